Background: an optimization exercise with open tools, aiming at small area. Do not read the settings as production practice. Function was checked by simulation only, so behaviour that the tests miss may differ from the original. Order is by start time. A run may have started before the one above it ended, and the first run may already hold edits. The series may have gaps, and a smaller design here may also do less where the tests do not look. Power and IR drop assume default switching activity.

--- design/flow/design.v ---
`timescale 1ns / 1ps
module XNOR1x7(
    input[6:0] img,
    input[6:0] wgt,
    input[2:0] height,
    output wire[6:0] xnor_out
    );
    wire [6:0] img_cal;
    assign img_cal[6] = height == 7? img[6] : 1'b1;
    assign img_cal[5] = height >= 5? img[5] : 1'b1;
    assign img_cal[4:2] = img[4:2];
    assign img_cal[1] = height >= 5? img[1] : 1'b1;
    assign img_cal[0] = height == 7? img[0] : 1'b1;
    assign xnor_out = img_cal~^wgt;
endmodule
`timescale 1ns / 1ps
module BPU(
    input clk,
    input ce, 
    input rst,
    input sel,
    input [2:0]height, 
    input [4:0]instruction,  
    input wgt_en,
    input [6:0][6:0] img, 
    input [6:0]wgt_input, 
    output reg signed[6:0] popcnt_add 
    );
    wire psum_rst; 
    assign psum_rst = instruction[0];
    wire [2:0]lut_sel; 
    assign lut_sel = instruction[3:1];
    wire psum_add; 
    assign psum_add = instruction[4];
    reg [6:0][6:0]wgt;
    always@(posedge clk)begin
        if(rst)begin
            wgt <= 0;
        end
        else if(ce & wgt_en & sel)begin
            wgt <= {wgt[5:0],wgt_input};
        end
    end
    wire [6:0][6:0] xnor_out;
    XNOR1x7 xnor0(
    .img(img[0]),
    .wgt(wgt[0]),
    .height(height),
    .xnor_out(xnor_out[0]));
    XNOR1x7 xnor1(
    .img(img[1]),
    .wgt(wgt[1]),
    .height(height),
    .xnor_out(xnor_out[1]));
    XNOR1x7 xnor2(
    .img(img[2]),
    .wgt(wgt[2]),
    .height(height),
    .xnor_out(xnor_out[2]));
    XNOR1x7 xnor3(
    .img(img[3]),
    .wgt(wgt[3]),
    .height(height),
    .xnor_out(xnor_out[3]));
    XNOR1x7 xnor4(
    .img(img[4]),
    .wgt(wgt[4]),
    .height(height),
    .xnor_out(xnor_out[4]));
    XNOR1x7 xnor5(
    .img(img[5]),
    .wgt(wgt[5]),
    .height(height),
    .xnor_out(xnor_out[5]));
    XNOR1x7 xnor6(
    .img(img[6]),
    .wgt(wgt[6]),
    .height(height),
    .xnor_out(xnor_out[6]));
    wire [6:0] lut_in_origin;
    assign lut_in_origin = (lut_sel == 3'd7) ? 7'd0 : xnor_out[lut_sel];
    wire [5:0] lut_in;
    assign lut_in = lut_in_origin[5:0];
    wire[63:0][2:0]reg_popcnt;
    genvar gi;
    generate
        for (gi = 0; gi < 64; gi = gi + 1) begin : g_popcnt
            assign reg_popcnt[gi] = ((gi>>5)&1)+((gi>>4)&1)+((gi>>3)&1)+((gi>>2)&1)+((gi>>1)&1)+(gi&1);
        end
    endgenerate
    reg signed[4:0] popcnt;
    wire[3:0] intern;
    assign intern=(reg_popcnt[lut_in]+lut_in_origin[6])<<1;
    always @(*) begin
        popcnt = intern-height;
    end
    always @(posedge clk) begin
        if(rst) begin
            popcnt_add <= 0;
        end
        else if(ce) begin
            if(psum_rst) popcnt_add <= 0;
            else
            if(psum_add) begin
                popcnt_add <= popcnt_add + $signed({{2{popcnt[4]}},popcnt});
            end
        end
    end
endmodule
`timescale 1ns / 1ps
module BPUG(
    input clk,
    input ce, 
    input rst,
    input [2:0]height,
    input sel,
    input [2:0]bpu_enable,
    input [12:0] instruction_in, 
    input [7:0]data_in, 
    output wire signed[7:0][6:0] bpu_out 
    );
    wire[7:0] bpu_ce;
    assign bpu_ce[0] = ce;
    assign bpu_ce[1] = ce & (bpu_enable>=1);
    assign bpu_ce[2] = ce & (bpu_enable>=2);
    assign bpu_ce[3] = ce & (bpu_enable>=3);
    assign bpu_ce[4] = ce & (bpu_enable>=4);
    assign bpu_ce[5] = ce & (bpu_enable>=5);
    assign bpu_ce[6] = ce & (bpu_enable>=6);
    assign bpu_ce[7] = ce & (bpu_enable>=7);
    wire[4:0] instruction; 
    assign instruction =instruction_in[4:0];
    wire data_sel; 
    assign data_sel = instruction_in[5]; 
    wire[1:0]en; 
    assign en = instruction_in[7:6];
    wire img_reg_up; 
    assign img_reg_up = instruction_in[8];
    wire img_reg_sel; 
    assign  img_reg_sel = instruction_in[9];
    wire [2:0] wgt_sel;
    assign wgt_sel = instruction_in[12:10];
    wire [7:0]img_in; 
    assign img_in = data_in;
    wire [6:0]wgt_in; 
    assign wgt_in = data_in[6:0];
    wire img_en; 
    assign img_en = en[1];
    wire wgt_en; 
    assign wgt_en = en[0];
    reg [15:0][7:0]img_reg; 
    always@(posedge clk)begin
        if(rst) begin
            img_reg<=0;
        end
        else if(ce & img_en & sel & (!img_reg_up))begin
            if (!img_reg_sel) begin
                img_reg[0] <= {img_reg[0][6:0],img_in[0]}; 
                img_reg[1] <= {img_reg[1][6:0],img_in[1]};
                img_reg[2] <= {img_reg[2][6:0],img_in[2]};
                img_reg[3] <= {img_reg[3][6:0],img_in[3]};
                img_reg[4] <= {img_reg[4][6:0],img_in[4]};
                img_reg[5] <= {img_reg[5][6:0],img_in[5]};
                img_reg[6] <= {img_reg[6][6:0],img_in[6]};
                img_reg[7] <= {img_reg[7][6:0],img_in[7]};
            end
            else if(img_reg_sel) begin
                img_reg[8] <= {img_reg[8][6:0],img_in[0]}; 
                img_reg[9] <= {img_reg[9][6:0],img_in[1]};
                img_reg[10] <= {img_reg[10][6:0],img_in[2]};
                img_reg[11] <= {img_reg[11][6:0],img_in[3]};
                img_reg[12] <= {img_reg[12][6:0],img_in[4]};
                img_reg[13] <= {img_reg[13][6:0],img_in[5]};
                img_reg[14] <= {img_reg[14][6:0],img_in[6]};
                img_reg[15] <= {img_reg[15][6:0],img_in[7]};
            end
        end
        else if (ce & img_reg_up & (!img_en)) begin
            img_reg[15:1] <= img_reg[14:0];
        end
    end
    wire [6:0][6:0]img;
    assign img[0] = data_sel? img_reg[9][7:1]:img_reg[9][6:0];
    assign img[1] = data_sel? img_reg[10][7:1]:img_reg[10][6:0];
    assign img[2] = data_sel? img_reg[11][7:1]:img_reg[11][6:0];
    assign img[3] = data_sel? img_reg[12][7:1]:img_reg[12][6:0];
    assign img[4] = data_sel? img_reg[13][7:1]:img_reg[13][6:0];
    assign img[5] = data_sel? img_reg[14][7:1]:img_reg[14][6:0];
    assign img[6] = data_sel? img_reg[15][7:1]:img_reg[15][6:0];
    wire[7:0] wgt_en_bpu;
    assign wgt_en_bpu[0] = wgt_sel==0? wgt_en:0;
    assign wgt_en_bpu[1] = wgt_sel==1? wgt_en:0;
    assign wgt_en_bpu[2] = wgt_sel==2? wgt_en:0;
    assign wgt_en_bpu[3] = wgt_sel==3? wgt_en:0;
    assign wgt_en_bpu[4] = wgt_sel==4? wgt_en:0;
    assign wgt_en_bpu[5] = wgt_sel==5? wgt_en:0;
    assign wgt_en_bpu[6] = wgt_sel==6? wgt_en:0;
    assign wgt_en_bpu[7] = wgt_sel==7? wgt_en:0;
    BPU bpu0(.clk(clk),
    .ce(bpu_ce[0]),
    .rst(rst),
    .sel(sel),
    .height(height),
    .wgt_en(wgt_en_bpu[0]),
    .instruction(instruction),
    .img(img),
    .wgt_input(wgt_in),
    .popcnt_add(bpu_out[0]));
    BPU bpu1(.clk(clk),
    .ce(bpu_ce[1]),
    .rst(rst),
    .sel(sel),
    .height(height),
    .wgt_en(wgt_en_bpu[1]),
    .instruction(instruction),
    .img(img),
    .wgt_input(wgt_in),
    .popcnt_add(bpu_out[1]));
    BPU bpu2(.clk(clk),
    .ce(bpu_ce[2]),
    .rst(rst),
    .sel(sel),
    .height(height),
    .wgt_en(wgt_en_bpu[2]),
    .instruction(instruction),
    .img(img),
    .wgt_input(wgt_in),
    .popcnt_add(bpu_out[2]));
    BPU bpu3(.clk(clk),
    .ce(bpu_ce[3]),
    .rst(rst),
    .sel(sel),
    .height(height),
    .wgt_en(wgt_en_bpu[3]),
    .instruction(instruction),
    .img(img),
    .wgt_input(wgt_in),
    .popcnt_add(bpu_out[3]));
    BPU bpu4(.clk(clk),
    .ce(bpu_ce[4]),
    .rst(rst),
    .sel(sel),
    .height(height),
    .wgt_en(wgt_en_bpu[4]),
    .instruction(instruction),
    .img(img),
    .wgt_input(wgt_in),
    .popcnt_add(bpu_out[4]));
    BPU bpu5(.clk(clk),
    .ce(bpu_ce[5]),
    .rst(rst),
    .sel(sel),
    .height(height),
    .wgt_en(wgt_en_bpu[5]),
    .instruction(instruction),
    .img(img),
    .wgt_input(wgt_in),
    .popcnt_add(bpu_out[5]));
    BPU bpu6(.clk(clk),
    .ce(bpu_ce[6]),
    .rst(rst),
    .sel(sel),
    .height(height),
    .wgt_en(wgt_en_bpu[6]),
    .instruction(instruction),
    .img(img),
    .wgt_input(wgt_in),
    .popcnt_add(bpu_out[6]));
    BPU bpu7(.clk(clk),
    .ce(bpu_ce[7]),
    .rst(rst),
    .sel(sel),
    .height(height),
    .wgt_en(wgt_en_bpu[7]),
    .instruction(instruction),
    .img(img),
    .wgt_input(wgt_in),
    .popcnt_add(bpu_out[7]));
endmodule
`timescale 1ns / 1ps
module BNNCore(
    input clk,
    input rst,
    input [3:0][7:0]data_in, 
    input [19:0] instruction, 
    output wire[3:0][7:0]result_bins 
    );
    reg[2:0][7:0]pooling_reg; 
    reg[15:0] bpug_enable;
    reg[2:0] bpu_enable;
    reg[2:0] height;
    always@(posedge clk) begin
        if (rst)begin
            bpug_enable <= 0;
            height <= 0;
            bpu_enable <= 0;
        end
        else if(instruction[15]&instruction[8])begin
            bpug_enable <= {data_in[1],data_in[0]};
            height <= data_in[2][2:0];
            bpu_enable <= data_in[2][5:3];
        end
    end
    wire[15:0] ce_bpug;
    assign ce_bpug = bpug_enable;
    wire[15:0]clkk;
    assign clkk = {16{clk}};
    wire [12:0] instruction_bpug; 
    assign instruction_bpug[3:0] = instruction[3:0];
    assign instruction_bpug[7:4] = instruction[8:5];
    assign instruction_bpug[9:8] = instruction[16:15];
    assign instruction_bpug[12:10] = instruction[19:17];
    wire [3:0] bpug_sel; 
    assign bpug_sel = instruction[4:1];
    wire psum_add;
    assign psum_add = instruction[9];
    wire cal_bin_wr; 
    assign cal_bin_wr = instruction[10];
    wire bias_wr; 
    assign bias_wr = instruction[11];
    wire pooling_en; 
    assign pooling_en = instruction[12];
    wire pooling_sel;
    assign pooling_sel = instruction[13];
    wire store; 
    assign store = instruction[14];
    wire img_reg_up; 
    assign img_reg_up = instruction[15];
    wire img_reg_sel; 
    assign img_reg_sel = instruction[16];
    wire[3:0] chip_sel;
    assign chip_sel[0] = bpug_sel==0? 1:0;
    assign chip_sel[1] = bpug_sel==1? 1:0;
    assign chip_sel[2] = bpug_sel==2? 1:0;
    assign chip_sel[3] = bpug_sel==3? 1:0;
    wire[7:0] cal_bin; 
    wire[1:0] pooling_cnt;
    assign pooling_cnt ={instruction[6],pooling_sel};
    reg[7:0][7:0]reg_bins;
    always@(posedge clk)begin
        if(rst)begin
            reg_bins <= 0;
            pooling_reg <= 0;
        end
        else begin
            if(cal_bin_wr)begin
                if(pooling_en)begin
                    if(pooling_cnt<2'b11) begin
                        pooling_reg[pooling_cnt]<=cal_bin;
                    end
                    else if(pooling_cnt==2'b11)begin
                        reg_bins <= {reg_bins[6:0],pooling_reg[0]|pooling_reg[1]|pooling_reg[2]|cal_bin};
                    end
                end
                else begin
                    reg_bins <= {reg_bins[6:0],cal_bin};
                end
            end
        end
    end
    assign result_bins = store? (instruction[6]?{reg_bins[7][7],reg_bins[6][7],reg_bins[5][7],reg_bins[4][7],reg_bins[3][7],reg_bins[2][7],reg_bins[1][7],reg_bins[0][7],reg_bins[7][6],reg_bins[6][6],reg_bins[5][6],reg_bins[4][6],reg_bins[3][6],reg_bins[2][6],reg_bins[1][6],reg_bins[0][6],reg_bins[7][5],reg_bins[6][5],reg_bins[5][5],reg_bins[4][5],reg_bins[3][5],reg_bins[2][5],reg_bins[1][5],reg_bins[0][5],reg_bins[7][4],reg_bins[6][4],reg_bins[5][4],reg_bins[4][4],reg_bins[3][4],reg_bins[2][4],reg_bins[1][4],reg_bins[0][4]}:
    {reg_bins[7][3],reg_bins[6][3],reg_bins[5][3],reg_bins[4][3],reg_bins[3][3],reg_bins[2][3],reg_bins[1][3],reg_bins[0][3],reg_bins[7][2],reg_bins[6][2],reg_bins[5][2],reg_bins[4][2],reg_bins[3][2],reg_bins[2][2],reg_bins[1][2],reg_bins[0][2],reg_bins[7][1],reg_bins[6][1],reg_bins[5][1],reg_bins[4][1],reg_bins[3][1],reg_bins[2][1],reg_bins[1][1],reg_bins[0][1],reg_bins[7][0],reg_bins[6][0],reg_bins[5][0],reg_bins[4][0],reg_bins[3][0],reg_bins[2][0],reg_bins[1][0],reg_bins[0][0]}) : 32'd0;
    wire [15:0][7:0][6:0] bpu_out; 
    wire[7:0][6:0] bpu_out_add;
    assign bpu_out_add = bpu_out[bpug_sel];
    reg[7:0][7:0] bias;
    always@(posedge clk)begin
        if(rst) bias <=0;
        else begin
            if(bias_wr)begin
                bias<={bias[3:0],data_in};
            end
        end
    end
    BPUG bpug0(.clk(clk),
    .ce(ce_bpug[0]),
    .rst(rst),
    .instruction_in(instruction_bpug),
    .data_in(data_in[0]),
    .height(height),
    .bpu_enable(bpu_enable),
    .sel(chip_sel[0]),
    .bpu_out(bpu_out[0]));
    BPUG bpug1(.clk(clk),
    .ce(ce_bpug[1]),
    .rst(rst),
    .instruction_in(instruction_bpug),
    .data_in(data_in[1]),
    .height(height),
    .bpu_enable(bpu_enable),
    .sel(chip_sel[0]),
    .bpu_out(bpu_out[1]));
    BPUG bpug2(.clk(clk),
    .ce(ce_bpug[2]),
    .rst(rst),
    .instruction_in(instruction_bpug),
    .data_in(data_in[2]),
    .height(height),
    .bpu_enable(bpu_enable),
    .sel(chip_sel[0]),
    .bpu_out(bpu_out[2]));
    BPUG bpug3(.clk(clk),
    .ce(ce_bpug[3]),
    .rst(rst),
    .instruction_in(instruction_bpug),
    .data_in(data_in[3]),
    .height(height),
    .bpu_enable(bpu_enable),
    .sel(chip_sel[0]),
    .bpu_out(bpu_out[3]));
    BPUG bpug4(.clk(clk),
    .ce(ce_bpug[4]),
    .rst(rst),
    .instruction_in(instruction_bpug),
    .data_in(data_in[0]),
    .height(height),
    .bpu_enable(bpu_enable),
    .sel(chip_sel[1]),
    .bpu_out(bpu_out[4]));
    BPUG bpug5(.clk(clk),
    .ce(ce_bpug[5]),
    .rst(rst),
    .instruction_in(instruction_bpug),
    .data_in(data_in[1]),
    .height(height),
    .bpu_enable(bpu_enable),
    .sel(chip_sel[1]),
    .bpu_out(bpu_out[5]));
    BPUG bpug6(.clk(clk),
    .ce(ce_bpug[6]),
    .rst(rst),
    .instruction_in(instruction_bpug),
    .data_in(data_in[2]),
    .height(height),
    .bpu_enable(bpu_enable),
    .sel(chip_sel[1]),
    .bpu_out(bpu_out[6]));
    BPUG bpug7(.clk(clk),
    .ce(ce_bpug[7]),
    .rst(rst),
    .instruction_in(instruction_bpug),
    .data_in(data_in[3]),
    .height(height),
    .bpu_enable(bpu_enable),
    .sel(chip_sel[1]),
    .bpu_out(bpu_out[7]));
    BPUG bpug8(.clk(clk),
    .ce(ce_bpug[8]),
    .rst(rst),
    .instruction_in(instruction_bpug),
    .data_in(data_in[0]),
    .height(height),
    .bpu_enable(bpu_enable),
    .sel(chip_sel[2]),
    .bpu_out(bpu_out[8]));
    BPUG bpug9(.clk(clk),
    .ce(ce_bpug[9]),
    .rst(rst),
    .instruction_in(instruction_bpug),
    .data_in(data_in[1]),
    .height(height),
    .bpu_enable(bpu_enable),
    .sel(chip_sel[2]),
    .bpu_out(bpu_out[9]));
    BPUG bpug10(.clk(clk),
    .ce(ce_bpug[10]),
    .rst(rst),
    .instruction_in(instruction_bpug),
    .data_in(data_in[2]),
    .height(height),
    .bpu_enable(bpu_enable),
    .sel(chip_sel[2]),
    .bpu_out(bpu_out[10]));
    BPUG bpug11(.clk(clk),
    .ce(ce_bpug[11]),
    .rst(rst),
    .instruction_in(instruction_bpug),
    .data_in(data_in[3]),
    .height(height),
    .bpu_enable(bpu_enable),
    .sel(chip_sel[2]),
    .bpu_out(bpu_out[11]));
    BPUG bpug12(.clk(clk),
    .ce(ce_bpug[12]),
    .rst(rst),
    .instruction_in(instruction_bpug),
    .data_in(data_in[0]),
    .height(height),
    .bpu_enable(bpu_enable),
    .sel(chip_sel[3]),
    .bpu_out(bpu_out[12]));
    BPUG bpug13(.clk(clk),
    .ce(ce_bpug[13]),
    .rst(rst),
    .instruction_in(instruction_bpug),
    .data_in(data_in[1]),
    .height(height),
    .bpu_enable(bpu_enable),
    .sel(chip_sel[3]),
    .bpu_out(bpu_out[13]));
    BPUG bpug14(.clk(clk),
    .ce(ce_bpug[14]),
    .rst(rst),
    .instruction_in(instruction_bpug),
    .data_in(data_in[2]),
    .height(height),
    .bpu_enable(bpu_enable),
    .sel(chip_sel[3]),
    .bpu_out(bpu_out[14]));
    BPUG bpug15(.clk(clk),
    .ce(ce_bpug[15]),
    .rst(rst),
    .instruction_in(instruction_bpug),
    .data_in(data_in[3]),
    .height(height),
    .bpu_enable(bpu_enable),
    .sel(chip_sel[3]),
    .bpu_out(bpu_out[15]));
    reg signed[7:0][10:0]cal_intern; 
    always @(posedge clk) begin
        if(rst||instruction[0]) begin
            cal_intern[0] <= $signed({{3{bias[0][7]}},bias[0]});
            cal_intern[1] <= $signed({{3{bias[1][7]}},bias[1]});
            cal_intern[2] <= $signed({{3{bias[2][7]}},bias[2]});
            cal_intern[3] <= $signed({{3{bias[3][7]}},bias[3]});
            cal_intern[4] <= $signed({{3{bias[4][7]}},bias[4]});
            cal_intern[5] <= $signed({{3{bias[5][7]}},bias[5]});
            cal_intern[6] <= $signed({{3{bias[6][7]}},bias[6]});
            cal_intern[7] <= $signed({{3{bias[7][7]}},bias[7]});
        end
        else if(psum_add)begin
            cal_intern[0] <= cal_intern[0]+$signed({{4{bpu_out_add[0][6]}},bpu_out_add[0]});
            cal_intern[1] <= cal_intern[1]+$signed({{4{bpu_out_add[1][6]}},bpu_out_add[1]});
            cal_intern[2] <= cal_intern[2]+$signed({{4{bpu_out_add[2][6]}},bpu_out_add[2]});
            cal_intern[3] <= cal_intern[3]+$signed({{4{bpu_out_add[3][6]}},bpu_out_add[3]});
            cal_intern[4] <= cal_intern[4]+$signed({{4{bpu_out_add[4][6]}},bpu_out_add[4]});
            cal_intern[5] <= cal_intern[5]+$signed({{4{bpu_out_add[5][6]}},bpu_out_add[5]});
            cal_intern[6] <= cal_intern[6]+$signed({{4{bpu_out_add[6][6]}},bpu_out_add[6]});
            cal_intern[7] <= cal_intern[7]+$signed({{4{bpu_out_add[7][6]}},bpu_out_add[7]});
        end
    end
    assign cal_bin[0] = ~cal_intern[0][10];
    assign cal_bin[1] = ~cal_intern[1][10];
    assign cal_bin[2] = ~cal_intern[2][10];
    assign cal_bin[3] = ~cal_intern[3][10];
    assign cal_bin[4] = ~cal_intern[4][10];
    assign cal_bin[5] = ~cal_intern[5][10];
    assign cal_bin[6] = ~cal_intern[6][10];
    assign cal_bin[7] = ~cal_intern[7][10];
endmodule
`timescale 1ns / 1ps
module BNNCtrl(
    input clk,
    input rst,
    input pause,
    input [15:0]inst, 
    output reg[19:0]bnncore_ctrl, 
    output reg[15:0]datasram_ctrl, 
    output wire[12:0]instsram_ctrl 
    );
    reg [15:0]pc1;
    reg [15:0]pc2;
    reg [15:0]pc3;
    reg [15:0]pc4;
    reg [15:0]r1;
    reg [15:0]r2;
    reg [15:0]r3;
    reg [15:0]r4;
    reg [15:0]r5;
    reg [15:0]r6;
    reg [15:0]r7;
    reg [15:0]r8;
    reg [15:0]r9;
    reg [15:0]r10;
    reg [15:0]r11;
    reg [15:0]r12;
    assign instsram_ctrl[10:0] = pc1[10:0];
    assign instsram_ctrl[11] = 1'b0;
    assign instsram_ctrl[12] = 1'b1;
    always @(posedge clk) begin
        if (rst) begin
            datasram_ctrl[15] <= 1;
            datasram_ctrl[14] <= 1;
            datasram_ctrl[13:0] <= 0;
            bnncore_ctrl <= 0;
            pc1 <= 0;
            pc2 <= 0;
            pc3 <= 0;
            pc4 <= 0;
            r1 <= 0;
            r2 <= 0;
            r3 <= 0;
            r4 <= 0;
            r5 <= 0;
            r6 <= 0;
            r7 <= 0;
            r8 <= 0;
            r9 <= 0;
            r10 <= 0;
            r11 <= 0;
            r12 <= 0;
        end
        else if (pause) begin
            bnncore_ctrl <= 0;
            datasram_ctrl[14] <= 1;
        end
        else case(inst[15:11])
        5'b00000: begin
            datasram_ctrl[14] <= 1;
            pc1<=pc1+1;
        end
        5'b00001: begin
                case(inst[10:8])
                    3'b000: ;
                    3'b001: pc2<={pc2[15:8],inst[7:0]};
                    3'b010: pc3<={pc3[15:8],inst[7:0]};
                    3'b011: pc4<={pc4[15:8],inst[7:0]};
                    3'b100: r1<={r1[15:8],inst[7:0]};
                    3'b101: r2<={r2[15:8],inst[7:0]};
                    3'b110: r3<={r3[15:8],inst[7:0]};
                    3'b111: r4<={r4[15:8],inst[7:0]};
                    default:;
                endcase
            pc1<=pc1+1;
            datasram_ctrl[14] <= 1;
            bnncore_ctrl <= 0;
        end
        5'b00010: begin
                case(inst[10:8])
                    3'b000: ;
                    3'b001: pc2<={inst[7:0],pc2[7:0]};
                    3'b010: pc3<={inst[7:0],pc3[7:0]};
                    3'b011: pc4<={inst[15:8],pc4[7:0]};
                    3'b100: r1<={inst[7:0],r1[7:0]};
                    3'b101: r2<={inst[7:0],r2[7:0]};
                    3'b110: r3<={inst[7:0],r3[7:0]};
                    3'b111: r4<={inst[7:0],r4[7:0]};
                    default:;
                endcase
            pc1<=pc1+1;
            datasram_ctrl[14] <= 1;
            bnncore_ctrl <= 0;
        end
        5'b00011: begin
            case(inst[10:9])
                2'b00:begin
                    bnncore_ctrl[7] <= 1; 
                    bnncore_ctrl[2:1] <= inst[8:7]; 
                    bnncore_ctrl[19:17] <= inst[6:4]; 
                    bnncore_ctrl[0] <= 0;
                    bnncore_ctrl[6:3] <= 0;
                    bnncore_ctrl[16:8] <= 0;
                    datasram_ctrl[13:0] <= pc2[13:0]; 
                    datasram_ctrl[14] <=0;
                    datasram_ctrl[15] <=1;
                end
                2'b01:begin
                    bnncore_ctrl[11] <= 1; 
                    bnncore_ctrl[10:0] <= 0;
                    bnncore_ctrl[19:12] <= 0;
                    datasram_ctrl[13:0] <= pc2[13:0];
                    datasram_ctrl[14] <=0;
                    datasram_ctrl[15] <=1;
                end
                2'b10:begin
                    bnncore_ctrl[8] <= 1; 
                    bnncore_ctrl[2:1] <=inst[8:7]; 
                    bnncore_ctrl[16] <= inst[6]; 
                    bnncore_ctrl[0] <= 0;
                    bnncore_ctrl[7:3] <= 0;
                    bnncore_ctrl[15:9] <= 0;
                    datasram_ctrl[13:0] <= pc2[13:0]; 
                    datasram_ctrl[14] <=0;
                    datasram_ctrl[15] <=1;
                end
                2'b11:begin
                    bnncore_ctrl[8] <= 1; 
                    bnncore_ctrl[15] <= 1; 
                    bnncore_ctrl[7:0] <= 0;
                    bnncore_ctrl[14:9] <= 0;
                    datasram_ctrl[13:0] <= pc2[13:0]; 
                    datasram_ctrl[14] <=0;
                    datasram_ctrl[15] <=1;
                end
            endcase
            pc1 <= pc1 + 1;
            if(inst[0])begin
                pc2 <= pc2 + 1;
            end
            else begin
                pc2 <= pc2 - 1;
            end
        end
        5'b00100:begin
            case(inst[10:7])
                4'b0000:;
                4'b0001:begin
                    pc2 <= pc2 + $signed({{9{inst[6]}},inst[6:0]});
                end
                4'b0010:begin
                    pc3 <= pc3 + $signed({{9{inst[6]}},inst[6:0]});
                end
                4'b0011:begin
                    pc4 <= pc4 + $signed({{9{inst[6]}},inst[6:0]});
                end
                4'b0100:begin
                    r1 <= r1 + $signed({{9{inst[6]}},inst[6:0]});
                end
                4'b0101:begin
                    r2 <= r2 + $signed({{9{inst[6]}},inst[6:0]});
                end
                4'b0110:begin
                    r3 <= r3 + $signed({{9{inst[6]}},inst[6:0]});
                end
                4'b0111:begin
                    r4 <= r4 + $signed({{9{inst[6]}},inst[6:0]});
                end
                4'b1000:begin
                    r5 <= r5 + $signed({{9{inst[6]}},inst[6:0]});
                end
                4'b1001:begin
                    r6 <= r6 + $signed({{9{inst[6]}},inst[6:0]});
                end
                4'b1010:begin
                    r7 <= r7 + $signed({{9{inst[6]}},inst[6:0]});
                end
                4'b1011:begin
                    r8 <= r8 + $signed({{9{inst[6]}},inst[6:0]});
                end
                4'b1100:begin
                    r9 <= r9 + $signed({{9{inst[6]}},inst[6:0]});
                end
                4'b1101:begin
                    r10 <= r10 + $signed({{9{inst[6]}},inst[6:0]});
                end
                4'b1110:begin
                    r11 <= r11 + $signed({{9{inst[6]}},inst[6:0]});
                end
                4'b1111:begin
                    r12 <= r12 + $signed({{9{inst[6]}},inst[6:0]});
                end
            endcase
            pc1<=pc1+1;
            datasram_ctrl[14] <= 1;
            bnncore_ctrl <= 0;
        end
        5'b00101:begin
            case(inst[10:7])
                4'b0000:begin
                    r1<= r1>=inst[6:0]?0:1;
                end
                4'b0001:begin
                    r1<= r2>=inst[6:0]?0:1;
                end
                4'b0010:begin
                    r1<= r3>=inst[6:0]?0:1;
                end
                4'b0011:begin
                    r1<= r4>=inst[6:0]?0:1;
                end
                4'b0100:begin
                    r1<= r5>=inst[6:0]?0:1;
                end
                4'b0101:begin
                    r1<= r6>=inst[6:0]?0:1;
                end
                4'b0110:begin
                    r1<= r7>=inst[6:0]?0:1;
                end
                4'b0111:begin
                    r1<= r8>=inst[6:0]?0:1;
                end
                4'b1000:begin
                    r1<= r9>=inst[6:0]?0:1;
                end
                4'b1001:begin
                    r1<= r10>=inst[6:0]?0:1;
                end
                4'b1010:begin
                    r1<= r11>=inst[6:0]?0:1;
                end
                4'b1011:begin
                    r1<= r12>=inst[6:0]?0:1;
                end
                4'b1100:begin
                    r1<= pc1>=inst[6:0]?0:1;
                end
                4'b1101:begin
                    r1<= pc2>=inst[6:0]?0:1;
                end
                4'b1110:begin
                    r1<= pc3>=inst[6:0]?0:1;
                end
                4'b1111:begin
                    r1<= pc4>=inst[6:0]?0:1;
                end
            endcase
            pc1<=pc1+1;
            datasram_ctrl[14] <= 1;
            bnncore_ctrl <= 0;
        end
        5'b00110:begin
            if (r1) begin
                pc1 <= pc1 - inst[10:0];
            end
            else pc1<=pc1+1;
            bnncore_ctrl <= 0;
            datasram_ctrl[14] <= 1;
        end
        5'b00111:begin
            bnncore_ctrl[0] <= 1;
            bnncore_ctrl[16:1] <=0;
            datasram_ctrl[14] <= 1;
            pc1<=pc1+1;
        end
        5'b01000:begin
            bnncore_ctrl[5] <= 1;
            bnncore_ctrl[3:1] <= inst[10:8];
            bnncore_ctrl[6] <= inst[7];
            bnncore_ctrl[0] <= 0;
            bnncore_ctrl[4] <= 0;
            bnncore_ctrl[16:7] <= 0;
            datasram_ctrl[14] <= 1;
            pc1 <= pc1 + 1;
        end
        5'b01001:begin
            bnncore_ctrl[9] <= 1;
            bnncore_ctrl[4:1] <= inst[10:7]; 
            bnncore_ctrl[0] <= 0;
            bnncore_ctrl[8:5] <= 0 ;
            bnncore_ctrl[16:10] <= 0;
            datasram_ctrl[14] <= 1;
            pc1 <= pc1 + 1;
        end
        5'b01010:begin
            bnncore_ctrl[10] <= 1; 
            bnncore_ctrl[12] <= inst[10]; 
            bnncore_ctrl[6] <= inst[9]; 
            bnncore_ctrl[13] <= inst[8]; 
            bnncore_ctrl[5:0] <= 0;
            bnncore_ctrl[9:7] <= 0;
            bnncore_ctrl[16:14] <= 0;
            datasram_ctrl[14] <= 1;
            pc1 <= pc1 + 1;
        end
        5'b01011:begin
            bnncore_ctrl[14] <= 1;
            bnncore_ctrl[6] <= inst[10];
            bnncore_ctrl[5:0] <= 0;
            bnncore_ctrl[13:7] <= 0;
            bnncore_ctrl[16:15] <= 0;
            datasram_ctrl[13:0] <= pc4[13:0];
            datasram_ctrl[14] <= 0;
            datasram_ctrl[15] <= 0;
            if (inst[9]) begin
                pc4 <= pc4 + 1;
            end
            else begin
                pc4 <= pc4 - 1;
            end
            pc1 <= pc1 + 1;
        end
        5'b01100:begin
            bnncore_ctrl[15] <= 1;
            bnncore_ctrl[14:0] <=0;
            bnncore_ctrl[16] <= 0;
            datasram_ctrl[14] <= 1;
            pc1 <= pc1 + 1;
        end
        5'b01101:begin
            pc1<=pc1+1;
            datasram_ctrl[14] <= 1;
            bnncore_ctrl <= 0;
            case (inst[10:8])  
                3'b000: pc1<=inst[7]?(inst[6]?(inst[5]?r4:r3):(inst[5]?r2:r1)):(inst[6]?(inst[5]?pc4:pc3):(inst[5]?pc2:pc1));
                3'b001: pc2<=inst[7]?(inst[6]?(inst[5]?r4:r3):(inst[5]?r2:r1)):(inst[6]?(inst[5]?pc4:pc3):(inst[5]?pc2:pc1));
                3'b010: pc3<=inst[7]?(inst[6]?(inst[5]?r4:r3):(inst[5]?r2:r1)):(inst[6]?(inst[5]?pc4:pc3):(inst[5]?pc2:pc1));
                3'b011: pc4<=inst[7]?(inst[6]?(inst[5]?r4:r3):(inst[5]?r2:r1)):(inst[6]?(inst[5]?pc4:pc3):(inst[5]?pc2:pc1));
                3'b100: r1<=inst[7]?(inst[6]?(inst[5]?r4:r3):(inst[5]?r2:r1)):(inst[6]?(inst[5]?pc4:pc3):(inst[5]?pc2:pc1));
                3'b101: r2<=inst[7]?(inst[6]?(inst[5]?r4:r3):(inst[5]?r2:r1)):(inst[6]?(inst[5]?pc4:pc3):(inst[5]?pc2:pc1));
                3'b110: r3<=inst[7]?(inst[6]?(inst[5]?r4:r3):(inst[5]?r2:r1)):(inst[6]?(inst[5]?pc4:pc3):(inst[5]?pc2:pc1));
                3'b111: r4<=inst[7]?(inst[6]?(inst[5]?r4:r3):(inst[5]?r2:r1)):(inst[6]?(inst[5]?pc4:pc3):(inst[5]?pc2:pc1));
            endcase
        end
        5'b01110: begin
                case(inst[10:8])
                    3'b000: r5<={r5[15:8],inst[7:0]};
                    3'b001: r6<={r6[15:8],inst[7:0]};
                    3'b010: r7<={r7[15:8],inst[7:0]};
                    3'b011: r8<={r8[15:8],inst[7:0]};
                    3'b100: r9<={r9[15:8],inst[7:0]};
                    3'b101: r10<={r10[15:8],inst[7:0]};
                    3'b110: r11<={r11[15:8],inst[7:0]};
                    3'b111: r12<={r12[15:8],inst[7:0]};
                    default:;
                endcase
            pc1<=pc1+1;
            datasram_ctrl[14] <= 1;
            bnncore_ctrl <= 0;
        end
        5'b01111: begin
                case(inst[10:8])
                    3'b000: r5<={inst[7:0],r5[7:0]};
                    3'b001: r6<={inst[7:0],r6[7:0]};
                    3'b010: r7<={inst[7:0],r7[7:0]};
                    3'b011: r8<={inst[7:0],r8[7:0]};
                    3'b100: r9<={inst[7:0],r9[7:0]};
                    3'b101: r10<={inst[7:0],r10[7:0]};
                    3'b110: r11<={inst[7:0],r11[7:0]};
                    3'b111: r12<={inst[7:0],r12[7:0]};
                    default:;
                endcase
            pc1<=pc1+1;
            datasram_ctrl[14] <= 1;
            bnncore_ctrl <= 0;
        end
        default:;
        endcase
    end
endmodule
`timescale 1ns / 1ps
module BNN(
    input         clk,
    input         rst,         
    input         pause,
    output [10:0] inst_addr,   
    input  [15:0] inst,        
    output [13:0] data_addr,   
    output        data_cen,    
    output        data_wen,    
    output [31:0] data_d,      
    input  [31:0] data_q       
    );
    wire [19:0] bnncore_ctrl;
    wire [15:0] datasram_ctrl;
    wire [12:0] instsram_ctrl;
    BNNCtrl BNNCtrl(
        .clk(clk),
        .rst(rst),
        .pause(pause),
        .inst(inst),
        .bnncore_ctrl(bnncore_ctrl),
        .datasram_ctrl(datasram_ctrl),
        .instsram_ctrl(instsram_ctrl));
    BNNCore BNNCore(
        .clk(clk),
        .rst(rst),
        .data_in(data_q),
        .instruction(bnncore_ctrl),
        .result_bins(data_d));
    assign inst_addr = instsram_ctrl[10:0];
    assign data_addr = datasram_ctrl[13:0];
    assign data_cen  = datasram_ctrl[14];
    assign data_wen  = datasram_ctrl[15];
endmodule
--- design/flow/run.sh ---
#!/bin/bash
# synth_recipe.tcl (not shown) runs the flow's synth.tcl, then flattens the netlist and writes it again
# the make line also repeats each setting of config.mk as NAME=value (left out here)
make -C /OpenROAD-flow-scripts/flow DESIGN_CONFIG=/design/flow/config.mk WORK_HOME=/design/flow/orfs CLKGATE_MAP_FILE= SYNTH_SCRIPT=/design/flow/synth_recipe.tcl finish
--- design/flow/config.mk ---
export PLATFORM = sky130hd
export DESIGN_NAME = BNN
export DESIGN_NICKNAME = BNN
export VERILOG_FILES = /design/flow/design.v
export SDC_FILE = /design/flow/constraint.sdc
export NUM_CORES = 8
export LEC_CHECK = 0
export CAP_MARGIN = 20
export CORE_MARGIN = 2
export CORE_UTILIZATION = 45
export PLACE_DENSITY = 0.6
export SLEW_MARGIN = 20
--- design/flow/constraint.sdc ---
create_clock -name core_clock -period 10.0 [get_ports {clk}]
set_input_delay 2.0000 -clock core_clock [delete_from_list [all_inputs] [get_ports {clk}]]
set_output_delay 2.0000 -clock core_clock [all_outputs]
set_load 0.01 [all_outputs]
==> metrics.cfg, run 1 <==
[power]
ir_worst_vdd_mv = 0.164
p_leak_uw = 0.220
power_per_cell_area_mw_per_mm2 = 146

[drt]
drt.antenna.violating_nets = 0
wl_met2_um = 921000
dr.pass1.iters = 8
wl_per_cell_um = 24.2
wl_met1_um = 925000
drt-initial-drc-count = 58600
via_per_inst = 5.88
drt-total-wl_um = 2170000
vias = 527000
wl_met3_um = 197000
drcViolationCount = 0
highest_layer = met5

[cells_and_area]
fin_util_pct = 49.6
final_cell_area_mm2 = 0.635
areaGrowthSynthToFinish_pct = 9.98
nFillCells = 125000
drive_gt1_share_pct = 6.83
final_cells = 89600
nets = 74200

[sta]
fin_skew_ns = 0.114
tns_ns = 0
worstMarginPinSlew_ns = 1.34
fin_crit_ns = 8.68
finalSetupViolCount = 0
slew_violations = 0
finalHoldViolCount = 0
layout_setup_ws_ns = 1.32
slew_headroom_pct = 10.3
fin_crit_sh_pct = 86.8
fmax_mhz = 115
rsz0062_at_grt = false

[clock_network]
numCtsBuffers = 1231
cts_tree = yes
htree_levels = 7
cts_buffer_depth = 6
postCtsSetupRepairBufs = 0
clkTransAtPathRegs_ns = 0.06
clk-insertion-delay-late_ns = 1.35
cts_root_buffer = clkbuf_16
cts_sinks = 9770
cts_hold_buf = 0
post_cts_resized = 0

[die]
dieHeight_um = 1140
ioPinCount = 110
core_area_mm2 = 1.28
die_area_mm2 = 1.29
die_w_um = 1140
initial_utilization_pct = 45.1
rows = 416

[yosys]
yosysTopAreaCell = dfxtp_1
async_flop_share_pct = 0
synth-seq-area-share_pct = 34.0
synth_top_area_share_pct = 33.6
synth_area_leaders = dfxtp_1 34%, nand2_1 12%, a21oi_1 7.5%, xnor2_1 5.5%, ha_1 5.1%
post_synth_num_cell_types = 126
synth-edff-count = 88
synthCells = 73900
ys_seq_elements = 9770
synth_area_per_cell_um2 = 7.81
yosysWarnings = 4
synth_area_mm2 = 0.577
ys.flop_type = dfxtp_1

[critical_path]
critical_path_class = flip-flop to flip-flop
critPathMaxFanout = 20
slowest_delay_ns = 0.86
r2r_cells = 26
critPathCaptureType = flip-flop
worstPathRequired_ns = 11.24
crit_buf_inv = 5
r2r_slack_ns = 1.32
cp_slowest_cell = xor2_1
cp_top_family = compound AO/OA/AOI/OAI gates
r2r_start = BNNCtrl.bnncore_ctrl[6]
worst_r2r_endpoint = BNNCore.bpug8.bpu0.popcnt_add[6]
worst_setup_path_start_kind = flip-flop
worstPathArrival_ns = 9.92

[global_route]
grt.overflow.total = 0
antenna_found_initial = 148
grt_pass1_wl_um = 3170000
grt_pass1_vias = 476000
grt_max_degree = 200
grt_usage_pct = 31.9

[run_status]
status = no timing/DRC/antenna violations

[run]
drv_cap = 0

[placement]
place_inst = 87400
dp_hpwl_um = 1460000
gp_congestion = 0.960
dpl-instance-area_mm2 = 0.594
place_ws_ns = 1.40
io_buffers = 109

[min_path]
hold_depth = 2
whs_endpoint = BNNCore.bpug6.img_reg[5]
hp-class = flip-flop to flip-flop
hp-start = BNNCore.bpug6.img_reg[4]

## stage by stage
stage               total power, uW  hold slack, ns
floorplan                     44900           0.436
global placement              48100           0.445
detailed placement            48200           0.448
CTS                           93000           0.414
global route                  95200           0.432
finish                        92700           0.413
## tightest hold or removal path: stages, from the launching register on
cell and delay, ns:
dfxtp_1 0.31, nand2_1 0.06, a21oi_1 0.05
## area by class of cell
class | instances | area [um^2] | share of cell area [%]
Antenna cell | 149 | 373 | 0.0587
Clock buffer | 1778 | 36200 | 5.70
Sequential cell | 9770 | 197000 | 31.0
Multi-Input combinational cell | 57700 | 358000 | 56.4
Tap cell | 17100 | 21400 | 3.38
Clock inverter | 298 | 3520 | 0.555
Timing Repair Buffer | 1526 | 13800 | 2.18
Inverter | 1259 | 4770 | 0.751
## Yosys cell counts, types with 559 or more instances
| master | number |
|---|---|
| a21o_1 | 730 |
| a22oi_1 | 944 |
| o21ai_0 | 1506 |
| nor2b_1 | 733 |
| clkbuf_1 | 4306 |
| xor2_1 | 3158 |
| ha_1 | 2346 |
| nor3_1 | 637 |
| a221oi_1 | 559 |
| a21oi_1 | 8708 |
| dfxtp_1 | 9682 |
| mux2i_1 | 1305 |
| a311oi_1 | 1704 |
| inv_1 | 1254 |
| nor2_1 | 4873 |
| xnor2_1 | 3595 |
| nand2_1 | 19100 |
## layer usage
layer,track usage (%),vias to the layer above
met5,0,-
met4,16.0,48
met3,5.81,3880
met1,43.6,253000
met2,48.3,21100
li1,-,249000
## report_power, final
part           switching (uW)  internal (uW)
Sequential               74.3          39000
Clock                   18300          26900
Combinational            5870           2600
## cells in the final DEF (no fill, tap or decap), types with 295 or more instances in the layout
| cell type | count |
|---|---|
| a22oi_1 | 944 |
| inv_1 | 1248 |
| o21ai_0 | 1503 |
| ha_1 | 2346 |
| a311oi_1 | 1703 |
| nor3_1 | 626 |
| a211oi_1 | 384 |
| o21a_1 | 319 |
| mux2i_1 | 1302 |
| nor2_1 | 4715 |
| o211ai_1 | 526 |
| nor4_1 | 339 |
| dfxtp_1 | 9670 |
| nand2b_1 | 496 |
| nand2_1 | 18900 |
| nor2b_1 | 728 |
| o2111ai_1 | 295 |
| a221oi_1 | 559 |
| mux4_2 | 549 |
| nand3_1 | 528 |
| clkbuf_16 | 1262 |
| and3_1 | 372 |
| buf_4 | 1262 |
| xnor2_1 | 3576 |
| a21o_1 | 730 |
| xor2_1 | 3149 |
| a21oi_1 | 8702 |
## how the worst max path moves through the flow
stage	end	start	depth (start not counted)
floorplan	BNNCore.bpug0.bpu6.popcnt_add[6]	BNNCore.height[1]	27
CTS	BNNCore.bpug5.bpu2.popcnt_add[6]	BNNCtrl.bnncore_ctrl[6]	25
detailed placement	BNNCore.bpug5.bpu2.popcnt_add[6]	BNNCtrl.bnncore_ctrl[6]	25
finish	BNNCore.bpug8.bpu0.popcnt_add[6]	BNNCtrl.bnncore_ctrl[6]	26
global route	BNNCore.bpug8.bpu0.popcnt_add[6]	BNNCtrl.bnncore_ctrl[6]	26
global placement	BNNCore.bpug5.bpu3.popcnt_add[6]	BNNCtrl.bnncore_ctrl[6]	24
## kinds of logic (layout without fill, tap and decap cells)
| family | after synthesis | after routing | synth area share [%] |
|---|---|---|---|
| flops | 9770 | 9770 | 34.0 |
| fa+ha+maj | 2684 | 2684 | 6.16 |
| mux | 2238 | 2238 | 5.49 |
| simple gates | 28400 | 28400 | 20.3 |
| compound gates | 17700 | 17700 | 19.4 |
| buf+inv | 6443 | 4861 | 4.38 |
| other cells | 0 | 149 | 0 |
| xor+xnor | 6756 | 6756 | 10.3 |
==> run 2, diff against run 1 <==
==> design/flow/design.v (replaced) <==
`timescale 1ns / 1ps
module XNOR1x7_fa(
    input a,
    input b,
    input c,
    output s,
    output co
    );
    assign s  = a ^ b ^ c;
    assign co = (a & b) | (c & (a ^ b));
endmodule
module XNOR1x7_add #(parameter W = 8) (
    input  [W-1:0] a,
    input  [W-1:0] b,
    input          cin,
    output [W-1:0] s
    );
    wire [W:0] c;
    assign c[0] = cin;
    genvar i;
    generate
        for (i = 0; i < W; i = i + 1) begin : g_bit
            XNOR1x7_fa fa(.a(a[i]), .b(b[i]), .c(c[i]), .s(s[i]), .co(c[i+1]));
        end
    endgenerate
endmodule
module XNOR1x7_pop7(
    input  [6:0] x,
    output [2:0] p
    );
    wire s0, c0, s1, c1, c2;
    XNOR1x7_fa fa0(.a(x[0]), .b(x[1]), .c(x[2]), .s(s0), .co(c0));
    XNOR1x7_fa fa1(.a(x[3]), .b(x[4]), .c(x[5]), .s(s1), .co(c1));
    XNOR1x7_fa fa2(.a(s0), .b(s1), .c(x[6]), .s(p[0]), .co(c2));
    XNOR1x7_fa fa3(.a(c0), .b(c1), .c(c2), .s(p[1]), .co(p[2]));
endmodule
`timescale 1ns / 1ps
module BPU(
    input clk,
    input wld,           
    input whold,         
    input aadd,          
    input ahold,         
    input [6:0] rowsel,  
    input [6:0] m,       
    input [4:0] kneg,    
    input [6:0] wgt_input,
    output reg [6:0] popcnt_add
    );
    reg [6:0][6:0] wgt;
    wire [6:0][6:0] wgt_prev = {wgt[5:0], wgt_input};
    always @(posedge clk)
        wgt <= ({49{wld}} & wgt_prev) | ({49{whold}} & wgt);
    wire [6:0][6:0] wsel;
    genvar r;
    generate
        for (r = 0; r < 7; r = r + 1) begin : g_row
            assign wsel[r] = {7{rowsel[r]}} & wgt[r];
        end
    endgenerate
    wire [6:0] w = wsel[0] | wsel[1] | wsel[2] | wsel[3] | wsel[4] | wsel[5] | wsel[6];
    wire [6:0] x = ~(m ^ w);
    wire [2:0] pop;
    XNOR1x7_pop7 pc(.x(x), .p(pop));
    wire [4:0] t;
    XNOR1x7_add #(.W(4)) at(.a({1'b0, pop}), .b(kneg[4:1]), .cin(1'b0), .s(t[4:1]));
    assign t[0] = kneg[0];
    wire [6:0] sum;
    XNOR1x7_add #(.W(7)) aa(.a(popcnt_add), .b({t[4], t[4], t}), .cin(1'b0), .s(sum));
    always @(posedge clk)
        popcnt_add <= ({7{aadd}} & sum) | ({7{ahold}} & popcnt_add);
endmodule
`timescale 1ns / 1ps
module BPUG(
    input clk,
    input rst,
    input ce,                
    input sel,               
    input img_ld,            
    input img_hi,            
    input img_up,            
    input [7:0] bpu_en,      
    input [7:0] wsel,        
    input empt,              
    input padd,              
    input [6:0] rowsel,      
    input row7,              
    input [6:0] keep1,       
    input data_sel,
    input [4:0] kneg,
    input [7:0] data_in,
    output [7:0][6:0] bpu_out
    );
    wire load  = ~rst & ce & sel & img_ld;
    wire ld_lo = load & ~img_hi;
    wire ld_hi = load & img_hi;
    wire up    = ~rst & ce & img_up;
    wire h0    = ~rst & ~ld_lo;
    wire h_lo  = ~rst & ~ld_lo & ~up;
    wire h_hi  = ~rst & ~ld_hi & ~up;
    reg [15:0][7:0] img_reg;
    always @(posedge clk)
        img_reg[0] <= ({8{ld_lo}} & {img_reg[0][6:0], data_in[0]}) | ({8{h0}} & img_reg[0]);
    genvar r;
    generate
        for (r = 1; r < 16; r = r + 1) begin : g_img
            always @(posedge clk)
                img_reg[r] <= ({8{r < 8 ? ld_lo : ld_hi}} & {img_reg[r][6:0], data_in[r % 8]})
                            | ({8{up}} & img_reg[r-1])
                            | ({8{r < 8 ? h_lo : h_hi}} & img_reg[r]);
        end
    endgenerate
    wire [6:0][7:0] rowm;
    generate
        for (r = 0; r < 7; r = r + 1) begin : g_rowm
            assign rowm[r] = {8{rowsel[r]}} & img_reg[9 + r];
        end
    endgenerate
    wire [7:0] row = rowm[0] | rowm[1] | rowm[2] | rowm[3] | rowm[4] | rowm[5] | rowm[6];
    wire [6:0] rs = data_sel ? row[7:1] : row[6:0];
    wire [6:0] m  = rs | keep1 | {7{row7}};
    genvar k;
    generate
        for (k = 0; k < 8; k = k + 1) begin : g_bpu
            wire cek   = ce & bpu_en[k];
            wire wld   = ~rst & cek & sel & wsel[k];
            wire clr   = rst | (cek & empt);
            wire aadd  = ~clr & cek & padd;
            BPU bpu(
                .clk(clk),
                .wld(wld),
                .whold(~rst & ~wld),
                .aadd(aadd),
                .ahold(~clr & ~aadd),
                .rowsel(rowsel),
                .m(m),
                .kneg(kneg),
                .wgt_input(data_in[6:0]),
                .popcnt_add(bpu_out[k]));
        end
    endgenerate
endmodule
`timescale 1ns / 1ps
module BNNCore(
    input clk,
    input rst,
    input [31:0] data_in,        
    input [19:0] instruction,    
    output [31:0] result_bins    
    );
    wire empt        = instruction[0];
    wire [3:0] bpug_sel = instruction[4:1];
    wire [2:0] lut_sel  = instruction[3:1];
    wire bpu_add     = instruction[5];
    wire data_sel    = instruction[6];
    wire wgt_en      = instruction[7];
    wire img_en      = instruction[8];
    wire psum_add    = instruction[9];
    wire cal_bin_wr  = instruction[10];
    wire bias_wr     = instruction[11];
    wire pooling_en  = instruction[12];
    wire pooling_sel = instruction[13];
    wire img_reg_up  = instruction[15];
    wire img_reg_sel = instruction[16];
    wire [2:0] wgt_sel  = instruction[19:17];
    reg [15:0] bpug_enable;
    reg [2:0] bpu_enable;
    reg [2:0] height;
    wire cfg = img_reg_up & img_en;
    always @(posedge clk) begin
        if (rst) begin
            bpug_enable <= 0;
            height <= 0;
            bpu_enable <= 0;
        end else if (cfg) begin
            bpug_enable <= data_in[15:0];
            height <= data_in[18:16];
            bpu_enable <= data_in[21:19];
        end
    end
    wire [7:0] bpu_en;
    wire [7:0] wsel;
    wire [6:0] rowsel;
    genvar k;
    generate
        for (k = 0; k < 8; k = k + 1) begin : g_dec
            assign bpu_en[k] = bpu_enable >= k;
            assign wsel[k] = wgt_en & (wgt_sel == k);
            if (k < 7) begin : g_row
                assign rowsel[k] = lut_sel == k;
            end
        end
    endgenerate
    wire row7 = lut_sel == 3'd7;
    wire h7 = height == 3'd7;
    wire h5 = height >= 3'd5;
    wire [6:0] keep1 = {~h7, ~h5, 3'b000, ~h5, ~h7};
    wire [4:0] kneg = 5'd0 - {2'b00, height};
    wire [15:0][7:0][6:0] bpu_out;
    generate
        for (k = 0; k < 16; k = k + 1) begin : g_bpug
            BPUG bpug(
                .clk(clk),
                .rst(rst),
                .ce(bpug_enable[k]),
                .sel(bpug_sel == (k / 4)),
                .img_ld(img_en & ~img_reg_up),
                .img_hi(img_reg_sel),
                .img_up(img_reg_up & ~img_en),
                .bpu_en(bpu_en),
                .wsel(wsel),
                .empt(empt),
                .padd(bpu_add),
                .rowsel(rowsel),
                .row7(row7),
                .keep1(keep1),
                .data_sel(data_sel),
                .kneg(kneg),
                .data_in(data_in[8 * (k % 4) +: 8]),
                .bpu_out(bpu_out[k]));
        end
    endgenerate
    reg [63:0] bias;
    always @(posedge clk) begin
        if (rst) bias <= 0;
        else if (bias_wr) bias <= {bias[31:0], data_in};
    end
    wire [15:0][55:0] bpu_out_m;
    generate
        for (k = 0; k < 16; k = k + 1) begin : g_sel
            assign bpu_out_m[k] = {56{bpug_sel == k}} & bpu_out[k];
        end
    endgenerate
    reg [55:0] bpu_out_or;
    integer j;
    always @(*) begin
        bpu_out_or = 56'd0;
        for (j = 0; j < 16; j = j + 1)
            bpu_out_or = bpu_out_or | bpu_out_m[j];
    end
    wire [7:0][6:0] bpu_out_add = bpu_out_or;
    reg [7:0][10:0] cal_intern;
    generate
        for (k = 0; k < 8; k = k + 1) begin : g_acc
            wire [10:0] sum;
            XNOR1x7_add #(.W(11)) add(.a(cal_intern[k]),
                .b({{4{bpu_out_add[k][6]}}, bpu_out_add[k]}), .cin(1'b0), .s(sum));
            always @(posedge clk) begin
                if (rst | empt) cal_intern[k] <= {{3{bias[8*k+7]}}, bias[8*k +: 8]};
                else if (psum_add) cal_intern[k] <= sum;
            end
        end
    endgenerate
    wire [7:0] cal_bin;
    generate
        for (k = 0; k < 8; k = k + 1) begin : g_bin
            assign cal_bin[k] = ~cal_intern[k][10];
        end
    endgenerate
    reg [2:0][7:0] pooling_reg;
    reg [7:0][7:0] reg_bins;
    wire [1:0] pooling_cnt = {data_sel, pooling_sel};
    always @(posedge clk) begin
        if (rst) begin
            reg_bins <= 0;
            pooling_reg <= 0;
        end else if (cal_bin_wr) begin
            if (pooling_en) begin
                if (pooling_cnt != 2'b11)
                    pooling_reg[pooling_cnt] <= cal_bin;
                else
                    reg_bins <= {reg_bins[6:0], pooling_reg[0] | pooling_reg[1] | pooling_reg[2] | cal_bin};
            end else begin
                reg_bins <= {reg_bins[6:0], cal_bin};
            end
        end
    end
    generate
        for (k = 0; k < 32; k = k + 1) begin : g_res
            assign result_bins[k] = data_sel ? reg_bins[k % 8][k / 8 + 4] : reg_bins[k % 8][k / 8];
        end
    endgenerate
endmodule
`timescale 1ns / 1ps
module BNNCtrl(
    input clk,
    input rst,
    input pause,
    input [15:0] inst,
    output reg [19:0] bnncore_ctrl,
    output reg [13:0] data_addr,
    output reg data_cen,
    output reg data_wen,
    output [10:0] inst_addr
    );
    reg [15:0] pc1;
    reg [15:1][15:0] rf;       
    assign inst_addr = pc1[10:0];
    wire [4:0] op = inst[15:11];
    wire halt  = op[4];
    wire run   = ~rst & ~pause & ~halt;
    wire o_nul = op == 5'd0;
    wire o_l1l = op == 5'd1;
    wire o_l1h = op == 5'd2;
    wire o_ld2 = op == 5'd3;
    wire o_add = op == 5'd4;
    wire o_cmp = op == 5'd5;
    wire o_jmp = op == 5'd6;
    wire o_st  = op == 5'd11;
    wire o_mov = op == 5'd13;
    wire o_l3l = op == 5'd14;
    wire o_l3h = op == 5'd15;
    reg [3:0] osel;
    always @(*) begin
        if (o_mov) osel = {1'b0, inst[7:5]};
        else if (o_cmp) osel = inst[10:7] + 4'd4;
        else if (o_ld2) osel = 4'd1;
        else if (o_st) osel = 4'd3;
        else osel = inst[10:7];
    end
    wire [15:0][15:0] regs = {rf, pc1};
    wire [15:0] opnd = regs[osel];
    wire step = o_st ? inst[9] : inst[0];
    wire [6:0] imm = o_add ? inst[6:0] : (step ? 7'd1 : 7'h7f);
    wire [15:0] sum = opnd + {{9{imm[6]}}, imm};
    wire lt = ~(|opnd[15:7] | (opnd[6:0] >= inst[6:0]));
    reg [3:0] widx;
    reg wlo, whi;
    reg [15:0] wv;
    always @(*) begin
        widx = 4'd0; wlo = 1'b0; whi = 1'b0; wv = sum;
        if (o_l1l | o_l1h | o_l3l | o_l3h) begin
            widx = {o_l3l | o_l3h, inst[10:8]};
            wlo = o_l1l | o_l3l;
            whi = o_l1h | o_l3h;
            wv = {(o_l1h & inst[10:8] == 3'b011) ? inst[15:8] : inst[7:0], inst[7:0]};
        end else if (o_add) begin
            widx = inst[10:7]; wlo = 1'b1; whi = 1'b1; wv = sum;
        end else if (o_cmp) begin
            widx = 4'd4; wlo = 1'b1; whi = 1'b1; wv = {15'd0, lt};
        end else if (o_mov) begin
            widx = {1'b0, inst[10:8]}; wlo = 1'b1; whi = 1'b1; wv = opnd;
        end else if (o_ld2) begin
            widx = 4'd1; wlo = 1'b1; whi = 1'b1; wv = sum;
        end else if (o_st) begin
            widx = 4'd3; wlo = 1'b1; whi = 1'b1; wv = sum;
        end
    end
    genvar i;
    generate
        for (i = 1; i < 16; i = i + 1) begin : g_rf
            wire wl = run & wlo & (widx == i);
            wire wh = run & whi & (widx == i);
            always @(posedge clk) begin
                if (rst) rf[i] <= 16'd0;
                else begin
                    if (wl) rf[i][7:0] <= wv[7:0];
                    if (wh) rf[i][15:8] <= wv[15:8];
                end
            end
        end
    endgenerate
    wire jump = o_jmp & (|rf[4]);
    wire [15:0] pc1_next;
    XNOR1x7_add #(.W(16)) apc(.a(pc1), .b(jump ? {5'h1f, ~inst[10:0]} : 16'd0), .cin(1'b1), .s(pc1_next));
    always @(posedge clk) begin
        if (rst) pc1 <= 16'd0;
        else if (run) begin
            if (o_mov & inst[10:8] == 3'd0) pc1 <= opnd;
            else pc1 <= pc1_next;
        end
    end
    always @(posedge clk) begin
        if (rst) begin
            data_cen <= 1'b1;
            data_wen <= 1'b1;
            data_addr <= 14'd0;
        end else if (pause) begin
            data_cen <= 1'b1;
        end else if (~halt) begin
            data_cen <= ~(o_ld2 | o_st);
            if (o_ld2 | o_st) begin
                data_wen <= o_ld2;
                data_addr <= opnd[13:0];
            end
        end
    end
    always @(posedge clk) begin
        if (rst | pause) bnncore_ctrl <= 20'd0;
        else if (~halt) begin
            case (op)
            5'd0: ;
            5'd3: case (inst[10:9])
                2'b00: bnncore_ctrl <= {inst[6:4], 9'd0, 1'b1, 4'd0, inst[8:7], 1'b0};
                2'b01: bnncore_ctrl <= 20'h00800;
                2'b10: bnncore_ctrl <= {bnncore_ctrl[19:17], inst[6], 7'd0, 1'b1, 5'd0, inst[8:7], 1'b0};
                2'b11: bnncore_ctrl <= {bnncore_ctrl[19:16], 1'b1, 6'd0, 1'b1, 8'd0};
                endcase
            5'd7: bnncore_ctrl <= {bnncore_ctrl[19:17], 16'd0, 1'b1};
            5'd8: bnncore_ctrl <= {bnncore_ctrl[19:17], 10'd0, inst[7], 1'b1, 1'b0, inst[10:8], 1'b0};
            5'd9: bnncore_ctrl <= {bnncore_ctrl[19:17], 7'd0, 1'b1, 4'd0, inst[10:7], 1'b0};
            5'd10: bnncore_ctrl <= {bnncore_ctrl[19:17], 3'd0, inst[8], inst[10], bnncore_ctrl[11], 1'b1, 3'd0, inst[9], 6'd0};
            5'd11: bnncore_ctrl <= {bnncore_ctrl[19:17], 2'd0, 1'b1, 7'd0, inst[10], 6'd0};
            5'd12: bnncore_ctrl <= {bnncore_ctrl[19:17], 1'b0, 1'b1, 15'd0};
            default: bnncore_ctrl <= 20'd0;
            endcase
        end
    end
endmodule
`timescale 1ns / 1ps
module BNN(
    input         clk,
    input         rst,         
    input         pause,
    output [10:0] inst_addr,   
    input  [15:0] inst,        
    output [13:0] data_addr,   
    output        data_cen,    
    output        data_wen,    
    output [31:0] data_d,      
    input  [31:0] data_q       
    );
    wire [19:0] bnncore_ctrl;
    BNNCtrl BNNCtrl(
        .clk(clk),
        .rst(rst),
        .pause(pause),
        .inst(inst),
        .bnncore_ctrl(bnncore_ctrl),
        .data_addr(data_addr),
        .data_cen(data_cen),
        .data_wen(data_wen),
        .inst_addr(inst_addr));
    BNNCore BNNCore(
        .clk(clk),
        .rst(rst),
        .data_in(data_q),
        .instruction(bnncore_ctrl),
        .result_bins(data_d));
endmodule
==> design/flow/flow/run.sh (new file) <==
#!/bin/bash
# Layout flow: the standard layout, with two changes.
#  1. Synthesis is the standard synthesis script (synth_recipe.tcl) with the
#     combinational mapping done by an area-oriented ABC script
#     (flow/abc_area.script). Registers are mapped by Yosys before ABC runs,
#     so they keep the standard synthesis's names and cell types.
#  2. Clock tree synthesis runs without dummy loads, with clkbuf_4 buffers.
# Each tool's output goes to a log file in this folder.
set -euo pipefail
W=$(pwd)
ABC_SCRIPT=$W/flow/abc_area.script

# synthesis script: synth_recipe.tcl with the ABC script replaced
{
  head -n 1 synth_recipe.tcl
  cat <<EOF
proc abc {args} {
  set i [lsearch -exact \$args -script]
  if {\$i >= 0} { lset args [expr {\$i + 1}] {$ABC_SCRIPT} }
  yosys abc {*}\$args
}
EOF
  tail -n +2 synth_recipe.tcl
} > own_synth.tcl
sed "s#SYNTH_SCRIPT=[^ ]*synth_recipe.tcl#SYNTH_SCRIPT=$W/own_synth.tcl#" standard.sh > own_standard.sh
grep -q "SYNTH_SCRIPT=$W/own_synth.tcl" own_standard.sh

bash own_standard.sh synth > synth.log 2>&1

export CTS_ARGS="-sink_clustering_enable -repair_clock_nets -dont_use_dummy_load -buf_list sky130_fd_sc_hd__clkbuf_4"
bash standard.sh finish > layout.log 2>&1
test -f out/final.def
==> design/flow/flow/abc_area.script (new file) <==
&get -n
&st
&dch
&nf -R 1000 -p -F 8 -A 8
&put
topo
stime -c
==> design/flow/standard.sh (new file) <==
#!/bin/bash
# synth_recipe.tcl (not shown) runs the flow's synth.tcl, then flattens the netlist and writes it again
# the make line also repeats each setting of config.mk as NAME=value (left out here)
make -C /OpenROAD-flow-scripts/flow DESIGN_CONFIG=/design/flow/config.mk WORK_HOME=/design/flow/orfs CLKGATE_MAP_FILE= SYNTH_SCRIPT=/design/flow/synth_recipe.tcl "${@:-finish}"
==> design/flow/config.mk (replaced) <==
export PLATFORM = sky130hd
export DESIGN_NAME = BNN
export DESIGN_NICKNAME = BNN
export VERILOG_FILES = /design/flow/design.v
export SDC_FILE = /design/flow/constraint.sdc
export NUM_CORES = 8
export LEC_CHECK = 0
export ABC_CLOCK_PERIOD_IN_PS = 10000
export CAP_MARGIN = 20
export CORE_MARGIN = 2
export CORE_UTILIZATION = 60
export PLACE_DENSITY = 0.7
export SLEW_MARGIN = 20
removed: design/flow/run.sh
==> run 2 against run 1 <==
Net effect: cell count is 49% lower; highest routed layer unchanged; clock skew is 0.052 ns higher; largest power group is now registers; area after synthesis is 33% lower; worst setup slack worse by 0.099 ns; sequential share of layout area is 15 points higher; count of clock-buffer cells in the layout is 773 higher; largest cell class is now sequential cells; core utilization is 17 points higher; sequential cell count is 1 lower.
==> metrics.cfg, run 2 <==
[yosys]
yosysMostFrequentCell = dfxtp_1  ; was nand2_1
ys_seq_elements = 9769  ; was 9,770
synth-edff-count = 88  ; unchanged
synth_area_leaders = dfxtp_1 50%, a22o_1 16%, a222oi_1 8.6%, fa_1 7.7%, clkinv_1 3.5%  ; was dfxtp_1 34%, nand2_1 12%, a21oi_1 7.5%, xnor2_1 5.5%, ha_1 5.1%
synth-seq-area-share_pct = 50.5  ; was 34.0%
ys.flop_type = dfxtp_1  ; unchanged
yosysWarnings = 4  ; unchanged
synth_area_per_cell_um2 = 11.5  ; was 7.81 um^2
yosysTopAreaCell = dfxtp_1  ; unchanged
synth_common_cells = 9,681 x dfxtp_1, 7,209 x a22o_1, 3,585 x clkinv_1  ; was 19,100 x nand2_1, 9,682 x dfxtp_1, 8,708 x a21oi_1
synthCells = 33700  ; was 73,900
async_flop_share_pct = 0  ; unchanged
synth_area_mm2 = 0.389  ; was 0.577 mm^2
synth_top_area_share_pct = 49.9  ; was 33.6%
post_synth_num_cell_types = 53  ; was 126

[critical_path]
r2r_start = BNNCtrl.bnncore_ctrl[1]  ; was BNNCtrl.bnncore_ctrl[6]
crit_start = BNNCtrl.bnncore_ctrl[1]  ; was BNNCtrl.bnncore_ctrl[6]
critPathMaxFanout = 26  ; was 20
worst_setup_path_start_kind = flip-flop  ; unchanged
r2r_slack_ns = 1.22  ; was 1.32 ns
worstPathRequired_ns = 11.67  ; was 11.24 ns
worst_r2r_endpoint = BNNCore.cal_intern[43]  ; was BNNCore.bpug8.bpu0.popcnt_add[6]
endpoint = BNNCore.cal_intern[43]  ; was BNNCore.bpug8.bpu0.popcnt_add[6]
critical_path_class = flip-flop to flip-flop  ; unchanged
r2r_cells = 24  ; was 26
worstPathArrival_ns = 10.44  ; was 9.92 ns
critPathCaptureType = flip-flop  ; unchanged

[die]
ioPinCount = 110  ; unchanged
die_w_um = 809  ; was 1140 um
rows = 295  ; was 416
core_area_mm2 = 0.646  ; was 1.28 mm^2
die_area_mm2 = 0.654  ; was 1.29 mm^2
initial_utilization_pct = 60.2  ; was 45.1%
dieHeight_um = 809  ; was 1140 um

[drt]
via_per_inst = 6.96  ; was 5.88
drcViolationCount = 0  ; unchanged
drt-initial-drc-count = 50600  ; was 58,600
wl_per_cell_um = 27.8  ; was 24.2 um
drt.antenna.violating_nets = 0  ; unchanged
drt-total-wl_um = 1280000  ; was 2,170,000 um
dr.pass1.iters = 22  ; was 8
vias = 320000  ; was 527,000

[power]
p_leak_uw = 0.160  ; was 0.220 uW
power_per_cell_area_mw_per_mm2 = 156  ; was 146 mW/mm^2
ir_worst_vdd_mv = 0.145  ; was 0.164 mV

[global_route]
grt_max_degree = 123  ; was 200
grt_pass1_vias = 305000  ; was 476,000
grt_pass1_wl_um = 1910000  ; was 3,170,000 um
antenna_found_initial = 61  ; was 148
grt_usage_pct = 37.6  ; was 31.9%
grt.overflow.total = 0  ; unchanged

[cells_and_area]
nFillCells = 50700  ; was 125,000
layout_common_cells = 9,672 x dfxtp_1, 7,209 x a22o_1, 3,582 x clkinv_1, 3,349 x a222oi_1, 2,553 x clkbuf_4  ; was 18,900 x nand2_1, 9,670 x dfxtp_1, 8,702 x a21oi_1, 4,715 x nor2_1, 3,576 x xnor2_1
multi_input_area_mm2 = 0.181  ; was 0.358 mm^2
layout_commonest_cell = dfxtp_1  ; was nand2_1
drive_gt1_share_pct = 11.0  ; was 6.83%
final_cells = 46000  ; was 89,600
seq_area_mm2 = 0.196  ; was 0.197 mm^2
areaGrowthSynthToFinish_pct = 11.1  ; was 9.98%
largest_register_ffs = 6272
nets = 39200  ; was 74,200

[sta]
rsz0062_at_grt = false  ; unchanged
finalSetupViolCount = 0  ; unchanged
tns_ns = 0  ; unchanged
fin_crit_ns = 8.78  ; was 8.68 ns
worstMarginPinSlew_ns = 1.29  ; was 1.34 ns
fin_crit_sh_pct = 87.8  ; was 86.8%
slew_headroom_pct = 14.0  ; was 10.3%
slew_violations = 0  ; unchanged
fin_skew_ns = 0.166  ; was 0.114 ns
fmax_mhz = 114  ; was 115 MHz
finalHoldViolCount = 0  ; unchanged
layout_setup_ws_ns = 1.22  ; was 1.32 ns

[clock_network]
cts_sinks = 9769  ; was 9,770
cts_hold_buf = 0  ; unchanged
post_cts_resized = 0  ; unchanged
cts_buffer_depth = 5  ; was 6
htree_levels = 8  ; was 7
clk-insertion-delay-late_ns = 2.06  ; was 1.35 ns
postCtsSetupRepairBufs = 0  ; unchanged
cts_tree = yes  ; unchanged
cts_root_buffer = clkbuf_4  ; was clkbuf_16
clkTransAtPathRegs_ns = 0.06  ; about the same
numCtsBuffers = 2551  ; was 1,231

[run]
drv_cap = 0  ; unchanged

[run_status]
status = no timing/DRC/antenna violations  ; unchanged

[placement]
place_inst = 43300  ; was 87,400
dp_hpwl_um = 800000  ; was 1,460,000 um
place_ws_ns = 0.560  ; was 1.40 ns
gp_congestion = 1.03  ; was 0.960
io_buffers = 109  ; unchanged

[min_path]
hp-class = flip-flop to flip-flop  ; unchanged
hold_depth = 1  ; was 2

run 2: worst min-delay path by stage:
stage	slack, ns	from	end
after floorplan	0.43	BNNCore.pooling_reg[22]	BNNCore.pooling_reg[22]
after global placement	0.43	BNNCtrl.data_wen	BNNCtrl.data_wen
after detailed placement	0.44	BNNCtrl.data_wen	BNNCtrl.data_wen
after CTS	0.14	data_q[22]	BNNCore.g_bpug[14].bpug.g_bpu[4].bpu.wgt[6]
after global routing	0.28	data_q[22]	BNNCore.g_bpug[14].bpug.g_bpu[4].bpu.wgt[6]
final	0.38	BNNCore.g_bpug[2].bpug.g_bpu[4].bpu.wgt[0]	BNNCore.g_bpug[2].bpug.g_bpu[4].bpu.wgt[7]
run 2: stage by stage:
step                      util, %  power [uW]  hold WS (ns)  instance area, um^2
after global routing         66.9       69500         0.283               432000
final                        66.9       67200         0.376               432000
after detailed placement     63.8       41700         0.436               412000
after CTS                    66.7       67500         0.143               431000
after global placement       63.7       41700         0.430               411000
after floorplan                 -       40800         0.426               389000
run 2: final cells by class:
| type | count | share of cell area (%) |
|---|---|---|
| inverter | 3585 | 3.12 |
| timing repair buffer | 1112 | 2.38 |
| tap | 8613 | 2.50 |
| sequential | 9769 | 45.5 |
| antenna | 60 | 0.0348 |
| clock buffer | 2551 | 4.44 |
| multi-input combinational | 20300 | 42.0 |
run 2: kinds of logic (layout without fill, tap and decap cells):
logic type	Yosys count	count (layout)	synth area share, %
fa+ha+maj	1793	1793	8.66
simple gates	3804	3804	4.25
compound gates	13300	13300	29.8
mux	111	111	0.296
flops	9769	9769	50.5
xor+xnor	1306	1306	2.94
other cells	0	60	0
buf+inv	3596	7248	3.48
run 2: power breakdown:
group | leakage, uW | switching (uW) | total, uW | internal, uW
clock | 0.0117 | 14700 | 26300 | 11600
sequential | 0.0788 | 28.2 | 39000 | 39000
combinational | 0.0699 | 1530 | 1880 | 352
run 2: critical path: stages, from the launching register on:
cell      delay (ns)
dfxtp_1         0.49
nor3_4          0.85
buf_12          0.36
buf_4           0.47
and2_2          0.79
a221o_1         0.51
a221o_1         0.18
a221o_1         0.21
a221o_1         0.16
ha_1            0.15
clkinv_1        0.08
fa_1            0.42
fa_1            0.45
fa_1            0.45
fa_1            0.44
fa_1            0.44
fa_1            0.40
clkinv_1        0.07
fa_1            0.17
clkinv_1        0.08
fa_1            0.42
fa_1            0.41
xnor2_1         0.18
xnor2_1         0.14
o21ai_0         0.09
run 2: per-layer routing:
layer	routed length, um	part of all wire, %	up-vias	GRT usage [%]
met3	145000	11	2873	10.3
li1	-	-	141000	-
met2	544000	43	17400	54.1
met1	513000	40	159000	50.6
met5	370	0.029	-	0.241
met4	77400	6.1	24	22.4
==> run 3, diff against run 2 <==
--- a/design/flow/design.v
+++ b/design/flow/design.v
@@ -240,15 +240,18 @@
     end
     wire [7:0][6:0] bpu_out_add = bpu_out_or;
     reg [7:0][10:0] cal_intern;
+    wire cal_ld   = rst | empt;
+    wire cal_add  = ~cal_ld & psum_add;
+    wire cal_hold = ~cal_ld & ~psum_add;
     generate
         for (k = 0; k < 8; k = k + 1) begin : g_acc
             wire [10:0] sum;
             XNOR1x7_add #(.W(11)) add(.a(cal_intern[k]),
                 .b({{4{bpu_out_add[k][6]}}, bpu_out_add[k]}), .cin(1'b0), .s(sum));
-            always @(posedge clk) begin
-                if (rst | empt) cal_intern[k] <= {{3{bias[8*k+7]}}, bias[8*k +: 8]};
-                else if (psum_add) cal_intern[k] <= sum;
-            end
+            always @(posedge clk)
+                cal_intern[k] <= ({11{cal_ld}} & {{3{bias[8*k+7]}}, bias[8*k +: 8]})
+                               | ({11{cal_add}} & sum)
+                               | ({11{cal_hold}} & cal_intern[k]);
         end
     endgenerate
     wire [7:0] cal_bin;
@@ -319,7 +322,20 @@
         else osel = inst[10:7];
     end
     wire [15:0][15:0] regs = {rf, pc1};
-    wire [15:0] opnd = regs[osel];
+    wire [15:0][15:0] regs_m;
+    genvar j;
+    generate
+        for (j = 0; j < 16; j = j + 1) begin : g_opnd
+            assign regs_m[j] = {16{osel == j}} & regs[j];
+        end
+    endgenerate
+    reg [15:0] opnd;
+    integer n;
+    always @(*) begin
+        opnd = 16'd0;
+        for (n = 0; n < 16; n = n + 1)
+            opnd = opnd | regs_m[n];
+    end
     wire step = o_st ? inst[9] : inst[0];
     wire [6:0] imm = o_add ? inst[6:0] : (step ? 7'd1 : 7'h7f);
     wire [15:0] sum = opnd + {{9{imm[6]}}, imm};
--- a/design/flow/flow/run.sh
+++ b/design/flow/flow/run.sh
@@ -4,7 +4,8 @@
 #     combinational mapping done by an area-oriented ABC script
 #     (flow/abc_area.script). Registers are mapped by Yosys before ABC runs,
 #     so they keep the standard synthesis's names and cell types.
-#  2. Clock tree synthesis runs without dummy loads, with clkbuf_4 buffers.
+#  2. Clock tree synthesis runs without dummy loads, with clkbuf_8 buffers
+#     and clusters of at most 14 sinks within 50 um.
 # Each tool's output goes to a log file in this folder.
 set -euo pipefail
 W=$(pwd)
@@ -27,6 +28,6 @@
 
 bash own_standard.sh synth > synth.log 2>&1
 
-export CTS_ARGS="-sink_clustering_enable -repair_clock_nets -dont_use_dummy_load -buf_list sky130_fd_sc_hd__clkbuf_4"
+export CTS_ARGS="-sink_clustering_enable -repair_clock_nets -dont_use_dummy_load -buf_list sky130_fd_sc_hd__clkbuf_8 -sink_clustering_size 14 -sink_clustering_max_diameter 50"
 bash standard.sh finish > layout.log 2>&1
 test -f out/final.def
--- a/design/flow/config.mk
+++ b/design/flow/config.mk
@@ -8,6 +8,6 @@
 export ABC_CLOCK_PERIOD_IN_PS = 10000
 export CAP_MARGIN = 20
 export CORE_MARGIN = 2
-export CORE_UTILIZATION = 60
-export PLACE_DENSITY = 0.7
+export CORE_UTILIZATION = 55
+export PLACE_DENSITY = 0.65
 export SLEW_MARGIN = 20
==> run 3 against run 2 <==
Net effect: via count is 3.7% lower; largest power group unchanged; count of clock-buffer cells in the layout is 1671 lower; the layout now fails its checks (slew limit); first-iteration DRC count is 5.2% lower; clock skew is 0.033 ns lower; critical path depth is 2 lower; combinational power is 22% lower; sequential cell count stayed put; largest cell class unchanged; cell count is 3.1% lower.
==> metrics.cfg, run 3 <==
[die]
die_area_mm2 = 0.711  ; was 0.654 mm^2
initial_utilization_pct = 55.1  ; was 60.2%
die_w_um = 843  ; was 809 um
core_area_mm2 = 0.703  ; was 0.646 mm^2
dieHeight_um = 843  ; was 809 um
ioPinCount = 110  ; unchanged
rows = 308  ; was 295

[cells_and_area]
drive_gt1_share_pct = 6.70  ; was 11.0%
largest_register_ffs = 6272  ; unchanged
nFillCells = 57800  ; was 50,700
final_cell_area_mm2 = 0.424  ; was 0.432 mm^2
multi_input_area_mm2 = 0.181  ; about the same
areaGrowthSynthToFinish_pct = 9.44  ; was 11.1%
nets = 37100  ; was 39,200
layout_common_cells = 9,759 x dfxtp_1, 7,233 x a22o_1, 3,577 x clkinv_1, 3,425 x a222oi_1, 1,495 x fa_1  ; was 9,672 x dfxtp_1, 7,209 x a22o_1, 3,582 x clkinv_1, 3,349 x a222oi_1, 2,553 x clkbuf_4
layout_commonest_cell = dfxtp_1  ; unchanged
seq_area_mm2 = 0.196  ; about the same

[sta]
fin_skew_ns = 0.133  ; was 0.166 ns
rsz0062_at_grt = false  ; unchanged
slew_violations = 1  ; was 0
fin_crit_ns = 8.83  ; was 8.78 ns
fmax_mhz = 113  ; was 114 MHz
slew_headroom_pct = -1.62  ; was 14.0%
finalHoldViolCount = 0  ; unchanged
fin_crit_sh_pct = 88.3  ; was 87.8%
worstMarginPinSlew_ns = 1.52  ; was 1.29 ns
whs_ns = 0.350  ; was 0.376 ns
finalSetupViolCount = 0  ; unchanged
tns_ns = 0  ; unchanged

[critical_path]
worst_setup_path_start_kind = flip-flop  ; unchanged
cp_cell_sequence = nor2b_4, a222oi_1, nand3_1, a221o_1, a221o_1, a221o_1, a221o_1, ha_1, fa_1, fa_1, fa_1, fa_1, fa_1, fa_1, fa_1, clkinv_1, fa_1, clkinv_1, fa_1, xor2_1, xnor2_1, o211ai_1  ; was nor3_4, buf_12, buf_4, and2_2, a221o_1, a221o_1, a221o_1, a221o_1, ha_1, clkinv_1, fa_1, fa_1, fa_1, fa_1, fa_1, fa_1, clkinv_1, fa_1, clkinv_1, fa_1, fa_1, xnor2_1, xnor2_1, o21ai_0
critical_path_class = flip-flop to flip-flop  ; unchanged
worstPathArrival_ns = 10.12  ; was 10.44 ns
path_depth = 22  ; was 24
worst_r2r_endpoint = BNNCore.cal_intern[76]  ; was BNNCore.cal_intern[43]
critPathMaxFanout = 23  ; was 26
slowest_delay_ns = 0.97  ; was 0.85 ns
r2r_cells = 22  ; was 24
cp_top_family = adder cells  ; unchanged
critPathCaptureType = flip-flop  ; unchanged
crit_top_cell = fa_1  ; unchanged
crit_start = BNNCtrl.bnncore_ctrl[4]  ; was BNNCtrl.bnncore_ctrl[1]
cp_slowest_cell = dfxtp_2  ; was nor3_4
endpoint = BNNCore.cal_intern[76]  ; was BNNCore.cal_intern[43]
r2r_slack_ns = 1.17  ; was 1.22 ns
r2r_start = BNNCtrl.bnncore_ctrl[4]  ; was BNNCtrl.bnncore_ctrl[1]
worstPathRequired_ns = 11.28  ; was 11.67 ns
crit_buf_inv = 2  ; was 5

[clock_network]
postCtsSetupRepairBufs = 0  ; unchanged
cts_buffer_depth = 4  ; was 5
numCtsBuffers = 880  ; was 2,551
htree_levels = 6  ; was 8
cts_tree = yes  ; unchanged
cts_root_buffer = clkbuf_8  ; was clkbuf_4
clkTransAtPathRegs_ns = 0.09  ; was 0.06 ns
clk-insertion-delay-late_ns = 1.46  ; was 2.06 ns
cts_sinks = 9769  ; unchanged
cts_hold_buf = 0  ; unchanged
post_cts_resized = 0  ; unchanged

[power]
swShare_pct = 23.2  ; was 24.1%
power.total_uw = 61000  ; was 67,200 uW
p_seq_share_pct = 63.7  ; was 58.1%
pwr-share-comb_pct = 2.4  ; was 2.8%
internal-power_uw = 46900  ; was 51,000 uW
ir_worst_vdd_mv = 0.155  ; was 0.145 mV
power_per_cell_area_mw_per_mm2 = 144  ; was 156 mW/mm^2
p_clk_share_pct = 33.9  ; was 39.1%
p_sw_uw = 14200  ; was 16,200 uW
p_leak_uw = 0.155  ; was 0.160 uW

[run]
drv_cap = 0  ; unchanged

[global_route]
grt_pass1_wl_um = 1880000  ; was 1,910,000 um
grt.overflow.total = 0  ; unchanged
antenna_found_initial = 55  ; was 61
grt_usage_pct = 33.9  ; was 37.6%
grt_pass1_vias = 289000  ; was 305,000
grt_max_degree = 107  ; was 123

[placement]
dpl-instance-area_mm2 = 0.410  ; was 0.412 mm^2
gp_congestion = 1.00  ; was 1.03
dp_hpwl_um = 801000  ; was 800,000 um
io_buffers = 109  ; unchanged

[yosys]
yosysMostFrequentCell = dfxtp_1  ; unchanged
ys_seq_elements = 9769  ; unchanged
post_synth_num_cell_types = 53  ; unchanged
ys.flop_type = dfxtp_1  ; unchanged
synth_area_per_cell_um2 = 11.6  ; was 11.5 um^2
synth_common_cells = 9,769 x dfxtp_1, 7,233 x a22o_1, 3,580 x clkinv_1  ; was 9,681 x dfxtp_1, 7,209 x a22o_1, 3,585 x clkinv_1
synth_area_mm2 = 0.387  ; was 0.389 mm^2
async_flop_share_pct = 0  ; unchanged
synthCells = 33300  ; was 33,700
synth_area_leaders = dfxtp_1 51%, a22o_1 16%, a222oi_1 8.9%, fa_1 7.7%, clkinv_1 3.5%  ; was dfxtp_1 50%, a22o_1 16%, a222oi_1 8.6%, fa_1 7.7%, clkinv_1 3.5%
yosysWarnings = 4  ; unchanged
synth-seq-area-share_pct = 50.5  ; about the same
yosysTopAreaCell = dfxtp_1  ; unchanged
synth-edff-count = 0  ; was 88
synth_top_area_share_pct = 50.5  ; was 49.9%

[drt]
drt-total-wl_um = 1270000  ; was 1,280,000 um
drt-initial-drc-count = 48000  ; was 50,600
via_per_inst = 6.92  ; was 6.96
dr.pass1.iters = 19  ; was 22
vias = 308000  ; was 320,000
drt.antenna.violating_nets = 0  ; unchanged
wl_per_cell_um = 28.5  ; was 27.8 um
drcViolationCount = 0  ; unchanged

[min_path]
hp-class = flip-flop to flip-flop  ; unchanged

[run_status]
status = finished with violations  ; was no timing/DRC/antenna violations
check-failures = slew limit

[run 3: cell count changes in the layout (fill, tap and decap cells not counted), moves of 38 or more]
| cell | change |
|---|---|
| clkbuf_4 | -2552 |
| dfxtp_1 | +87 |
| nand2_1 | -118 |
| a222oi_1 | +76 |
| a221oi_1 | +38 |
| o22ai_1 | -77 |
| o21ai_0 | -217 |
| a221o_1 | +85 |
| edfxtp_1 | -88 |
| nor2_1 | -145 |
| clkbuf_8 | +880 |
| buf_4 | -57 |
| nor2_4 | +39 |
[run 3: cell families after synthesis]
logic type      count (synthesis)  synth area share [%]
simple gates                 3522                  3.97
mux                            96                 0.258
fa+ha+maj                    1794                  8.69
flops                        9769                  50.5
xor+xnor                     1312                  2.97
buf+inv                      3591                  3.49
compound gates              13200                  30.1
[run 3: final cells by class]
cell class | count | share of cell area [%]
Antenna cell | 34 | 0.0201
Clock buffer | 880 | 2.86
Inverter | 3580 | 3.18
Multi-Input combinational cell | 19900 | 42.7
Sequential cell | 9769 | 46.2
Tap cell | 9300 | 2.75
Timing Repair Buffer | 1061 | 2.34
[run 3: power by group through the flow]
stage	Combinational, uW	Sequential, uW	Clock [uW]
2_1_floorplan	606	39800	0
3_3_place_gp	1410	39800	0
3_5_place_dp	1420	39800	0
4_1_cts	1420	38900	21000
5_1_grt	1510	38900	22400
6_report	1460	38900	20700
[run 3: through the flow]
| stage | utilization, % | std cells | setup slack [ns] |
|---|---|---|---|
| 5_1_grt | 60.3 | 44500 | 0.960 |
| 3_5_place_dp | 58.4 | 43600 | 0.454 |
| 6_report | 60.3 | 44600 | 1.17 |
| 3_3_place_gp | 58.4 | 43600 | 0.281 |
| 2_1_floorplan | - | 33300 | -17.47 |
| 4_1_cts | 60.1 | 44500 | 1.16 |
[run 3: metal layers]
metal / global-route usage, % / vias up / part of all wire, % / wire length, um
met5: 0 / - / 0.015 / 187
met4: 16.7 / 28 / 5.7 / 72400
met3: 6.88 / 2479 / 9.6 / 122000
met2: 50.3 / 14300 / 43 / 546000
met1: 47.3 / 155000 / 42 / 529000
li1: - / 136000 / - / -
[run 3: worst min-delay path by stage]
stage          slack, ns                                                 to                                               from  depth (start not counted)
3_5_place_dp        0.45  BNNCore.g_bpug[1].bpug.g_bpu[6].bpu.popcnt_add[4]  BNNCore.g_bpug[1].bpug.g_bpu[6].bpu.popcnt_add[4]                          2
6_report            0.35                BNNCore.g_bpug[11].bpug.img_reg[55]                BNNCore.g_bpug[11].bpug.img_reg[47]                          2
5_1_grt             0.40                BNNCore.g_bpug[11].bpug.img_reg[55]                BNNCore.g_bpug[11].bpug.img_reg[47]                          2
2_1_floorplan       0.43                            BNNCore.pooling_reg[22]                            BNNCore.pooling_reg[22]                          2
3_3_place_gp        0.44  BNNCore.g_bpug[1].bpug.g_bpu[3].bpu.popcnt_add[4]  BNNCore.g_bpug[1].bpug.g_bpu[3].bpu.popcnt_add[4]                          2
4_1_cts             0.36                BNNCore.g_bpug[11].bpug.img_reg[55]                BNNCore.g_bpug[11].bpug.img_reg[47]                          2
[run 3: worst reg2reg max path: stages (launching register included)]
cell and delay (ns):
dfxtp_2 0.97, nor2b_4 0.42, a222oi_1 0.97, nand3_1 0.44
a221o_1 0.55, a221o_1 0.32, a221o_1 0.30, a221o_1 0.30
ha_1 0.21, fa_1 0.42, fa_1 0.42, fa_1 0.42
fa_1 0.43, fa_1 0.46, fa_1 0.44, fa_1 0.41
clkinv_1 0.07, fa_1 0.17, clkinv_1 0.08, fa_1 0.40
xor2_1 0.18, xnor2_1 0.17, o211ai_1 0.10
==> run 4, diff against run 3 <==
--- a/design/flow/design.v
+++ b/design/flow/design.v
@@ -278,9 +278,10 @@
             end
         end
     end
+    wire store = instruction[14];
     generate
         for (k = 0; k < 32; k = k + 1) begin : g_res
-            assign result_bins[k] = data_sel ? reg_bins[k % 8][k / 8 + 4] : reg_bins[k % 8][k / 8];
+            assign result_bins[k] = store & (data_sel ? reg_bins[k % 8][k / 8 + 4] : reg_bins[k % 8][k / 8]);
         end
     endgenerate
 endmodule
==> design/flow/flow/run.sh (replaced) <==
#!/bin/bash
# Layout flow: the standard layout (standard.sh), unchanged except for
# clock tree synthesis, which runs without dummy loads, with clkbuf_8
# buffers and clusters of at most 14 sinks within 50 um.
# Each tool's output goes to a log file in this folder.
set -euo pipefail
export CTS_ARGS="-sink_clustering_enable -repair_clock_nets -dont_use_dummy_load -buf_list sky130_fd_sc_hd__clkbuf_8 -sink_clustering_size 14 -sink_clustering_max_diameter 50"
bash standard.sh synth > synth.log 2>&1
bash standard.sh finish > layout.log 2>&1
test -f out/final.def
==> design/flow/config.mk (replaced) <==
export PLATFORM = sky130hd
export DESIGN_NAME = BNN
export DESIGN_NICKNAME = BNN
export VERILOG_FILES = /design/flow/design.v
export SDC_FILE = /design/flow/constraint.sdc
export NUM_CORES = 8
export LEC_CHECK = 0
export ABC_AREA = 1
export ABC_CLOCK_PERIOD_IN_PS = 10000
export CAP_MARGIN = 30
export CORE_MARGIN = 2
export CORE_UTILIZATION = 55
export PLACE_DENSITY = 0.65
export SLEW_MARGIN = 40
removed: design/flow/flow/abc_area.script
==> run 4 against run 3 <==
Net effect: the run now finishes clean; cell count up 28%; critical path depth up 4; sequential cell count up 1; core utilization down 2.1 points; sequential share of layout area down 1.8 points; count of clock-buffer cells in the layout up 30; routed wire length up 13%; design area up 4.1%; clock skew up 0.0052 ns; critical path type unchanged.
==> metrics.cfg, run 4 <==
[run_status]
status = no timing/DRC/antenna violations  ; was finished with violations

[sta]
finalHoldViolCount = 0  ; unchanged
slew_headroom_pct = 25.7  ; was -1.62%
fin_crit_sh_pct = 88.6  ; was 88.3%
layout_setup_ws_ns = 1.14  ; was 1.17 ns
fmax_mhz = 113  ; about the same
rsz0062_at_grt = false  ; unchanged
slew_violations = 0  ; was 1
fin_crit_ns = 8.86  ; was 8.83 ns
tns_ns = 0  ; unchanged
finalSetupViolCount = 0  ; unchanged
fin_skew_ns = 0.138  ; was 0.133 ns
worstMarginPinSlew_ns = 1.11  ; was 1.52 ns

[global_route]
antenna_found_initial = 83  ; was 55
grt_pass1_wl_um = 2100000  ; was 1,880,000 um
grt_pass1_vias = 329000  ; was 289,000
grt_max_degree = 119  ; was 107
grt.overflow.total = 0  ; unchanged
grt_usage_pct = 35.7  ; was 33.9%

[critical_path]
worstPathRequired_ns = 11.32  ; was 11.28 ns
worstPathArrival_ns = 10.18  ; was 10.12 ns
critPathMaxFanout = 38  ; was 23
critPathCaptureType = flip-flop  ; unchanged
r2r_slack_ns = 1.14  ; was 1.17 ns
crit_start = BNNCtrl.bnncore_ctrl[3]  ; was BNNCtrl.bnncore_ctrl[4]
r2r_cells = 26  ; was 22
worst_r2r_endpoint = BNNCore.g_bpug[1].bpug.g_bpu[6].bpu.popcnt_add[6]  ; was BNNCore.cal_intern[76]
critical_path_class = flip-flop to flip-flop  ; unchanged
r2r_start = BNNCtrl.bnncore_ctrl[3]  ; was BNNCtrl.bnncore_ctrl[4]
endpoint = BNNCore.g_bpug[1].bpug.g_bpu[6].bpu.popcnt_add[6]  ; was BNNCore.cal_intern[76]
worst_setup_path_start_kind = flip-flop  ; unchanged

[yosys]
yosysMostFrequentCell = inv_1  ; was dfxtp_1
synth_top_area_share_pct = 46.8  ; was 50.5%
synth_area_leaders = dfxtp_1 47%, o22ai_1 11%, inv_1 9.3%, fa_1 7.2%, o221ai_1 5.0%  ; was dfxtp_1 51%, a22o_1 16%, a222oi_1 8.9%, fa_1 7.7%, clkinv_1 3.5%
post_synth_num_cell_types = 53  ; unchanged
synth-edff-count = 0  ; unchanged
async_flop_share_pct = 0  ; unchanged
synth_common_cells = 10,400 x inv_1, 9,770 x dfxtp_1, 7,526 x o22ai_1  ; was 9,769 x dfxtp_1, 7,233 x a22o_1, 3,580 x clkinv_1
ys.flop_type = dfxtp_1  ; unchanged
yosysWarnings = 4  ; unchanged
synth_area_mm2 = 0.418  ; was 0.387 mm^2
synth_area_per_cell_um2 = 8.71  ; was 11.6 um^2
synthCells = 48000  ; was 33,300
ys_seq_elements = 9770  ; was 9,769
yosysTopAreaCell = dfxtp_1  ; unchanged
synth-seq-area-share_pct = 46.8  ; was 50.5%

[cells_and_area]
areaGrowthSynthToFinish_pct = 5.60  ; was 9.44%
layout_commonest_cell = inv_1  ; was dfxtp_1
layout_common_cells = 10,400 x inv_1, 9,764 x dfxtp_1, 7,517 x o22ai_1, 4,174 x nand2_1, 2,363 x o221ai_1  ; was 9,759 x dfxtp_1, 7,233 x a22o_1, 3,577 x clkinv_1, 3,425 x a222oi_1, 1,495 x fa_1
largest_register_ffs = 6272  ; unchanged
nets = 48500  ; was 37,100
drive_gt1_share_pct = 4.83  ; was 6.70%
final_cells = 56800  ; was 44,600
fin_util_pct = 58.2  ; was 60.3%

[placement]
gp_congestion = 1.07  ; was 1.00
dp_hpwl_um = 940000  ; was 801,000 um
place_ws_ns = 0.450  ; was 0.454 ns
io_buffers = 109  ; unchanged
place_inst = 55900  ; was 43,600

[clock_network]
numCtsBuffers = 910  ; was 880
cts_buffer_depth = 4  ; unchanged
clk-insertion-delay-late_ns = 1.54  ; was 1.46 ns
cts_root_buffer = clkbuf_8  ; unchanged
cts_tree = yes  ; unchanged
cts_hold_buf = 0  ; unchanged
post_cts_resized = 0  ; unchanged
clkTransAtPathRegs_ns = 0.09  ; about the same
htree_levels = 6  ; unchanged
postCtsSetupRepairBufs = 0  ; unchanged
cts_sinks = 9770  ; was 9,769

[power]
p_leak_uw = 0.153  ; was 0.155 uW
ir_worst_vdd_mv = 0.162  ; was 0.155 mV
power.total_uw = 61800  ; was 61,000 uW
power_per_cell_area_mw_per_mm2 = 140  ; was 144 mW/mm^2

[die]
core_area_mm2 = 0.758  ; was 0.703 mm^2
die_w_um = 876  ; was 843 um
rows = 320  ; was 308
ioPinCount = 110  ; unchanged
dieHeight_um = 876  ; was 843 um
die_area_mm2 = 0.767  ; was 0.711 mm^2
initial_utilization_pct = 55.1  ; about the same

[drt]
wl_per_cell_um = 25.2  ; was 28.5 um
drt-total-wl_um = 1430000  ; was 1,270,000 um
drt-initial-drc-count = 39400  ; was 48,000
dr.pass1.iters = 10  ; was 19
via_per_inst = 6.18  ; was 6.92
drt.antenna.violating_nets = 0  ; unchanged
drcViolationCount = 0  ; unchanged
vias = 351000  ; was 308,000

[min_path]
hp-class = flip-flop to flip-flop  ; unchanged

[run]
drv_cap = 0  ; unchanged

==> run 4: routing by layer <==
layer,global-route usage (%),share of wire [%],routed length (um),vias up
met5,0,0.020,289,-
li1,-,-,-,161000
met4,19.0,6.4,91500,40
met3,6.60,9.6,137000,3286
met1,48.1,41,582000,171000
met2,54.6,43,620000,15700
==> run 4: worst min-delay path by stage <==
stage | slack [ns] | startpoint | cells after the start | endpoint
3_3_place_gp | 0.45 | BNNCore.bias[33] | 2 | BNNCore.bias[33]
2_1_floorplan | 0.43 | BNNCore.bias[33] | 2 | BNNCore.bias[33]
4_1_cts | 0.41 | BNNCore.g_bpug[7].bpug.img_reg[47] | 2 | BNNCore.g_bpug[7].bpug.img_reg[55]
5_1_grt | 0.44 | BNNCore.g_bpug[6].bpug.g_bpu[2].bpu.wgt[34] | 2 | BNNCore.g_bpug[6].bpug.g_bpu[2].bpu.wgt[41]
3_5_place_dp | 0.45 | BNNCore.g_bpug[12].bpug.img_reg[47] | 2 | BNNCore.g_bpug[12].bpug.img_reg[55]
6_report | 0.40 | BNNCore.g_bpug[14].bpug.img_reg[31] | 2 | BNNCore.g_bpug[14].bpug.img_reg[39]
==> run 4: cell families (layout without fill, tap and decap cells) <==
kind of cell,count (synthesis),after routing,synth area share [%]
AO/OA/AOI/OAI,14700,14700,23.4
XOR/XNOR,1281,1281,2.68
adder cells (fa/ha/maj),1794,1794,8.06
buffers and inverters,13800,12400,12.5
flip-flops,9770,9770,46.8
other,0,40,0
AND/OR/NAND/NOR,6702,6702,6.56
==> run 4: critical path, stage by stage (launching register included) <==
cell,delay (ns)
dfxtp_1,0.59
inv_1,0.30
nor2_4,0.74
inv_8,0.43
buf_12,0.34
o22ai_1,0.17
a221oi_1,0.06
o2111ai_1,0.18
a21oi_1,0.12
nand2_1,0.67
xnor2_1,0.19
fa_1,0.56
inv_1,0.05
fa_1,0.39
fa_1,0.93
inv_1,0.15
fa_1,0.55
inv_1,0.06
fa_1,0.39
fa_1,0.39
inv_1,0.08
fa_1,0.16
inv_1,0.05
fa_1,0.40
xnor2_1,0.15
xor2_1,0.19
a32o_1,0.24
==> run 4: area by class of cell <==
cell class | instances | area, um^2
repair buffers | 1002 | 9190
diodes | 40 | 100
inverters | 10500 | 39600
clock buffers | 910 | 12500
fillers | 67900 | 317000
flip-flops and latches | 9770 | 196000
multi-input cells | 24500 | 172000
well taps | 10100 | 12700
==> run 4: power breakdown <==
group          total [uW]  internal, uW  switching, uW
clock               21200          8030          13100
combinational        1760           321           1440
sequential          38900         38900           23.4
total               61800         47200          14600
==> run 4: through the flow <==
| stage | area, um^2 | hold WS, ns |
|---|---|---|
| 6_report | 441000 | 0.403 |
| 5_1_grt | 441000 | 0.443 |
| 4_1_cts | 441000 | 0.407 |
| 3_5_place_dp | 429000 | 0.448 |
| 3_3_place_gp | 428000 | 0.446 |
| 2_1_floorplan | 418000 | 0.434 |
==> run 5, diff against run 4 <==
--- a/design/flow/design.v
+++ b/design/flow/design.v
@@ -1,38 +1,23 @@
 `timescale 1ns / 1ps
-module XNOR1x7_fa(
-    input a,
-    input b,
-    input c,
-    output s,
-    output co
+module XNOR1x7_hold(
+    input ld,
+    input d,
+    input hold,
+    input q,
+    output y
     );
-    assign s  = a ^ b ^ c;
-    assign co = (a & b) | (c & (a ^ b));
+    assign y = (ld & d) | (hold & q);
 endmodule
-module XNOR1x7_add #(parameter W = 8) (
-    input  [W-1:0] a,
-    input  [W-1:0] b,
-    input          cin,
-    output [W-1:0] s
+module XNOR1x7_hold2(
+    input ld,
+    input d,
+    input ld2,
+    input d2,
+    input hold,
+    input q,
+    output y
     );
-    wire [W:0] c;
-    assign c[0] = cin;
-    genvar i;
-    generate
-        for (i = 0; i < W; i = i + 1) begin : g_bit
-            XNOR1x7_fa fa(.a(a[i]), .b(b[i]), .c(c[i]), .s(s[i]), .co(c[i+1]));
-        end
-    endgenerate
-endmodule
-module XNOR1x7_pop7(
-    input  [6:0] x,
-    output [2:0] p
-    );
-    wire s0, c0, s1, c1, c2;
-    XNOR1x7_fa fa0(.a(x[0]), .b(x[1]), .c(x[2]), .s(s0), .co(c0));
-    XNOR1x7_fa fa1(.a(x[3]), .b(x[4]), .c(x[5]), .s(s1), .co(c1));
-    XNOR1x7_fa fa2(.a(s0), .b(s1), .c(x[6]), .s(p[0]), .co(c2));
-    XNOR1x7_fa fa3(.a(c0), .b(c1), .c(c2), .s(p[1]), .co(p[2]));
+    assign y = (ld & d) | (ld2 & d2) | (hold & q);
 endmodule
 `timescale 1ns / 1ps
 module BPU(
@@ -49,8 +34,15 @@
     );
     reg [6:0][6:0] wgt;
     wire [6:0][6:0] wgt_prev = {wgt[5:0], wgt_input};
+    wire [48:0] wgt_d;
+    genvar b;
+    generate
+        for (b = 0; b < 49; b = b + 1) begin : g_wh
+            XNOR1x7_hold h(.ld(wld), .d(wgt_prev[b / 7][b % 7]), .hold(whold), .q(wgt[b / 7][b % 7]), .y(wgt_d[b]));
+        end
+    endgenerate
     always @(posedge clk)
-        wgt <= ({49{wld}} & wgt_prev) | ({49{whold}} & wgt);
+        wgt <= wgt_d;
     wire [6:0][6:0] wsel;
     genvar r;
     generate
@@ -60,15 +52,47 @@
     endgenerate
     wire [6:0] w = wsel[0] | wsel[1] | wsel[2] | wsel[3] | wsel[4] | wsel[5] | wsel[6];
     wire [6:0] x = ~(m ^ w);
+    wire s0 = x[0] ^ x[1] ^ x[2];
+    wire c0 = (x[0] & x[1]) | (x[2] & (x[0] ^ x[1]));
+    wire s1 = x[3] ^ x[4] ^ x[5];
+    wire c1 = (x[3] & x[4]) | (x[5] & (x[3] ^ x[4]));
     wire [2:0] pop;
-    XNOR1x7_pop7 pc(.x(x), .p(pop));
+    assign pop[0] = s0 ^ s1 ^ x[6];
+    wire c2 = (s0 & s1) | (x[6] & (s0 ^ s1));
+    assign pop[1] = c0 ^ c1 ^ c2;
+    assign pop[2] = (c0 & c1) | (c2 & (c0 ^ c1));
     wire [4:0] t;
-    XNOR1x7_add #(.W(4)) at(.a({1'b0, pop}), .b(kneg[4:1]), .cin(1'b0), .s(t[4:1]));
+    wire [4:1] tc;
     assign t[0] = kneg[0];
+    assign t[1] = pop[0] ^ kneg[1];
+    assign tc[2] = pop[0] & kneg[1];
+    genvar i;
+    generate
+        for (i = 2; i < 4; i = i + 1) begin : g_t
+            assign t[i] = pop[i-1] ^ kneg[i] ^ tc[i];
+            assign tc[i+1] = (pop[i-1] & kneg[i]) | (tc[i] & (pop[i-1] ^ kneg[i]));
+        end
+    endgenerate
+    assign t[4] = kneg[4] ^ tc[4];
+    wire [6:0] b7 = {t[4], t[4], t};
     wire [6:0] sum;
-    XNOR1x7_add #(.W(7)) aa(.a(popcnt_add), .b({t[4], t[4], t}), .cin(1'b0), .s(sum));
+    wire [7:1] sc;
+    assign sum[0] = popcnt_add[0] ^ b7[0];
+    assign sc[1] = popcnt_add[0] & b7[0];
+    generate
+        for (i = 1; i < 7; i = i + 1) begin : g_s
+            assign sum[i] = popcnt_add[i] ^ b7[i] ^ sc[i];
+            assign sc[i+1] = (popcnt_add[i] & b7[i]) | (sc[i] & (popcnt_add[i] ^ b7[i]));
+        end
+    endgenerate
+    wire [6:0] acc_d;
+    generate
+        for (b = 0; b < 7; b = b + 1) begin : g_ah
+            XNOR1x7_hold h(.ld(aadd), .d(sum[b]), .hold(ahold), .q(popcnt_add[b]), .y(acc_d[b]));
+        end
+    endgenerate
     always @(posedge clk)
-        popcnt_add <= ({7{aadd}} & sum) | ({7{ahold}} & popcnt_add);
+        popcnt_add <= acc_d;
 endmodule
 `timescale 1ns / 1ps
 module BPUG(
@@ -99,17 +123,21 @@
     wire h_lo  = ~rst & ~ld_lo & ~up;
     wire h_hi  = ~rst & ~ld_hi & ~up;
     reg [15:0][7:0] img_reg;
-    always @(posedge clk)
-        img_reg[0] <= ({8{ld_lo}} & {img_reg[0][6:0], data_in[0]}) | ({8{h0}} & img_reg[0]);
-    genvar r;
+    wire [15:0][7:0] img_d;
+    genvar r, b;
     generate
+        for (b = 0; b < 8; b = b + 1) begin : g_img0
+            XNOR1x7_hold h(.ld(ld_lo), .d(b == 0 ? data_in[0] : img_reg[0][b - 1]), .hold(h0), .q(img_reg[0][b]), .y(img_d[0][b]));
+        end
         for (r = 1; r < 16; r = r + 1) begin : g_img
-            always @(posedge clk)
-                img_reg[r] <= ({8{r < 8 ? ld_lo : ld_hi}} & {img_reg[r][6:0], data_in[r % 8]})
-                            | ({8{up}} & img_reg[r-1])
-                            | ({8{r < 8 ? h_lo : h_hi}} & img_reg[r]);
+            for (b = 0; b < 8; b = b + 1) begin : g_bit
+                XNOR1x7_hold2 h(.ld(r < 8 ? ld_lo : ld_hi), .d(b == 0 ? data_in[r % 8] : img_reg[r][b - 1]),
+                    .ld2(up), .d2(img_reg[r-1][b]), .hold(r < 8 ? h_lo : h_hi), .q(img_reg[r][b]), .y(img_d[r][b]));
+            end
         end
     endgenerate
+    always @(posedge clk)
+        img_reg <= img_d;
     wire [6:0][7:0] rowm;
     generate
         for (r = 0; r < 7; r = r + 1) begin : g_rowm
@@ -167,21 +195,21 @@
     reg [2:0] bpu_enable;
     reg [2:0] height;
     wire cfg = img_reg_up & img_en;
-    always @(posedge clk) begin
-        if (rst) begin
-            bpug_enable <= 0;
-            height <= 0;
-            bpu_enable <= 0;
-        end else if (cfg) begin
-            bpug_enable <= data_in[15:0];
-            height <= data_in[18:16];
-            bpu_enable <= data_in[21:19];
+    wire cfg_ld = ~rst & cfg;
+    wire cfg_hold = ~rst & ~cfg;
+    wire [21:0] cfg_q = {bpu_enable, height, bpug_enable};
+    wire [21:0] cfg_d;
+    genvar k;
+    generate
+        for (k = 0; k < 22; k = k + 1) begin : g_cfg
+            XNOR1x7_hold h(.ld(cfg_ld), .d(data_in[k]), .hold(cfg_hold), .q(cfg_q[k]), .y(cfg_d[k]));
         end
-    end
+    endgenerate
+    always @(posedge clk)
+        {bpu_enable, height, bpug_enable} <= cfg_d;
     wire [7:0] bpu_en;
     wire [7:0] wsel;
     wire [6:0] rowsel;
-    genvar k;
     generate
         for (k = 0; k < 8; k = k + 1) begin : g_dec
             assign bpu_en[k] = bpu_enable >= k;
@@ -221,10 +249,16 @@
         end
     endgenerate
     reg [63:0] bias;
-    always @(posedge clk) begin
-        if (rst) bias <= 0;
-        else if (bias_wr) bias <= {bias[31:0], data_in};
-    end
+    wire bias_ld = ~rst & bias_wr;
+    wire bias_hold = ~rst & ~bias_wr;
+    wire [63:0] bias_d;
+    generate
+        for (k = 0; k < 64; k = k + 1) begin : g_bias
+            XNOR1x7_hold h(.ld(bias_ld), .d(k < 32 ? data_in[k % 32] : bias[k - 32]), .hold(bias_hold), .q(bias[k]), .y(bias_d[k]));
+        end
+    endgenerate
+    always @(posedge clk)
+        bias <= bias_d;
     wire [15:0][55:0] bpu_out_m;
     generate
         for (k = 0; k < 16; k = k + 1) begin : g_sel
@@ -243,15 +277,25 @@
     wire cal_ld   = rst | empt;
     wire cal_add  = ~cal_ld & psum_add;
     wire cal_hold = ~cal_ld & ~psum_add;
+    genvar i;
     generate
         for (k = 0; k < 8; k = k + 1) begin : g_acc
+            wire [10:0] b = {{4{bpu_out_add[k][6]}}, bpu_out_add[k]};
+            wire [10:0] bx = {{3{bias[8*k+7]}}, bias[8*k +: 8]};
             wire [10:0] sum;
-            XNOR1x7_add #(.W(11)) add(.a(cal_intern[k]),
-                .b({{4{bpu_out_add[k][6]}}, bpu_out_add[k]}), .cin(1'b0), .s(sum));
+            wire [11:1] c;
+            assign sum[0] = cal_intern[k][0] ^ b[0];
+            assign c[1] = cal_intern[k][0] & b[0];
+            wire [10:0] cal_d;
+            for (i = 1; i < 11; i = i + 1) begin : g_add
+                assign sum[i] = cal_intern[k][i] ^ b[i] ^ c[i];
+                assign c[i+1] = (cal_intern[k][i] & b[i]) | (c[i] & (cal_intern[k][i] ^ b[i]));
+            end
+            for (i = 0; i < 11; i = i + 1) begin : g_h
+                XNOR1x7_hold2 h(.ld(cal_ld), .d(bx[i]), .ld2(cal_add), .d2(sum[i]), .hold(cal_hold), .q(cal_intern[k][i]), .y(cal_d[i]));
+            end
             always @(posedge clk)
-                cal_intern[k] <= ({11{cal_ld}} & {{3{bias[8*k+7]}}, bias[8*k +: 8]})
-                               | ({11{cal_add}} & sum)
-                               | ({11{cal_hold}} & cal_intern[k]);
+                cal_intern[k] <= cal_d;
         end
     endgenerate
     wire [7:0] cal_bin;
@@ -263,21 +307,27 @@
     reg [2:0][7:0] pooling_reg;
     reg [7:0][7:0] reg_bins;
     wire [1:0] pooling_cnt = {data_sel, pooling_sel};
-    always @(posedge clk) begin
-        if (rst) begin
-            reg_bins <= 0;
-            pooling_reg <= 0;
-        end else if (cal_bin_wr) begin
-            if (pooling_en) begin
-                if (pooling_cnt != 2'b11)
-                    pooling_reg[pooling_cnt] <= cal_bin;
-                else
-                    reg_bins <= {reg_bins[6:0], pooling_reg[0] | pooling_reg[1] | pooling_reg[2] | cal_bin};
-            end else begin
-                reg_bins <= {reg_bins[6:0], cal_bin};
-            end
+    wire rb_ld = ~rst & cal_bin_wr & (~pooling_en | pooling_cnt == 2'b11);
+    wire rb_hold = ~rst & ~rb_ld;
+    wire [7:0] rb_in = pooling_en ? (pooling_reg[0] | pooling_reg[1] | pooling_reg[2] | cal_bin) : cal_bin;
+    wire [63:0] rb_d;
+    generate
+        for (k = 0; k < 64; k = k + 1) begin : g_rb
+            XNOR1x7_hold h(.ld(rb_ld), .d(k < 8 ? rb_in[k % 8] : reg_bins[k / 8 - 1][k % 8]), .hold(rb_hold),
+                .q(reg_bins[k / 8][k % 8]), .y(rb_d[k]));
         end
-    end
+    endgenerate
+    always @(posedge clk)
+        reg_bins <= rb_d;
+    wire [2:0][7:0] pool_d;
+    generate
+        for (k = 0; k < 24; k = k + 1) begin : g_pool
+            wire pl = ~rst & cal_bin_wr & pooling_en & (pooling_cnt == k / 8);
+            XNOR1x7_hold h(.ld(pl), .d(cal_bin[k % 8]), .hold(~rst & ~pl), .q(pooling_reg[k / 8][k % 8]), .y(pool_d[k / 8][k % 8]));
+        end
+    endgenerate
+    always @(posedge clk)
+        pooling_reg <= pool_d;
     wire store = instruction[14];
     generate
         for (k = 0; k < 32; k = k + 1) begin : g_res
@@ -363,30 +413,41 @@
             widx = 4'd3; wlo = 1'b1; whi = 1'b1; wv = sum;
         end
     end
-    genvar i;
+    genvar i, b;
     generate
         for (i = 1; i < 16; i = i + 1) begin : g_rf
-            wire wl = run & wlo & (widx == i);
-            wire wh = run & whi & (widx == i);
-            always @(posedge clk) begin
-                if (rst) rf[i] <= 16'd0;
-                else begin
-                    if (wl) rf[i][7:0] <= wv[7:0];
-                    if (wh) rf[i][15:8] <= wv[15:8];
-                end
+            wire wl = ~rst & run & wlo & (widx == i);
+            wire wh = ~rst & run & whi & (widx == i);
+            wire [15:0] d;
+            for (b = 0; b < 16; b = b + 1) begin : g_b
+                XNOR1x7_hold h(.ld(b < 8 ? wl : wh), .d(wv[b]), .hold(b < 8 ? ~rst & ~wl : ~rst & ~wh), .q(rf[i][b]), .y(d[b]));
             end
+            always @(posedge clk)
+                rf[i] <= d;
         end
     endgenerate
     wire jump = o_jmp & (|rf[4]);
+    wire [15:0] pb = jump ? {5'h1f, ~inst[10:0]} : 16'd0;
     wire [15:0] pc1_next;
-    XNOR1x7_add #(.W(16)) apc(.a(pc1), .b(jump ? {5'h1f, ~inst[10:0]} : 16'd0), .cin(1'b1), .s(pc1_next));
-    always @(posedge clk) begin
-        if (rst) pc1 <= 16'd0;
-        else if (run) begin
-            if (o_mov & inst[10:8] == 3'd0) pc1 <= opnd;
-            else pc1 <= pc1_next;
+    wire [16:0] pcc;
+    assign pcc[0] = 1'b1;
+    generate
+        for (b = 0; b < 16; b = b + 1) begin : g_pc
+            assign pc1_next[b] = pc1[b] ^ pb[b] ^ pcc[b];
+            assign pcc[b+1] = (pc1[b] & pb[b]) | (pcc[b] & (pc1[b] ^ pb[b]));
         end
-    end
+    endgenerate
+    wire pc_ld = ~rst & run;
+    wire pc_hold = ~rst & ~run;
+    wire [15:0] pc_in = (o_mov & inst[10:8] == 3'd0) ? opnd : pc1_next;
+    wire [15:0] pc_d;
+    generate
+        for (b = 0; b < 16; b = b + 1) begin : g_pch
+            XNOR1x7_hold h(.ld(pc_ld), .d(pc_in[b]), .hold(pc_hold), .q(pc1[b]), .y(pc_d[b]));
+        end
+    endgenerate
+    always @(posedge clk)
+        pc1 <= pc_d;
     always @(posedge clk) begin
         if (rst) begin
             data_cen <= 1'b1;
==> design/flow/config.mk (replaced) <==
export PLATFORM = sky130hd
export DESIGN_NAME = BNN
export DESIGN_NICKNAME = BNN
export VERILOG_FILES = /design/flow/design.v
export SDC_FILE = /design/flow/constraint.sdc
export NUM_CORES = 8
export LEC_CHECK = 0
export ABC_CLOCK_PERIOD_IN_PS = 10000
export CAP_MARGIN = 25
export CORE_MARGIN = 2
export CORE_UTILIZATION = 55
export PLACE_DENSITY = 0.65
export SLEW_MARGIN = 35
export SYNTH_HIERARCHICAL = 1
export SYNTH_MINIMUM_KEEP_SIZE = 0
==> run 5 against run 4 <==
Net effect: clock power decreased by 3%; still clean; via count is 11% lower; fmax is 2.5% higher; sequential share of layout area is 1.3 points higher; area after synthesis fell by 5.7%; critical path depth shrank 3; core utilization is 1.9 points higher; register-to-register slack gained 0.21 ns; total power is 0.72% higher; worst setup slack gained 0.21 ns.
==> metrics.cfg, run 5 <==
[clock_network]
cts_sinks = 9770  ; unchanged
clkTransAtPathRegs_ns = 0.10  ; was 0.09 ns
postCtsSetupRepairBufs = 0  ; unchanged
cts_tree = yes  ; unchanged
numCtsBuffers = 867  ; was 910
clk-insertion-delay-late_ns = 1.51  ; was 1.54 ns
post_cts_resized = 0  ; unchanged
cts_hold_buf = 0  ; unchanged
cts_buffer_depth = 4  ; unchanged
htree_levels = 6  ; unchanged
cts_root_buffer = clkbuf_8  ; unchanged

[critical_path]
cp_slowest_cell = inv_8  ; was fa_1
r2r_start = BNNCtrl.bnncore_ctrl[2]  ; was BNNCtrl.bnncore_ctrl[3]
cp_top_family = adder cells  ; unchanged
cp_cell_sequence = nor2b_1, nand2_1, inv_8, buf_12, buf_12, a222oi_1, nand3_1, nor2_1, o21ai_4, xor2_1, fa_1, fa_2, fa_1, inv_1, fa_1, inv_1, fa_1, fa_1, fa_2, fa_2, xnor2_1, xnor2_1, a22o_1
r2r_cells = 23  ; was 26
slowest_delay_ns = 0.80  ; was 0.93 ns
critPathCaptureType = flip-flop  ; unchanged
worst_r2r_endpoint = BNNCore.g_bpug[2].bpug.g_bpu[4].bpu.popcnt_add[6]  ; was BNNCore.g_bpug[1].bpug.g_bpu[6].bpu.popcnt_add[6]
crit_top_cell = fa_1  ; unchanged
critPathMaxFanout = 36  ; was 38
crit_buf_inv = 5  ; was 8
crit_start = BNNCtrl.bnncore_ctrl[2]  ; was BNNCtrl.bnncore_ctrl[3]
worst_setup_path_start_kind = flip-flop  ; unchanged
worstPathRequired_ns = 11.30  ; was 11.32 ns
worstPathArrival_ns = 9.94  ; was 10.18 ns
critical_path_class = flip-flop to flip-flop  ; unchanged
r2r_slack_ns = 1.35  ; was 1.14 ns

[yosys]
ys_seq_elements = 9770  ; unchanged
yosysMostFrequentCell = dfxtp_1  ; was inv_1
synth_area_mm2 = 0.394  ; was 0.418 mm^2
synthCells = 34000  ; was 48,000
async_flop_share_pct = 0  ; unchanged
synth-seq-area-share_pct = 49.6  ; was 46.8%
ys.flop_type = dfxtp_1  ; unchanged
synth_area_leaders = dfxtp_1 50%, a22o_1 17%, a222oi_1 7.7%, fa_1 7.6%, a22oi_1 4.4%  ; was dfxtp_1 47%, o22ai_1 11%, inv_1 9.3%, fa_1 7.2%, o221ai_1 5.0%
post_synth_num_cell_types = 108  ; was 53
yosysWarnings = 10  ; was 4
yosysTopAreaCell = dfxtp_1  ; unchanged
synth_area_per_cell_um2 = 11.6  ; was 8.71 um^2
synth_common_cells = 9,770 x dfxtp_1, 7,792 x a22o_1, 4,010 x inv_1  ; was 10,400 x inv_1, 9,770 x dfxtp_1, 7,526 x o22ai_1
synth-edff-count = 0  ; unchanged
synth_top_area_share_pct = 49.6  ; was 46.8%

[global_route]
grt_max_degree = 110  ; was 119
grt_usage_pct = 35.8  ; was 35.7%
grt_pass1_vias = 292000  ; was 329,000
antenna_found_initial = 106  ; was 83
grt_pass1_wl_um = 1980000  ; was 2,100,000 um
grt.overflow.total = 0  ; unchanged

[die]
die_w_um = 850  ; was 876 um
core_area_mm2 = 0.713  ; was 0.758 mm^2
dieHeight_um = 850  ; was 876 um
die_area_mm2 = 0.723  ; was 0.767 mm^2
ioPinCount = 110  ; unchanged
rows = 310  ; was 320
initial_utilization_pct = 55.2  ; was 55.1%

[sta]
fmax_mhz = 116  ; was 113 MHz
fin_crit_sh_pct = 86.5  ; was 88.6%
fin_skew_ns = 0.148  ; was 0.138 ns
fin_crit_ns = 8.65  ; was 8.86 ns
finalHoldViolCount = 0  ; unchanged
rsz0062_at_grt = false  ; unchanged
whs_ns = 0.422  ; was 0.403 ns
slew_violations = 0  ; unchanged
worstMarginPinSlew_ns = 1.08  ; was 1.11 ns
tns_ns = 0  ; unchanged
finalSetupViolCount = 0  ; unchanged
slew_headroom_pct = 25.9  ; was 25.7%

[power]
p_leak_uw = 0.176  ; was 0.153 uW
ir_worst_vdd_mv = 0.161  ; was 0.162 mV
power_per_cell_area_mw_per_mm2 = 145  ; was 140 mW/mm^2
power.total_uw = 62300  ; was 61,800 uW

[min_path]
hp-class = flip-flop to flip-flop  ; unchanged
hp-start = BNNCore.bias[25]  ; was BNNCore.g_bpug[14].bpug.img_reg[31]
hold_depth = 1  ; was 2
whs_endpoint = BNNCore.bias[57]  ; was BNNCore.g_bpug[14].bpug.img_reg[39]

[cells_and_area]
areaGrowthSynthToFinish_pct = 8.87  ; was 5.60%
layout_common_cells = 9,757 x dfxtp_1, 7,792 x a22o_1, 4,007 x inv_1, 3,026 x a222oi_1, 2,288 x a22oi_1  ; was 10,400 x inv_1, 9,764 x dfxtp_1, 7,517 x o22ai_1, 4,174 x nand2_1, 2,363 x o221ai_1
nets = 37400  ; was 48,500
drive_gt1_share_pct = 7.87  ; was 4.83%
nFillCells = 59000  ; was 67,900
layout_commonest_cell = dfxtp_1  ; was inv_1
final_cell_area_mm2 = 0.429  ; was 0.441 mm^2
largest_register_ffs = 6272  ; unchanged

[placement]
io_buffers = 109  ; unchanged
dpl-instance-area_mm2 = 0.417  ; was 0.429 mm^2
dp_hpwl_um = 883000  ; was 940,000 um
gp_congestion = 1.10  ; was 1.07

[drt]
dr.pass1.iters = 15  ; was 10
drt-total-wl_um = 1360000  ; was 1,430,000 um
drcViolationCount = 0  ; unchanged
drt.antenna.violating_nets = 0  ; unchanged
vias = 314000  ; was 351,000
wl_per_cell_um = 30.2  ; was 25.2 um
drt-initial-drc-count = 51500  ; was 39,400
via_per_inst = 6.95  ; was 6.18

[run]
drv_cap = 0  ; unchanged

[run_status]
status = no timing/DRC/antenna violations  ; unchanged

run 5: cell count changes after synthesis, sizes merged, moves of 2346 or more:
cell / change
a22o: +7722
nand2: -4003
o22ai: -7460
o221ai: -2346
a222oi: +3026
clkbuf: -2559
inv: -6442
run 5: kinds of logic after synthesis:
kind of cell,Yosys count,share of synthesized area (%)
multiplexers,182,0.515
AND/OR/NAND/NOR,2618,3.28
flip-flops,9770,49.6
adder cells (fa/ha/maj),1790,8.53
other,2,0.00191
XOR/XNOR,1312,2.92
buffers and inverters,4403,4.44
AO/OA/AOI/OAI,13900,30.7
run 5: stage by stage:
stage	setup WS, ns	cells	util [%]
after global routing	1.21	45100	60.1
after global placement	0.219	44100	58.3
final	1.35	45100	60.1
after floorplan	-12.55	34100	-
after detailed placement	0.400	44200	58.4
after CTS	1.51	45000	60.1
run 5: area by class of cell:
type,instances,area (um^2),share of cell area [%]
inverter,4014,15100,3.52
antenna,69,173,0.0402
timing repair buffer,1001,9450,2.20
sequential,9770,196000,45.6
multi-input combinational,19900,185000,43.1
clock buffer,867,11900,2.78
tap,9516,11900,2.78
run 5: worst max path at each step:
stage,cells after the start,end
after global routing,22,BNNCtrl.rf[62]
after detailed placement,22,BNNCtrl.rf[78]
after floorplan,21,BNNCore.g_bpug[15].bpug.g_bpu[4].bpu.popcnt_add[6]
after global placement,22,BNNCtrl.rf[78]
after CTS,23,BNNCore.g_bpug[2].bpug.g_bpu[2].bpu.popcnt_add[6]
final,23,BNNCore.g_bpug[2].bpug.g_bpu[4].bpu.popcnt_add[6]
run 5: per-module statistics from Yosys, one instance, submodules excluded, excerpt:
module	times used	flip-flops and latches
BPUG	16	128
XNOR1x7_hold2	2008	0
XNOR1x7_hold	7726	0
BPU	128	56
BNNCtrl	1	292
BNNCore	1	262
run 5: worst reg2reg max path, delay by kind of cell (launching register included):
family	cells	cell delay [ns]
buffers and inverters	5	1.78
adder cells (fa/ha/maj)	8	3.52
AND/OR/NAND/NOR	4	1.06
XOR/XNOR	3	0.51
flip-flops	1	0.73
AO/OA/AOI/OAI	3	0.95
run 5: report_power, final:
group / leakage [uW] / internal (uW) / switching [uW]
Combinational: 0.0910 / 658 / 2220
Clock: 0.00623 / 7670 / 12900
Sequential: 0.0787 / 38900 / 9.24
run 5: layer usage:
layer	up-vias	global-route usage, %	part of all wire [%]
met5	-	0	0.024
met3	2613	6.51	9.5
li1	137000	-	-
met4	46	16.7	5.1
met2	15400	52.8	43
met1	158000	51.0	42
==> run 6, diff against run 5 <==
--- a/design/flow/design.v
+++ b/design/flow/design.v
@@ -19,6 +19,25 @@
     );
     assign y = (ld & d) | (ld2 & d2) | (hold & q);
 endmodule
+module XNOR1x7_fa(
+    input a,
+    input b,
+    input c,
+    output s,
+    output co
+    );
+    assign s  = a ^ b ^ c;
+    assign co = (a & b) | (c & (a ^ b));
+endmodule
+module XNOR1x7_ha(
+    input a,
+    input b,
+    output s,
+    output co
+    );
+    assign s  = a ^ b;
+    assign co = a & b;
+endmodule
 `timescale 1ns / 1ps
 module BPU(
     input clk,
@@ -52,39 +71,30 @@
     endgenerate
     wire [6:0] w = wsel[0] | wsel[1] | wsel[2] | wsel[3] | wsel[4] | wsel[5] | wsel[6];
     wire [6:0] x = ~(m ^ w);
-    wire s0 = x[0] ^ x[1] ^ x[2];
-    wire c0 = (x[0] & x[1]) | (x[2] & (x[0] ^ x[1]));
-    wire s1 = x[3] ^ x[4] ^ x[5];
-    wire c1 = (x[3] & x[4]) | (x[5] & (x[3] ^ x[4]));
+    wire s0, c0, s1, c1, c2;
     wire [2:0] pop;
-    assign pop[0] = s0 ^ s1 ^ x[6];
-    wire c2 = (s0 & s1) | (x[6] & (s0 ^ s1));
-    assign pop[1] = c0 ^ c1 ^ c2;
-    assign pop[2] = (c0 & c1) | (c2 & (c0 ^ c1));
+    XNOR1x7_fa f0(.a(x[0]), .b(x[1]), .c(x[2]), .s(s0), .co(c0));
+    XNOR1x7_fa f1(.a(x[3]), .b(x[4]), .c(x[5]), .s(s1), .co(c1));
+    XNOR1x7_fa f2(.a(s0), .b(s1), .c(x[6]), .s(pop[0]), .co(c2));
+    XNOR1x7_fa f3(.a(c0), .b(c1), .c(c2), .s(pop[1]), .co(pop[2]));
     wire [4:0] t;
-    wire [4:1] tc;
+    wire [4:2] tc;
     assign t[0] = kneg[0];
-    assign t[1] = pop[0] ^ kneg[1];
-    assign tc[2] = pop[0] & kneg[1];
-    genvar i;
-    generate
-        for (i = 2; i < 4; i = i + 1) begin : g_t
-            assign t[i] = pop[i-1] ^ kneg[i] ^ tc[i];
-            assign tc[i+1] = (pop[i-1] & kneg[i]) | (tc[i] & (pop[i-1] ^ kneg[i]));
-        end
-    endgenerate
+    XNOR1x7_ha t1(.a(pop[0]), .b(kneg[1]), .s(t[1]), .co(tc[2]));
+    XNOR1x7_fa t2(.a(pop[1]), .b(kneg[2]), .c(tc[2]), .s(t[2]), .co(tc[3]));
+    XNOR1x7_fa t3(.a(pop[2]), .b(kneg[3]), .c(tc[3]), .s(t[3]), .co(tc[4]));
     assign t[4] = kneg[4] ^ tc[4];
     wire [6:0] b7 = {t[4], t[4], t};
     wire [6:0] sum;
-    wire [7:1] sc;
-    assign sum[0] = popcnt_add[0] ^ b7[0];
-    assign sc[1] = popcnt_add[0] & b7[0];
-    generate
-        for (i = 1; i < 7; i = i + 1) begin : g_s
-            assign sum[i] = popcnt_add[i] ^ b7[i] ^ sc[i];
-            assign sc[i+1] = (popcnt_add[i] & b7[i]) | (sc[i] & (popcnt_add[i] ^ b7[i]));
+    wire [6:1] sc;
+    XNOR1x7_ha a0(.a(popcnt_add[0]), .b(b7[0]), .s(sum[0]), .co(sc[1]));
+    genvar i;
+    generate
+        for (i = 1; i < 6; i = i + 1) begin : g_s
+            XNOR1x7_fa a(.a(popcnt_add[i]), .b(b7[i]), .c(sc[i]), .s(sum[i]), .co(sc[i+1]));
         end
     endgenerate
+    assign sum[6] = popcnt_add[6] ^ b7[6] ^ sc[6];
     wire [6:0] acc_d;
     generate
         for (b = 0; b < 7; b = b + 1) begin : g_ah
@@ -284,13 +294,12 @@
             wire [10:0] bx = {{3{bias[8*k+7]}}, bias[8*k +: 8]};
             wire [10:0] sum;
             wire [11:1] c;
-            assign sum[0] = cal_intern[k][0] ^ b[0];
-            assign c[1] = cal_intern[k][0] & b[0];
+            XNOR1x7_ha h0(.a(cal_intern[k][0]), .b(b[0]), .s(sum[0]), .co(c[1]));
             wire [10:0] cal_d;
-            for (i = 1; i < 11; i = i + 1) begin : g_add
-                assign sum[i] = cal_intern[k][i] ^ b[i] ^ c[i];
-                assign c[i+1] = (cal_intern[k][i] & b[i]) | (c[i] & (cal_intern[k][i] ^ b[i]));
+            for (i = 1; i < 10; i = i + 1) begin : g_add
+                XNOR1x7_fa f(.a(cal_intern[k][i]), .b(b[i]), .c(c[i]), .s(sum[i]), .co(c[i+1]));
             end
+            assign sum[10] = cal_intern[k][10] ^ b[10] ^ c[10];
             for (i = 0; i < 11; i = i + 1) begin : g_h
                 XNOR1x7_hold2 h(.ld(cal_ld), .d(bx[i]), .ld2(cal_add), .d2(sum[i]), .hold(cal_hold), .q(cal_intern[k][i]), .y(cal_d[i]));
             end
@@ -430,13 +439,14 @@
     wire [15:0] pb = jump ? {5'h1f, ~inst[10:0]} : 16'd0;
     wire [15:0] pc1_next;
     wire [16:0] pcc;
-    assign pcc[0] = 1'b1;
+    assign pc1_next[0] = ~(pc1[0] ^ pb[0]);
+    assign pcc[1] = pc1[0] | pb[0];
     generate
-        for (b = 0; b < 16; b = b + 1) begin : g_pc
-            assign pc1_next[b] = pc1[b] ^ pb[b] ^ pcc[b];
-            assign pcc[b+1] = (pc1[b] & pb[b]) | (pcc[b] & (pc1[b] ^ pb[b]));
+        for (b = 1; b < 15; b = b + 1) begin : g_pc
+            XNOR1x7_fa f(.a(pc1[b]), .b(pb[b]), .c(pcc[b]), .s(pc1_next[b]), .co(pcc[b+1]));
         end
     endgenerate
+    assign pc1_next[15] = pc1[15] ^ pb[15] ^ pcc[15];
     wire pc_ld = ~rst & run;
     wire pc_hold = ~rst & ~run;
     wire [15:0] pc_in = (o_mov & inst[10:8] == 3'd0) ? opnd : pc1_next;
==> run 6 against run 5 <==
Net effect: area after synthesis decreased by 2.0%; sequential cell count is the same; total power about the same; non-clock buffer count down 7; combinational power hardly changed; fmax down 0.58%; clock skew fell by 0.013 ns; critical path type unchanged; highest routed layer unchanged.
==> metrics.cfg, run 6 <==
[run_status]
status = no timing/DRC/antenna violations  ; unchanged

[power]
p_seq_share_pct = 62.4  ; about the same
internal-power_uw = 47300  ; was 47,200 uW
p_sw_uw = 15000  ; was 15,100 uW
pwr-share-comb_pct = 4.6  ; about the same
swShare_pct = 24.1  ; was 24.2%
p_leak_uw = 0.174  ; was 0.176 uW
power_per_cell_area_mw_per_mm2 = 148  ; was 145 mW/mm^2
ir_worst_vdd_mv = 0.181  ; was 0.161 mV
p_clk_share_pct = 33.0  ; about the same

[sta]
slew_headroom_pct = 23.0  ; was 25.9%
fmax_mhz = 115  ; was 116 MHz
slew_violations = 0  ; unchanged
fin_crit_ns = 8.70  ; was 8.65 ns
finalSetupViolCount = 0  ; unchanged
fin_crit_sh_pct = 87.0  ; was 86.5%
whs_ns = 0.429  ; was 0.422 ns
tns_ns = 0  ; unchanged
fin_skew_ns = 0.135  ; was 0.148 ns
worstMarginPinSlew_ns = 1.13  ; was 1.08 ns
rsz0062_at_grt = false  ; unchanged
finalHoldViolCount = 0  ; unchanged

[cells_and_area]
nFillCells = 57400  ; was 59,000
layout_common_cells = 9,759 x dfxtp_1, 7,778 x a22o_1, 3,017 x a222oi_1, 2,321 x a22oi_1, 2,060 x inv_1  ; was 9,757 x dfxtp_1, 7,792 x a22o_1, 4,007 x inv_1, 3,026 x a222oi_1, 2,288 x a22oi_1
largest_register_ffs = 6272  ; unchanged
layout_commonest_cell = dfxtp_1  ; unchanged
areaGrowthSynthToFinish_pct = 9.07  ; was 8.87%
nets = 35400  ; was 37,400
drive_gt1_share_pct = 7.80  ; was 7.87%

[yosys]
synth_area_mm2 = 0.386  ; was 0.394 mm^2
yosysMostFrequentCell = dfxtp_1  ; unchanged
synthCells = 32000  ; was 34,000
synth-edff-count = 0  ; unchanged
async_flop_share_pct = 0  ; unchanged
synth_area_leaders = dfxtp_1 51%, a22o_1 18%, a222oi_1 7.8%, fa_1 7.7%, a22oi_1 4.5%  ; was dfxtp_1 50%, a22o_1 17%, a222oi_1 7.7%, fa_1 7.6%, a22oi_1 4.4%
synth-seq-area-share_pct = 50.6  ; was 49.6%
yosysWarnings = 10  ; unchanged
yosysTopAreaCell = dfxtp_1  ; unchanged
synth_area_per_cell_um2 = 12.1  ; was 11.6 um^2
synth_top_area_share_pct = 50.6  ; was 49.6%
ys.flop_type = dfxtp_1  ; unchanged
ys_seq_elements = 9770  ; unchanged
post_synth_num_cell_types = 93  ; was 108
synth_common_cells = 9,770 x dfxtp_1, 7,778 x a22o_1, 3,017 x a222oi_1  ; was 9,770 x dfxtp_1, 7,792 x a22o_1, 4,010 x inv_1

[min_path]
hp-start = BNNCore.g_bpug[5].bpug.g_bpu[7].bpu.wgt[6]  ; was BNNCore.bias[25]
whs_endpoint = BNNCore.g_bpug[5].bpug.g_bpu[7].bpu.wgt[13]  ; was BNNCore.bias[57]
hold_depth = 1  ; unchanged
hp-class = flip-flop to flip-flop  ; unchanged

[critical_path]
slowest_delay_ns = 0.91  ; was 0.80 ns
worstPathRequired_ns = 11.31  ; was 11.30 ns
worstPathArrival_ns = 10.01  ; was 9.94 ns
critical_path_class = flip-flop to flip-flop  ; unchanged
worst_r2r_endpoint = BNNCore.g_bpug[5].bpug.g_bpu[6].bpu.popcnt_add[6]  ; was BNNCore.g_bpug[2].bpug.g_bpu[4].bpu.popcnt_add[6]
r2r_cells = 21  ; was 23
cp_slowest_cell = fa_1  ; was inv_8
crit_buf_inv = 3  ; was 5
r2r_slack_ns = 1.30  ; was 1.35 ns
crit_top_cell = fa_1  ; unchanged
critPathMaxFanout = 35  ; was 36
cp_cell_sequence = nor2b_2, nand2_1, clkinvlp_4, buf_12, buf_12, a222oi_1, nand3_1, o22ai_1, nand2_1, xnor2_1, fa_1, fa_1, fa_1, fa_1, fa_1, fa_1, fa_1, fa_1, xnor2_1, xnor2_1, a22o_1  ; was nor2b_1, nand2_1, inv_8, buf_12, buf_12, a222oi_1, nand3_1, nor2_1, o21ai_4, xor2_1, fa_1, fa_2, fa_1, inv_1, fa_1, inv_1, fa_1, fa_1, fa_2, fa_2, xnor2_1, xnor2_1, a22o_1
critPathCaptureType = flip-flop  ; unchanged
r2r_start = BNNCtrl.bnncore_ctrl[3]  ; was BNNCtrl.bnncore_ctrl[2]
cp_top_family = adder cells  ; unchanged
worst_setup_path_start_kind = flip-flop  ; unchanged

[global_route]
grt_pass1_vias = 284000  ; was 292,000
grt_pass1_wl_um = 1910000  ; was 1,980,000 um
grt.overflow.total = 0  ; unchanged
grt_max_degree = 108  ; was 110
antenna_found_initial = 95  ; was 106
grt_usage_pct = 34.9  ; was 35.8%

[placement]
io_buffers = 109  ; unchanged
gp_congestion = 1.05  ; was 1.10
dp_hpwl_um = 836000  ; was 883,000 um

[die]
die_area_mm2 = 0.709  ; was 0.723 mm^2
ioPinCount = 110  ; unchanged
die_w_um = 842  ; was 850 um
core_area_mm2 = 0.699  ; was 0.713 mm^2
initial_utilization_pct = 55.2  ; about the same
dieHeight_um = 842  ; was 850 um
rows = 307  ; was 310

[drt]
drt.antenna.violating_nets = 0  ; unchanged
via_per_inst = 7.09  ; was 6.95
drt-total-wl_um = 1310000  ; was 1,360,000 um
drcViolationCount = 0  ; unchanged
wl_per_cell_um = 30.5  ; was 30.2 um
vias = 304000  ; was 314,000
dr.pass1.iters = 15  ; unchanged
drt-initial-drc-count = 47800  ; was 51,500

[clock_network]
postCtsSetupRepairBufs = 0  ; unchanged
cts_sinks = 9770  ; unchanged
cts_hold_buf = 0  ; unchanged
cts_root_buffer = clkbuf_8  ; unchanged
cts_tree = yes  ; unchanged
cts_buffer_depth = 4  ; unchanged
clk-insertion-delay-late_ns = 1.49  ; was 1.51 ns
post_cts_resized = 0  ; unchanged
htree_levels = 6  ; unchanged
clkTransAtPathRegs_ns = 0.10  ; about the same
numCtsBuffers = 869  ; was 867

[run]
drv_cap = 0  ; unchanged

-- run 6: cell count changes in the layout (fill, tap and decap cells not counted), moves of 20 or more --
cell	before	now
inv_1	4007	2060
xor2_1	900	131
xnor2_1	410	1056
fa_1	1112	1396
fa_2	383	99
xnor2_2	1	123
a22oi_1	2288	2321
nand2_1	237	269
nor3_1	53	25
o22ai_1	66	93
diode_2	69	95
a221oi_1	76	56
-- run 6: worst max path at each step --
stage	depth (start not counted)	endpoint	start
6_report	21	BNNCore.g_bpug[5].bpug.g_bpu[6].bpu.popcnt_add[6]	BNNCtrl.bnncore_ctrl[3]
2_1_floorplan	21	BNNCore.g_bpug[10].bpug.g_bpu[1].bpu.popcnt_add[6]	BNNCtrl.bnncore_ctrl[2]
3_5_place_dp	26	BNNCtrl.pc1[15]	inst[12]
3_3_place_gp	26	BNNCtrl.pc1[15]	inst[12]
5_1_grt	21	BNNCore.g_bpug[5].bpug.g_bpu[6].bpu.popcnt_add[6]	BNNCtrl.bnncore_ctrl[3]
4_1_cts	21	BNNCore.g_bpug[5].bpug.g_bpu[6].bpu.popcnt_add[6]	BNNCtrl.bnncore_ctrl[3]
-- run 6: layer usage --
metal	global-route usage [%]	wire length [um]	up-vias	share of wire, %
met5	0	304	-	0.023
met4	16.1	66100	44	5.0
met3	6.21	120000	2545	9.2
met2	52.1	571000	14700	44
met1	49.6	551000	154000	42
li1	-	-	133000	-
-- run 6: Yosys stat by module, one instance, submodules excluded, excerpt --
module         flip-flops and latches  cell area [um^2]  times used
XNOR1x7_ha                          0              12.5         264
XNOR1x7_fa                          0              20.0        1494
BNNCore                           262             13500           1
BPU                                56              1420         128
BNNCtrl                           292             10900           1
XNOR1x7_hold                        0              8.76        7726
BPUG                              128              3240          16
XNOR1x7_hold2                       0              13.8        2008
-- run 6: power groups by stage --
stage	clock, uW	sequential, uW	combinational (uW)
floorplan	0	39800	1350
global placement	0	39800	2770
detailed placement	0	39800	2800
CTS	20900	38900	2820
global route	22200	38900	2990
finish	20600	38900	2870
-- run 6: cells by family (layout without fill, tap and decap cells) --
logic type	Yosys count	after routing	share of synthesized area, %
flops	9770	9770	50.6
buf+inv	2449	3929	2.58
compound gates	13900	13900	31.2
other cells	2	191	0.00194
mux	203	203	0.586
xor+xnor	1311	1311	2.97
simple gates	2614	2614	3.33
fa+ha+maj	1790	1790	8.70
-- run 6: worst register-to-register path: stages, from the launching register on --
cell and delay (ns):
dfxtp_4 0.86, nor2b_2 0.37, nand2_1 0.35, clkinvlp_4 0.22
buf_12 0.20, buf_12 0.19, a222oi_1 0.55, nand3_1 0.17
o22ai_1 0.18, nand2_1 0.50, xnor2_1 0.46, fa_1 0.46
fa_1 0.45, fa_1 0.91, fa_1 0.54, fa_1 0.42
fa_1 0.43, fa_1 0.42, fa_1 0.40, xnor2_1 0.15
xnor2_1 0.14, a22o_1 0.22
-- run 6: metrics by stage --
stage               cell area (um^2)  total power, uW  utilization (%)  setup slack, ns  std cells
floorplan                     389000            41100                -            -6.72      32100
global placement              408000            42600             58.3            0.243      41900
detailed placement            409000            42600             58.4            0.492      42000
CTS                           421000            62600             60.1             1.46      42800
global route                  421000            64100             60.2             1.06      42900
finish                        421000            62300             60.2             1.30      42900
-- run 6: area by class of cell --
class                           instances  area [um^2]  share of cell area, %
Multi-Input combinational cell      19900       185000                   43.9
Tap cell                             9270        11600                   2.75
Sequential cell                      9770       196000                   46.4
Timing Repair Buffer                  994         9370                   2.22
Inverter                             2066         7780                   1.85
Antenna cell                           95          238                 0.0564
Clock buffer                          869        12000                   2.84
==> run 7, diff against run 6 <==
--- a/design/flow/design.v
+++ b/design/flow/design.v
@@ -38,6 +38,51 @@
     assign s  = a ^ b;
     assign co = a & b;
 endmodule
+module XNOR1x7_aoi(
+    input [2:0] a,
+    input [2:0] b,
+    output y
+    );
+    assign y = ~|(a & b);
+endmodule
+module XNOR1x7_nand6(
+    input [5:0] a,
+    output y
+    );
+    assign y = ~&a;
+endmodule
+module XNOR1x7_sel16(
+    input [15:0] d,
+    input [15:0] s,
+    output y
+    );
+    wire [5:0] p;
+    genvar i;
+    generate
+        for (i = 0; i < 5; i = i + 1) begin : g_t
+            XNOR1x7_aoi t(.a(d[3*i +: 3]), .b(s[3*i +: 3]), .y(p[i]));
+        end
+    endgenerate
+    assign p[5] = ~(d[15] & s[15]);
+    XNOR1x7_nand6 o(.a(p), .y(y));
+endmodule
+module XNOR1x7_nand3(
+    input [2:0] a,
+    output y
+    );
+    assign y = ~&a;
+endmodule
+module XNOR1x7_sel7(
+    input [6:0] d,
+    input [6:0] s,
+    output y
+    );
+    wire [2:0] p;
+    XNOR1x7_aoi t0(.a(d[2:0]), .b(s[2:0]), .y(p[0]));
+    XNOR1x7_aoi t1(.a(d[5:3]), .b(s[5:3]), .y(p[1]));
+    assign p[2] = ~(d[6] & s[6]);
+    XNOR1x7_nand3 o(.a(p), .y(y));
+endmodule
 `timescale 1ns / 1ps
 module BPU(
     input clk,
@@ -54,7 +99,7 @@
     reg [6:0][6:0] wgt;
     wire [6:0][6:0] wgt_prev = {wgt[5:0], wgt_input};
     wire [48:0] wgt_d;
-    genvar b;
+    genvar b, i;
     generate
         for (b = 0; b < 49; b = b + 1) begin : g_wh
             XNOR1x7_hold h(.ld(wld), .d(wgt_prev[b / 7][b % 7]), .hold(whold), .q(wgt[b / 7][b % 7]), .y(wgt_d[b]));
@@ -62,14 +107,17 @@
     endgenerate
     always @(posedge clk)
         wgt <= wgt_d;
-    wire [6:0][6:0] wsel;
+    wire [6:0] w;
     genvar r;
     generate
         for (r = 0; r < 7; r = r + 1) begin : g_row
-            assign wsel[r] = {7{rowsel[r]}} & wgt[r];
+            wire [6:0] d;
+            for (i = 0; i < 7; i = i + 1) begin : g_d
+                assign d[i] = wgt[i][r];
+            end
+            XNOR1x7_sel7 m7(.d(d), .s(rowsel), .y(w[r]));
         end
     endgenerate
-    wire [6:0] w = wsel[0] | wsel[1] | wsel[2] | wsel[3] | wsel[4] | wsel[5] | wsel[6];
     wire [6:0] x = ~(m ^ w);
     wire s0, c0, s1, c1, c2;
     wire [2:0] pop;
@@ -88,7 +136,6 @@
     wire [6:0] sum;
     wire [6:1] sc;
     XNOR1x7_ha a0(.a(popcnt_add[0]), .b(b7[0]), .s(sum[0]), .co(sc[1]));
-    genvar i;
     generate
         for (i = 1; i < 6; i = i + 1) begin : g_s
             XNOR1x7_fa a(.a(popcnt_add[i]), .b(b7[i]), .c(sc[i]), .s(sum[i]), .co(sc[i+1]));
@@ -269,25 +316,26 @@
     endgenerate
     always @(posedge clk)
         bias <= bias_d;
-    wire [15:0][55:0] bpu_out_m;
+    genvar i;
+    wire [15:0] gsel;
+    wire [55:0] bpu_out_or;
     generate
-        for (k = 0; k < 16; k = k + 1) begin : g_sel
-            assign bpu_out_m[k] = {56{bpug_sel == k}} & bpu_out[k];
+        for (k = 0; k < 16; k = k + 1) begin : g_gsel
+            assign gsel[k] = bpug_sel == k;
+        end
+        for (k = 0; k < 56; k = k + 1) begin : g_sel
+            wire [15:0] d;
+            for (i = 0; i < 16; i = i + 1) begin : g_d
+                assign d[i] = bpu_out[i][k / 7][k % 7];
+            end
+            XNOR1x7_sel16 m(.d(d), .s(gsel), .y(bpu_out_or[k]));
         end
     endgenerate
-    reg [55:0] bpu_out_or;
-    integer j;
-    always @(*) begin
-        bpu_out_or = 56'd0;
-        for (j = 0; j < 16; j = j + 1)
-            bpu_out_or = bpu_out_or | bpu_out_m[j];
-    end
     wire [7:0][6:0] bpu_out_add = bpu_out_or;
     reg [7:0][10:0] cal_intern;
     wire cal_ld   = rst | empt;
     wire cal_add  = ~cal_ld & psum_add;
     wire cal_hold = ~cal_ld & ~psum_add;
-    genvar i;
     generate
         for (k = 0; k < 8; k = k + 1) begin : g_acc
             wire [10:0] b = {{4{bpu_out_add[k][6]}}, bpu_out_add[k]};
@@ -382,20 +430,21 @@
         else osel = inst[10:7];
     end
     wire [15:0][15:0] regs = {rf, pc1};
-    wire [15:0][15:0] regs_m;
-    genvar j;
-    generate
-        for (j = 0; j < 16; j = j + 1) begin : g_opnd
-            assign regs_m[j] = {16{osel == j}} & regs[j];
+    wire [15:0] osel_oh;
+    wire [15:0] opnd;
+    genvar j, n;
+    generate
+        for (j = 0; j < 16; j = j + 1) begin : g_osel
+            assign osel_oh[j] = osel == j;
+        end
+        for (n = 0; n < 16; n = n + 1) begin : g_opnd
+            wire [15:0] d;
+            for (j = 0; j < 16; j = j + 1) begin : g_d
+                assign d[j] = regs[j][n];
+            end
+            XNOR1x7_sel16 m16(.d(d), .s(osel_oh), .y(opnd[n]));
         end
     endgenerate
-    reg [15:0] opnd;
-    integer n;
-    always @(*) begin
-        opnd = 16'd0;
-        for (n = 0; n < 16; n = n + 1)
-            opnd = opnd | regs_m[n];
-    end
     wire step = o_st ? inst[9] : inst[0];
     wire [6:0] imm = o_add ? inst[6:0] : (step ? 7'd1 : 7'h7f);
     wire [15:0] sum = opnd + {{9{imm[6]}}, imm};
==> design/flow/flow/run.sh (replaced) <==
#!/bin/bash
# Layout flow: the standard layout (standard.sh), unchanged except for
# clock tree synthesis, which runs without dummy loads, with clkbuf_8
# buffers at the sink clusters (at most 15 sinks within 55 um) and clkbuf_4
# buffers above them.
# Each tool's output goes to a log file in this folder.
set -euo pipefail
export CTS_ARGS="-sink_clustering_enable -repair_clock_nets -dont_use_dummy_load -buf_list sky130_fd_sc_hd__clkbuf_4 -sink_clustering_buffer sky130_fd_sc_hd__clkbuf_8 -sink_clustering_size 15 -sink_clustering_max_diameter 55"
bash standard.sh synth > synth.log 2>&1
bash standard.sh finish > layout.log 2>&1
test -f out/final.def
==> run 7 against run 6 <==
Net effect: still clean; cell count down 1.5%; total power fell by 1.8%; routed wire length fell by 7.1%; combinational power rose by 7%; count of clock-buffer cells in the layout is 80 lower; area after synthesis decreased by 0.95%; clock skew up 0.073 ns; sequential share of layout area grew 0.72 points; clock power decreased by 7%; synthesized cell count shrank 1.9%; critical endpoint is now BNNCore.g_bpug[11].bpug.g_bpu[2].bpu.popcnt_add[6]; highest routed layer unchanged.
==> metrics.cfg, run 7 <==
[run_status]
status = no timing/DRC/antenna violations  ; unchanged

[sta]
fin_skew_ns = 0.208  ; was 0.135 ns
slew_headroom_pct = 20.7  ; was 23.0%
fmax_mhz = 110  ; was 115 MHz
rsz0062_at_grt = false  ; unchanged
finalSetupViolCount = 0  ; unchanged
tns_ns = 0  ; unchanged
finalHoldViolCount = 0  ; unchanged
slew_violations = 0  ; unchanged
layout_setup_ws_ns = 0.938  ; was 1.30 ns
whs_ns = 0.378  ; was 0.429 ns
worstMarginPinSlew_ns = 1.19  ; was 1.13 ns
fin_crit_sh_pct = 90.6  ; was 87.0%
fin_crit_ns = 9.06  ; was 8.70 ns

[critical_path]
worst_setup_path_start_kind = flip-flop  ; unchanged
crit_start = BNNCtrl.bnncore_ctrl[3]  ; unchanged
crit_top_cell = fa_1  ; unchanged
slowest_delay_ns = 0.83  ; was 0.91 ns
r2r_start = BNNCtrl.bnncore_ctrl[3]  ; unchanged
critical_path_class = flip-flop to flip-flop  ; unchanged
worstPathArrival_ns = 10.92  ; was 10.01 ns
critPathCaptureType = flip-flop  ; unchanged
worstPathRequired_ns = 11.86  ; was 11.31 ns
cp_cell_sequence = clkinvlp_4, nor2_4, buf_12, buf_4, buf_4, a222oi_1, nand3_1, o22ai_1, nand2_1, xnor2_1, fa_1, fa_1, fa_1, fa_1, fa_1, fa_1, fa_2, fa_1, xnor2_1, xnor2_1, a22o_1  ; was nor2b_2, nand2_1, clkinvlp_4, buf_12, buf_12, a222oi_1, nand3_1, o22ai_1, nand2_1, xnor2_1, fa_1, fa_1, fa_1, fa_1, fa_1, fa_1, fa_1, fa_1, xnor2_1, xnor2_1, a22o_1
critPathMaxFanout = 40  ; was 35
cp_slowest_cell = fa_1  ; unchanged

[yosys]
async_flop_share_pct = 0  ; unchanged
ys_seq_elements = 9770  ; unchanged
synthCells = 31400  ; was 32,000
yosysWarnings = 10  ; unchanged
post_synth_num_cell_types = 73  ; was 93
synth_area_mm2 = 0.383  ; was 0.386 mm^2
synth_area_per_cell_um2 = 12.2  ; was 12.1 um^2
synth_top_area_share_pct = 51.1  ; was 50.6%
synth-edff-count = 0  ; unchanged
synth-seq-area-share_pct = 51.1  ; was 50.6%
yosysMostFrequentCell = dfxtp_1  ; unchanged
ys.flop_type = dfxtp_1  ; unchanged
synth_area_leaders = dfxtp_1 51%, a22o_1 18%, a222oi_1 11%, fa_1 7.8%, xnor2_1 2.7%  ; was dfxtp_1 51%, a22o_1 18%, a222oi_1 7.8%, fa_1 7.7%, a22oi_1 4.5%
yosysTopAreaCell = dfxtp_1  ; unchanged
synth_common_cells = 9,770 x dfxtp_1, 7,727 x a22o_1, 4,259 x a222oi_1  ; was 9,770 x dfxtp_1, 7,778 x a22o_1, 3,017 x a222oi_1

[cells_and_area]
nets = 34800  ; was 35,400
seq_area_mm2 = 0.196  ; about the same
multi_input_area_mm2 = 0.181  ; was 0.185 mm^2
areaGrowthSynthToFinish_pct = 8.44  ; was 9.07%
layout_commonest_cell = dfxtp_1  ; unchanged
final_cells = 42300  ; was 42,900
layout_common_cells = 9,761 x dfxtp_1, 7,727 x a22o_1, 4,259 x a222oi_1, 2,061 x inv_1, 1,362 x fa_1  ; was 9,759 x dfxtp_1, 7,778 x a22o_1, 3,017 x a222oi_1, 2,321 x a22oi_1, 2,060 x inv_1
nFillCells = 56700  ; was 57,400
largest_register_ffs = 6272  ; unchanged
fin_util_pct = 59.8  ; was 60.2%
drive_gt1_share_pct = 7.26  ; was 7.80%

[power]
ir_worst_vdd_mv = 0.140  ; was 0.181 mV
p_leak_uw = 0.171  ; was 0.174 uW
power_per_cell_area_mw_per_mm2 = 147  ; was 148 mW/mm^2

[clock_network]
post_cts_resized = 0  ; unchanged
cts_buffer_depth = 4  ; unchanged
numCtsBuffers = 789  ; was 869
postCtsSetupRepairBufs = 0  ; unchanged
clk-insertion-delay-late_ns = 2.05  ; was 1.49 ns
clkTransAtPathRegs_ns = 0.09  ; was 0.10 ns
htree_levels = 6  ; unchanged
cts_hold_buf = 0  ; unchanged
cts_tree = yes  ; unchanged
cts_root_buffer = clkbuf_4  ; was clkbuf_8
cts_sinks = 9770  ; unchanged

[global_route]
grt_usage_pct = 32.9  ; was 34.9%
grt_pass1_wl_um = 1800000  ; was 1,910,000 um
grt.overflow.total = 0  ; unchanged
grt_max_degree = 109  ; was 108
antenna_found_initial = 91  ; was 95
grt_pass1_vias = 279000  ; was 284,000

[drt]
wl_per_cell_um = 28.7  ; was 30.5 um
drt-initial-drc-count = 53600  ; was 47,800
vias = 299000  ; was 304,000
drt.antenna.violating_nets = 0  ; unchanged
drt-total-wl_um = 1220000  ; was 1,310,000 um
dr.pass1.iters = 15  ; unchanged
via_per_inst = 7.07  ; was 7.09
drcViolationCount = 0  ; unchanged

[die]
rows = 306  ; was 307
die_w_um = 838  ; was 842 um
initial_utilization_pct = 55.2  ; about the same
die_area_mm2 = 0.702  ; was 0.709 mm^2
dieHeight_um = 838  ; was 842 um
ioPinCount = 110  ; unchanged
core_area_mm2 = 0.694  ; was 0.699 mm^2

[min_path]
hp-class = flip-flop to flip-flop  ; unchanged
hp-start = BNNCore.g_bpug[12].bpug.img_reg[25]  ; was BNNCore.g_bpug[5].bpug.g_bpu[7].bpu.wgt[6]

[run]
drv_cap = 0  ; unchanged

[placement]
place_inst = 41400  ; was 42,000
place_ws_ns = 0.247  ; was 0.492 ns
gp_congestion = 0.963  ; was 1.05
dp_hpwl_um = 751000  ; was 836,000 um
io_buffers = 109  ; unchanged

run 7: changes by cell type in the layout (fill, tap and decap cells not counted), sizes merged, moves of 49 or more:
cell    change
o22ai      -58
clkbuf     -81
and4       +72
a22oi    -2020
nand2     +890
a222oi   +1242
a221oi     -55
mux2i      -88
nor2       -79
a22o       -51
mux2       -49
buf        -77
run 7: kinds of logic (layout without fill, tap and decap cells):
logic type	count (synthesis)	after routing	share of synthesized area, %
other	2	204	0.00196
XOR/XNOR	1307	1307	3.24
AO/OA/AOI/OAI	12700	12700	30.1
AND/OR/NAND/NOR	3433	3433	4.19
adder cells (fa/ha/maj)	1790	1790	8.79
multiplexers	54	54	0.152
buffers and inverters	2299	3767	2.41
flip-flops	9770	9770	51.1
run 7: through the flow:
| stage | instance area (um^2) | total power (uW) |
|---|---|---|
| after CTS | 414000 | 61400 |
| after global routing | 415000 | 63000 |
| final | 415000 | 61200 |
| after detailed placement | 404000 | 42800 |
| after global placement | 403000 | 42700 |
| after floorplan | 384000 | 41100 |
run 7: power by group:
part	internal (uW)	total (uW)	switching (uW)
Sequential	38900	38900	6.45
Combinational	693	3060	2370
Clock	6640	19200	12600
Total	46200	61200	15000
run 7: critical path: cells and delay by family, from the launching register on:
| kind | cells | cell delay [ns] |
|---|---|---|
| AOI/OAI and AO/OA | 3 | 0.56 |
| xor gates and xnor gates | 3 | 0.51 |
| and+or+nand+nor | 3 | 1.58 |
| buffers and inverters | 4 | 1.49 |
| DFF | 1 | 0.70 |
| adders and majority gates | 8 | 3.93 |
run 7: final timing paths:
kind	endpoint	slack, ns	cells after the start
worst min-delay path	BNNCore.g_bpug[12].bpug.img_reg[33]	0.38	2
worst max-delay path	BNNCore.g_bpug[11].bpug.g_bpu[2].bpu.popcnt_add[6]	0.94	21
worst min register to register	BNNCore.g_bpug[12].bpug.img_reg[33]	0.38	2
worst max register to register	BNNCore.g_bpug[11].bpug.g_bpu[2].bpu.popcnt_add[6]	0.94	21
run 7: area by class of cell:
cell class	instances	share of cell area, %
Antenna cell	108	0.0651
Clock buffer	789	2.51
Inverter	2062	1.87
Multi-Input combinational cell	19400	43.6
Sequential cell	9770	47.1
Tap cell	9240	2.79
Timing Repair Buffer	916	2.00
run 7: Yosys stat by module, one instance, submodules excluded, excerpt:
module         area [um^2]  flops+latches  times used
BPUG                  3240            128          16
BNNCore               6560            262           1
XNOR1x7_sel7          3.75              0         896
XNOR1x7_fa            20.0              0        1494
XNOR1x7_nand3         5.00              0         896
XNOR1x7_nand6         13.8              0          72
run 7: layer usage:
metal	up-vias	share of wire (%)	global-route usage, %
met2	14100	44	49.3
met3	2252	10	7.17
met5	-	0.026	0
li1	131000	-	-
met1	151000	41	45.8
met4	42	5.0	14.8
==> run 8, diff against run 7 <==
==> design/flow/flow/run.sh (replaced) <==
#!/bin/bash
# Layout flow: the standard layout (standard.sh), unchanged except for
#  - clock tree synthesis, which runs without dummy loads, with clkbuf_8
#    buffers at the sink clusters (at most 15 sinks within 55 um) and clkbuf_4
#    buffers above them;
#  - the buffers that placement puts on every input and output port, which
#    are buf_1 cells.
# Each tool's output goes to a log file in this folder.
set -euo pipefail
export CTS_ARGS="-sink_clustering_enable -repair_clock_nets -dont_use_dummy_load -buf_list sky130_fd_sc_hd__clkbuf_4 -sink_clustering_buffer sky130_fd_sc_hd__clkbuf_8 -sink_clustering_size 15 -sink_clustering_max_diameter 55"
export BUFFER_PORTS_ARGS="-buffer_cell sky130_fd_sc_hd__buf_1"
bash standard.sh synth > synth.log 2>&1
bash standard.sh finish > layout.log 2>&1
test -f out/final.def
==> run 8 against run 7 <==
Net effect: combinational power is essentially flat; core utilization about the same; cell count about the same; register-to-register slack better by 0.38 ns; largest power group unchanged; synthesized cell count unchanged.
==> metrics.cfg, run 8 <==
[cells_and_area]
drive_gt1_share_pct = 7.25  ; was 7.26%
largest_register_ffs = 6272  ; unchanged
layout_common_cells = 9,762 x dfxtp_1, 7,727 x a22o_1, 4,259 x a222oi_1, 2,061 x inv_1, 1,363 x fa_1  ; was 9,761 x dfxtp_1, 7,727 x a22o_1, 4,259 x a222oi_1, 2,061 x inv_1, 1,362 x fa_1
nets = 34800  ; about the same
areaGrowthSynthToFinish_pct = 8.37  ; was 8.44%
layout_commonest_cell = dfxtp_1  ; unchanged
fin_util_pct = 59.8  ; about the same

[drt]
wl_per_cell_um = 28.7  ; about the same
drt.antenna.violating_nets = 0  ; unchanged
drt-initial-drc-count = 51800  ; was 53,600
drcViolationCount = 0  ; unchanged
vias = 298000  ; was 299,000
drt-total-wl_um = 1210000  ; was 1,220,000 um
via_per_inst = 7.05  ; was 7.07
dr.pass1.iters = 14  ; was 15

[die]
die_w_um = 838  ; unchanged
rows = 306  ; unchanged
ioPinCount = 110  ; unchanged
dieHeight_um = 838  ; unchanged
die_area_mm2 = 0.702  ; unchanged
initial_utilization_pct = 55.2  ; unchanged
core_area_mm2 = 0.694  ; unchanged

[yosys]
synth_area_per_cell_um2 = 12.2  ; unchanged
ys.flop_type = dfxtp_1  ; unchanged
ys_seq_elements = 9770  ; unchanged
yosysTopAreaCell = dfxtp_1  ; unchanged
post_synth_num_cell_types = 73  ; unchanged
yosysWarnings = 10  ; unchanged
synth-edff-count = 0  ; unchanged
synth_top_area_share_pct = 51.1  ; unchanged
synth_area_mm2 = 0.383  ; unchanged
yosysMostFrequentCell = dfxtp_1  ; unchanged
synthCells = 31400  ; unchanged
synth_common_cells = 9,770 x dfxtp_1, 7,727 x a22o_1, 4,259 x a222oi_1  ; unchanged
synth-seq-area-share_pct = 51.1  ; unchanged
async_flop_share_pct = 0  ; unchanged
synth_area_leaders = dfxtp_1 51%, a22o_1 18%, a222oi_1 11%, fa_1 7.8%, xnor2_1 2.7%  ; unchanged

[sta]
layout_setup_ws_ns = 1.32  ; was 0.938 ns
tns_ns = 0  ; unchanged
slew_headroom_pct = 25.9  ; was 20.7%
fin_crit_ns = 8.68  ; was 9.06 ns
finalSetupViolCount = 0  ; unchanged
rsz0062_at_grt = false  ; unchanged
fin_crit_sh_pct = 86.8  ; was 90.6%
finalHoldViolCount = 0  ; unchanged
worstMarginPinSlew_ns = 1.11  ; was 1.19 ns
fin_skew_ns = 0.240  ; was 0.208 ns
whs_ns = 0.361  ; was 0.378 ns
slew_violations = 0  ; unchanged
fmax_mhz = 115  ; was 110 MHz

[min_path]
hp-start = BNNCore.g_bpug[4].bpug.g_bpu[0].bpu.wgt[22]  ; was BNNCore.g_bpug[12].bpug.img_reg[25]
hp-class = flip-flop to flip-flop  ; unchanged

[clock_network]
cts_root_buffer = clkbuf_4  ; unchanged
numCtsBuffers = 791  ; was 789
cts_hold_buf = 0  ; unchanged
clkTransAtPathRegs_ns = 0.10  ; was 0.09 ns
post_cts_resized = 0  ; unchanged
cts_sinks = 9770  ; unchanged
htree_levels = 6  ; unchanged
cts_buffer_depth = 4  ; unchanged
cts_tree = yes  ; unchanged
clk-insertion-delay-late_ns = 2.03  ; was 2.05 ns
postCtsSetupRepairBufs = 0  ; unchanged

[critical_path]
worstPathRequired_ns = 11.79  ; was 11.86 ns
critPathCaptureType = flip-flop  ; unchanged
critical_path_class = flip-flop to flip-flop  ; unchanged
crit_start = BNNCtrl.rf[48]  ; was BNNCtrl.bnncore_ctrl[3]
slowest_delay_ns = 0.70  ; was 0.83 ns
r2r_start = BNNCtrl.rf[48]  ; was BNNCtrl.bnncore_ctrl[3]
crit_top_cell = fa_1  ; unchanged
worstPathArrival_ns = 10.47  ; was 10.92 ns
crit_buf_inv = 2  ; was 4
critPathMaxFanout = 3  ; was 40
worst_setup_path_start_kind = flip-flop  ; unchanged
cp_slowest_cell = nor4_1  ; was fa_1
cp_top_family = adder cells  ; unchanged

[global_route]
grt_pass1_wl_um = 1800000  ; about the same
grt_pass1_vias = 279000  ; about the same
antenna_found_initial = 84  ; was 91
grt_usage_pct = 32.8  ; was 32.9%
grt_max_degree = 102  ; was 109
grt.overflow.total = 0  ; unchanged

[placement]
dp_hpwl_um = 754000  ; was 751,000 um
gp_congestion = 0.944  ; was 0.963
place_ws_ns = 0.655  ; was 0.247 ns
io_buffers = 109  ; unchanged

[power]
p_leak_uw = 0.171  ; about the same
power.total_uw = 61200  ; about the same
power_per_cell_area_mw_per_mm2 = 148  ; was 147 mW/mm^2
ir_worst_vdd_mv = 0.144  ; was 0.140 mV

[run_status]
status = no timing/DRC/antenna violations  ; unchanged

[run]
drv_cap = 0  ; unchanged

## run 8: cell count changes in the layout (fill, tap and decap cells not counted), moves of 4 or more
cell,change
and3_1,+4
and3_2,-6
buf_1,+76
buf_12,+21
buf_4,-35
buf_6,-10
buf_8,-4
clkbuf_4,+29
clkbuf_8,+4
clkdlybuf4s50_1,-77
diode_2,-12
nor2_2,-5
nor2_4,+4
## run 8: final cells by class
class | instances | area, um^2
clock buffer | 791 | 10500
inverter | 2062 | 7740
timing repair buffer | 917 | 8030
fill | 56800 | 279000
sequential | 9770 | 196000
antenna | 96 | 240
tap | 9240 | 11600
multi-input combinational | 19400 | 181000
## run 8: logic make-up (layout without fill, tap and decap cells)
| group | Yosys count | in the layout | synth area share [%] |
|---|---|---|---|
| mux | 54 | 54 | 0.152 |
| xor+xnor | 1307 | 1307 | 3.24 |
| buf+inv | 2299 | 3770 | 2.41 |
| flops | 9770 | 9770 | 51.1 |
| simple gates | 3433 | 3433 | 4.19 |
| fa+ha+maj | 1790 | 1790 | 8.79 |
| other cells | 2 | 192 | 0.00196 |
| compound gates | 12700 | 12700 | 30.1 |
## run 8: modules after synthesis (local to each module, per instance), excerpt
| module | copies in the design | cell area (um^2) |
|---|---|---|
| XNOR1x7_fa | 1494 | 20.0 |
| XNOR1x7_sel16 | 72 | 3.75 |
| XNOR1x7_nand6 | 72 | 13.8 |
| BNNCtrl | 1 | 9440 |
| BPUG | 16 | 3240 |
| BPU | 128 | 1220 |
| XNOR1x7_hold | 7726 | 8.76 |
| XNOR1x7_hold2 | 2008 | 13.8 |
| XNOR1x7_aoi | 2152 | 10.0 |
| XNOR1x7_ha | 264 | 12.5 |
## run 8: final timing paths
kind | to | slack (ns) | cells after the start
max | BNNCtrl.pc1[15] | 1.32 | 25
min | BNNCore.g_bpug[4].bpug.g_bpu[0].bpu.wgt[29] | 0.36 | 1
max reg2reg | BNNCtrl.pc1[15] | 1.32 | 25
min reg2reg | BNNCore.g_bpug[4].bpug.g_bpu[0].bpu.wgt[29] | 0.36 | 1
## run 8: through the flow
| step | instance area (um^2) | std cells |
|---|---|---|
| 4_1_cts | 414000 | 42200 |
| 3_3_place_gp | 403000 | 41400 |
| 6_report | 415000 | 42300 |
| 2_1_floorplan | 384000 | 31500 |
| 5_1_grt | 415000 | 42200 |
| 3_5_place_dp | 404000 | 41400 |
## run 8: report_power, final
part	switching [uW]	internal [uW]	leakage, uW
Clock	12600	6660	0.00551
Combinational	2380	690	0.0871
Sequential	6.22	38900	0.0787
Total	15000	46200	0.171
## run 8: per-layer routing
layer / vias up / routed length (um) / part of all wire [%] / global-route usage (%)
met3: 2215 / 121000 / 10 / 6.87
met2: 13800 / 530000 / 44 / 49.4
met4: 48 / 61300 / 5.1 / 14.8
met5: - / 365 / 0.030 / 0
li1: 131000 / - / - / -
met1: 151000 / 500000 / 41 / 45.5

[static timing again, ports no longer ideal]
Ports are ideal in the flow. The routed layouts listed here were re-timed in OpenROAD. Step 1 (the two cells are an assumption about what drives the block):
set clk [get_ports {clk}]
set_driving_cell -lib_cell sky130_fd_sc_hd__clkbuf_16 $clk
set_driving_cell -lib_cell sky130_fd_sc_hd__buf_2 [delete_from_list [all_inputs] $clk]
Step 2, shift: input delay + t, output delay - t, t = (earliest + latest rising clock arrival at the registers) / 2. This alone moves slack from input paths to output paths. a / b / c = ideal ports / drivers / drivers and shift; a / b = the first two.
run	shift t [ns]	slack for setup (ns)	worst setup path at the end	latest minus earliest clock arrival (ns)
run 1	1.454	1.321 / 1.321 / 1.321	register to register	0.132 / 0.133
run 2	2.125	1.222 / 1.222 / 0.547	input to register	0.216 / 0.217
run 3	1.572	1.167 / 1.167 / 0.434	input to register	0.166 / 0.166
run 4	1.626	1.140 / 1.140 / 0.382	input to register	0.166 / 0.166
run 5	1.582	1.353 / 1.353 / -0.005	input to register	0.151 / 0.151
run 6	1.570	1.303 / 1.303 / 0.419	input to register	0.150 / 0.150
run 7	2.093	0.938 / 0.938 / 0.123	input to register	0.229 / 0.228
run 8	2.091	1.321 / 1.320 / 0.493	input to register	0.285 / 0.284
Met with ideal ports but missed after step 2: setup timing in run 5. The setup slack of run 5, which loses most, moves by 0.000 ns with the drivers and by -1.358 ns with both steps.
